This design comes from an exercise in tuning for small area, a short achievable clock period and few clock cycles on the open sky130 flow, not from production work. Where RTL was checked, it was by simulation tests only, not by an equivalence proof against the original. Order is by start time. A run may have started before the one above it ended, and the first run may already hold edits. The series may have gaps, and a smaller design here may also do less where the tests do not look. For runs 3 to 11, 13, 14 and 17, only the layout was checked, not whether the RTL still works.

File: config.mk
export PLATFORM = sky130hd
export DESIGN_NAME = JAM
export DESIGN_NICKNAME = JAM
export VERILOG_FILES = /design/flow/design.v
export SDC_FILE = /design/flow/constraint.sdc
export NUM_CORES = 4
export LEC_CHECK = 0
export CAP_MARGIN = 20
export CORE_MARGIN = 2
export CORE_UTILIZATION = 40
export SLEW_MARGIN = 20
File: run.sh
#!/bin/bash
# synth_recipe.tcl (not shown) runs the flow's synth.tcl, then flattens the netlist and writes it again
# the make line also repeats each setting of config.mk as NAME=value (left out here)
make -C /OpenROAD-flow-scripts/flow DESIGN_CONFIG=/design/flow/config.mk WORK_HOME=/design/flow/orfs CLKGATE_MAP_FILE= SYNTH_SCRIPT=/design/flow/synth_recipe.tcl finish
File: constraint.sdc
create_clock -name core_clock -period 5.0 [get_ports {CLK}]
set_input_delay 1.0000 -clock core_clock [delete_from_list [all_inputs] [get_ports {CLK}]]
set_output_delay 1.0000 -clock core_clock [all_outputs]
set_load 0.01 [all_outputs]
File: design.v
module JAM (
input CLK,
input RST,
output [2:0] W,
output [2:0] J,
input [6:0] Cost,
output reg [3:0] MatchCount,
output [9:0] MinCost,
output Valid );
reg [2:0]dataN[7:0];
reg [2:0]dataN_reg[7:0];
reg [2:0]countA,countA_next;
reg [3:0]countC,countC_next;
reg [2:0]fsm1,fsm1_next;
reg [2:0]fsm2,fsm2_next;
reg [9:0]sum;
reg mod,mod_next;
reg [10:0]MinCost1,MinCost1_next;
reg [3:0]MatchCount_next;
reg [2:0]dataA,dataA_next;
reg [2:0]dataB,dataB_next;
reg ch;
reg [2:0]dataC;
reg last;
wire [9:0]sum_add_cost;
assign W = countC[2:0];
assign J = dataN_reg[0];
assign Valid  = (fsm2 == 3'd2)? 1'b1:1'b0;
assign MinCost = MinCost1[9:0];
assign sum_add_cost = sum + Cost;
always @(posedge CLK,posedge RST) 
begin
    if(RST)
    begin
        dataN[0] <= 3'd0;
        dataN[1] <= 3'd1;
        dataN[2] <= 3'd2;
        dataN[3] <= 3'd3;
        dataN[4] <= 3'd4;
        dataN[5] <= 3'd5;
        dataN[6] <= 3'd6;
        dataN[7] <= 3'd7;
        dataN_reg[0] <= 3'd0;
        dataN_reg[1] <= 3'd1;
        dataN_reg[2] <= 3'd2;
        dataN_reg[3] <= 3'd3;
        dataN_reg[4] <= 3'd4;
        dataN_reg[5] <= 3'd5;
        dataN_reg[6] <= 3'd6;
        dataN_reg[7] <= 3'd7;
        countA <= 3'd7;
        countC <= 4'd0;
        fsm1 <= 3'd0;
        fsm2 <= 3'd7;
        mod <= 1'b0;
        MinCost1 <= 11'h400;
        MatchCount <= 4'd1;
        dataA <= 3'd7;
        dataB <= 3'd0;
        sum <= 10'd0;
        last <= 1'b0;
    end
    else 
    begin
        if(fsm2 == 3'b0 && countC <= 4'd8 &&  countC != 4'd0)
            sum <= sum_add_cost;
        if(fsm2 == 3'b1)
            sum <= 10'd0;
        if(ch == 1'b1)
        begin
            dataN[dataC] <= dataN[dataB];
            dataN[dataB] <= dataN[dataC];
        end
        if(fsm1 == 3'd1)
        begin
            case(dataA)
                3'd0:
                begin
                    dataN[1] <= dataN[7];
                    dataN[7] <= dataN[1];
                    dataN[2] <= dataN[6];
                    dataN[6] <= dataN[2];
                    dataN[3] <= dataN[5];
                    dataN[5] <= dataN[3];
                end
                3'd1:
                begin
                    dataN[2] <= dataN[7];
                    dataN[7] <= dataN[2];
                    dataN[3] <= dataN[6];
                    dataN[6] <= dataN[3];
                    dataN[4] <= dataN[5];
                    dataN[5] <= dataN[4];
                end
                3'd2:
                begin
                    dataN[3] <= dataN[7];
                    dataN[7] <= dataN[3];
                    dataN[4] <= dataN[6];
                    dataN[6] <= dataN[4];
                end
                3'd3:
                begin
                    dataN[4] <= dataN[7];
                    dataN[7] <= dataN[4];
                    dataN[5] <= dataN[6];
                    dataN[6] <= dataN[5];
                end
                3'd4:
                begin
                    dataN[5] <= dataN[7];
                    dataN[7] <= dataN[5];
                end
                3'd5:
                begin
                    dataN[6] <= dataN[7];
                    dataN[7] <= dataN[6];
                end
            endcase
        end 
        if(mod == 1'b1)
        begin
            dataN_reg[0] <= dataN[0];
            dataN_reg[1] <= dataN[1];
            dataN_reg[2] <= dataN[2];
            dataN_reg[3] <= dataN[3];
            dataN_reg[4] <= dataN[4];
            dataN_reg[5] <= dataN[5];
            dataN_reg[6] <= dataN[6];
            dataN_reg[7] <= dataN[7];
        end
        else if(fsm2 == 3'd0 && countC != 4'd8)
        begin
            dataN_reg[0] <= dataN_reg[1];
            dataN_reg[1] <= dataN_reg[2];
            dataN_reg[2] <= dataN_reg[3];
            dataN_reg[3] <= dataN_reg[4];
            dataN_reg[4] <= dataN_reg[5];
            dataN_reg[5] <= dataN_reg[6];
            dataN_reg[6] <= dataN_reg[7];
            dataN_reg[7] <= dataN_reg[0];
        end
        if(mod == 1'b1)
            last <= (dataN[0] == 3'd7 && dataN[1] == 3'd6 && dataN[2] == 3'd5 && dataN[3] == 3'd4 &&
                     dataN[4] == 3'd3 && dataN[5] == 3'd2 && dataN[6] == 3'd1 && dataN[7] == 3'd0);
        if(mod == 1'b1)
            mod <= 1'b0;
        else
            mod <= mod_next;
        countA <= countA_next;
        countC <= countC_next;
        fsm1 <= fsm1_next;
        fsm2 <= fsm2_next;
        MinCost1 <= MinCost1_next;
        MatchCount <= MatchCount_next;
        dataA <= dataA_next;
        dataB <= dataB_next;
    end
end
always@(*)
begin
    case(fsm2)
        3'd7:
        begin
            fsm2_next = 3'd0;
            countC_next = 4'd0; 
            MinCost1_next = MinCost1;
            MatchCount_next = MatchCount;
        end
        3'd0:
        begin
            if(countC == 4'd8)
            begin
                fsm2_next = 3'd1;
                countC_next = 4'd0;
                if(MinCost1 > sum_add_cost)
                begin
                    MinCost1_next = sum_add_cost;
                    MatchCount_next = 4'd1;
                end
                else if(MinCost1 == sum_add_cost)
                begin
                    MatchCount_next = MatchCount + 4'd1;
                    MinCost1_next = MinCost1;
                end 
                else
                begin
                    MinCost1_next = MinCost1;
                    MatchCount_next = MatchCount;
                end
            end
            else
            begin
                if(countC != 4'd0 && MinCost1 != 11'h400 && MinCost1 < sum_add_cost)
                    fsm2_next = 3'd1;
                else
                    fsm2_next = fsm2;
                countC_next = countC + 4'd1; 
                MinCost1_next = MinCost1;
                MatchCount_next = MatchCount;
            end
        end
        3'd1:
        begin
            if(last)
            begin
                fsm2_next = 3'd2;
                countC_next =  4'd0;
                MinCost1_next = MinCost1;
                MatchCount_next = MatchCount;
            end
            else
            begin
                if(mod)
                begin
                    fsm2_next = 3'd0;
                    countC_next = 4'd0; 
                    MinCost1_next = MinCost1;
                    MatchCount_next = MatchCount;
                end
                else
                begin
                    fsm2_next = fsm2;
                    countC_next = countC; 
                    MinCost1_next = MinCost1;
                    MatchCount_next = MatchCount;
                end
            end
        end
        default:
        begin
            fsm2_next = fsm2;
            countC_next = countC; 
            MinCost1_next = MinCost1;
            MatchCount_next = MatchCount;
        end
    endcase
end
always@(*)
begin
    if(dataN[6] < dataN[7])
    begin
        dataC = 3'd6;
    end
    else if(dataN[5] < dataN[6])
    begin
        dataC = 3'd5;
    end
    else if(dataN[4] < dataN[5])
    begin
        dataC = 3'd4;
    end
    else if(dataN[3] < dataN[4])
    begin
        dataC = 3'd3;
    end
    else if(dataN[2] < dataN[3])
    begin
        dataC = 3'd2;
    end
    else if(dataN[1] < dataN[2])
    begin
        dataC = 3'd1;
    end
    else
    begin
        dataC = 3'd0;
    end
end
always@(*)
begin
    case(fsm1)
        3'd0:
        begin
            mod_next = mod;
            if(countA == dataC)
            begin
                countA_next = countA;
                dataA_next = dataC;
                dataB_next = dataB;
                fsm1_next = 3'd1;
                ch = 1'b1;
            end
            else
            begin
                countA_next = countA - 3'd1;
                fsm1_next = fsm1;
                ch = 1'b0;
                if(dataN[dataC] < dataN[countA] && dataN[countA] <= dataA)
                begin
                    dataA_next = dataN[countA];
                    dataB_next = countA;
                end
                else
                begin
                    dataA_next = dataA;
                    dataB_next = dataB;
                end
            end
        end
        3'd1:
        begin
            countA_next = countA;
            dataA_next = dataA;
            dataB_next = dataB;
            fsm1_next = 3'd2;
            mod_next = mod;
            ch = 1'b0;
        end
        3'd2:
        begin
            ch = 1'b0;
            if(fsm2 != 3'd0)
            begin
                fsm1_next = 3'd0;
                countA_next = 3'd7;
                dataA_next = 3'd7;
                dataB_next = 3'd0;
                mod_next = 1'b1;
            end
            else
            begin
                fsm1_next = fsm1;
                countA_next = countA;
                dataA_next = dataA;
                dataB_next = dataB;
                mod_next = mod;
            end
        end 
        default:
        begin
            countA_next = countA;
            dataA_next = dataA;
            dataB_next = dataB;
            fsm1_next = fsm1;
            mod_next = mod;
            ch = 1'b0;
        end 
    endcase
end
endmodule
==> notes.md, run 1 <==
# TYPE chip_impl_metric gauge
chip_impl_metric{name="cts_setup_buffers",unit=""} 0
chip_impl_metric{name="async_flop_share",unit="%"} 100
chip_impl_metric{name="cp_data_required_time",unit="ps"} 5230
chip_impl_metric{name="die_height",unit="um"} 139
chip_impl_metric{name="effective_utilization_at_floorplan",unit="%"} 40.6
chip_impl_info{name="tritoncts_clock_tree",value="built"} 1
chip_impl_metric{name="place_worst_setup_slack",unit="ps"} -31.9
chip_impl_metric{name="maxSlewHeadroom",unit="%"} 34.8
chip_impl_info{name="synth_top_area_cell",value="dfrtp_1"} 1
chip_impl_metric{name="grt_overflow",unit=""} 0
chip_impl_metric{name="max_freq",unit="MHz"} 211
chip_impl_metric{name="detailedRoute.firstPassIterationCount",unit=""} 5
chip_impl_metric{name="vias",unit=""} 6359
chip_impl_metric{name="hold_viol",unit=""} 0
chip_impl_metric{name="gr-usage-met2",unit="%"} 33.1
chip_impl_info{name="post_synth_main_area_contributors",value="dfrtp_1 (20%), dfstp_2 (13%), ha_1 (7.9%)"} 1
chip_impl_metric{name="fin_crit",unit="ps"} 4730
chip_impl_metric{name="residual_drc",unit=""} 0
chip_impl_info{name="startpoint",value="Cost[0]"} 1
chip_impl_info{name="worstSetupStartpointType",value="primary input"} 1
chip_impl_metric{name="htree_num_levels",unit=""} 3
chip_impl_metric{name="flow.area_growth_from_synthesis",unit="%"} 9.61
chip_impl_metric{name="setup_ws",unit="ps"} 269
chip_impl_info{name="ys_top_cells_by_count",value="nand2_1 (93), o21ai_0 (79), a21oi_1 (63), dfrtp_1 (58), mux2i_1 (51)"} 1
chip_impl_metric{name="cts.path.max_buffers",unit=""} 2
chip_impl_info{name="cts.root.buffer_cell",value="clkbuf_16"} 1
chip_impl_metric{name="crit_buf_inv",unit=""} 1
chip_impl_metric{name="hpwlAfterDp",unit="um"} 14900
chip_impl_metric{name="max_stage_delay",unit="ps"} 590
chip_impl_metric{name="post-route-util",unit="%"} 44.5
chip_impl_metric{name="largest_register_ffs",unit=""} 48
chip_impl_metric{name="drt-wirelength-per-cell",unit="um"} 19.3
chip_impl_metric{name="antenna_found_initial",unit=""} 0
chip_impl_metric{name="globalRouteTotalUtil",unit="%"} 22.0
chip_impl_metric{name="drive_gt1_share",unit="%"} 12.8
chip_impl_info{name="synthFlopType",value="dfrtp_1"} 1
chip_impl_metric{name="clk_latency",unit="ps"} 350
chip_impl_info{name="min-delay-path-class",value="register to register"} 1
chip_impl_info{name="worstSetupEndpointType",value="register"} 1
chip_impl_metric{name="slew_viol_final",unit=""} 0
chip_impl_info{name="timing.setup.critical_path_class",value="primary input to register"} 1
chip_impl_metric{name="tritoncts_num_sinks",unit=""} 93
chip_impl_metric{name="worst_setup_hold_path_clk_slew",unit="ps"} 60
chip_impl_metric{name="number_of_placed_i_o_pins",unit=""} 30
chip_impl_metric{name="mapped_cell_area",unit="sq mm"} 0.00727
chip_impl_metric{name="mapped_cells",unit=""} 852
chip_impl_metric{name="grt_max_degree",unit=""} 51
chip_impl_info{name="timing.critical_path.cells",value="clkdlybuf4s50_1 -> ha_1 -> fa_1 -> a21o_1 -> a21oi_1 -> o21bai_1 -> a21oi_1 -> nor2b_1 -> o21ai_0 -> xor2_1 -> ha_1 -> nand4_1 -> or4_1 -> nand4_1 -> a21oi_2 -> mux2_2"} 1
chip_impl_metric{name="synth-seq-cells",unit=""} 93
chip_impl_metric{name="worst_pin_slew",unit="ps"} 978
chip_impl_metric{name="grt_pass1_wl",unit="um"} 33800
chip_impl_metric{name="gp_congestion",unit=""} 0.970
chip_impl_metric{name="finalSetupViolCount",unit=""} 0
chip_impl_info{name="min_from",value="sum[2]"} 1
chip_impl_metric{name="antenna_left",unit=""} 0
chip_impl_metric{name="insertedDiodeCount",unit=""} 0
chip_impl_info{name="grt_busiest_layer",value="met2"} 1
chip_impl_metric{name="final_min_period_over_clock_period",unit="%"} 94.6
chip_impl_metric{name="wirelength",unit="um"} 20900
chip_impl_metric{name="synth.avg_cell_area",unit="sq um"} 8.53
chip_impl_metric{name="drtIter0Drc",unit=""} 698
chip_impl_metric{name="synth.yosys.warnings",unit=""} 3
chip_impl_metric{name="cp_data_arrival_time",unit="ps"} 4960
chip_impl_info{name="grt_setup_unrepaired",value="false"} 1
chip_impl_metric{name="synth_cell_types",unit=""} 76
chip_impl_metric{name="gr-usage-met3",unit="%"} 4.56
chip_impl_info{name="critical_path.slowest_cell",value="a21oi_2"} 1
chip_impl_metric{name="final_nets",unit=""} 904
chip_impl_metric{name="num_rows",unit=""} 49
chip_impl_info{name="status",value="timing/DRC/antenna clean"} 1
chip_impl_metric{name="count_of_flip_flops_with_a_built_in_enable_after_synthesis",unit=""} 0
chip_impl_metric{name="clock_skew",unit="ps"} 13.4
chip_impl_info{name="synthMostInstantiatedCell",value="nand2_1"} 1
chip_impl_metric{name="synth.yosys.seq_area_share",unit="%"} 32.6
chip_impl_metric{name="worstPathMaxFanout",unit=""} 10
chip_impl_metric{name="numPortBuffers",unit=""} 29
chip_impl_metric{name="grt.met1_usage",unit="%"} 31.4
chip_impl_metric{name="post_cts_hold_buffer_count",unit=""} 0
chip_impl_metric{name="grt_pass1_vias",unit=""} 6050
chip_impl_info{name="cell_type_group_with_the_largest_total_delay_on_the_critical_path",value="compound AO/OA/AOI/OAI gates"} 1
chip_impl_info{name="timing.rr.start",value="countA[1]"} 1
chip_impl_metric{name="numCtsBuffers",unit=""} 9
chip_impl_metric{name="chipWidth",unit="um"} 139
chip_impl_metric{name="via_per_inst",unit=""} 5.88
chip_impl_metric{name="post_cts_resize_count",unit=""} 0
chip_impl_metric{name="maxCapViolations",unit=""} 0
chip_impl_metric{name="netlist.area_leader.share",unit="%"} 20.0
chip_impl_metric{name="placeableCoreArea",unit="sq mm"} 0.0179
chip_impl_metric{name="floorplan.die_area",unit="sq mm"} 0.0193
worst paths after layout:
kind                       depth (start not counted)               to  slack (ps)
max                                               16      MinCost1[1]         270
min                                                2           sum[2]         500
max reg2reg                                       13         dataB[0]         850
min reg2reg                                        2           sum[2]         500
max in group asynchronous                          3  dataN_reg[3][0]        3130
min in group asynchronous                          2          fsm1[0]        1000
metrics by stage:
| stage | instances | hold slack [ps] | TNS [ps] | cell area, sq um |
|---|---|---|---|---|
| 2_1_floorplan | 852 | 454 | 0 | 7270 |
| 3_3_place_gp | 1066 | 474 | 0 | 7660 |
| 3_5_place_dp | 1066 | 489 | -143 | 7660 |
| 4_1_cts | 1082 | 502 | 0 | 7960 |
| 5_1_grt | 1082 | 527 | 0 | 7960 |
| 6_report | 1082 | 498 | 0 | 7960 |
cells in the final DEF (no fill, tap or decap), types with 5 or more instances in the layout:
cell type,netlist,routed
buf_4,15,19
a22oi_1,8,8
o21ai_0,79,79
ha_1,46,46
dfstp_2,35,35
a21o_1,13,13
a31oi_1,13,13
a211oi_1,9,9
nor3_1,18,18
nor2_1,49,49
xnor2_1,6,6
clkdlybuf4s50_1,0,29
a21oi_1,63,63
dfrtp_1,58,58
nand3_1,19,19
a22o_1,8,8
inv_1,47,46
o21a_1,11,11
nor2b_1,15,15
o22ai_1,8,8
o211ai_1,5,5
nand2_1,93,93
mux2_2,18,18
mux2i_1,51,51
nor4_1,5,5
a221oi_1,11,11
o21ai_1,16,16
nand2b_1,6,6
clkbuf_16,0,9
worst register-to-register path, cell delays in order, from the launching register on:
cell and delay (ps):
dfstp_2 590, inv_1 150, ha_1 300, a2111oi_1 740, mux2i_1 510, ha_1 230
inv_1 40, a21o_1 160, a21oi_1 150, a31oi_1 70, a211oi_1 220, o22ai_1 130
or3_4 420, mux2_4 310
cell families after synthesis:
group                    Yosys count  synth area share [%]
multiplexers                      71                  10.2
AO/OA/AOI/OAI                    283                  25.0
XOR/XNOR                           8                 0.964
buffers and inverters            111                  6.97
flip-flops                        93                  32.6
adder cells (fa/ha/maj)           47                  8.20
AND/OR/NAND/NOR                  239                  16.0
cell type report:
cell class / count / area [sq um]
Clock inverter: 5 / 60.1
Inverter: 48 / 183
Tap cell: 229 / 287
Sequential cell: 93 / 2370
Fill cell: 1808 / 9940
Clock buffer: 11 / 243
Multi-Input combinational cell: 648 / 4390
Timing Repair Buffer: 48 / 433
layer usage:
metal | wire, um | vias to the layer above
met3 | 1530 | 55
met4 | 660 | 0
met1 | 9570 | 2969
li1 | - | 3080
met5 | 0 | -
met2 | 9160 | 255
Testbench counts, summed over its fixed seeds: cycles 3,632,609.
Power of run 1 is not shown: the default activity estimate is doubtful for this run.
==> inputs of run 2 (changes only) <==
==> design.v (replaced) <==
module JAM (
input CLK,
input RST,
output [2:0] W,
output [2:0] J,
input [6:0] Cost,
output [3:0] MatchCount,
output [9:0] MinCost,
output Valid );
localparam P_RED = 2'd0, P_DFS = 2'd1, P_DONE = 2'd2;
reg [1:0] phase;
reg [6:0] a;         
reg [6:0] d;         
reg [6:0] rm [0:7];
reg [6:0] cm [0:7];
reg [7:0] zc [0:7];  
reg [9:0] base;      
reg [9:0] S [1:7];   
reg [2:0] js [0:7];  
reg [7:0] ph;        
reg [7:0] used;      
reg [2:0] lv;        
reg       ev;        
reg       st;        
reg [9:0] best;
reg [3:0] cnt;
assign MinCost = best;
assign MatchCount = cnt;
assign Valid = (phase == P_DONE);
wire       pass2 = d[6];
wire [2:0] dw = pass2 ? d[2:0] : d[5:3];
wire [2:0] dj = pass2 ? d[5:3] : d[2:0];
wire [6:0] rmin = (dj == 3'd0 || Cost < rm[dw]) ? Cost : rm[dw];
wire [6:0] x = Cost - rm[dw];
wire       xlt = x < cm[dj];
wire       xeq = x == cm[dj];
wire [6:0] cmin = (dw == 3'd0 || xlt) ? x : cm[dj];
wire [7:0] dwbit = 8'd1 << dw;
wire [7:0] zcol = (dw == 3'd0 || xlt) ? dwbit : (xeq ? (zc[dj] | dwbit) : zc[dj]);
function [7:0] zrow(input [2:0] w);
    integer k;
    for (k = 0; k < 8; k = k + 1) zrow[k] = zc[k][w];
endfunction
function [7:0] above(input [2:0] j);
    above = ~((8'd2 << j) - 8'd1);
endfunction
function [4:0] pick(input [7:0] m0, input [7:0] m1);
    integer k;
    reg f; reg [2:0] jj; reg p;
    begin
        f = 1'b0; jj = 3'd0; p = 1'b0;
        for (k = 7; k >= 0; k = k - 1)
            if (m1[k]) begin f = 1'b1; jj = k; p = 1'b1; end
        for (k = 7; k >= 0; k = k - 1)
            if (m0[k]) begin f = 1'b1; jj = k; p = 1'b0; end
        pick = {f, p, jj};
    end
endfunction
wire [2:0] lvp = lv - 3'd1;
wire [2:0] lvpp = lv - 3'd2;
wire [2:0] lvc = lv + 3'd1;
wire [2:0] jc = js[lv];
wire [2:0] jp = js[lvp];
wire [2:0] jpp = js[lvpp];
wire [9:0] Sc = (lv == 3'd0) ? base : S[lv];
wire [9:0] Sp = (lvp == 3'd0) ? base : S[lvp];
wire [7:0] bc = 8'd1 << jc;
wire [7:0] bp = 8'd1 << jp;
wire [7:0] bpp = 8'd1 << jpp;
wire [10:0] v = ph[lv] ? ({1'b0, Sc} + {4'd0, Cost} - {4'd0, rm[lv]} - {4'd0, cm[jc]}) : {1'b0, Sc};
wire le = v <= {1'b0, best};
wire lt = v <  {1'b0, best};
wire leaf = (lv == 3'd7);
wire lfe = ev & leaf;
wire [7:0] zch = zrow(lvc);
wire [7:0] fch = ~(used | bc);
wire [4:0] cch = pick(zch & fch, ~zch & fch & {8{lt}});
wire desc = ev & ~leaf & le & cch[4];
wire [7:0] zcu = zrow(lv);
wire [7:0] fcu = ~used;
wire [7:0] acu = st ? 8'hff : above(jc);
wire       alc = Sc < best;
wire [4:0] csb = pick(ph[lv] ? 8'd0 : (zcu & fcu & acu), ~zcu & fcu & (ph[lv] ? acu : 8'hff) & {8{alc}});
wire [7:0] zpa = zrow(lvp);
wire [7:0] fpa = ~(used & ~bp);
wire [7:0] apa = above(jp);
wire       alp = (Sp < best) & ~(lfe & (v <= {1'b0, Sp}));
wire [4:0] cpa = pick(ph[lvp] ? 8'd0 : (zpa & fpa & apa), ~zpa & fpa & (ph[lvp] ? apa : 8'hff) & {8{alp}});
reg [2:0] nW, nJ;
always @(*) begin
    if (phase == P_RED) begin
        nW = a[6] ? a[2:0] : a[5:3];
        nJ = a[6] ? a[5:3] : a[2:0];
    end else if (desc) begin
        nW = lvc; nJ = cch[2:0];
    end else if (csb[4]) begin
        nW = lv; nJ = csb[2:0];
    end else begin
        nW = lvp; nJ = cpa[2:0];
    end
end
assign W = nW;
assign J = nJ;
integer i;
always @(posedge CLK or posedge RST) begin
    if (RST) begin
        phase <= P_RED;
        a <= 7'd0;
        d <= 7'd0;
        for (i = 0; i < 8; i = i + 1) begin
            rm[i] <= 7'd0;
            cm[i] <= 7'd0;
            zc[i] <= 8'd0;
            js[i] <= 3'd0;
        end
        for (i = 1; i < 8; i = i + 1) S[i] <= 10'd0;
        base <= 10'd0;
        ph <= 8'd0;
        used <= 8'd0;
        lv <= 3'd0;
        ev <= 1'b0;
        st <= 1'b0;
        best <= 10'h3ff;
        cnt <= 4'd0;
    end else begin
        case (phase)
        P_RED: begin
            a <= a + 7'd1;
            d <= a;
            if (!pass2) begin
                rm[dw] <= rmin;
                if (dj == 3'd7) base <= base + rmin;
            end else begin
                cm[dj] <= cmin;
                zc[dj] <= zcol;
                if (dw == 3'd7) base <= base + cmin;
                if (d == 7'd127) begin
                    phase <= P_DFS;
                    st <= 1'b1;
                end
            end
        end
        P_DFS: begin
            st <= 1'b0;
            if (lfe) begin
                if (lt) begin best <= v[9:0]; cnt <= 4'd1; end
                else if (v[9:0] == best) cnt <= cnt + 4'd1;
            end
            if (desc) begin
                S[lvc] <= v[9:0];
                used <= used | bc;
                lv <= lvc;
                js[lvc] <= cch[2:0];
                ph[lvc] <= cch[3];
                ev <= 1'b1;
            end else if (csb[4]) begin
                js[lv] <= csb[2:0];
                ph[lv] <= csb[3];
                ev <= 1'b1;
            end else if (lv != 3'd0 && cpa[4]) begin
                lv <= lvp;
                used <= used & ~bp;
                js[lvp] <= cpa[2:0];
                ph[lvp] <= cpa[3];
                ev <= 1'b1;
            end else if (lv <= 3'd1) begin
                phase <= P_DONE;
                ev <= 1'b0;
            end else begin
                lv <= lvpp;
                used <= used & ~bp & ~bpp;
                ev <= 1'b0;
            end
        end
        default: ;
        endcase
    end
end
endmodule
==> run 2 against run 1 <==
Clock skew increased by 12 ps. Worst setup slack worse by 4400 ps. Now fails the layout checks on negative setup slack. Synthesized area grew to 3.3 times the previous value. Cell count grew to 4.0 times the previous value. Critical path type is now register to output pin.
==> notes.md, run 2 <==
# TYPE chip_impl_metric gauge
chip_impl_metric{name="hold_viol",unit=""} 0
chip_impl_metric{name="floorplan.die_area",unit="sq mm"} 0.0614
chip_impl_metric{name="timing.reg2reg.setup_slack",unit="ps"} -3290
chip_impl_info{name="worstSetupStartpointType",value="register"} 1
chip_impl_metric{name="max_freq",unit="MHz"} 109
chip_impl_metric{name="drive_gt1_share",unit="%"} 38.8
chip_impl_metric{name="grt_overflow",unit=""} 0
chip_impl_metric{name="post_cts_hold_buffer_count",unit=""} 0
chip_impl_metric{name="cts.path.max_buffers",unit=""} 3
chip_impl_info{name="cts.root.buffer_cell",value="clkbuf_16"} 1
chip_impl_metric{name="gp_congestion",unit=""} 1.01
chip_impl_metric{name="synth.yosys.seq_area_share",unit="%"} 34.9
chip_impl_metric{name="cp_data_required_time",unit="ps"} 4000
chip_impl_metric{name="count_of_flip_flops_with_a_built_in_enable_after_synthesis",unit=""} 0
chip_impl_metric{name="synth.avg_cell_area",unit="sq um"} 8.63
chip_impl_metric{name="flow.area_growth_from_synthesis",unit="%"} 44.1
chip_impl_metric{name="vias",unit=""} 26024
chip_impl_metric{name="drt-wirelength-per-cell",unit="um"} 23.8
chip_impl_metric{name="async_flop_share",unit="%"} 100
chip_impl_metric{name="via_per_inst",unit=""} 6.07
chip_impl_metric{name="number_of_placed_i_o_pins",unit=""} 30
chip_impl_metric{name="cp_data_arrival_time",unit="ps"} 8150
chip_impl_info{name="layout_common_cells",value="buf_4 (745), nand2_1 (394), dfrtp_1 (317), a21oi_1 (180), nor2_1 (179)"} 1
chip_impl_metric{name="n_fill_cell",unit=""} 5059
chip_impl_info{name="tritoncts_clock_tree",value="built"} 1
chip_impl_info{name="min-delay-path-class",value="register to register"} 1
chip_impl_metric{name="setup_ws",unit="ps"} -4150
chip_impl_info{name="synthFlopType",value="dfrtp_1"} 1
chip_impl_metric{name="crit_buf_inv",unit=""} 10
chip_impl_info{name="check.faults",value="negative setup slack"} 1
chip_impl_info{name="regMostFlops",value="S"} 1
chip_impl_info{name="ys_top_cells_by_count",value="nand2_1 (437), dfrtp_1 (321), a21oi_1 (231), nor2_1 (219), o21ai_0 (216)"} 1
chip_impl_info{name="leading_cell_type_in_the_layout_fill_and_taps_excluded",value="buf_4"} 1
chip_impl_metric{name="numCtsBuffers",unit=""} 42
chip_impl_info{name="synth_top_area_cell",value="dfrtp_1"} 1
chip_impl_metric{name="antenna_found_initial",unit=""} 0
chip_impl_info{name="reg.largest.list",value="S (70), zc (64)"} 1
chip_impl_metric{name="worst_pin_slew",unit="ps"} 1170
chip_impl_metric{name="synth.yosys.warnings",unit=""} 6
chip_impl_metric{name="grt_pass1_vias",unit=""} 25066
chip_impl_metric{name="die_height",unit="um"} 248
chip_impl_metric{name="final_nets",unit=""} 3602
chip_impl_metric{name="grt_pass1_wl",unit="um"} 151000
chip_impl_metric{name="detailedRoute.firstPassIterationCount",unit=""} 6
chip_impl_metric{name="clock_skew",unit="ps"} 25.8
chip_impl_info{name="worstSetupEndpointType",value="output pin"} 1
chip_impl_metric{name="grt_max_degree",unit=""} 128
chip_impl_metric{name="fin_crit",unit="ps"} 9150
chip_impl_metric{name="synth-seq-cells",unit=""} 331
chip_impl_metric{name="placeableCoreArea",unit="sq mm"} 0.0589
chip_impl_metric{name="numPortBuffers",unit=""} 29
chip_impl_metric{name="netlist.area_leader.share",unit="%"} 33.8
chip_impl_metric{name="worst_setup_hold_path_clk_slew",unit="ps"} 60
chip_impl_metric{name="tritoncts_num_sinks",unit=""} 331
chip_impl_metric{name="chipWidth",unit="um"} 248
chip_impl_metric{name="worstPathMaxFanout",unit=""} 7
chip_impl_info{name="critical_path.slowest_cell",value="fa_2"} 1
chip_impl_metric{name="slew_viol_final",unit=""} 0
chip_impl_metric{name="synth_cell_types",unit=""} 108
chip_impl_metric{name="finalSetupViolCount",unit=""} 146
chip_impl_metric{name="maxCapViolations",unit=""} 0
chip_impl_metric{name="mapped_cell_area",unit="sq mm"} 0.0238
chip_impl_metric{name="globalRouteTotalUtil",unit="%"} 32.2
chip_impl_metric{name="clk_latency",unit="ps"} 600
chip_impl_metric{name="drtIter0Drc",unit=""} 2690
chip_impl_metric{name="residual_drc",unit=""} 0
chip_impl_metric{name="antenna_left",unit=""} 0
chip_impl_metric{name="maxSlewHeadroom",unit="%"} 22.1
chip_impl_info{name="post_synth_main_area_contributors",value="dfrtp_1 (34%), nand2_1 (6.9%), ha_1 (4.9%)"} 1
chip_impl_info{name="cell_type_group_with_the_largest_total_delay_on_the_critical_path",value="compound AO/OA/AOI/OAI gates"} 1
chip_impl_info{name="synthMostInstantiatedCell",value="nand2_1"} 1
chip_impl_metric{name="max_stage_delay",unit="ps"} 600
chip_impl_metric{name="final_min_period_over_clock_period",unit="%"} 183
chip_impl_metric{name="mapped_cells",unit=""} 2755
chip_impl_metric{name="num_rows",unit=""} 89
chip_impl_metric{name="effective_utilization_at_floorplan",unit="%"} 40.4
chip_impl_info{name="status",value="complete, but fails checks"} 1
chip_impl_metric{name="largest_register_ffs",unit=""} 70
chip_impl_metric{name="htree_num_levels",unit=""} 2
chip_impl_info{name="grt_setup_unrepaired",value="true"} 1
chip_impl_metric{name="wirelength",unit="um"} 102000
chip_impl_info{name="timing.setup.critical_path_class",value="register to output pin"} 1
chip_impl_metric{name="totalNegativeSetupSlack",unit="ps"} -428180
chip_impl_metric{name="hpwlAfterDp",unit="um"} 73600
[run 2: worst reg2reg max path: cells and delay by family (launching register included)]
kind / cells / cell delay (ps)
fa+ha+maj: 6 / 1910
simple gates: 6 / 1020
buf+inv: 12 / 1610
flops: 1 / 430
xor+xnor: 1 / 100
compound gates: 16 / 2610
mux: 2 / 500
[run 2: final timing paths]
check	cells after the start	from	to
max in group asynchronous	3	RST	zc[7][7]
worst min-delay path	2	best[6]	best[6]
worst min register to register	2	best[6]	best[6]
worst max-delay path	41	lv[1]	W[0]
min in group asynchronous	3	RST	phase[0]
worst max register to register	43	lv[1]	S[5][2]
[run 2: kinds of logic (layout without fill, tap and decap cells)]
group | after synthesis | count (layout) | share of synthesized area (%)
muxes | 207 | 207 | 11.1
adders and majority gates | 110 | 110 | 6.30
AOI/OAI and AO/OA | 840 | 840 | 23.3
xor gates and xnor gates | 32 | 32 | 1.26
buffers and inverters | 280 | 1041 | 5.11
DFF | 331 | 331 | 34.9
and+or+nand+nor | 955 | 955 | 18.1
other | 0 | 1 | 0
[run 2: timing repair]
item	4_1_cts	5_1_grt
resized for setup	234	277
endpoints found under the setup margin	261	263
cloned	3	8
buffers inserted	34	52
pin swaps	77	106
[run 2: area by class of cell]
class	count	area, sq um	share of cell area, %
multi-input combinational	2144	16000	46.7
tap	773	967	2.82
sequential	331	8300	24.2
clock inverter	12	136	0.398
inverter	102	398	1.16
timing repair buffer	862	7160	20.9
clock buffer	65	1300	3.79
antenna	1	2.50	0.00731
[run 2: through the flow]
stage	setup WS (ps)	utilization, %	hold slack [ps]	cells	cell area (sq um)
finish	-4150	58.1	513	4290	34200
global route	-4490	58.1	547	4289	34200
CTS	-3960	55.6	513	4236	32700
detailed placement	-4220	51.3	501	4124	30200
global placement	-3930	51.3	488	4124	30200
floorplan	-3700	-	445	2755	24200
[run 2: layer usage]
layer | up-vias | global-route usage, % | routed length (um)
met5 | - | 0 | 0
met4 | 0 | 13.4 | 4620
met1 | 12758 | 44.6 | 42300
met2 | 1404 | 49.5 | 45200
li1 | 11584 | - | -
met3 | 278 | 6.02 | 9950
Testbench counts for the RTL of run 2, summed over its fixed seeds: cycles 8,663.
Power of run 2 is not shown: default switching activity piles up to over one toggle a cycle in this logic, so the estimate is an artifact.
==> inputs of run 3 (changes only) <==
==> design.v (replaced) <==
module JAM (
input CLK,
input RST,
output [2:0] W,
output [2:0] J,
input [6:0] Cost,
output [3:0] MatchCount,
output [9:0] MinCost,
output Valid );
reg        dfs, done;    
reg        first;        
reg  [6:0] p;            
reg  [6:0] mn;           
reg  [7:0] zm;           
reg  [9:0] base;         
reg  [6:0] rm [0:7];     
reg  [6:0] cm [0:7];     
reg  [7:0] zc [0:7];     
reg  [6:0] R  [0:7];     
reg  [2:0] js [0:7];     
reg  [7:0] used;         
reg  [7:0] L;            
reg  [2:0] lv;           
reg  [7:0] jo;           
reg        ev;           
reg        st;           
reg  [9:0] best;
reg  [3:0] cnt;
reg [11:0] G;            
reg [11:0] Gq;           
reg        fix;          
reg        addp;         
reg  [6:0] rq;           
assign MinCost = best;
assign MatchCount = cnt;
assign Valid = done;
integer i;
function [12:0] fadd(input [11:0] a, input [11:0] b, input cin);
    reg [11:0] g, p, gg, pp, c;
    integer k, m;
    begin
        g = a & b;
        p = a ^ b;
        gg = g; pp = p;
        for (k = 1; k < 12; k = k * 2)
            for (m = 11; m >= k; m = m - 1) begin
                gg[m] = gg[m] | (pp[m] & gg[m-k]);
                pp[m] = pp[m] & pp[m-k];
            end
        c[0] = cin;
        for (m = 1; m < 12; m = m + 1) c[m] = gg[m-1] | (pp[m-1] & cin);
        fadd = {gg[11] | (pp[11] & cin), p ^ c};
    end
endfunction
wire [7:0] Lc  = {L[6:0], L[7]};
wire [7:0] Lp  = {L[0], L[7:1]};
wire [7:0] Lpp = {L[1:0], L[7:2]};
function [7:0] zrow(input [7:0] sel);
    integer k;
    for (k = 0; k < 8; k = k + 1) zrow[k] = |(zc[k] & sel);
endfunction
reg [6:0] rmc, cmc, Rpp, Rppp;
reg [2:0] jp, jpp;
always @(*) begin
    rmc = 7'd0; cmc = 7'd0; Rpp = 7'd0; Rppp = 7'd0; jp = 3'd0; jpp = 3'd0;
    for (i = 0; i < 8; i = i + 1) begin
        rmc  = rmc  | (rm[i] & {7{L[i]}});
        cmc  = cmc  | (cm[i] & {7{jo[i]}});
        Rpp  = Rpp  | (R[i]  & {7{Lpp[i]}});
        Rppp = Rppp | (R[i]  & {7{L[(i+3)%8]}});
        jp   = jp   | (js[i] & {3{Lp[i]}});
        jpp  = jpp  | (js[i] & {3{Lpp[i]}});
    end
end
wire [7:0] zr_c  = zrow(L);
wire [7:0] zr_ch = zrow(Lc);
wire [7:0] zr_p  = zrow(Lp);
wire [7:0] bp  = 8'd1 << jp;
wire [7:0] bpp = 8'd1 << jpp;
wire       pass2 = p[6];
wire [6:0] x = pass2 ? (Cost - rmc) : Cost;         
wire       newmin = (p[2:0] == 3'd0) | (x < mn);
wire [6:0] mnn = newmin ? x : mn;
wire [7:0] zmn = newmin ? L : ((x == mn) ? (zm | L) : zm);
wire       lastpos = (p[2:0] == 3'd7);
wire [6:0] pa = p + {6'd0, ~first};                  
function [7:0] lowbit(input [7:0] m);
    lowbit = m & (~m + 8'd1);
endfunction
function [2:0] enc(input [7:0] oh);
    enc = {|(oh & 8'hf0), |(oh & 8'hcc), |(oh & 8'haa)};
endfunction
function [7:0] above(input [7:0] oh);    
    integer k;
    begin
        above[0] = 1'b0;
        for (k = 1; k < 8; k = k + 1) above[k] = above[k-1] | oh[k-1];
    end
endfunction
wire        phc = ~st & ~|(zr_c & jo);               
wire        php = ~|(zr_p & bp);
wire        sle = ~G[11];
wire        slt = (~G[11] & (|G)) | st;
wire        alp = ~Gq[11] & (|Gq);
wire [12:0] Ux  = fadd(G, {5'd0, rq}, 1'b0);
wire [11:0] U   = Ux[11:0];
wire [12:0] Ulx = fadd({5'd0, G[6:0]}, {5'd0, rq}, 1'b0);
wire [7:0]  Ul  = Ulx[7:0];                           
wire        Gbig = ~G[11] & (|G[10:7]);
wire [12:0] cmpe = fadd({4'd0, Ul}, {4'hf, 1'b1, ~Cost}, 1'b1);    
wire [12:0] cmpt = fadd({4'd0, Ul}, {4'hf, 1'b1, ~Cost}, 1'b0);    
wire        cle = Gbig | ~cmpe[11];
wire        clt = Gbig | ~cmpt[11];
wire [9:0]  Y   = best - U[9:0];                      
wire        le  = phc ? cle : sle;
wire        lt  = phc ? clt : slt;
wire [12:0] slx = fadd(U, {5'h1f, ~Cost}, 1'b1);
wire [11:0] sl  = phc ? slx[11:0] : G;               
wire [9:0]  v   = phc ? (Y + {3'd0, Cost}) : (best - G[9:0]);
wire        leaf = L[7];
wire        lfe = ev & leaf;
wire        imp = lfe & lt;                           
wire [7:0] fch = ~used & ~jo;
wire [7:0] m0c = zr_ch & fch;
wire [7:0] m1c = ~zr_ch & fch;
wire       f0c = |m0c;
wire       f1c = |m1c;
wire [7:0] ohc = f0c ? lowbit(m0c) : lowbit(m1c);
wire       desc = ev & ~leaf & le & (f0c | (lt & f1c));
wire [7:0] acu = st ? 8'hff : above(jo);
wire [7:0] m0s = phc ? 8'd0 : (zr_c & ~used & acu);
wire [7:0] m1s = ~zr_c & ~used & (phc ? acu : 8'hff) & {8{slt}};
wire       f0s = |m0s;
wire       fs  = f0s | (|m1s);
wire [7:0] ohs = f0s ? lowbit(m0s) : lowbit(m1s);
wire [7:0] fpa = ~(used & ~bp);
wire [7:0] apa = above(bp);
wire [7:0] m0p = php ? 8'd0 : (zr_p & fpa & apa);
wire [7:0] m1p = ~zr_p & fpa & (php ? apa : 8'hff) & {8{alp}};
wire       f0p = |m0p;
wire       fp  = (f0p | (|m1p)) & ~L[0];
wire [7:0] ohp = f0p ? lowbit(m0p) : lowbit(m1p);
wire [11:0] gpp  = Gq + {5'd0, Rpp};                 
wire [11:0] gppp = gpp + {5'd0, Rppp};               
wire [6:0]  rnew = phc ? (Cost - rq) : 7'd0;    
reg [6:0] rmch, rmp, cmch, cmnc;
always @(*) begin
    rmch = 7'd0; rmp = 7'd0; cmch = 7'd0; cmnc = 7'd0;
    for (i = 0; i < 8; i = i + 1) begin
        rmch = rmch | (rm[i] & {7{Lc[i]}});
        rmp  = rmp  | (rm[i] & {7{Lp[i]}});
        cmch = cmch | (cm[i] & {7{ohc[i]}});
        cmnc = cmnc | (cm[i] & {7{fs ? ohs[i] : ohp[i]}});
    end
end
wire [12:0] rqchx = fadd({5'd0, rmch}, {5'd0, cmch}, 1'b0);
wire [6:0] rqch = rqchx[6:0];
wire [12:0] rqncx = fadd({5'd0, fs ? rmc : rmp}, {5'd0, cmnc}, 1'b0);
wire [6:0] rqnc = rqncx[6:0];
wire [2:0] Wnc = !dfs ? (pass2 ? pa[2:0] : pa[5:3]) : (fs ? lv : lv - 3'd1);
wire [2:0] Jnc = !dfs ? (pass2 ? pa[5:3] : pa[2:0]) : enc(fs ? ohs : ohp);
assign W = desc ? lv + 3'd1 : Wnc;
assign J = desc ? enc(ohc) : Jnc;
always @(posedge CLK) begin
    if (!dfs && !done) begin
        mn <= mnn;
        zm <= zmn;
        if (!pass2 && lastpos) begin
            for (i = 0; i < 7; i = i + 1) rm[i] <= rm[i+1];
            rm[7] <= mnn;
        end
        if (pass2 && lastpos) begin
            for (i = 0; i < 7; i = i + 1) begin cm[i] <= cm[i+1]; zc[i] <= zc[i+1]; end
            cm[7] <= mnn;
            zc[7] <= zmn;
        end
    end else if (dfs && !fix) begin
        if (desc) begin
            for (i = 0; i < 8; i = i + 1) if (L[i]) R[i] <= rnew;
            for (i = 0; i < 8; i = i + 1) if (Lc[i]) js[i] <= enc(ohc);
        end else if (imp) begin
        end else if (fs) begin
            for (i = 0; i < 8; i = i + 1) if (L[i]) js[i] <= enc(ohs);
        end else if (fp) begin
            for (i = 0; i < 8; i = i + 1) if (Lp[i]) js[i] <= enc(ohp);
        end
    end
end
always @(posedge CLK or posedge RST) begin
    if (RST) begin
        dfs <= 1'b0; done <= 1'b0; first <= 1'b1; p <= 7'd0; addp <= 1'b0; fix <= 1'b0; Gq <= 12'd0;
        base <= 10'd0;
        L <= 8'd1; lv <= 3'd0; used <= 8'd0; jo <= 8'd0;
        ev <= 1'b0; st <= 1'b0;
        best <= 10'h3ff; cnt <= 4'd0; G <= 12'd0; rq <= 7'd0;
    end else begin
    if (addp) base <= base + {3'd0, mn};
    if (!dfs && !done) begin
        addp <= lastpos;
        first <= 1'b0;
        p <= pa;
        if (pass2) L <= Lc;
        if (p == 7'd127) begin dfs <= 1'b1; st <= 1'b1; end
    end else if (dfs && fix) begin
        fix <= 1'b0;
        Gq <= Gq - G;
    end else if (dfs) begin
        st <= 1'b0;
        addp <= 1'b0;
        fix <= imp;
        if (lfe) begin
            if (lt) begin best <= v; cnt <= 4'd1; end
            else if (le) cnt <= cnt + 4'd1;
        end
        if (desc) begin
            used <= used | jo;
            L <= Lc; lv <= lv + 3'd1; jo <= ohc; ev <= 1'b1; G <= sl; Gq <= G; rq <= rqch;
        end else if (imp) begin
            ev <= 1'b0; G <= sl;
        end else if (fs) begin
            jo <= ohs; ev <= 1'b1; rq <= rqnc;
        end else if (fp) begin
            used <= used & ~bp;
            L <= Lp; lv <= lv - 3'd1; jo <= ohp; ev <= 1'b1; G <= Gq; Gq <= gpp; rq <= rqnc;
        end else if (L[0] | L[1]) begin
            done <= 1'b1; dfs <= 1'b0;
        end else begin
            used <= used & ~bp & ~bpp;
            L <= Lpp; lv <= lv - 3'd2; jo <= bpp; ev <= 1'b0; G <= gpp; Gq <= gppp;
        end
        if (st) G <= {2'b00, best} - {2'b00, base} - {5'd0, mn};
    end
    end
end
endmodule
==> run 3 against run 2 <==
Global-route usage shrank 3.4 points. Critical path depth down 22. Still fails the layout checks on negative setup slack. Cell count fell by 12%. Die area is 1.5% higher. Via count decreased by 10%. Non-clock buffer count down 226. First-iteration DRC count shrank 12%. Final area shrank 4.5%. Highest routed layer unchanged. Synthesized cell count down 12%.
==> notes.md, run 3 <==
# TYPE chip_impl_metric gauge
chip_impl_metric{name="dpl_cell_area",unit="sq mm"} 0.0289
chip_impl_metric{name="largest_register_ffs",unit=""} 64
chip_impl_metric{name="floorplan.die_area",unit="sq mm"} 0.0623
chip_impl_info{name="cts.root.buffer_cell",value="clkbuf_16"} 1
chip_impl_info{name="grt_setup_unrepaired",value="true"} 1
chip_impl_metric{name="netlist.area_leader.share",unit="%"} 33.7
chip_impl_metric{name="via_per_inst",unit=""} 6.19
chip_impl_metric{name="mapped_cells",unit=""} 2424
chip_impl_metric{name="drive_gt1_share",unit="%"} 31.5
chip_impl_metric{name="numPlacedInstances",unit=""} 3607
chip_impl_metric{name="maxSlewHeadroom",unit="%"} 39.5
chip_impl_metric{name="detailedRoute.firstPassIterationCount",unit=""} 9
chip_impl_metric{name="numCtsBuffers",unit=""} 44
chip_impl_metric{name="vias",unit=""} 23409
chip_impl_metric{name="wirelength",unit="um"} 92700
chip_impl_metric{name="max_freq",unit="MHz"} 183
chip_impl_info{name="crit_top_cell",value="a21o_1"} 1
chip_impl_info{name="synthFlopType",value="edfxtp_1"} 1
chip_impl_metric{name="effective_utilization_at_floorplan",unit="%"} 40.2
chip_impl_metric{name="final_nets",unit=""} 3114
chip_impl_metric{name="worstPathMaxFanout",unit=""} 5
chip_impl_info{name="layout_common_cells",value="buf_4 (540), edfxtp_1 (271), a22oi_1 (238), nor2_1 (159), nand2_1 (125)"} 1
chip_impl_metric{name="worst_setup_hold_path_clk_slew",unit="ps"} 60
chip_impl_info{name="critical_path.slowest_cell",value="a2111o_2"} 1
chip_impl_info{name="ys_top_cells_by_count",value="a22oi_1 (277), edfxtp_1 (271), nor2_1 (171), a21oi_1 (135), nand2_1 (133)"} 1
chip_impl_metric{name="grt_pass1_wl",unit="um"} 139000
chip_impl_metric{name="final_cell_area",unit="sq mm"} 0.0327
chip_impl_info{name="synthMostInstantiatedCell",value="a22oi_1"} 1
chip_impl_metric{name="numPortBuffers",unit=""} 29
chip_impl_info{name="regMostFlops",value="zc"} 1
chip_impl_info{name="worstSetupStartpointType",value="register"} 1
chip_impl_metric{name="mapped_cell_area",unit="sq mm"} 0.0241
chip_impl_metric{name="hold_viol",unit=""} 0
chip_impl_metric{name="num_rows",unit=""} 90
chip_impl_metric{name="clock_skew",unit="ps"} 22.7
chip_impl_metric{name="cp_data_arrival_time",unit="ps"} 4480
chip_impl_metric{name="synth.yosys.seq_area_share",unit="%"} 43.7
chip_impl_metric{name="final_min_period_over_clock_period",unit="%"} 110
chip_impl_metric{name="chipWidth",unit="um"} 250
chip_impl_info{name="post_synth_main_area_contributors",value="edfxtp_1 (34%), dfrtp_1 (8.7%), a22oi_1 (8.6%)"} 1
chip_impl_metric{name="flow.area_growth_from_synthesis",unit="%"} 35.6
chip_impl_info{name="synth_top_area_cell",value="edfxtp_1"} 1
chip_impl_metric{name="antenna_found_initial",unit=""} 0
chip_impl_metric{name="hpwlAfterDp",unit="um"} 69100
chip_impl_metric{name="residual_drc",unit=""} 0
chip_impl_metric{name="insertedDiodeCount",unit=""} 0
chip_impl_metric{name="n_fill_cell",unit=""} 5306
chip_impl_metric{name="finalSetupViolCount",unit=""} 9
chip_impl_metric{name="count_of_flip_flops_with_a_built_in_enable_after_synthesis",unit=""} 271
chip_impl_metric{name="stdcell_count",unit=""} 3783
chip_impl_metric{name="async_flop_share",unit="%"} 26.2
chip_impl_metric{name="synth.avg_cell_area",unit="sq um"} 9.95
chip_impl_metric{name="worst_pin_slew",unit="ps"} 906
chip_impl_metric{name="grt_pass1_vias",unit=""} 23168
chip_impl_info{name="min-delay-path-class",value="register to register"} 1
chip_impl_metric{name="maxCapViolations",unit=""} 0
chip_impl_metric{name="die_height",unit="um"} 250
chip_impl_metric{name="drtIter0Drc",unit=""} 2362
chip_impl_metric{name="synth-seq-cells",unit=""} 367
chip_impl_metric{name="grt_max_degree",unit=""} 35
chip_impl_metric{name="setup_ws",unit="ps"} -477
chip_impl_info{name="leading_cell_type_in_the_layout_fill_and_taps_excluded",value="buf_4"} 1
chip_impl_metric{name="globalRouteTotalUtil",unit="%"} 28.9
chip_impl_info{name="timing.critical_path.cells",value="ha_4 -> fa_2 -> a21o_1 -> a21oi_2 -> o21bai_1 -> a21oi_1 -> xnor2_1 -> ha_1 -> nand4_1 -> inv_1 -> a21o_1 -> nor2_1 -> a32o_2 -> a2111o_2 -> nor2_4 -> buf_4 -> nand2_2 -> a21boi_2 -> buf_2"} 1
chip_impl_metric{name="number_of_placed_i_o_pins",unit=""} 30
chip_impl_metric{name="drt-wirelength-per-cell",unit="um"} 24.5
chip_impl_metric{name="cp_data_required_time",unit="ps"} 4000
chip_impl_metric{name="max_stage_delay",unit="ps"} 450
chip_impl_metric{name="gp_congestion",unit=""} 1.02
chip_impl_metric{name="synth.yosys.warnings",unit=""} 6
chip_impl_info{name="check.faults",value="negative setup slack"} 1
chip_impl_metric{name="cts.path.max_buffers",unit=""} 3
chip_impl_metric{name="htree_num_levels",unit=""} 2
chip_impl_metric{name="tritoncts_num_sinks",unit=""} 367
chip_impl_metric{name="antenna_left",unit=""} 0
chip_impl_info{name="timing.setup.critical_path_class",value="register to output pin"} 1
chip_impl_metric{name="slew_viol_final",unit=""} 0
chip_impl_info{name="status",value="complete, but fails checks"} 1
chip_impl_metric{name="placeableCoreArea",unit="sq mm"} 0.0600
chip_impl_info{name="tritoncts_clock_tree",value="built"} 1
chip_impl_metric{name="clk_latency",unit="ps"} 610
chip_impl_metric{name="post-route-util",unit="%"} 54.5
chip_impl_metric{name="synth_cell_types",unit=""} 89
chip_impl_info{name="worstSetupEndpointType",value="output pin"} 1
chip_impl_metric{name="fin_crit",unit="ps"} 5480
chip_impl_metric{name="grt_overflow",unit=""} 0
## run 3: cell types whose count changed after synthesis, moves of 39 or more
| cell | delta |
|---|---|
| dfrtp_1 | -237 |
| nor2_1 | -48 |
| a211oi_1 | +39 |
| a22oi_1 | +244 |
| a21oi_1 | -96 |
| xnor2_1 | +53 |
| nand3_1 | -58 |
| edfxtp_1 | +271 |
| mux2_2 | -61 |
| nand2_1 | -304 |
| o21ai_0 | -95 |
| mux2i_1 | -74 |
## run 3: final timing paths
path / startpoint / end / slack (ps) / cells past startpoint
setup / recovery: G[0] / J[2] / -480 / 19
hold / removal: first / first / 470 / 2
setup reg to reg: L[3] / rq[6] / -150 / 26
hold reg to reg: first / first / 470 / 2
max in group asynchronous: RST / first / 3300 / 3
min in group asynchronous: RST / cnt[1] / 790 / 2
## run 3: what timing repair did
item | in CTS | in global routing
setup endpoints to repair | 77 | 147
pin swaps | 45 | 108
cloned | 1 | 1
hold buffers | 0 | 0
buffers inserted | 39 | 56
gates resized for setup | 144 | 204
## run 3: kinds of logic after synthesis
kind of cell             count (synthesis)  synth area share, %
multiplexers                            28                 1.21
buffers and inverters                  273                 4.39
adder cells (fa/ha/maj)                140                 7.85
other                                    1               0.0155
XOR/XNOR                               117                 4.25
flip-flops                             367                 43.7
AND/OR/NAND/NOR                        621                 13.0
AO/OA/AOI/OAI                          877                 25.6
## run 3: routing by layer
layer  GRT usage (%)  vias up  part of all wire [%]
met5               0        -                     0
met4            15.9        0                   5.9
met3            4.50      293                   6.7
met2            48.1     1088                    48
met1            35.9    11522                    40
li1                -    10506                     -
## run 3: layout make-up
type	instances	area, sq um	share of cell area [%]
inverters	126	475	1.45
clock inverters	28	475	1.45
clock buffers	54	1180	3.60
repair buffers	636	5290	16.2
flip-flops and latches	367	10600	32.3
well taps	782	978	2.99
multi-input cells	1790	13700	42.0
## run 3: through the flow
step | setup TNS, ps | hold WS, ps | setup slack, ps
6_report | -2980 | 471 | -477
4_1_cts | -3020 | 471 | -544
5_1_grt | -6640 | 480 | -723
3_3_place_gp | -11950 | 451 | -560
3_5_place_dp | -18640 | 462 | -712
2_1_floorplan | -62.7 | 443 | -62.7
## run 3: worst max-delay path: cells and delay by family (launching register included)
family | cells | cell delay, ps
AOI/OAI and AO/OA | 8 | 1690
xor gates and xnor gates | 1 | 120
adders and majority gates | 3 | 840
buffers and inverters | 3 | 380
DFF | 1 | 410
and+or+nand+nor | 4 | 450
Power of run 3 is left out for the same reason.
==> inputs of run 4 (changes only) <==
--- a/design.v
+++ b/design.v
@@ -11,7 +11,7 @@
 reg        first;        
 reg  [6:0] p;            
 reg  [6:0] mn;           
-reg  [7:0] zm;           
+reg  [6:0] bf [0:7];     
 reg  [9:0] base;         
 reg  [6:0] rm [0:7];     
 reg  [6:0] cm [0:7];     
@@ -20,6 +20,10 @@
 reg  [2:0] js [0:7];     
 reg  [7:0] used;         
 reg  [7:0] L;            
+reg  [2:0] perm [0:7];   
+reg  [7:0] picked;       
+reg  [2:0] sk;           
+reg        srt;          
 reg  [2:0] lv;           
 reg  [7:0] jo;           
 reg        ev;           
@@ -30,7 +34,9 @@
 reg [11:0] Gq;           
 reg        fix;          
 reg        addp;         
+reg        addc;         
 reg  [6:0] rq;           
+reg [11:0] U;            
 assign MinCost = best;
 assign MatchCount = cnt;
 assign Valid = done;
@@ -59,12 +65,24 @@
     integer k;
     for (k = 0; k < 8; k = k + 1) zrow[k] = |(zc[k] & sel);
 endfunction
+reg [2:0] pc, pch, pp;
+always @(*) begin
+    pc = 3'd0; pch = 3'd0; pp = 3'd0;
+    for (i = 0; i < 8; i = i + 1) begin
+        pc  = pc  | (perm[i] & {3{L[i]}});
+        pch = pch | (perm[i] & {3{Lc[i]}});
+        pp  = pp  | (perm[i] & {3{Lp[i]}});
+    end
+end
+wire [7:0] Rc  = 8'd1 << pc;
+wire [7:0] Rch = 8'd1 << pch;
+wire [7:0] Rp  = 8'd1 << pp;
 reg [6:0] rmc, cmc, Rpp, Rppp;
 reg [2:0] jp, jpp;
 always @(*) begin
     rmc = 7'd0; cmc = 7'd0; Rpp = 7'd0; Rppp = 7'd0; jp = 3'd0; jpp = 3'd0;
     for (i = 0; i < 8; i = i + 1) begin
-        rmc  = rmc  | (rm[i] & {7{L[i]}});
+        rmc  = rmc  | (rm[i] & {7{Rc[i]}});
         cmc  = cmc  | (cm[i] & {7{jo[i]}});
         Rpp  = Rpp  | (R[i]  & {7{Lpp[i]}});
         Rppp = Rppp | (R[i]  & {7{L[(i+3)%8]}});
@@ -72,17 +90,38 @@
         jpp  = jpp  | (js[i] & {3{Lpp[i]}});
     end
 end
-wire [7:0] zr_c  = zrow(L);
-wire [7:0] zr_ch = zrow(Lc);
-wire [7:0] zr_p  = zrow(Lp);
+wire [7:0] zr_c  = zrow(Rc);
+wire [7:0] zr_ch = zrow(Rch);
+wire [7:0] zr_p  = zrow(Rp);
 wire [7:0] bp  = 8'd1 << jp;
 wire [7:0] bpp = 8'd1 << jpp;
-wire       pass2 = p[6];
-wire [6:0] x = pass2 ? (Cost - rmc) : Cost;         
-wire       newmin = (p[2:0] == 3'd0) | (x < mn);
-wire [6:0] mnn = newmin ? x : mn;
-wire [7:0] zmn = newmin ? L : ((x == mn) ? (zm | L) : zm);
+reg [3:0] zk [0:7];
+always @(*) begin
+    for (i = 0; i < 8; i = i + 1)
+        zk[i] = picked[i] ? 4'd15 :
+                ({3'd0, zc[0][i]} + {3'd0, zc[1][i]} + {3'd0, zc[2][i]} + {3'd0, zc[3][i]} +
+                 {3'd0, zc[4][i]} + {3'd0, zc[5][i]} + {3'd0, zc[6][i]} + {3'd0, zc[7][i]});
+end
+function [6:0] kmin(input [6:0] a, input [6:0] b);    
+    kmin = (b[6:3] < a[6:3]) ? b : a;
+endfunction
+wire [6:0] k01 = kmin({zk[0], 3'd0}, {zk[1], 3'd1});
+wire [6:0] k23 = kmin({zk[2], 3'd2}, {zk[3], 3'd3});
+wire [6:0] k45 = kmin({zk[4], 3'd4}, {zk[5], 3'd5});
+wire [6:0] k67 = kmin({zk[6], 3'd6}, {zk[7], 3'd7});
+wire [6:0] kmn = kmin(kmin(k01, k23), kmin(k45, k67));
+wire [2:0] wsel = kmn[2:0];
+wire       red = ~dfs & ~done & ~srt;
+wire       rdrow = ~p[6];                            
 wire       lastpos = (p[2:0] == 3'd7);
+wire [6:0] rmin = ((p[2:0] == 3'd0) | (Cost < mn)) ? Cost : mn;
+wire [3:0] wq = p[6:3] - 4'd1;                       
+wire [7:0] wqoh = 8'd1 << wq[2:0];
+wire [6:0] x = bf[0] - rm[7];
+wire       colinit = (wq == 4'd0);
+wire       xlt = x < cm[0];
+wire [6:0] cmn = (colinit | xlt) ? x : cm[0];
+wire [7:0] zcn = (colinit | xlt) ? wqoh : ((x == cm[0]) ? (zc[0] | wqoh) : zc[0]);
 wire [6:0] pa = p + {6'd0, ~first};                  
 function [7:0] lowbit(input [7:0] m);
     lowbit = m & (~m + 8'd1);
@@ -102,15 +141,9 @@
 wire        sle = ~G[11];
 wire        slt = (~G[11] & (|G)) | st;
 wire        alp = ~Gq[11] & (|Gq);
-wire [12:0] Ux  = fadd(G, {5'd0, rq}, 1'b0);
-wire [11:0] U   = Ux[11:0];
-wire [12:0] Ulx = fadd({5'd0, G[6:0]}, {5'd0, rq}, 1'b0);
-wire [7:0]  Ul  = Ulx[7:0];                           
-wire        Gbig = ~G[11] & (|G[10:7]);
-wire [12:0] cmpe = fadd({4'd0, Ul}, {4'hf, 1'b1, ~Cost}, 1'b1);    
-wire [12:0] cmpt = fadd({4'd0, Ul}, {4'hf, 1'b1, ~Cost}, 1'b0);    
-wire        cle = Gbig | ~cmpe[11];
-wire        clt = Gbig | ~cmpt[11];
+wire        Ubig = ~U[11] & (|U[10:7]);
+wire        cle = Ubig | ({1'b0, Cost} <= {1'b0, U[6:0]});
+wire        clt = Ubig | ({1'b0, Cost} <  {1'b0, U[6:0]});
 wire [9:0]  Y   = best - U[9:0];                      
 wire        le  = phc ? cle : sle;
 wire        lt  = phc ? clt : slt;
@@ -147,8 +180,8 @@
 always @(*) begin
     rmch = 7'd0; rmp = 7'd0; cmch = 7'd0; cmnc = 7'd0;
     for (i = 0; i < 8; i = i + 1) begin
-        rmch = rmch | (rm[i] & {7{Lc[i]}});
-        rmp  = rmp  | (rm[i] & {7{Lp[i]}});
+        rmch = rmch | (rm[i] & {7{Rch[i]}});
+        rmp  = rmp  | (rm[i] & {7{Rp[i]}});
         cmch = cmch | (cm[i] & {7{ohc[i]}});
         cmnc = cmnc | (cm[i] & {7{fs ? ohs[i] : ohp[i]}});
     end
@@ -157,22 +190,29 @@
 wire [6:0] rqch = rqchx[6:0];
 wire [12:0] rqncx = fadd({5'd0, fs ? rmc : rmp}, {5'd0, cmnc}, 1'b0);
 wire [6:0] rqnc = rqncx[6:0];
-wire [2:0] Wnc = !dfs ? (pass2 ? pa[2:0] : pa[5:3]) : (fs ? lv : lv - 3'd1);
-wire [2:0] Jnc = !dfs ? (pass2 ? pa[5:3] : pa[2:0]) : enc(fs ? ohs : ohp);
-assign W = desc ? lv + 3'd1 : Wnc;
+wire [12:0] Uchx = fadd(sl, {5'd0, rqch}, 1'b0);
+wire [12:0] Uncx = fadd(fs ? G : Gq, {5'd0, rqnc}, 1'b0);
+wire [2:0] Wnc = !dfs ? pa[5:3] : (fs ? pc : pp);
+wire [2:0] Jnc = !dfs ? pa[2:0] : enc(fs ? ohs : ohp);
+assign W = desc ? pch : Wnc;
 assign J = desc ? enc(ohc) : Jnc;
 always @(posedge CLK) begin
-    if (!dfs && !done) begin
-        mn <= mnn;
-        zm <= zmn;
-        if (!pass2 && lastpos) begin
+    if (!srt) picked <= 8'd0;
+    else begin
+        picked <= picked | (8'd1 << wsel);
+        for (i = 0; i < 8; i = i + 1) if (sk == i) perm[i] <= wsel;
+    end
+    if (red) begin
+        if (!first) begin
+            for (i = 0; i < 7; i = i + 1) begin
+                bf[i] <= bf[i+1]; cm[i] <= cm[i+1]; zc[i] <= zc[i+1];
+            end
+            bf[7] <= Cost; cm[7] <= cmn; zc[7] <= zcn;
+        end
+        if (rdrow) mn <= rmin;
+        if (rdrow && lastpos) begin
             for (i = 0; i < 7; i = i + 1) rm[i] <= rm[i+1];
-            rm[7] <= mnn;
-        end
-        if (pass2 && lastpos) begin
-            for (i = 0; i < 7; i = i + 1) begin cm[i] <= cm[i+1]; zc[i] <= zc[i+1]; end
-            cm[7] <= mnn;
-            zc[7] <= zmn;
+            rm[7] <= rmin;
         end
     end else if (dfs && !fix) begin
         if (desc) begin
@@ -188,25 +228,32 @@
 end
 always @(posedge CLK or posedge RST) begin
     if (RST) begin
-        dfs <= 1'b0; done <= 1'b0; first <= 1'b1; p <= 7'd0; addp <= 1'b0; fix <= 1'b0; Gq <= 12'd0;
+        dfs <= 1'b0; done <= 1'b0; first <= 1'b1; p <= 7'd0; srt <= 1'b0; sk <= 3'd0; addp <= 1'b0; addc <= 1'b0; fix <= 1'b0; Gq <= 12'd0;
         base <= 10'd0;
         L <= 8'd1; lv <= 3'd0; used <= 8'd0; jo <= 8'd0;
         ev <= 1'b0; st <= 1'b0;
-        best <= 10'h3ff; cnt <= 4'd0; G <= 12'd0; rq <= 7'd0;
+        best <= 10'h3ff; cnt <= 4'd0; G <= 12'd0; rq <= 7'd0; U <= 12'd0;
     end else begin
-    if (addp) base <= base + {3'd0, mn};
-    if (!dfs && !done) begin
-        addp <= lastpos;
+    if (addp | addc) base <= base + {3'd0, addp ? mn : cm[7]};
+    if (srt) begin
+        sk <= sk + 3'd1;
+        if (sk == 3'd7) srt <= 1'b0;
+    end
+    if (!dfs && !done && !srt) begin
+        addp <= rdrow & lastpos;
+        addc <= (wq == 4'd7) & ~first;
         first <= 1'b0;
         p <= pa;
-        if (pass2) L <= Lc;
-        if (p == 7'd127) begin dfs <= 1'b1; st <= 1'b1; end
+        if (p == 7'd71) srt <= 1'b1;
+    end else if (!dfs && !done) begin
+        addp <= 1'b0; addc <= 1'b0;
+        dfs <= 1'b1; st <= 1'b1;
+        G <= {2'b00, best} - {2'b00, base} - {5'd0, cm[7]};
     end else if (dfs && fix) begin
         fix <= 1'b0;
         Gq <= Gq - G;
     end else if (dfs) begin
         st <= 1'b0;
-        addp <= 1'b0;
         fix <= imp;
         if (lfe) begin
             if (lt) begin best <= v; cnt <= 4'd1; end
@@ -214,21 +261,20 @@
         end
         if (desc) begin
             used <= used | jo;
-            L <= Lc; lv <= lv + 3'd1; jo <= ohc; ev <= 1'b1; G <= sl; Gq <= G; rq <= rqch;
+            L <= Lc; lv <= lv + 3'd1; jo <= ohc; ev <= 1'b1; G <= sl; Gq <= G; rq <= rqch; U <= Uchx[11:0];
         end else if (imp) begin
             ev <= 1'b0; G <= sl;
         end else if (fs) begin
-            jo <= ohs; ev <= 1'b1; rq <= rqnc;
+            jo <= ohs; ev <= 1'b1; rq <= rqnc; U <= Uncx[11:0];
         end else if (fp) begin
             used <= used & ~bp;
-            L <= Lp; lv <= lv - 3'd1; jo <= ohp; ev <= 1'b1; G <= Gq; Gq <= gpp; rq <= rqnc;
+            L <= Lp; lv <= lv - 3'd1; jo <= ohp; ev <= 1'b1; G <= Gq; Gq <= gpp; rq <= rqnc; U <= Uncx[11:0];
         end else if (L[0] | L[1]) begin
             done <= 1'b1; dfs <= 1'b0;
         end else begin
             used <= used & ~bp & ~bpp;
             L <= Lpp; lv <= lv - 3'd2; jo <= bpp; ev <= 1'b0; G <= gpp; Gq <= gppp;
         end
-        if (st) G <= {2'b00, best} - {2'b00, base} - {5'd0, mn};
     end
     end
 end
==> run 4 against run 3 <==
The layout still fails its checks (negative setup slack). Largest cell class unchanged. Routed wire length increased by 26%. Highest routed layer unchanged. Sequential cell count increased by 94. Synthesized cell count increased by 35%. Utilization increased by 0.46 points. Worst hold slack got worse by 53 ps. First-iteration DRC count increased by 30%. Critical path depth increased by 11. Worst setup slack got worse by 1200 ps. Die area increased by 31%. Non-clock buffer count increased by 227. Register-to-register slack got worse by 1600 ps.
==> notes.md, run 4 <==
# TYPE chip_impl_metric gauge
chip_impl_info{name="ys_top_cells_by_count",value="edfxtp_1 (343), nand2_1 (309), inv_1 (266), a21oi_1 (222), nor2_1 (222)"} 1
chip_impl_info{name="cts.root.buffer_cell",value="clkbuf_16"} 1
chip_impl_metric{name="tritoncts_num_sinks",unit=""} 461
chip_impl_metric{name="final_min_period_over_clock_period",unit="%"} 134
chip_impl_info{name="check.faults",value="negative setup slack"} 1
chip_impl_metric{name="clk_latency",unit="ps"} 650
chip_impl_metric{name="netlist.area_leader.share",unit="%"} 32.4
chip_impl_metric{name="drt-wirelength-per-cell",unit="um"} 22.8
chip_impl_metric{name="mapped_cell_area",unit="sq mm"} 0.0317
chip_impl_metric{name="max_freq",unit="MHz"} 149
chip_impl_metric{name="final_nets",unit=""} 4295
chip_impl_info{name="crit-reg2reg-capture",value="U[10]"} 1
chip_impl_info{name="synthMostInstantiatedCell",value="edfxtp_1"} 1
chip_impl_metric{name="detailedRoute.firstPassIterationCount",unit=""} 7
chip_impl_metric{name="worst_pin_slew",unit="ps"} 935
chip_impl_metric{name="num_rows",unit=""} 103
chip_impl_metric{name="number_of_placed_i_o_pins",unit=""} 30
chip_impl_metric{name="die_height",unit="um"} 286
chip_impl_metric{name="effective_utilization_at_floorplan",unit="%"} 40.3
chip_impl_metric{name="grt_pass1_wl",unit="um"} 173000
chip_impl_info{name="synthFlopType",value="edfxtp_1"} 1
chip_impl_info{name="regMostFlops",value="zc"} 1
chip_impl_metric{name="synth_cell_types",unit=""} 91
chip_impl_info{name="grt_setup_unrepaired",value="true"} 1
chip_impl_info{name="tritoncts_clock_tree",value="built"} 1
chip_impl_metric{name="place_worst_setup_slack",unit="ps"} -1900
chip_impl_metric{name="max_stage_delay",unit="ps"} 630
chip_impl_metric{name="placeableCoreArea",unit="sq mm"} 0.0787
chip_impl_metric{name="async_flop_share",unit="%"} 23.9
chip_impl_metric{name="cell_count_of_the_worst_reg_to_reg_path",unit=""} 30
chip_impl_metric{name="maxCapViolations",unit=""} 0
chip_impl_metric{name="flow.area_growth_from_synthesis",unit="%"} 36.3
chip_impl_info{name="status",value="complete, but fails checks"} 1
chip_impl_metric{name="route.met3.wl",unit="um"} 8750
chip_impl_metric{name="worst_setup_hold_path_clk_slew",unit="ps"} 60
chip_impl_metric{name="timing.reg2reg.setup_slack",unit="ps"} -1710
chip_impl_info{name="post_synth_main_area_contributors",value="edfxtp_1 (32%), dfrtp_1 (7.7%), ha_1 (7.7%)"} 1
chip_impl_metric{name="synth.avg_cell_area",unit="sq um"} 9.67
chip_impl_info{name="min_from",value="bf[4][2]"} 1
chip_impl_metric{name="grt_pass1_vias",unit=""} 28235
chip_impl_info{name="timing.setup.critical_path_class",value="register to register"} 1
chip_impl_info{name="crit_top_cell",value="a22o_1"} 1
chip_impl_info{name="worstSetupStartpointType",value="register"} 1
chip_impl_metric{name="grt_overflow",unit=""} 0
chip_impl_metric{name="chipWidth",unit="um"} 286
chip_impl_metric{name="synth.yosys.warnings",unit=""} 9
chip_impl_metric{name="vias",unit=""} 29518
chip_impl_info{name="worstSetupEndpointType",value="register"} 1
chip_impl_metric{name="drtIter0Drc",unit=""} 3064
chip_impl_metric{name="gp_congestion",unit=""} 0.983
chip_impl_metric{name="numPortBuffers",unit=""} 29
chip_impl_metric{name="htree_num_levels",unit=""} 2
chip_impl_metric{name="wirelength",unit="um"} 117000
chip_impl_info{name="leading_cell_type_in_the_layout_fill_and_taps_excluded",value="buf_4"} 1
chip_impl_metric{name="count_of_flip_flops_with_a_built_in_enable_after_synthesis",unit=""} 343
chip_impl_metric{name="via_per_inst",unit=""} 5.75
chip_impl_metric{name="fin_crit",unit="ps"} 6710
chip_impl_metric{name="largest_register_ffs",unit=""} 64
chip_impl_metric{name="antenna_found_initial",unit=""} 1
chip_impl_metric{name="hpwlAfterDp",unit="um"} 87600
chip_impl_metric{name="worstPathMaxFanout",unit=""} 8
chip_impl_info{name="maxUsedRoutingLayer",value="met4"} 1
chip_impl_metric{name="maxSlewHeadroom",unit="%"} 37.7
chip_impl_metric{name="insertedDiodeCount",unit=""} 0
chip_impl_metric{name="globalRouteTotalUtil",unit="%"} 27.6
chip_impl_metric{name="cp_data_required_time",unit="ps"} 5540
chip_impl_metric{name="synth-seq-cells",unit=""} 461
chip_impl_metric{name="grt_max_degree",unit=""} 114
chip_impl_info{name="min-delay-path-class",value="register to register"} 1
chip_impl_info{name="layout_common_cells",value="buf_4 (726), edfxtp_1 (343), nand2_1 (305), inv_1 (262), nor2_1 (201)"} 1
chip_impl_metric{name="crit_buf_inv",unit=""} 4
chip_impl_metric{name="hold_depth",unit=""} 0
chip_impl_metric{name="setup_ws",unit="ps"} -1710
chip_impl_metric{name="met1_length",unit="um"} 50200
chip_impl_info{name="timing.rr.start",value="L[2]"} 1
chip_impl_metric{name="cp_data_arrival_time",unit="ps"} 7250
chip_impl_metric{name="clock_skew",unit="ps"} 34.3
chip_impl_info{name="cell_type_group_with_the_largest_total_delay_on_the_critical_path",value="compound AO/OA/AOI/OAI gates"} 1
chip_impl_info{name="critical_path.slowest_cell",value="fa_2"} 1
chip_impl_metric{name="cts.path.max_buffers",unit=""} 3
chip_impl_metric{name="antenna_left",unit=""} 0
chip_impl_metric{name="numCtsBuffers",unit=""} 55
chip_impl_metric{name="post_cts_hold_buffer_count",unit=""} 0
chip_impl_metric{name="floorplan.die_area",unit="sq mm"} 0.0816
chip_impl_metric{name="mapped_cells",unit=""} 3281
chip_impl_metric{name="synth.yosys.seq_area_share",unit="%"} 41.7
chip_impl_metric{name="n_fill_cell",unit=""} 6960
chip_impl_info{name="whs_endpoint",value="bf[3][2]"} 1
chip_impl_metric{name="drive_gt1_share",unit="%"} 30.6
chip_impl_metric{name="residual_drc",unit=""} 0
chip_impl_metric{name="finalSetupViolCount",unit=""} 142
chip_impl_metric{name="post-route-util",unit="%"} 55.0
chip_impl_metric{name="routed-wl-met2",unit="um"} 53200
chip_impl_info{name="synth_top_area_cell",value="edfxtp_1"} 1
chip_impl_metric{name="hold_viol",unit=""} 0
chip_impl_metric{name="slew_viol_final",unit=""} 0
chip_impl_metric{name="worst_hold_slack",unit="ps"} 417
-- run 4: final cells by class --
type	count	area, sq um	share of cell area, %
clock inverter	43	495	1.14
multi-input combinational	2392	18400	42.5
sequential	461	13200	30.6
inverter	266	1000	2.32
timing repair buffer	863	7420	17.2
tap	1050	1310	3.04
clock buffer	61	1400	3.23
-- run 4: kinds of logic after synthesis --
family / share of synthesized area (%)
buffers and inverters: 5.33
AOI/OAI and AO/OA: 21.4
xor gates and xnor gates: 3.53
muxes: 3.42
other: 0.0118
and+or+nand+nor: 13.7
adders and majority gates: 11.0
DFF: 41.7
-- run 4: layer usage --
| layer | vias to the layer above | track usage (%) |
|---|---|---|
| met5 | - | 0 |
| met4 | 0 | 10.2 |
| met3 | 253 | 4.02 |
| met2 | 1223 | 44.1 |
| met1 | 14317 | 38.0 |
| li1 | 13725 | - |
-- run 4: worst max path at each step --
stage                     startpoint          to  cells past startpoint  slack, ps
after global routing            L[6]       U[11]                     33      -2050
after detailed placement        L[1]        U[8]                     33      -1900
after global placement          L[1]        U[8]                     33      -1910
after floorplan             zc[3][1]  perm[0][1]                     26      -1460
final                           L[2]       U[10]                     30      -1710
after CTS                       L[1]        U[8]                     31      -1630
-- run 4: stage by stage --
step	std cells	setup TNS (ps)	instance area, sq um
floorplan	3287	-49730	32200
global placement	4920	-120670	38700
detailed placement	4920	-114920	38700
CTS	5076	-69550	41700
global route	5136	-118000	43300
finish	5136	-80060	43300
-- run 4: what timing repair did --
item | CTS | global route
gates cloned | 2 | 13
setup endpoints to repair | 202 | 202
setup buffers | 53 | 54
gates resized for setup | 131 | 255
pin swaps | 73 | 110
Power of run 4 is left out for the same reason.
==> inputs of run 5 (changes only) <==
==> design.v (replaced) <==
module JAM (
input CLK,
input RST,
output [2:0] W,
output [2:0] J,
input [6:0] Cost,
output [3:0] MatchCount,
output [9:0] MinCost,
output Valid );
reg        dfs, done;    
reg        srt;          
reg        first;        
reg  [6:0] p;            
reg  [6:0] mn;           
reg  [6:0] bf [0:7];     
reg        addp;         
reg        addc;         
reg  [9:0] base;         
reg  [6:0] rm [0:7];     
reg  [6:0] cm [0:7];     
reg  [7:0] zc [0:7];     
reg  [2:0] row [0:7];    
reg  [7:0] sk;           
reg  [6:0] R  [0:7];     
reg  [2:0] js [0:7];     
reg  [7:0] used;         
reg  [7:0] L;            
reg  [7:0] jo;           
reg        ev;           
reg        st;           
reg        fix;          
reg [11:0] G;            
reg [11:0] Gq;           
reg [11:0] H;            
reg  [9:0] best;
reg  [3:0] cnt;
assign MinCost = best;
assign MatchCount = cnt;
assign Valid = done;
integer i;
function [12:0] fadd(input [11:0] a, input [11:0] b, input cin);
    reg [11:0] g, q, gg, pp, c;
    integer k, m;
    begin
        g = a & b;
        q = a ^ b;
        gg = g; pp = q;
        for (k = 1; k < 12; k = k * 2)
            for (m = 11; m >= k; m = m - 1) begin
                gg[m] = gg[m] | (pp[m] & gg[m-k]);
                pp[m] = pp[m] & pp[m-k];
            end
        c[0] = cin;
        for (m = 1; m < 12; m = m + 1) c[m] = gg[m-1] | (pp[m-1] & cin);
        fadd = {gg[11] | (pp[11] & cin), q ^ c};
    end
endfunction
function [7:0] lowbit(input [7:0] m);
    lowbit = m & (~m + 8'd1);
endfunction
function [2:0] enc(input [7:0] oh);
    enc = {|(oh & 8'hf0), |(oh & 8'hcc), |(oh & 8'haa)};
endfunction
function [7:0] above(input [7:0] oh);    
    integer k;
    begin
        above[0] = 1'b0;
        for (k = 1; k < 8; k = k + 1) above[k] = above[k-1] | oh[k-1];
    end
endfunction
wire [7:0] Lc   = {L[6:0], L[7]};
wire [7:0] Lp   = {L[0], L[7:1]};
wire [7:0] Lpp  = {L[1:0], L[7:2]};
wire [7:0] Lppp = {L[2:0], L[7:3]};
reg [6:0] rmc, rmch, rmp, rmpp, cmc, Rpp, Rppp;
reg [2:0] jp, jpp, wc, wch, wp;
always @(*) begin
    rmc = 7'd0; rmch = 7'd0; rmp = 7'd0; rmpp = 7'd0; cmc = 7'd0; Rpp = 7'd0; Rppp = 7'd0;
    jp = 3'd0; jpp = 3'd0; wc = 3'd0; wch = 3'd0; wp = 3'd0;
    for (i = 0; i < 8; i = i + 1) begin
        rmc  = rmc  | (rm[i] & {7{L[i]}});
        rmch = rmch | (rm[i] & {7{Lc[i]}});
        rmp  = rmp  | (rm[i] & {7{Lp[i]}});
        rmpp = rmpp | (rm[i] & {7{Lpp[i]}});
        cmc  = cmc  | (cm[i] & {7{jo[i]}});
        Rpp  = Rpp  | (R[i]  & {7{Lpp[i]}});
        Rppp = Rppp | (R[i]  & {7{Lppp[i]}});
        jp   = jp   | (js[i] & {3{Lp[i]}});
        jpp  = jpp  | (js[i] & {3{Lpp[i]}});
        wc   = wc   | (row[i] & {3{L[i]}});
        wch  = wch  | (row[i] & {3{Lc[i]}});
        wp   = wp   | (row[i] & {3{Lp[i]}});
    end
end
reg  [7:0] zr_c, zr_ch, zr_p;                        
always @(*) begin
    for (i = 0; i < 8; i = i + 1) begin
        zr_c[i]  = |(zc[i] & L);
        zr_ch[i] = |(zc[i] & Lc);
        zr_p[i]  = |(zc[i] & Lp);
    end
end
wire [7:0] bp  = 8'd1 << jp;
wire [7:0] bpp = 8'd1 << jpp;
wire       red = ~dfs & ~done & ~srt;
wire       rdrow = ~p[6];                            
wire       lastpos = (p[2:0] == 3'd7);
wire [6:0] rmin = ((p[2:0] == 3'd0) | (Cost < mn)) ? Cost : mn;
wire [3:0] wq = p[6:3] - 4'd1;                       
wire [7:0] wqoh = 8'd1 << wq[2:0];
wire [6:0] x = bf[0] - rm[7];
wire       colinit = (wq == 4'd0);
wire       xlt = x < cm[0];
wire [6:0] cmn = (colinit | xlt) ? x : cm[0];
wire [7:0] zcn = (colinit | xlt) ? wqoh : ((x == cm[0]) ? (zc[0] | wqoh) : zc[0]);
wire [6:0] pa = p + {6'd0, ~first};                  
reg [3:0] zk [0:7];
reg [7:0] placed;
always @(*) begin
    placed[7] = 1'b0;
    for (i = 6; i >= 0; i = i - 1) placed[i] = placed[i+1] | sk[i+1];
    for (i = 0; i < 8; i = i + 1)
        zk[i] = placed[i] ? 4'd15 :
                ({3'd0, zc[0][i]} + {3'd0, zc[1][i]} + {3'd0, zc[2][i]} + {3'd0, zc[3][i]} +
                 {3'd0, zc[4][i]} + {3'd0, zc[5][i]} + {3'd0, zc[6][i]} + {3'd0, zc[7][i]});
end
function [6:0] kmin(input [6:0] a, input [6:0] b);    
    kmin = (b[6:3] < a[6:3]) ? b : a;
endfunction
wire [6:0] k01 = kmin({zk[0], 3'd0}, {zk[1], 3'd1});
wire [6:0] k23 = kmin({zk[2], 3'd2}, {zk[3], 3'd3});
wire [6:0] k45 = kmin({zk[4], 3'd4}, {zk[5], 3'd5});
wire [6:0] k67 = kmin({zk[6], 3'd6}, {zk[7], 3'd7});
wire [6:0] kmn = kmin(kmin(k01, k23), kmin(k45, k67));
wire [7:0] ws = 8'd1 << kmn[2:0];                    
reg  [6:0] rm_k, rm_w;
reg  [2:0] row_k, row_w;
reg  [7:0] z_k, z_w;                                 
always @(*) begin
    rm_k = 7'd0; rm_w = 7'd0; row_k = 3'd0; row_w = 3'd0;
    for (i = 0; i < 8; i = i + 1) begin
        rm_k  = rm_k  | (rm[i]  & {7{sk[i]}});
        rm_w  = rm_w  | (rm[i]  & {7{ws[i]}});
        row_k = row_k | (row[i] & {3{sk[i]}});
        row_w = row_w | (row[i] & {3{ws[i]}});
    end
end
always @(*) begin
    for (i = 0; i < 8; i = i + 1) begin
        z_k[i] = |(zc[i] & sk);
        z_w[i] = |(zc[i] & ws);
    end
end
wire        phc = ~st & ~|(zr_c & jo);               
wire        php = ~|(zr_p & bp);
wire        sle = ~G[11];
wire        slt = (~G[11] & (|G)) | st;
wire        alp = ~Gq[11] & (|Gq);
wire [6:0]  d   = Cost - cmc;                         
wire        Hbig = ~H[11] & (|H[10:7]);
wire        cle = Hbig | (d <= H[6:0]);
wire        clt = Hbig | (d <  H[6:0]);
wire        le  = phc ? cle : sle;
wire        lt  = phc ? clt : slt;
wire [12:0] slx = fadd(H, {5'h1f, ~d}, 1'b1);        
wire [11:0] sl  = phc ? slx[11:0] : G;               
wire [9:0]  v   = best - sl[9:0];
wire        leaf = L[7];
wire        lfe = ev & leaf;
wire        imp = lfe & lt;                           
wire [7:0] fch = ~used & ~jo;
wire [7:0] m0c = zr_ch & fch;
wire [7:0] m1c = ~zr_ch & fch;
wire       f0c = |m0c;
wire       f1c = |m1c;
wire [7:0] ohc = f0c ? lowbit(m0c) : lowbit(m1c);
wire       desc = ev & ~leaf & le & (f0c | (lt & f1c));
wire [7:0] acu = st ? 8'hff : above(jo);
wire [7:0] m0s = phc ? 8'd0 : (zr_c & ~used & acu);
wire [7:0] m1s = ~zr_c & ~used & (phc ? acu : 8'hff) & {8{slt}};
wire       f0s = |m0s;
wire       fs  = f0s | (|m1s);
wire [7:0] ohs = f0s ? lowbit(m0s) : lowbit(m1s);
wire [7:0] fpa = ~(used & ~bp);
wire [7:0] apa = above(bp);
wire [7:0] m0p = php ? 8'd0 : (zr_p & fpa & apa);
wire [7:0] m1p = ~zr_p & fpa & (php ? apa : 8'hff) & {8{alp}};
wire       f0p = |m0p;
wire       fp  = (f0p | (|m1p)) & ~L[0];
wire [7:0] ohp = f0p ? lowbit(m0p) : lowbit(m1p);
wire [12:0] Hchx  = fadd(sl, {5'd0, rmch}, 1'b0);
wire [12:0] Hpx   = fadd(Gq, {5'd0, rmp}, 1'b0);
wire [12:0] gppx  = fadd(Gq, {5'd0, Rpp}, 1'b0);     
wire [12:0] gpppx = fadd(gppx[11:0], {5'd0, Rppp}, 1'b0);
wire [12:0] Hppx  = fadd(gppx[11:0], {5'd0, rmpp}, 1'b0);
wire [11:0] rnew  = G - sl;                            
wire [11:0] g0    = {2'b00, best} - {2'b00, base};
wire [2:0] Wnc = !dfs ? pa[5:3] : (fs ? wc : wp);
wire [2:0] Jnc = !dfs ? pa[2:0] : enc(fs ? ohs : ohp);
assign W = desc ? wch : Wnc;
assign J = desc ? enc(ohc) : Jnc;
always @(posedge CLK) begin
    if (red) begin
        if (!first) begin
            for (i = 0; i < 7; i = i + 1) begin
                bf[i] <= bf[i+1]; cm[i] <= cm[i+1]; zc[i] <= zc[i+1];
            end
            bf[7] <= Cost; cm[7] <= cmn; zc[7] <= zcn;
        end
        if (rdrow) mn <= rmin;
        if (rdrow && lastpos) begin
            for (i = 0; i < 7; i = i + 1) rm[i] <= rm[i+1];
            rm[7] <= rmin;
        end
        for (i = 0; i < 8; i = i + 1) row[i] <= i;
    end else if (srt) begin
        for (i = 0; i < 8; i = i + 1) begin
            if (ws[i]) begin
                rm[i] <= rm_k; row[i] <= row_k;
                for (int j = 0; j < 8; j = j + 1) zc[j][i] <= z_k[j];
            end
            if (sk[i]) begin
                rm[i] <= rm_w; row[i] <= row_w;
                for (int j = 0; j < 8; j = j + 1) zc[j][i] <= z_w[j];
            end
        end
    end else if (dfs && !fix) begin
        if (desc) begin
            for (i = 0; i < 8; i = i + 1) if (L[i]) R[i] <= rnew[6:0];
            for (i = 0; i < 8; i = i + 1) if (Lc[i]) js[i] <= enc(ohc);
        end else if (imp) begin
        end else if (fs) begin
            for (i = 0; i < 8; i = i + 1) if (L[i]) js[i] <= enc(ohs);
        end else if (fp) begin
            for (i = 0; i < 8; i = i + 1) if (Lp[i]) js[i] <= enc(ohp);
        end
    end
end
always @(posedge CLK or posedge RST) begin
    if (RST) begin
        dfs <= 1'b0; done <= 1'b0; srt <= 1'b0; first <= 1'b1; p <= 7'd0;
        addp <= 1'b0; addc <= 1'b0; base <= 10'd0; sk <= 8'd1;
        L <= 8'd1; used <= 8'd0; jo <= 8'd0;
        ev <= 1'b0; st <= 1'b0; fix <= 1'b0;
        G <= 12'd0; Gq <= 12'd0; H <= 12'd0;
        best <= 10'h3ff; cnt <= 4'd0;
    end else begin
    if (addp | addc) base <= base + {3'd0, addp ? mn : cm[7]};
    if (red) begin
        addp <= rdrow & lastpos;
        addc <= (wq == 4'd7) & ~first;
        first <= 1'b0;
        p <= pa;
        if (p == 7'd71) srt <= 1'b1;
    end else if (srt) begin
        addp <= 1'b0; addc <= 1'b0;
        sk <= {sk[6:0], sk[7]};
        if (sk[6]) begin
            srt <= 1'b0; dfs <= 1'b1; st <= 1'b1;
            G <= g0;
            H <= g0 + {5'd0, rm[0]};
        end
    end else if (dfs && fix) begin
        fix <= 1'b0;
        Gq <= Gq - G;
    end else if (dfs) begin
        st <= 1'b0;
        fix <= imp;
        if (lfe) begin
            if (lt) begin best <= v; cnt <= 4'd1; end
            else if (le) cnt <= cnt + 4'd1;
        end
        if (desc) begin
            used <= used | jo;
            L <= Lc; jo <= ohc; ev <= 1'b1;
            G <= sl; Gq <= G; H <= Hchx[11:0];
        end else if (imp) begin
            ev <= 1'b0; G <= sl;
        end else if (fs) begin
            jo <= ohs; ev <= 1'b1;
        end else if (fp) begin
            used <= used & ~bp;
            L <= Lp; jo <= ohp; ev <= 1'b1;
            G <= Gq; Gq <= gppx[11:0]; H <= Hpx[11:0];
        end else if (L[0] | L[1]) begin
            done <= 1'b1; dfs <= 1'b0;
        end else begin
            used <= used & ~bp & ~bpp;
            L <= Lpp; jo <= bpp; ev <= 1'b0;
            G <= gppx[11:0]; Gq <= gpppx[11:0]; H <= Hppx[11:0];
        end
    end
    end
end
endmodule
==> run 5 against run 4 <==
Die area is 9.6% higher. Synthesized cell count is 14% higher. Clock skew is 12 ps lower. Worst setup slack worse by 780 ps. Critical path depth is 2 higher. Critical endpoint is now rm[5][0]. Global-route usage is 2.4 points higher. Count of clock-buffer cells in the layout is 3 higher. Worst hold slack worse by 2.1 ps. The layout still fails its checks (negative setup slack). First-iteration DRC count is 37% higher. Fmax is 10% lower. Sequential cell count is 10 lower. Non-clock buffer count is 102 lower.
==> notes.md, run 5 <==
# TYPE chip_impl_metric gauge
chip_impl_metric{name="max_freq",unit="MHz"} 133
chip_impl_metric{name="floorplan.die_area",unit="sq mm"} 0.0894
chip_impl_metric{name="effective_utilization_at_floorplan",unit="%"} 40.3
chip_impl_metric{name="netlist.area_leader.share",unit="%"} 27.5
chip_impl_metric{name="final_nets",unit=""} 4534
chip_impl_metric{name="flow.area_growth_from_synthesis",unit="%"} 28.4
chip_impl_metric{name="finalSetupViolCount",unit=""} 322
chip_impl_info{name="worstSetupEndpointType",value="register"} 1
chip_impl_metric{name="mapped_cell_area",unit="sq mm"} 0.0348
chip_impl_info{name="timing.setup.critical_path_class",value="register to register"} 1
chip_impl_info{name="critical_path.slowest_cell",value="fa_1"} 1
chip_impl_metric{name="count_of_flip_flops_with_a_built_in_enable_after_synthesis",unit=""} 319
chip_impl_metric{name="clock_skew",unit="ps"} 22.7
chip_impl_metric{name="tritoncts_num_sinks",unit=""} 451
chip_impl_metric{name="cp_data_required_time",unit="ps"} 5350
chip_impl_metric{name="max_stage_delay",unit="ps"} 570
chip_impl_info{name="post_synth_main_area_contributors",value="edfxtp_1 (28%), a22oi_1 (8.3%), dfrtp_1 (6.8%)"} 1
chip_impl_metric{name="final_min_period_over_clock_period",unit="%"} 150
chip_impl_metric{name="number_of_placed_i_o_pins",unit=""} 30
chip_impl_metric{name="worst_pin_slew",unit="ps"} 1120
chip_impl_info{name="worstSetupStartpointType",value="register"} 1
chip_impl_metric{name="cp_data_arrival_time",unit="ps"} 7850
chip_impl_info{name="layout_common_cells",value="buf_4 (645), a22oi_1 (382), edfxtp_1 (319), inv_1 (253), o21ai_0 (232)"} 1
chip_impl_metric{name="grt_pass1_wl",unit="um"} 207000
chip_impl_metric{name="synth.yosys.warnings",unit=""} 9
chip_impl_metric{name="synth_cell_types",unit=""} 117
chip_impl_info{name="ys_top_cells_by_count",value="a22oi_1 (387), edfxtp_1 (319), inv_1 (261), o21ai_0 (261), nand2_1 (218)"} 1
chip_impl_info{name="regMostFlops",value="zc"} 1
chip_impl_metric{name="hold_viol",unit=""} 0
chip_impl_metric{name="synth-seq-cells",unit=""} 451
chip_impl_metric{name="synth.avg_cell_area",unit="sq um"} 9.33
chip_impl_metric{name="largest_register_ffs",unit=""} 64
chip_impl_metric{name="synth.yosys.seq_area_share",unit="%"} 36.7
chip_impl_info{name="synthFlopType",value="edfxtp_1"} 1
chip_impl_metric{name="vias",unit=""} 34592
chip_impl_metric{name="worst_setup_hold_path_clk_slew",unit="ps"} 60
chip_impl_info{name="crit-reg2reg-capture",value="rm[5][0]"} 1
chip_impl_metric{name="maxCapViolations",unit=""} 0
chip_impl_metric{name="drive_gt1_share",unit="%"} 26.0
chip_impl_metric{name="async_flop_share",unit="%"} 23.9
chip_impl_info{name="tritoncts_clock_tree",value="built"} 1
chip_impl_metric{name="fin_crit",unit="ps"} 7500
chip_impl_metric{name="residual_drc",unit=""} 0
chip_impl_info{name="grt_setup_unrepaired",value="true"} 1
chip_impl_metric{name="clk_latency",unit="ps"} 650
chip_impl_info{name="whs_endpoint",value="bf[5][4]"} 1
chip_impl_metric{name="grt_max_degree",unit=""} 141
chip_impl_metric{name="worstPathMaxFanout",unit=""} 7
chip_impl_metric{name="numPortBuffers",unit=""} 29
chip_impl_metric{name="numCtsBuffers",unit=""} 52
chip_impl_metric{name="slew_viol_final",unit=""} 0
chip_impl_info{name="timing.rr.start",value="zc[0][5]"} 1
chip_impl_metric{name="detailedRoute.firstPassIterationCount",unit=""} 6
chip_impl_metric{name="die_height",unit="um"} 299
chip_impl_metric{name="insertedDiodeCount",unit=""} 0
chip_impl_metric{name="antenna_left",unit=""} 0
chip_impl_metric{name="drtIter0Drc",unit=""} 4189
chip_impl_metric{name="cts.path.max_buffers",unit=""} 3
chip_impl_metric{name="drt-wirelength-per-cell",unit="um"} 25.2
chip_impl_info{name="synthMostInstantiatedCell",value="a22oi_1"} 1
chip_impl_metric{name="timing.reg2reg.setup_slack",unit="ps"} -2500
chip_impl_metric{name="chipWidth",unit="um"} 299
chip_impl_metric{name="post-route-util",unit="%"} 51.7
chip_impl_metric{name="placeableCoreArea",unit="sq mm"} 0.0865
chip_impl_metric{name="grt_overflow",unit=""} 0
chip_impl_metric{name="grt_pass1_vias",unit=""} 32828
chip_impl_metric{name="maxSlewHeadroom",unit="%"} 25.4
chip_impl_info{name="status",value="complete, but fails checks"} 1
chip_impl_metric{name="globalRouteTotalUtil",unit="%"} 30.0
chip_impl_info{name="synth_top_area_cell",value="edfxtp_1"} 1
chip_impl_metric{name="hpwlAfterDp",unit="um"} 100000
chip_impl_info{name="check.faults",value="negative setup slack"} 1
chip_impl_info{name="leading_cell_type_in_the_layout_fill_and_taps_excluded",value="buf_4"} 1
chip_impl_metric{name="mapped_cells",unit=""} 3733
chip_impl_info{name="min-delay-path-class",value="register to register"} 1
chip_impl_metric{name="hold_depth",unit=""} 0
chip_impl_metric{name="post_cts_hold_buffer_count",unit=""} 0
chip_impl_metric{name="htree_num_levels",unit=""} 2
chip_impl_metric{name="antenna_found_initial",unit=""} 1
chip_impl_metric{name="gp_congestion",unit=""} 0.970
chip_impl_metric{name="via_per_inst",unit=""} 6.29
chip_impl_info{name="min_from",value="bf[6][4]"} 1
chip_impl_metric{name="wirelength",unit="um"} 138000
chip_impl_info{name="cts.root.buffer_cell",value="clkbuf_16"} 1
chip_impl_metric{name="cell_count_of_the_worst_reg_to_reg_path",unit=""} 32
chip_impl_metric{name="num_rows",unit=""} 108
chip_impl_metric{name="setup_ws",unit="ps"} -2500
[run 5: cell count changes after synthesis, sizes merged, moves of 33 or more]
| cell | before | now |
|---|---|---|
| a21oi | 222 | 167 |
| nand4 | 54 | 112 |
| and3 | 27 | 60 |
| a31oi | 21 | 96 |
| a21o | 57 | 147 |
| a22oi | 148 | 393 |
| clkbuf | 90 | 152 |
| nand2 | 309 | 221 |
| o21ai | 191 | 283 |
[run 5: worst max path at each step]
stage | from | to | slack [ps] | depth (start not counted)
global route | zc[3][4] | zc[2][4] | -2710 | 35
detailed placement | zc[3][4] | row[5][2] | -2630 | 31
finish | zc[0][5] | rm[5][0] | -2500 | 32
global placement | zc[3][5] | row[5][2] | -2580 | 30
CTS | zc[1][5] | zc[4][5] | -2540 | 32
floorplan | zc[3][5] | zc[7][0] | -2810 | 35
[run 5: metrics by stage]
step | setup WS [ps] | TNS, ps | area, sq um | std cells | hold WS (ps)
6_report | -2500 | -654770 | 44700 | 5498 | 415
5_1_grt | -2710 | -719880 | 44700 | 5498 | 428
3_3_place_gp | -2580 | -753740 | 41400 | 5339 | 402
2_1_floorplan | -2810 | -705310 | 35300 | 3739 | 400
4_1_cts | -2540 | -649080 | 43900 | 5469 | 418
3_5_place_dp | -2630 | -776700 | 41400 | 5339 | 405
[run 5: area by class of cell]
| type | count | area (sq um) |
|---|---|---|
| sequential | 451 | 12800 |
| timing repair buffer | 761 | 6560 |
| fill | 7941 | 41800 |
| tap | 1155 | 1450 |
| multi-input combinational | 2773 | 21100 |
| clock inverter | 31 | 470 |
| clock buffer | 64 | 1350 |
| inverter | 263 | 992 |
[run 5: metal layers]
layer	share of wire [%]	vias to the layer above	track usage [%]
li1	-	15464	-
met1	42	16925	42.3
met2	44	1896	46.3
met3	9.5	305	5.14
met4	3.7	2	10.8
met5	0.036	-	0
[run 5: critical path, delay by kind of cell (launching register included)]
family          cells  cell delay, ps
compound gates     10            1910
fa+ha+maj           8            2850
buf+inv             7             810
flops               1             420
mux                 1             130
simple gates        6            1060
[run 5: logic make-up (layout without fill, tap and decap cells)]
kind of cell               count (synthesis)  after routing  share of synthesized area (%)
and+or+nand+nor                          862            862                           12.6
buffers and inverters                    515           1119                           6.00
muxes                                    155            155                           4.67
other                                      1              7                         0.0108
xor gates and xnor gates                 117            117                           2.94
AOI/OAI and AO/OA                       1409           1409                           28.1
DFF                                      451            451                           36.7
adders and majority gates                223            223                           8.98
[run 5: repair_timing]
item,CTS,global route
setup buffers,32,32
gates resized for setup,105,118
pin swaps,36,65
endpoints found under the setup margin,314,332
cloned,3,1
Power of run 5 is left out for the same reason.
==> inputs of run 6 (changes only) <==
--- a/design.v
+++ b/design.v
@@ -156,15 +156,19 @@
 wire        sle = ~G[11];
 wire        slt = (~G[11] & (|G)) | st;
 wire        alp = ~Gq[11] & (|Gq);
-wire [6:0]  d   = Cost - cmc;                         
+wire [12:0] dx  = fadd({5'd0, Cost}, {5'h1f, ~cmc}, 1'b1);
+wire [6:0]  d   = dx[6:0];                            
 wire        Hbig = ~H[11] & (|H[10:7]);
-wire        cle = Hbig | (d <= H[6:0]);
-wire        clt = Hbig | (d <  H[6:0]);
+wire [12:0] he  = fadd({5'd0, H[6:0]}, {5'h1f, ~d}, 1'b1);    
+wire [12:0] ht  = fadd({5'd0, H[6:0]}, {5'h1f, ~d}, 1'b0);    
+wire        cle = Hbig | ~he[11];
+wire        clt = Hbig | ~ht[11];
 wire        le  = phc ? cle : sle;
 wire        lt  = phc ? clt : slt;
 wire [12:0] slx = fadd(H, {5'h1f, ~d}, 1'b1);        
 wire [11:0] sl  = phc ? slx[11:0] : G;               
-wire [9:0]  v   = best - sl[9:0];
+wire [12:0] vx  = fadd({2'b00, best}, ~sl, 1'b1);
+wire [9:0]  v   = vx[9:0];                            
 wire        leaf = L[7];
 wire        lfe = ev & leaf;
 wire        imp = lfe & lt;                           
@@ -193,7 +197,8 @@
 wire [12:0] gppx  = fadd(Gq, {5'd0, Rpp}, 1'b0);     
 wire [12:0] gpppx = fadd(gppx[11:0], {5'd0, Rppp}, 1'b0);
 wire [12:0] Hppx  = fadd(gppx[11:0], {5'd0, rmpp}, 1'b0);
-wire [11:0] rnew  = G - sl;                            
+wire [12:0] rnx   = fadd(G, ~sl, 1'b1);
+wire [11:0] rnew  = rnx[11:0];                        
 wire [11:0] g0    = {2'b00, best} - {2'b00, base};
 wire [2:0] Wnc = !dfs ? pa[5:3] : (fs ? wc : wp);
 wire [2:0] Jnc = !dfs ? pa[2:0] : enc(fs ? ohs : ohp);
==> run 6 against run 5 <==
Still fails the layout checks on negative setup slack. Worst setup slack better by 360 ps. Sequential cell count stayed put. Clock skew is 11 ps higher. Via count is 0.96% higher. Die area is 1.4% lower. Synthesized cell count hardly changed. Global-route usage is 0.62 points higher. Final area is 1.9% higher. Critical path depth stayed put. Worst hold slack better by 2.4 ps. Routed wire length is 2.7% higher. Cell count is 0.40% higher. Critical endpoint is now row[1][2].
==> notes.md, run 6 <==
# TYPE chip_impl_metric gauge
chip_impl_metric{name="effective_utilization_at_floorplan",unit="%"} 40.3
chip_impl_info{name="synthFlopType",value="edfxtp_1"} 1
chip_impl_metric{name="chipWidth",unit="um"} 297
chip_impl_info{name="tritoncts_clock_tree",value="built"} 1
chip_impl_info{name="leading_cell_type_in_the_layout_fill_and_taps_excluded",value="buf_4"} 1
chip_impl_metric{name="netlist.area_leader.share",unit="%"} 27.9
chip_impl_metric{name="max_stage_delay",unit="ps"} 560
chip_impl_metric{name="drive_gt1_share",unit="%"} 29.3
chip_impl_metric{name="clk_latency",unit="ps"} 640
chip_impl_metric{name="maxSlewHeadroom",unit="%"} 6.59
chip_impl_metric{name="final_nets",unit=""} 4556
chip_impl_metric{name="mapped_cells",unit=""} 3732
chip_impl_info{name="cts.root.buffer_cell",value="clkbuf_16"} 1
chip_impl_metric{name="wirelength",unit="um"} 142000
chip_impl_metric{name="post-route-util",unit="%"} 53.5
chip_impl_metric{name="residual_drc",unit=""} 0
chip_impl_metric{name="numCtsBuffers",unit=""} 53
chip_impl_metric{name="mapped_cell_area",unit="sq mm"} 0.0343
chip_impl_metric{name="largest_register_ffs",unit=""} 64
chip_impl_metric{name="drt-wirelength-per-cell",unit="um"} 25.7
chip_impl_info{name="critical_path.slowest_cell",value="fa_1"} 1
chip_impl_metric{name="flow.area_growth_from_synthesis",unit="%"} 32.6
chip_impl_metric{name="hpwlAfterDp",unit="um"} 102000
chip_impl_info{name="worstSetupStartpointType",value="register"} 1
chip_impl_metric{name="cp_data_arrival_time",unit="ps"} 7630
chip_impl_metric{name="setup_ws",unit="ps"} -2130
chip_impl_metric{name="clock_skew",unit="ps"} 33.6
chip_impl_metric{name="post_cts_hold_buffer_count",unit=""} 0
chip_impl_metric{name="hold_viol",unit=""} 0
chip_impl_metric{name="grt_max_degree",unit=""} 74
chip_impl_metric{name="synth.yosys.warnings",unit=""} 9
chip_impl_info{name="layout_common_cells",value="buf_4 (656), a22oi_1 (392), edfxtp_1 (319), nor2_1 (281), nand2_1 (277)"} 1
chip_impl_metric{name="grt_pass1_wl",unit="um"} 209000
chip_impl_metric{name="die_height",unit="um"} 297
chip_impl_metric{name="num_rows",unit=""} 107
chip_impl_info{name="min-delay-path-class",value="register to register"} 1
chip_impl_metric{name="grt_overflow",unit=""} 0
chip_impl_metric{name="grt_pass1_vias",unit=""} 32756
chip_impl_info{name="ys_top_cells_by_count",value="a22oi_1 (398), edfxtp_1 (319), nor2_1 (296), nand2_1 (293), a21oi_1 (234)"} 1
chip_impl_metric{name="slew_viol_final",unit=""} 0
chip_impl_metric{name="cell_count_of_the_worst_reg_to_reg_path",unit=""} 32
chip_impl_info{name="synthMostInstantiatedCell",value="a22oi_1"} 1
chip_impl_info{name="worstSetupEndpointType",value="register"} 1
chip_impl_metric{name="finalSetupViolCount",unit=""} 439
chip_impl_metric{name="antenna_found_initial",unit=""} 0
chip_impl_metric{name="placeableCoreArea",unit="sq mm"} 0.0851
chip_impl_info{name="post_synth_main_area_contributors",value="edfxtp_1 (28%), a22oi_1 (8.7%), dfrtp_1 (6.9%)"} 1
chip_impl_metric{name="drtIter0Drc",unit=""} 5220
chip_impl_metric{name="worst_pin_slew",unit="ps"} 1400
chip_impl_metric{name="cts.path.max_buffers",unit=""} 3
chip_impl_metric{name="vias",unit=""} 34924
chip_impl_metric{name="fin_crit",unit="ps"} 7130
chip_impl_metric{name="floorplan.die_area",unit="sq mm"} 0.0882
chip_impl_metric{name="number_of_placed_i_o_pins",unit=""} 30
chip_impl_info{name="status",value="complete, but fails checks"} 1
chip_impl_metric{name="count_of_flip_flops_with_a_built_in_enable_after_synthesis",unit=""} 319
chip_impl_metric{name="gp_congestion",unit=""} 1.01
chip_impl_metric{name="antenna_left",unit=""} 0
chip_impl_metric{name="maxCapViolations",unit=""} 0
chip_impl_metric{name="synth-seq-cells",unit=""} 451
chip_impl_metric{name="htree_num_levels",unit=""} 2
chip_impl_metric{name="globalRouteTotalUtil",unit="%"} 30.6
chip_impl_metric{name="numPortBuffers",unit=""} 29
chip_impl_metric{name="async_flop_share",unit="%"} 23.9
chip_impl_info{name="check.faults",value="negative setup slack"} 1
chip_impl_metric{name="tritoncts_num_sinks",unit=""} 451
chip_impl_metric{name="final_min_period_over_clock_period",unit="%"} 143
chip_impl_metric{name="hold_depth",unit=""} 0
chip_impl_metric{name="cp_data_required_time",unit="ps"} 5490
chip_impl_metric{name="worstPathMaxFanout",unit=""} 8
chip_impl_metric{name="worst_setup_hold_path_clk_slew",unit="ps"} 60
chip_impl_metric{name="detailedRoute.firstPassIterationCount",unit=""} 9
chip_impl_info{name="grt_setup_unrepaired",value="true"} 1
chip_impl_metric{name="synth.yosys.seq_area_share",unit="%"} 37.2
chip_impl_metric{name="synth_cell_types",unit=""} 113
chip_impl_info{name="timing.setup.critical_path_class",value="register to register"} 1
chip_impl_info{name="regMostFlops",value="zc"} 1
chip_impl_metric{name="synth.avg_cell_area",unit="sq um"} 9.20
chip_impl_metric{name="via_per_inst",unit=""} 6.33
chip_impl_metric{name="max_freq",unit="MHz"} 140
chip_impl_info{name="synth_top_area_cell",value="edfxtp_1"} 1
==> run 6: cell count changes in the layout (fill, tap and decap cells not counted), sizes merged, moves of 24 or more <==
cell,delta
nand2,+76
a221oi,+53
nand4,-24
mux2i,-43
inv,-29
nor2,+97
a31oi,-59
o22ai,-26
a21oi,+69
o21ai,-71
buf,+25
and3,-50
a21o,-86
==> run 6: area by class of cell <==
type                       instances  area (sq um)
sequential                       451         12800
antenna                            1          2.50
timing repair buffer             790          6980
tap                             1144          1430
inverter                         235           897
clock buffer                      59          1390
fill                            7747         39600
multi-input combinational       2799         21600
clock inverter                    41           450
==> run 6: cell families after synthesis <==
family                     Yosys count  synth area share [%]
AOI/OAI and AO/OA                 1345                  27.6
xor gates and xnor gates           113                  2.88
adders and majority gates          218                  8.85
buffers and inverters              489                  5.97
DFF                                451                  37.2
muxes                              117                  3.56
other                                1                0.0109
and+or+nand+nor                    998                  14.0
==> run 6: path summary, 6_finish.rpt <==
kind | start | to | slack, ps
min reg2reg | bf[4][2] | bf[3][2] | 420
max reg2reg | zc[0][0] | row[1][2] | -2130
min | bf[4][2] | bf[3][2] | 420
max | zc[0][0] | row[1][2] | -2130
max in group asynchronous | RST | L[0] | 3230
min in group asynchronous | RST | H[8] | 840
==> run 6: per-layer routing <==
metal | up-vias | routed length, um | GRT usage (%)
li1 | 15485 | - | -
met1 | 16815 | 59500 | 43.6
met2 | 2176 | 60200 | 45.7
met3 | 448 | 15900 | 6.38
met4 | 0 | 6390 | 11.4
met5 | - | 0 | 0
==> run 6: what timing repair did <==
item / in CTS / in global routing
endpoints found under the setup margin: 440 / 468
pin swaps: 53 / 98
setup buffers: 28 / 63
resized for setup: 89 / 231
cloned: 1 / 6
==> run 6: metrics by stage <==
stage                     worst slack [ps]  instance area [sq um]  hold slack [ps]  setup TNS (ps)  std cells
after floorplan                      -2650                  35400              400         -649610       3738
after global placement               -2240                  41500              402         -784480       5331
after detailed placement             -2290                  41500              405         -806150       5331
after CTS                            -2100                  43900              418         -637580       5458
after global routing                 -2380                  45500              425         -691400       5519
final                                -2130                  45500              418         -594440       5520
==> run 6: critical path: cells and delay by family (launching register included) <==
family	cells	cell delay, ps
simple gates	5	820
flops	1	420
compound gates	10	1640
buf+inv	7	670
fa+ha+maj	8	2740
mux	2	710
Power of run 6 is not shown: the default activity estimate is doubtful for this run.
==> inputs of run 7 (changes only) <==
--- a/design.v
+++ b/design.v
@@ -21,6 +21,10 @@
 reg  [7:0] zc [0:7];     
 reg  [2:0] row [0:7];    
 reg  [7:0] sk;           
+reg  [7:0] wsr;          
+reg        sw;           
+reg        sk0;          
+reg  [3:0] zkr [0:7];    
 reg  [6:0] R  [0:7];     
 reg  [2:0] js [0:7];     
 reg  [7:0] used;         
@@ -31,7 +35,7 @@
 reg        fix;          
 reg [11:0] G;            
 reg [11:0] Gq;           
-reg [11:0] H;            
+reg [11:0] T;            
 reg  [9:0] best;
 reg  [3:0] cnt;
 assign MinCost = best;
@@ -115,14 +119,16 @@
 wire [7:0] zcn = (colinit | xlt) ? wqoh : ((x == cm[0]) ? (zc[0] | wqoh) : zc[0]);
 wire [6:0] pa = p + {6'd0, ~first};                  
 reg [3:0] zk [0:7];
+reg [3:0] zcount [0:7];
 reg [7:0] placed;
 always @(*) begin
     placed[7] = 1'b0;
     for (i = 6; i >= 0; i = i - 1) placed[i] = placed[i+1] | sk[i+1];
-    for (i = 0; i < 8; i = i + 1)
-        zk[i] = placed[i] ? 4'd15 :
-                ({3'd0, zc[0][i]} + {3'd0, zc[1][i]} + {3'd0, zc[2][i]} + {3'd0, zc[3][i]} +
-                 {3'd0, zc[4][i]} + {3'd0, zc[5][i]} + {3'd0, zc[6][i]} + {3'd0, zc[7][i]});
+    for (i = 0; i < 8; i = i + 1) begin
+        zcount[i] = {3'd0, zc[0][i]} + {3'd0, zc[1][i]} + {3'd0, zc[2][i]} + {3'd0, zc[3][i]} +
+                    {3'd0, zc[4][i]} + {3'd0, zc[5][i]} + {3'd0, zc[6][i]} + {3'd0, zc[7][i]};
+        zk[i] = placed[i] ? 4'd15 : zkr[i];
+    end
 end
 function [6:0] kmin(input [6:0] a, input [6:0] b);    
     kmin = (b[6:3] < a[6:3]) ? b : a;
@@ -132,13 +138,16 @@
 wire [6:0] k45 = kmin({zk[4], 3'd4}, {zk[5], 3'd5});
 wire [6:0] k67 = kmin({zk[6], 3'd6}, {zk[7], 3'd7});
 wire [6:0] kmn = kmin(kmin(k01, k23), kmin(k45, k67));
-wire [7:0] ws = 8'd1 << kmn[2:0];                    
+wire [7:0] ws = wsr;                                 
 reg  [6:0] rm_k, rm_w;
+reg  [3:0] zk_k, zk_w;
 reg  [2:0] row_k, row_w;
 reg  [7:0] z_k, z_w;                                 
 always @(*) begin
-    rm_k = 7'd0; rm_w = 7'd0; row_k = 3'd0; row_w = 3'd0;
+    rm_k = 7'd0; rm_w = 7'd0; row_k = 3'd0; row_w = 3'd0; zk_k = 4'd0; zk_w = 4'd0;
     for (i = 0; i < 8; i = i + 1) begin
+        zk_k  = zk_k  | (zkr[i] & {4{sk[i]}});
+        zk_w  = zk_w  | (zkr[i] & {4{ws[i]}});
         rm_k  = rm_k  | (rm[i]  & {7{sk[i]}});
         rm_w  = rm_w  | (rm[i]  & {7{ws[i]}});
         row_k = row_k | (row[i] & {3{sk[i]}});
@@ -156,16 +165,14 @@
 wire        sle = ~G[11];
 wire        slt = (~G[11] & (|G)) | st;
 wire        alp = ~Gq[11] & (|Gq);
-wire [12:0] dx  = fadd({5'd0, Cost}, {5'h1f, ~cmc}, 1'b1);
-wire [6:0]  d   = dx[6:0];                            
-wire        Hbig = ~H[11] & (|H[10:7]);
-wire [12:0] he  = fadd({5'd0, H[6:0]}, {5'h1f, ~d}, 1'b1);    
-wire [12:0] ht  = fadd({5'd0, H[6:0]}, {5'h1f, ~d}, 1'b0);    
-wire        cle = Hbig | ~he[11];
-wire        clt = Hbig | ~ht[11];
+wire        Tbig = ~T[11] & (|T[10:7]);
+wire [12:0] te  = fadd({5'd0, T[6:0]}, {5'h1f, ~Cost}, 1'b1);    
+wire [12:0] tt  = fadd({5'd0, T[6:0]}, {5'h1f, ~Cost}, 1'b0);    
+wire        cle = Tbig | ~te[11];
+wire        clt = Tbig | ~tt[11];
 wire        le  = phc ? cle : sle;
 wire        lt  = phc ? clt : slt;
-wire [12:0] slx = fadd(H, {5'h1f, ~d}, 1'b1);        
+wire [12:0] slx = fadd(T, {5'h1f, ~Cost}, 1'b1);     
 wire [11:0] sl  = phc ? slx[11:0] : G;               
 wire [12:0] vx  = fadd({2'b00, best}, ~sl, 1'b1);
 wire [9:0]  v   = vx[9:0];                            
@@ -192,11 +199,21 @@
 wire       f0p = |m0p;
 wire       fp  = (f0p | (|m1p)) & ~L[0];
 wire [7:0] ohp = f0p ? lowbit(m0p) : lowbit(m1p);
-wire [12:0] Hchx  = fadd(sl, {5'd0, rmch}, 1'b0);
-wire [12:0] Hpx   = fadd(Gq, {5'd0, rmp}, 1'b0);
+reg  [6:0] cmch, cmnc;
+always @(*) begin
+    cmch = 7'd0; cmnc = 7'd0;
+    for (i = 0; i < 8; i = i + 1) begin
+        cmch = cmch | (cm[i] & {7{ohc[i]}});
+        cmnc = cmnc | (cm[i] & {7{fs ? ohs[i] : ohp[i]}});
+    end
+end
+wire [12:0] ocx   = fadd({5'd0, rmch}, {5'd0, cmch}, 1'b0);
+wire [12:0] Tchx  = fadd(sl, ocx[11:0], 1'b0);        
+wire [12:0] hcx   = fadd(G, {5'd0, rmc}, 1'b0);
+wire [12:0] hpx   = fadd(Gq, {5'd0, rmp}, 1'b0);
+wire [12:0] Tncx  = fadd(fs ? hcx[11:0] : hpx[11:0], {5'd0, cmnc}, 1'b0);
 wire [12:0] gppx  = fadd(Gq, {5'd0, Rpp}, 1'b0);     
 wire [12:0] gpppx = fadd(gppx[11:0], {5'd0, Rppp}, 1'b0);
-wire [12:0] Hppx  = fadd(gppx[11:0], {5'd0, rmpp}, 1'b0);
 wire [12:0] rnx   = fadd(G, ~sl, 1'b1);
 wire [11:0] rnew  = rnx[11:0];                        
 wire [11:0] g0    = {2'b00, best} - {2'b00, base};
@@ -218,14 +235,16 @@
             rm[7] <= rmin;
         end
         for (i = 0; i < 8; i = i + 1) row[i] <= i;
-    end else if (srt) begin
+    end else if (srt && sk0) begin
+        for (i = 0; i < 8; i = i + 1) zkr[i] <= zcount[i];
+    end else if (srt && sw) begin
         for (i = 0; i < 8; i = i + 1) begin
             if (ws[i]) begin
-                rm[i] <= rm_k; row[i] <= row_k;
+                rm[i] <= rm_k; row[i] <= row_k; zkr[i] <= zk_k;
                 for (int j = 0; j < 8; j = j + 1) zc[j][i] <= z_k[j];
             end
             if (sk[i]) begin
-                rm[i] <= rm_w; row[i] <= row_w;
+                rm[i] <= rm_w; row[i] <= row_w; zkr[i] <= zk_w;
                 for (int j = 0; j < 8; j = j + 1) zc[j][i] <= z_w[j];
             end
         end
@@ -244,10 +263,10 @@
 always @(posedge CLK or posedge RST) begin
     if (RST) begin
         dfs <= 1'b0; done <= 1'b0; srt <= 1'b0; first <= 1'b1; p <= 7'd0;
-        addp <= 1'b0; addc <= 1'b0; base <= 10'd0; sk <= 8'd1;
+        addp <= 1'b0; addc <= 1'b0; base <= 10'd0; sk <= 8'd1; sw <= 1'b0; wsr <= 8'd0; sk0 <= 1'b0;
         L <= 8'd1; used <= 8'd0; jo <= 8'd0;
         ev <= 1'b0; st <= 1'b0; fix <= 1'b0;
-        G <= 12'd0; Gq <= 12'd0; H <= 12'd0;
+        G <= 12'd0; Gq <= 12'd0; T <= 12'd0;
         best <= 10'h3ff; cnt <= 4'd0;
     end else begin
     if (addp | addc) base <= base + {3'd0, addp ? mn : cm[7]};
@@ -256,14 +275,16 @@
         addc <= (wq == 4'd7) & ~first;
         first <= 1'b0;
         p <= pa;
-        if (p == 7'd71) srt <= 1'b1;
+        if (p == 7'd71) begin srt <= 1'b1; sk0 <= 1'b1; end
     end else if (srt) begin
         addp <= 1'b0; addc <= 1'b0;
-        sk <= {sk[6:0], sk[7]};
-        if (sk[6]) begin
+        sk0 <= 1'b0;
+        sw <= ~sw & ~sk0;
+        wsr <= 8'd1 << kmn[2:0];
+        if (sw) sk <= {sk[6:0], sk[7]};
+        if (sw && sk[6]) begin
             srt <= 1'b0; dfs <= 1'b1; st <= 1'b1;
             G <= g0;
-            H <= g0 + {5'd0, rm[0]};
         end
     end else if (dfs && fix) begin
         fix <= 1'b0;
@@ -278,21 +299,21 @@
         if (desc) begin
             used <= used | jo;
             L <= Lc; jo <= ohc; ev <= 1'b1;
-            G <= sl; Gq <= G; H <= Hchx[11:0];
+            G <= sl; Gq <= G; T <= Tchx[11:0];
         end else if (imp) begin
             ev <= 1'b0; G <= sl;
         end else if (fs) begin
-            jo <= ohs; ev <= 1'b1;
+            jo <= ohs; ev <= 1'b1; T <= Tncx[11:0];
         end else if (fp) begin
             used <= used & ~bp;
             L <= Lp; jo <= ohp; ev <= 1'b1;
-            G <= Gq; Gq <= gppx[11:0]; H <= Hpx[11:0];
+            G <= Gq; Gq <= gppx[11:0]; T <= Tncx[11:0];
         end else if (L[0] | L[1]) begin
             done <= 1'b1; dfs <= 1'b0;
         end else begin
             used <= used & ~bp & ~bpp;
             L <= Lpp; jo <= bpp; ev <= 1'b0;
-            G <= gppx[11:0]; Gq <= gpppx[11:0]; H <= Hppx[11:0];
+            G <= gppx[11:0]; Gq <= gpppx[11:0];
         end
     end
     end
==> run 7 against run 6 <==
Still fails the layout checks on negative setup slack. Clock skew is 6.1 ps lower. Worst hold slack improved by 0.65 ps. Register-to-register slack better by 1700 ps. First-iteration DRC count up 6.3%. Global-route usage decreased by 0.38 points. Sequential share of layout area is 2.1 points higher. Final area grew 1.7%. Synthesized cell count is 7.6% higher. Highest routed layer unchanged.
==> notes.md, run 7 <==
# TYPE chip_impl_metric gauge
chip_impl_info{name="grt_setup_unrepaired",value="true"} 1
chip_impl_metric{name="synth_cell_types",unit=""} 113
chip_impl_metric{name="synth-seq-cells",unit=""} 493
chip_impl_info{name="startpoint",value="L[2]"} 1
chip_impl_metric{name="clock_skew",unit="ps"} 27.5
chip_impl_metric{name="netlist.area_leader.share",unit="%"} 29.0
chip_impl_metric{name="drtIter0Drc",unit=""} 5550
chip_impl_metric{name="maxCapViolations",unit=""} 0
chip_impl_metric{name="antenna_left",unit=""} 0
chip_impl_metric{name="cp_data_arrival_time",unit="ps"} 4430
chip_impl_metric{name="finalSetupViolCount",unit=""} 22
chip_impl_metric{name="tritoncts_num_sinks",unit=""} 493
chip_impl_metric{name="maxSlewHeadroom",unit="%"} 33.7
chip_impl_metric{name="async_flop_share",unit="%"} 23.9
chip_impl_metric{name="hpwlAfterDp",unit="um"} 104000
chip_impl_metric{name="grt_max_degree",unit=""} 244
chip_impl_metric{name="gp_congestion",unit=""} 0.998
chip_impl_metric{name="chipWidth",unit="um"} 306
chip_impl_metric{name="max_freq",unit="MHz"} 184
chip_impl_metric{name="detailedRoute.firstPassIterationCount",unit=""} 7
chip_impl_metric{name="globalRouteTotalUtil",unit="%"} 30.3
chip_impl_metric{name="number_of_placed_i_o_pins",unit=""} 30
chip_impl_metric{name="effective_utilization_at_floorplan",unit="%"} 40.4
chip_impl_metric{name="synth.avg_cell_area",unit="sq um"} 9.07
chip_impl_info{name="min-delay-path-class",value="register to register"} 1
chip_impl_metric{name="multiInputGateArea",unit="sq mm"} 0.0218
chip_impl_info{name="tritoncts_clock_tree",value="built"} 1
chip_impl_metric{name="drive_gt1_share",unit="%"} 26.1
chip_impl_metric{name="die_height",unit="um"} 306
chip_impl_metric{name="wirelength",unit="um"} 147000
chip_impl_info{name="timing.setup.critical_path_class",value="register to output pin"} 1
chip_impl_metric{name="hold_viol",unit=""} 0
chip_impl_metric{name="flow.area_growth_from_synthesis",unit="%"} 27.2
chip_impl_metric{name="final_nets",unit=""} 4753
chip_impl_metric{name="grt_overflow",unit=""} 0
chip_impl_info{name="worstSetupStartpointType",value="register"} 1
chip_impl_info{name="synthFlopType",value="edfxtp_1"} 1
chip_impl_metric{name="worst_hold_slack",unit="ps"} 418
chip_impl_metric{name="numPortBuffers",unit=""} 29
chip_impl_info{name="post_synth_main_area_contributors",value="edfxtp_1 (29%), a22oi_1 (9.5%), dfrtp_1 (7.2%)"} 1
chip_impl_metric{name="n_fill_cell",unit=""} 8133
chip_impl_metric{name="residual_drc",unit=""} 0
chip_impl_metric{name="timing.reg2reg.setup_slack",unit="ps"} -420
chip_impl_info{name="synthMostInstantiatedCell",value="a22oi_1"} 1
chip_impl_metric{name="num_rows",unit=""} 110
chip_impl_metric{name="mapped_cells",unit=""} 4014
chip_impl_info{name="ys_top_cells_by_count",value="a22oi_1 (459), nand2_1 (380), edfxtp_1 (351), o21ai_0 (326), nor2_1 (285)"} 1
chip_impl_metric{name="worstPathMaxFanout",unit=""} 5
chip_impl_info{name="endpoint",value="J[2]"} 1
chip_impl_metric{name="slew_viol_final",unit=""} 0
chip_impl_metric{name="drt-wirelength-per-cell",unit="um"} 25.5
chip_impl_metric{name="floorplan.die_area",unit="sq mm"} 0.0934
chip_impl_metric{name="count_of_flip_flops_with_a_built_in_enable_after_synthesis",unit=""} 351
chip_impl_metric{name="worst_pin_slew",unit="ps"} 994
chip_impl_info{name="layout_common_cells",value="buf_4 (619), a22oi_1 (419), nand2_1 (370), edfxtp_1 (351), o21ai_0 (287)"} 1
chip_impl_metric{name="synth.yosys.warnings",unit=""} 11
chip_impl_info{name="cts.root.buffer_cell",value="clkbuf_16"} 1
chip_impl_info{name="status",value="complete, but fails checks"} 1
chip_impl_metric{name="fin_crit",unit="ps"} 5430
chip_impl_metric{name="largest_register_ffs",unit=""} 64
chip_impl_info{name="regMostFlops",value="zc"} 1
chip_impl_info{name="check.faults",value="negative setup slack"} 1
chip_impl_metric{name="cell_count_of_the_worst_reg_to_reg_path",unit=""} 24
chip_impl_metric{name="via_per_inst",unit=""} 6.30
chip_impl_metric{name="regArea",unit="sq mm"} 0.0140
chip_impl_info{name="leading_cell_type_in_the_layout_fill_and_taps_excluded",value="buf_4"} 1
chip_impl_metric{name="grt_pass1_vias",unit=""} 33961
chip_impl_metric{name="synth.yosys.seq_area_share",unit="%"} 38.4
chip_impl_info{name="synth_top_area_cell",value="edfxtp_1"} 1
chip_impl_metric{name="final_min_period_over_clock_period",unit="%"} 109
chip_impl_metric{name="cts.path.max_buffers",unit=""} 3
chip_impl_metric{name="htree_num_levels",unit=""} 2
chip_impl_metric{name="numCtsBuffers",unit=""} 58
chip_impl_info{name="timing.rr.start",value="L[2]"} 1
chip_impl_metric{name="worst_setup_hold_path_clk_slew",unit="ps"} 70
chip_impl_metric{name="grt_pass1_wl",unit="um"} 217000
chip_impl_metric{name="antenna_found_initial",unit=""} 0
chip_impl_metric{name="mapped_cell_area",unit="sq mm"} 0.0364
chip_impl_info{name="worstSetupEndpointType",value="output pin"} 1
chip_impl_metric{name="place_worst_setup_slack",unit="ps"} -712
chip_impl_metric{name="clk_latency",unit="ps"} 660
chip_impl_metric{name="cp_data_required_time",unit="ps"} 4000
chip_impl_metric{name="setup_ws",unit="ps"} -429
chip_impl_info{name="crit-reg2reg-capture",value="T[11]"} 1
chip_impl_metric{name="insertedDiodeCount",unit=""} 0
chip_impl_metric{name="vias",unit=""} 36194
chip_impl_metric{name="placeableCoreArea",unit="sq mm"} 0.0901
==> run 7: worst min-delay path by stage <==
stage / from / to / slack [ps] / cells past startpoint
after detailed placement: bf[1][1] / bf[0][1] / 400 / 0
after global placement: bf[1][1] / bf[0][1] / 400 / 0
after CTS: bf[1][3] / bf[0][3] / 420 / 0
after global routing: bf[6][0] / bf[5][0] / 430 / 0
final: bf[2][0] / bf[1][0] / 420 / 0
after floorplan: bf[1][0] / bf[0][0] / 400 / 0
==> run 7: metrics by stage <==
step           utilization, %  TNS (ps)  cells  area (sq um)
6_report                 51.3     -5510   5748         46300
5_1_grt                  51.3     -9070   5748         46300
4_1_cts                  50.0     -3480   5706         45000
3_5_place_dp             46.1    -10570   5517         41500
3_3_place_gp             46.1     -9510   5517         41500
2_1_floorplan               -      -268   4020         36600
==> run 7: timing repair <==
item / 4_1_cts / 5_1_grt
setup endpoints to repair: 22 / 39
gates resized for setup: 231 / 189
buffers inserted: 86 / 55
hold buffers: 0 / 0
gates cloned: 1 / 0
pin swaps: 93 / 138
==> run 7: cell families after synthesis <==
logic type | share of synthesized area, %
AO/OA/AOI/OAI | 27.6
XOR/XNOR | 2.91
adder cells (fa/ha/maj) | 8.42
buffers and inverters | 6.09
flip-flops | 38.4
multiplexers | 1.97
other | 0.0103
AND/OR/NAND/NOR | 14.6
==> run 7: final cells by class <==
class | instances | share of cell area, %
Timing Repair Buffer | 743 | 13.3
Inverter | 232 | 1.90
Tap cell | 1176 | 3.18
Clock inverter | 39 | 0.889
Clock buffer | 68 | 3.42
Sequential cell | 493 | 30.3
Multi-Input combinational cell | 2997 | 47.0
==> run 7: layer usage <==
metal | track usage [%] | vias to the layer above | share of wire, %
met2 | 45.1 | 2062 | 43
li1 | - | 16210 | -
met1 | 43.0 | 17542 | 42
met4 | 11.2 | 0 | 4.1
met3 | 6.41 | 380 | 10
met5 | 0 | - | 0
==> run 7: worst max-delay path: stages (launching register included) <==
cell	delay [ps]
dfrtp_4	550
buf_6	160
buf_6	110
a22oi_2	220
and4_4	310
buf_6	140
o21ai_4	60
or3_1	360
a32o_2	270
nor4b_4	140
a31o_2	280
a21o_1	200
buf_6	130
or3_4	380
nor3_4	210
o21ai_4	100
buf_6	160
Power of run 7 is not shown: the default activity estimate is doubtful for this run.
==> inputs of run 8 (changes only) <==
--- a/design.v
+++ b/design.v
@@ -21,15 +21,16 @@
 reg  [7:0] zc [0:7];     
 reg  [2:0] row [0:7];    
 reg  [7:0] sk;           
+reg        sk0;          
 reg  [7:0] wsr;          
 reg        sw;           
-reg        sk0;          
 reg  [3:0] zkr [0:7];    
 reg  [6:0] R  [0:7];     
 reg  [2:0] js [0:7];     
 reg  [7:0] used;         
 reg  [7:0] L;            
 reg  [7:0] jo;           
+reg  [7:0] zr_c, zr_ch, zr_p;    
 reg        ev;           
 reg        st;           
 reg        fix;          
@@ -96,12 +97,15 @@
         wp   = wp   | (row[i] & {3{Lp[i]}});
     end
 end
-reg  [7:0] zr_c, zr_ch, zr_p;                        
+wire [7:0] Lcc = {L[5:0], L[7:6]};
+reg  [7:0] zr_cc, zr_pp, zr_ppp, zr_0, zr_1;          
 always @(*) begin
     for (i = 0; i < 8; i = i + 1) begin
-        zr_c[i]  = |(zc[i] & L);
-        zr_ch[i] = |(zc[i] & Lc);
-        zr_p[i]  = |(zc[i] & Lp);
+        zr_cc[i]  = |(zc[i] & Lcc);
+        zr_pp[i]  = |(zc[i] & Lpp);
+        zr_ppp[i] = |(zc[i] & Lppp);
+        zr_0[i]   = zc[i][0];
+        zr_1[i]   = zc[i][1];
     end
 end
 wire [7:0] bp  = 8'd1 << jp;
@@ -130,14 +134,16 @@
         zk[i] = placed[i] ? 4'd15 : zkr[i];
     end
 end
-function [6:0] kmin(input [6:0] a, input [6:0] b);    
-    kmin = (b[6:3] < a[6:3]) ? b : a;
-endfunction
-wire [6:0] k01 = kmin({zk[0], 3'd0}, {zk[1], 3'd1});
-wire [6:0] k23 = kmin({zk[2], 3'd2}, {zk[3], 3'd3});
-wire [6:0] k45 = kmin({zk[4], 3'd4}, {zk[5], 3'd5});
-wire [6:0] k67 = kmin({zk[6], 3'd6}, {zk[7], 3'd7});
-wire [6:0] kmn = kmin(kmin(k01, k23), kmin(k45, k67));
+reg [7:0] tc [0:7];
+reg [7:0] cand;
+always @(*) begin
+    for (i = 0; i < 8; i = i + 1)
+        for (int c = 0; c < 8; c = c + 1)
+            tc[c][i] = ~placed[i] & (zkr[i] <= c + 1);
+    cand = tc[7];
+    for (int c = 6; c >= 0; c = c - 1)
+        if (|tc[c]) cand = tc[c];
+end
 wire [7:0] ws = wsr;                                 
 reg  [6:0] rm_k, rm_w;
 reg  [3:0] zk_k, zk_w;
@@ -199,19 +205,21 @@
 wire       f0p = |m0p;
 wire       fp  = (f0p | (|m1p)) & ~L[0];
 wire [7:0] ohp = f0p ? lowbit(m0p) : lowbit(m1p);
-reg  [6:0] cmch, cmnc;
+reg  [6:0] cmch, cmsb, cmpa;
 always @(*) begin
-    cmch = 7'd0; cmnc = 7'd0;
+    cmch = 7'd0; cmsb = 7'd0; cmpa = 7'd0;
     for (i = 0; i < 8; i = i + 1) begin
         cmch = cmch | (cm[i] & {7{ohc[i]}});
-        cmnc = cmnc | (cm[i] & {7{fs ? ohs[i] : ohp[i]}});
+        cmsb = cmsb | (cm[i] & {7{ohs[i]}});
+        cmpa = cmpa | (cm[i] & {7{ohp[i]}});
     end
 end
 wire [12:0] ocx   = fadd({5'd0, rmch}, {5'd0, cmch}, 1'b0);
 wire [12:0] Tchx  = fadd(sl, ocx[11:0], 1'b0);        
 wire [12:0] hcx   = fadd(G, {5'd0, rmc}, 1'b0);
 wire [12:0] hpx   = fadd(Gq, {5'd0, rmp}, 1'b0);
-wire [12:0] Tncx  = fadd(fs ? hcx[11:0] : hpx[11:0], {5'd0, cmnc}, 1'b0);
+wire [12:0] Tsbx  = fadd(hcx[11:0], {5'd0, cmsb}, 1'b0);
+wire [12:0] Tpax  = fadd(hpx[11:0], {5'd0, cmpa}, 1'b0);
 wire [12:0] gppx  = fadd(Gq, {5'd0, Rpp}, 1'b0);     
 wire [12:0] gpppx = fadd(gppx[11:0], {5'd0, Rppp}, 1'b0);
 wire [12:0] rnx   = fadd(G, ~sl, 1'b1);
@@ -222,12 +230,14 @@
 assign W = desc ? wch : Wnc;
 assign J = desc ? enc(ohc) : Jnc;
 always @(posedge CLK) begin
+    for (i = 0; i < 7; i = i + 1) bf[i] <= bf[i+1];
+    bf[7] <= Cost;
     if (red) begin
         if (!first) begin
             for (i = 0; i < 7; i = i + 1) begin
-                bf[i] <= bf[i+1]; cm[i] <= cm[i+1]; zc[i] <= zc[i+1];
+                cm[i] <= cm[i+1]; zc[i] <= zc[i+1];
             end
-            bf[7] <= Cost; cm[7] <= cmn; zc[7] <= zcn;
+            cm[7] <= cmn; zc[7] <= zcn;
         end
         if (rdrow) mn <= rmin;
         if (rdrow && lastpos) begin
@@ -263,10 +273,11 @@
 always @(posedge CLK or posedge RST) begin
     if (RST) begin
         dfs <= 1'b0; done <= 1'b0; srt <= 1'b0; first <= 1'b1; p <= 7'd0;
-        addp <= 1'b0; addc <= 1'b0; base <= 10'd0; sk <= 8'd1; sw <= 1'b0; wsr <= 8'd0; sk0 <= 1'b0;
+        addp <= 1'b0; addc <= 1'b0; base <= 10'd0; sk <= 8'd1; sk0 <= 1'b0; sw <= 1'b0; wsr <= 8'd0;
         L <= 8'd1; used <= 8'd0; jo <= 8'd0;
         ev <= 1'b0; st <= 1'b0; fix <= 1'b0;
         G <= 12'd0; Gq <= 12'd0; T <= 12'd0;
+        zr_c <= 8'd0; zr_ch <= 8'd0; zr_p <= 8'd0;
         best <= 10'h3ff; cnt <= 4'd0;
     end else begin
     if (addp | addc) base <= base + {3'd0, addp ? mn : cm[7]};
@@ -280,11 +291,12 @@
         addp <= 1'b0; addc <= 1'b0;
         sk0 <= 1'b0;
         sw <= ~sw & ~sk0;
-        wsr <= 8'd1 << kmn[2:0];
+        wsr <= lowbit(cand);
         if (sw) sk <= {sk[6:0], sk[7]};
         if (sw && sk[6]) begin
             srt <= 1'b0; dfs <= 1'b1; st <= 1'b1;
             G <= g0;
+            zr_c <= zr_0; zr_ch <= zr_1;
         end
     end else if (dfs && fix) begin
         fix <= 1'b0;
@@ -299,21 +311,24 @@
         if (desc) begin
             used <= used | jo;
             L <= Lc; jo <= ohc; ev <= 1'b1;
+            zr_p <= zr_c; zr_c <= zr_ch; zr_ch <= zr_cc;
             G <= sl; Gq <= G; T <= Tchx[11:0];
         end else if (imp) begin
             ev <= 1'b0; G <= sl;
         end else if (fs) begin
-            jo <= ohs; ev <= 1'b1; T <= Tncx[11:0];
+            jo <= ohs; ev <= 1'b1; T <= Tsbx[11:0];
         end else if (fp) begin
             used <= used & ~bp;
             L <= Lp; jo <= ohp; ev <= 1'b1;
-            G <= Gq; Gq <= gppx[11:0]; T <= Tncx[11:0];
+            G <= Gq; Gq <= gppx[11:0]; T <= Tpax[11:0];
+            zr_c <= zr_p; zr_ch <= zr_c; zr_p <= zr_pp;
         end else if (L[0] | L[1]) begin
             done <= 1'b1; dfs <= 1'b0;
         end else begin
             used <= used & ~bp & ~bpp;
             L <= Lpp; jo <= bpp; ev <= 1'b0;
             G <= gppx[11:0]; Gq <= gpppx[11:0];
+            zr_c <= zr_pp; zr_ch <= zr_p; zr_p <= zr_ppp;
         end
     end
     end
==> run 8 against run 7 <==
Still fails the layout checks on negative setup slack. Synthesized cell count is 7.2% higher. Clock skew increased by 4.4 ps. Global-route usage is 0.54 points higher. Cell count up 1.7%. Final area down 3.5%. Sequential share of layout area rose by 1.2 points. Critical path depth fell by 1. Via count up 4.6%. Utilization shrank 3.3 points. Worst hold slack worse by 96 ps. Non-clock buffer count shrank 216. Synthesized area increased by 2.9%. Critical endpoint is now J[1]. Highest routed layer unchanged.
==> notes.md, run 8 <==
# TYPE chip_impl_metric gauge
chip_impl_metric{name="synth.avg_cell_area",unit="sq um"} 8.70
chip_impl_metric{name="number_of_placed_i_o_pins",unit=""} 30
chip_impl_info{name="regMostFlops",value="zc"} 1
chip_impl_metric{name="slew_viol_final",unit=""} 0
chip_impl_metric{name="count_of_flip_flops_with_a_built_in_enable_after_synthesis",unit=""} 295
chip_impl_metric{name="die_height",unit="um"} 310
chip_impl_metric{name="flow.area_growth_from_synthesis",unit="%"} 19.3
chip_impl_metric{name="numPortBuffers",unit=""} 29
chip_impl_metric{name="htree_num_levels",unit=""} 2
chip_impl_metric{name="maxSlewHeadroom",unit="%"} 23.4
chip_impl_info{name="whs_endpoint",value="bf[6][6]"} 1
chip_impl_metric{name="stdcell_count",unit=""} 5845
chip_impl_metric{name="globalRouteTotalUtil",unit="%"} 30.8
chip_impl_metric{name="gp_congestion",unit=""} 0.984
chip_impl_metric{name="worstPathMaxFanout",unit=""} 3
chip_impl_metric{name="final_nets",unit=""} 4747
chip_impl_metric{name="cts.path.max_buffers",unit=""} 3
chip_impl_metric{name="synth.yosys.seq_area_share",unit="%"} 37.5
chip_impl_metric{name="floorplan.die_area",unit="sq mm"} 0.0961
chip_impl_metric{name="worst_setup_hold_path_clk_slew",unit="ps"} 60
chip_impl_metric{name="worst_pin_slew",unit="ps"} 1150
chip_impl_metric{name="grt_pass1_wl",unit="um"} 225000
chip_impl_metric{name="setup_ws",unit="ps"} -516
chip_impl_metric{name="clock_skew",unit="ps"} 31.9
chip_impl_info{name="worstSetupStartpointType",value="register"} 1
chip_impl_metric{name="mapped_cell_area",unit="sq mm"} 0.0374
chip_impl_metric{name="place_worst_setup_slack",unit="ps"} -515
chip_impl_metric{name="hold_depth",unit=""} 0
chip_impl_metric{name="hpwlAfterDp",unit="um"} 105000
chip_impl_metric{name="numPlacedInstances",unit=""} 5686
chip_impl_info{name="timing.setup.critical_path_class",value="register to output pin"} 1
chip_impl_info{name="tritoncts_clock_tree",value="built"} 1
chip_impl_metric{name="num_rows",unit=""} 112
chip_impl_metric{name="final_min_period_over_clock_period",unit="%"} 110
chip_impl_metric{name="placeableCoreArea",unit="sq mm"} 0.0930
chip_impl_metric{name="max_freq",unit="MHz"} 181
chip_impl_metric{name="hold_viol",unit=""} 0
chip_impl_metric{name="cp_data_required_time",unit="ps"} 4000
chip_impl_metric{name="antenna_left",unit=""} 0
chip_impl_metric{name="drt-wirelength-per-cell",unit="um"} 26.0
chip_impl_metric{name="cp_data_arrival_time",unit="ps"} 4520
chip_impl_metric{name="clk_latency",unit="ps"} 680
chip_impl_metric{name="timing.reg2reg.setup_slack",unit="ps"} -360
chip_impl_metric{name="antenna_found_initial",unit=""} 2
chip_impl_metric{name="cell_count_of_the_worst_reg_to_reg_path",unit=""} 24
chip_impl_metric{name="final_cell_area",unit="sq mm"} 0.0447
chip_impl_metric{name="vias",unit=""} 37852
chip_impl_info{name="synth_top_area_cell",value="edfxtp_1"} 1
chip_impl_info{name="synthMostInstantiatedCell",value="a22oi_1"} 1
chip_impl_metric{name="grt_max_degree",unit=""} 122
chip_impl_metric{name="tritoncts_num_sinks",unit=""} 517
chip_impl_metric{name="wirelength",unit="um"} 152000
chip_impl_metric{name="numCtsBuffers",unit=""} 60
chip_impl_metric{name="synth.yosys.warnings",unit=""} 12
chip_impl_metric{name="async_flop_share",unit="%"} 27.5
chip_impl_metric{name="drtIter0Drc",unit=""} 5556
chip_impl_metric{name="finalSetupViolCount",unit=""} 11
chip_impl_info{name="crit-reg2reg-capture",value="T[11]"} 1
chip_impl_metric{name="effective_utilization_at_floorplan",unit="%"} 40.2
chip_impl_info{name="timing.rr.start",value="L[0]"} 1
chip_impl_metric{name="synth_cell_types",unit=""} 98
chip_impl_info{name="synthFlopType",value="edfxtp_1"} 1
chip_impl_metric{name="n_fill_cell",unit=""} 8893
chip_impl_metric{name="detailedRoute.firstPassIterationCount",unit=""} 10
chip_impl_info{name="min_from",value="bf[7][6]"} 1
chip_impl_metric{name="synth-seq-cells",unit=""} 517
chip_impl_info{name="post_synth_main_area_contributors",value="edfxtp_1 (24%), a22oi_1 (8.9%), dfrtp_1 (8.6%)"} 1
chip_impl_metric{name="fin_crit",unit="ps"} 5520
chip_impl_metric{name="worst_hold_slack",unit="ps"} 322
chip_impl_metric{name="via_per_inst",unit=""} 6.48
chip_impl_metric{name="dpl_cell_area",unit="sq mm"} 0.0417
chip_impl_metric{name="netlist.area_leader.share",unit="%"} 23.7
chip_impl_info{name="status",value="complete, but fails checks"} 1
chip_impl_metric{name="maxCapViolations",unit=""} 0
chip_impl_info{name="grt_setup_unrepaired",value="true"} 1
chip_impl_info{name="min-delay-path-class",value="register to register"} 1
chip_impl_info{name="worstSetupEndpointType",value="output pin"} 1
chip_impl_metric{name="grt_pass1_vias",unit=""} 34985
chip_impl_info{name="leading_cell_type_in_the_layout_fill_and_taps_excluded",value="buf_4"} 1
chip_impl_metric{name="mapped_cells",unit=""} 4305
chip_impl_info{name="check.faults",value="negative setup slack"} 1
chip_impl_metric{name="largest_register_ffs",unit=""} 64
chip_impl_metric{name="chipWidth",unit="um"} 310
chip_impl_metric{name="grt_overflow",unit=""} 0
chip_impl_metric{name="residual_drc",unit=""} 0
chip_impl_info{name="cts.root.buffer_cell",value="clkbuf_16"} 1
chip_impl_info{name="layout_common_cells",value="buf_4 (453), a22oi_1 (442), nand2_1 (398), o21ai_0 (323), nor2_1 (299)"} 1
chip_impl_metric{name="drive_gt1_share",unit="%"} 17.4
chip_impl_info{name="ys_top_cells_by_count",value="a22oi_1 (442), nand2_1 (401), o21ai_0 (341), nor2_1 (302), edfxtp_1 (295)"} 1
==> run 8: cell types whose count changed after synthesis, moves of 28 or more <==
cell,change
a211oi_1,+28
a21oi_1,+49
a221oi_1,+46
clkbuf_1,+85
dfxtp_1,+56
edfxtp_1,-56
==> run 8: logic make-up (layout without fill, tap and decap cells) <==
family | count (synthesis) | count (layout) | synth area share (%)
buf+inv | 597 | 875 | 6.09
xor+xnor | 130 | 130 | 3.04
flops | 517 | 517 | 37.5
fa+ha+maj | 200 | 200 | 7.57
other cells | 1 | 8 | 0.0100
simple gates | 1184 | 1185 | 15.0
mux | 42 | 42 | 1.21
compound gates | 1634 | 1634 | 29.6
==> run 8: worst max-delay path by stage <==
stage | startpoint | endpoint | slack [ps] | depth (start not counted)
global placement | Cost[6] | J[1] | -490 | 17
detailed placement | Cost[6] | J[1] | -520 | 16
CTS | js[0][0] | J[1] | -470 | 17
finish | js[0][0] | J[1] | -520 | 15
floorplan | L[0] | T[10] | -80 | 26
global route | js[0][0] | J[1] | -660 | 15
==> run 8: stage by stage <==
stage,setup TNS (ps),utilization (%)
6_report,-2810,48.0
5_1_grt,-5330,48.0
4_1_cts,-3020,47.7
3_5_place_dp,-5380,44.8
3_3_place_gp,-4570,44.8
2_1_floorplan,-151,-
==> run 8: final cells by class <==
type / instances / area (sq um) / area share (%)
clock buffers: 87 / 1760 / 3.93
multi-input cells: 3198 / 21700 / 48.7
well taps: 1254 / 1570 / 3.51
flip-flops and latches: 517 / 14100 / 31.5
repair buffers: 527 / 4360 / 9.75
inverters: 234 / 883 / 1.98
diodes: 1 / 2.50 / 0.00560
clock inverters: 27 / 307 / 0.686
==> run 8: critical path, cell delays in order, from the launching register on <==
cell	delay, ps
edfxtp_1	410
a22o_4	290
buf_4	150
buf_4	130
o41a_1	360
a2111oi_4	290
buf_4	190
nor4b_4	50
buf_4	140
a41o_1	210
a32o_1	220
a32o_2	280
or4_4	440
a2111oi_4	360
a211oi_2	160
buf_2	170
==> run 8: layer usage <==
| metal | track usage (%) | vias to the layer above | wire length, um |
|---|---|---|---|
| met5 | 0.101 | - | 0 |
| met4 | 13.0 | 0 | 7080 |
| met3 | 7.22 | 429 | 17500 |
| met2 | 45.7 | 2419 | 64700 |
| met1 | 42.9 | 18227 | 62500 |
| li1 | - | 16777 | - |
==> run 8: repair_timing <==
item	4_1_cts	5_1_grt
endpoints found under the setup margin	16	23
gates cloned	1	0
hold buffers	0	0
pin swaps	56	45
gates resized for setup	101	66
buffers inserted	34	14
Power of run 8 is left out: the tool's default activity adds up to more than one toggle a clock period on the data nets, which glitch-free logic cannot reach.
==> inputs of run 9 (changes only) <==
--- a/design.v
+++ b/design.v
@@ -31,6 +31,7 @@
 reg  [7:0] L;            
 reg  [7:0] jo;           
 reg  [7:0] zr_c, zr_ch, zr_p;    
+reg  [7:0] bp;           
 reg        ev;           
 reg        st;           
 reg        fix;          
@@ -78,10 +79,10 @@
 wire [7:0] Lpp  = {L[1:0], L[7:2]};
 wire [7:0] Lppp = {L[2:0], L[7:3]};
 reg [6:0] rmc, rmch, rmp, rmpp, cmc, Rpp, Rppp;
-reg [2:0] jp, jpp, wc, wch, wp;
+reg [2:0] jpp, jppp, wc, wch, wp;
 always @(*) begin
     rmc = 7'd0; rmch = 7'd0; rmp = 7'd0; rmpp = 7'd0; cmc = 7'd0; Rpp = 7'd0; Rppp = 7'd0;
-    jp = 3'd0; jpp = 3'd0; wc = 3'd0; wch = 3'd0; wp = 3'd0;
+    jpp = 3'd0; jppp = 3'd0; wc = 3'd0; wch = 3'd0; wp = 3'd0;
     for (i = 0; i < 8; i = i + 1) begin
         rmc  = rmc  | (rm[i] & {7{L[i]}});
         rmch = rmch | (rm[i] & {7{Lc[i]}});
@@ -90,7 +91,7 @@
         cmc  = cmc  | (cm[i] & {7{jo[i]}});
         Rpp  = Rpp  | (R[i]  & {7{Lpp[i]}});
         Rppp = Rppp | (R[i]  & {7{Lppp[i]}});
-        jp   = jp   | (js[i] & {3{Lp[i]}});
+        jppp = jppp | (js[i] & {3{Lppp[i]}});
         jpp  = jpp  | (js[i] & {3{Lpp[i]}});
         wc   = wc   | (row[i] & {3{L[i]}});
         wch  = wch  | (row[i] & {3{Lc[i]}});
@@ -108,8 +109,8 @@
         zr_1[i]   = zc[i][1];
     end
 end
-wire [7:0] bp  = 8'd1 << jp;
 wire [7:0] bpp = 8'd1 << jpp;
+wire [7:0] bppp = 8'd1 << jppp;
 wire       red = ~dfs & ~done & ~srt;
 wire       rdrow = ~p[6];                            
 wire       lastpos = (p[2:0] == 3'd7);
@@ -277,7 +278,7 @@
         L <= 8'd1; used <= 8'd0; jo <= 8'd0;
         ev <= 1'b0; st <= 1'b0; fix <= 1'b0;
         G <= 12'd0; Gq <= 12'd0; T <= 12'd0;
-        zr_c <= 8'd0; zr_ch <= 8'd0; zr_p <= 8'd0;
+        zr_c <= 8'd0; zr_ch <= 8'd0; zr_p <= 8'd0; bp <= 8'd0;
         best <= 10'h3ff; cnt <= 4'd0;
     end else begin
     if (addp | addc) base <= base + {3'd0, addp ? mn : cm[7]};
@@ -310,7 +311,7 @@
         end
         if (desc) begin
             used <= used | jo;
-            L <= Lc; jo <= ohc; ev <= 1'b1;
+            L <= Lc; jo <= ohc; ev <= 1'b1; bp <= jo;
             zr_p <= zr_c; zr_c <= zr_ch; zr_ch <= zr_cc;
             G <= sl; Gq <= G; T <= Tchx[11:0];
         end else if (imp) begin
@@ -319,14 +320,14 @@
             jo <= ohs; ev <= 1'b1; T <= Tsbx[11:0];
         end else if (fp) begin
             used <= used & ~bp;
-            L <= Lp; jo <= ohp; ev <= 1'b1;
+            L <= Lp; jo <= ohp; ev <= 1'b1; bp <= bpp;
             G <= Gq; Gq <= gppx[11:0]; T <= Tpax[11:0];
             zr_c <= zr_p; zr_ch <= zr_c; zr_p <= zr_pp;
         end else if (L[0] | L[1]) begin
             done <= 1'b1; dfs <= 1'b0;
         end else begin
             used <= used & ~bp & ~bpp;
-            L <= Lpp; jo <= bpp; ev <= 1'b0;
+            L <= Lpp; jo <= bpp; ev <= 1'b0; bp <= bppp;
             G <= gppx[11:0]; Gq <= gpppx[11:0];
             zr_c <= zr_pp; zr_ch <= zr_p; zr_p <= zr_ppp;
         end
==> run 9 against run 8 <==
The layout still fails its checks (negative setup slack). First-iteration DRC count increased by 5.8%. Worst setup slack improved by 410 ps. Count of clock-buffer cells in the layout increased by 5. Register-to-register slack improved by 250 ps. Clock skew increased by 5.8 ps. Sequential cell count increased by 8. Via count increased by 0.81%. Final area about the same. Die area increased by 1.2%. Routed wire length increased by 1.2%. Critical path type is now register to register. Cell count increased by 0.51%. Sequential share of layout area increased by 0.47 points.
==> notes.md, run 9 <==
# TYPE chip_impl_metric gauge
chip_impl_info{name="status",value="complete, but fails checks"} 1
chip_impl_info{name="check.faults",value="negative setup slack"} 1
chip_impl_metric{name="tritoncts_num_sinks",unit=""} 525
chip_impl_info{name="timing.setup.critical_path_class",value="register to register"} 1
chip_impl_metric{name="residual_drc",unit=""} 0
chip_impl_metric{name="hold_viol",unit=""} 0
chip_impl_metric{name="setup_ws",unit="ps"} -108
chip_impl_metric{name="grt.met1_usage",unit="%"} 41.9
chip_impl_metric{name="netlist.area_leader.share",unit="%"} 23.4
chip_impl_info{name="layout_common_cells",value="nand2_1 (518), a22oi_1 (448), buf_4 (378), o21ai_0 (371), edfxtp_1 (295)"} 1
chip_impl_metric{name="drtIter0Drc",unit=""} 5880
chip_impl_metric{name="final_nets",unit=""} 4775
chip_impl_metric{name="numCtsBuffers",unit=""} 66
chip_impl_info{name="crit_top_cell",value="or4_4"} 1
chip_impl_metric{name="gr-usage-met2",unit="%"} 46.3
chip_impl_info{name="worstSetupEndpointType",value="register"} 1
chip_impl_metric{name="gr-usage-met3",unit="%"} 6.58
chip_impl_info{name="min-delay-path-class",value="register to register"} 1
chip_impl_metric{name="stdcell_count",unit=""} 5875
chip_impl_metric{name="slew_viol_final",unit=""} 0
chip_impl_metric{name="drive_gt1_share",unit="%"} 15.6
chip_impl_metric{name="htree_num_levels",unit=""} 3
chip_impl_metric{name="detailedRoute.firstPassIterationCount",unit=""} 10
chip_impl_metric{name="number_of_placed_i_o_pins",unit=""} 30
chip_impl_metric{name="largest_register_ffs",unit=""} 64
chip_impl_metric{name="synth-seq-cells",unit=""} 525
chip_impl_metric{name="synth_cell_types",unit=""} 100
chip_impl_info{name="post_synth_main_area_contributors",value="edfxtp_1 (23%), dfrtp_1 (9.0%), a22oi_1 (8.9%)"} 1
chip_impl_info{name="regMostFlops",value="zc"} 1
chip_impl_metric{name="async_flop_share",unit="%"} 28.6
chip_impl_metric{name="floorplan.die_area",unit="sq mm"} 0.0972
chip_impl_metric{name="max_freq",unit="MHz"} 196
chip_impl_metric{name="die_height",unit="um"} 312
chip_impl_metric{name="grt_pass1_wl",unit="um"} 229000
chip_impl_metric{name="count_of_flip_flops_with_a_built_in_enable_after_synthesis",unit=""} 295
chip_impl_info{name="synth_top_area_cell",value="edfxtp_1"} 1
chip_impl_metric{name="num_rows",unit=""} 112
chip_impl_info{name="leading_cell_type_in_the_layout_fill_and_taps_excluded",value="nand2_1"} 1
chip_impl_info{name="worstSetupStartpointType",value="register"} 1
chip_impl_metric{name="effective_utilization_at_floorplan",unit="%"} 40.5
chip_impl_metric{name="fin_crit",unit="ps"} 5110
chip_impl_metric{name="grt_overflow",unit=""} 0
chip_impl_metric{name="maxCapViolations",unit=""} 0
chip_impl_metric{name="gp_congestion",unit=""} 1.00
chip_impl_metric{name="finalSetupViolCount",unit=""} 5
chip_impl_metric{name="maxSlewHeadroom",unit="%"} 33.0
chip_impl_metric{name="cp_data_required_time",unit="ps"} 5530
chip_impl_metric{name="crit_buf_inv",unit=""} 2
chip_impl_info{name="critical_path.slowest_cell",value="or4_4"} 1
chip_impl_metric{name="synth.yosys.warnings",unit=""} 12
chip_impl_metric{name="globalRouteTotalUtil",unit="%"} 30.5
chip_impl_metric{name="antenna_left",unit=""} 0
chip_impl_metric{name="mapped_cell_area",unit="sq mm"} 0.0379
chip_impl_metric{name="placeableCoreArea",unit="sq mm"} 0.0936
chip_impl_metric{name="max_stage_delay",unit="ps"} 550
chip_impl_metric{name="post_cts_hold_buffer_count",unit=""} 0
chip_impl_metric{name="wirelength",unit="um"} 153000
chip_impl_metric{name="grt_max_degree",unit=""} 243
chip_impl_info{name="cts.root.buffer_cell",value="clkbuf_16"} 1
chip_impl_info{name="grt_busiest_layer",value="met2"} 1
chip_impl_metric{name="via_per_inst",unit=""} 6.49
chip_impl_info{name="synthFlopType",value="edfxtp_1"} 1
chip_impl_metric{name="vias",unit=""} 38157
chip_impl_metric{name="worst_setup_hold_path_clk_slew",unit="ps"} 70
chip_impl_metric{name="cts.path.max_buffers",unit=""} 3
chip_impl_metric{name="final_cell_area",unit="sq mm"} 0.0447
chip_impl_info{name="timing.critical_path.cells",value="or4_4 -> or4_4 -> nand3b_1 -> a41oi_2 -> a211o_4 -> or4_4 -> o22ai_4 -> buf_6 -> nand2_2 -> nand4_1 -> ha_2 -> inv_2 -> fa_2 -> nor2b_1 -> o21ai_1 -> nand2b_1 -> a21o_1 -> a31o_4 -> nand2_1 -> xor2_1 -> nor2_1 -> a211oi_2 -> o31a_1"} 1
chip_impl_metric{name="antenna_found_initial",unit=""} 3
chip_impl_info{name="tritoncts_clock_tree",value="built"} 1
chip_impl_metric{name="final_min_period_over_clock_period",unit="%"} 102
chip_impl_metric{name="clock_skew",unit="ps"} 37.7
chip_impl_metric{name="numPortBuffers",unit=""} 29
chip_impl_metric{name="grt_pass1_vias",unit=""} 35340
chip_impl_info{name="ys_top_cells_by_count",value="nand2_1 (521), a22oi_1 (448), o21ai_0 (384), nor2_1 (301), edfxtp_1 (295)"} 1
chip_impl_metric{name="synth.yosys.seq_area_share",unit="%"} 37.5
chip_impl_metric{name="worst_hold_slack",unit="ps"} 323
chip_impl_metric{name="worst_pin_slew",unit="ps"} 1000
chip_impl_metric{name="dpl_cell_area",unit="sq mm"} 0.0415
chip_impl_metric{name="flow.area_growth_from_synthesis",unit="%"} 17.9
chip_impl_metric{name="hpwlAfterDp",unit="um"} 108000
chip_impl_metric{name="mapped_cells",unit=""} 4411
chip_impl_metric{name="synth.avg_cell_area",unit="sq um"} 8.59
chip_impl_metric{name="numPlacedInstances",unit=""} 5713
chip_impl_metric{name="cp_data_arrival_time",unit="ps"} 5640
chip_impl_info{name="synthMostInstantiatedCell",value="nand2_1"} 1
chip_impl_metric{name="clk_latency",unit="ps"} 650
chip_impl_metric{name="chipWidth",unit="um"} 312
chip_impl_metric{name="n_fill_cell",unit=""} 8950
chip_impl_info{name="grt_setup_unrepaired",value="true"} 1
chip_impl_info{name="cell_type_group_with_the_largest_total_delay_on_the_critical_path",value="simple AND/OR/NAND/NOR gates"} 1
chip_impl_metric{name="worstPathMaxFanout",unit=""} 3
chip_impl_metric{name="drt-wirelength-per-cell",unit="um"} 26.1
==> run 9: logic make-up (layout without fill, tap and decap cells) <==
family | count (synthesis) | in the layout | share of synthesized area (%)
other | 1 | 9 | 0.00989
multiplexers | 43 | 43 | 1.21
AO/OA/AOI/OAI | 1621 | 1621 | 28.7
buffers and inverters | 581 | 783 | 5.91
AND/OR/NAND/NOR | 1313 | 1313 | 16.2
flip-flops | 525 | 525 | 37.5
adder cells (fa/ha/maj) | 201 | 201 | 7.50
XOR/XNOR | 126 | 126 | 2.91
==> run 9: area by class of cell <==
cell class,instances,area (sq um),share of cell area [%]
Sequential cell,525,14300,31.9
Tap cell,1254,1570,3.51
Timing Repair Buffer,442,3690,8.26
Clock inverter,29,383,0.857
Inverter,220,830,1.86
Antenna cell,2,5.00,0.0112
Clock buffer,92,1920,4.29
Multi-Input combinational cell,3311,22000,49.3
==> run 9: repair_timing <==
item	4_1_cts	5_1_grt
setup buffers	18	26
resized for setup	70	83
endpoints found under the setup margin	13	14
pin swaps	40	65
==> run 9: metrics by stage <==
stage,util [%],setup TNS (ps),setup slack [ps]
after detailed placement,44.4,-4630,-669
after global routing,47.7,-1870,-270
after global placement,44.4,-3200,-654
after CTS,47.2,-98.8,-32.9
after floorplan,-,0,2.18
final,47.7,-376,-108
==> run 9: path summary, 6_finish.rpt <==
check / from / end / slack, ps / cells past startpoint
max: st / T[8] / -110 / 23
min: bf[7][2] / bf[6][2] / 320 / 0
max reg2reg: st / T[8] / -110 / 23
min reg2reg: bf[7][2] / bf[6][2] / 320 / 0
max in group asynchronous: RST / sk[2] / 3200 / 3
min in group asynchronous: RST / bp[7] / 980 / 3
==> run 9: layer usage <==
metal	vias up	part of all wire [%]
li1	16917	-
met1	18247	41
met2	2538	43
met3	449	11
met4	6	4.7
met5	-	0.027
Power of run 9 is left out for the same reason.
==> inputs of run 10 (changes only) <==
--- a/config.mk
+++ b/config.mk
@@ -7,5 +7,6 @@
 export LEC_CHECK = 0
 export CAP_MARGIN = 20
 export CORE_MARGIN = 2
-export CORE_UTILIZATION = 40
+export CORE_UTILIZATION = 55
+export PLACE_DENSITY = 0.68
 export SLEW_MARGIN = 20
==> run 10 against run 9 <==
Still fails the layout checks on negative setup slack. Worst hold slack worse by 2.7 ps. Routed wire length shrank 3.8%. Register-to-register slack got worse by 40 ps. Cell count decreased by 6.1%. Count of clock-buffer cells in the layout decreased by 6. Synthesized area stayed put. Synthesized cell count unchanged. Utilization grew 16 points. Final area is 1.7% lower. Non-clock buffer count increased by 24. First-iteration DRC count increased by 4.6%. Die area decreased by 27%. Highest routed layer unchanged.
==> notes.md, run 10 <==
# TYPE chip_impl_metric gauge
chip_impl_metric{name="antenna_found_initial",unit=""} 2
chip_impl_metric{name="synth-seq-cells",unit=""} 525
chip_impl_info{name="timing.critical_path.cells",value="buf_4 -> a22oi_2 -> buf_4 -> and4_1 -> a211oi_2 -> nor4b_4 -> buf_4 -> a21oi_4 -> nor4_4 -> buf_4 -> nor2_4 -> o211ai_1 -> buf_4 -> o221ai_2 -> o21ai_1 -> buf_4 -> buf_6"} 1
chip_impl_metric{name="count_of_flip_flops_with_a_built_in_enable_after_synthesis",unit=""} 295
chip_impl_metric{name="hpwlAfterDp",unit="um"} 105000
chip_impl_metric{name="maxSlewHeadroom",unit="%"} 24.3
chip_impl_metric{name="via_per_inst",unit=""} 6.92
chip_impl_metric{name="largest_register_ffs",unit=""} 64
chip_impl_metric{name="chipWidth",unit="um"} 267
chip_impl_metric{name="globalRouteTotalUtil",unit="%"} 40.6
chip_impl_metric{name="drt-wirelength-per-cell",unit="um"} 26.8
chip_impl_metric{name="worst_pin_slew",unit="ps"} 1140
chip_impl_metric{name="stdcell_count",unit=""} 5517
chip_impl_metric{name="grt_max_degree",unit=""} 130
chip_impl_metric{name="placeableCoreArea",unit="sq mm"} 0.0685
chip_impl_metric{name="async_flop_share",unit="%"} 28.6
chip_impl_metric{name="mapped_cells",unit=""} 4411
chip_impl_metric{name="drive_gt1_share",unit="%"} 15.6
chip_impl_metric{name="number_of_placed_i_o_pins",unit=""} 30
chip_impl_info{name="timing.setup.critical_path_class",value="register to output pin"} 1
chip_impl_metric{name="grt_pass1_vias",unit=""} 35933
chip_impl_metric{name="gp_congestion",unit=""} 1.01
chip_impl_metric{name="effective_utilization_at_floorplan",unit="%"} 55.4
chip_impl_info{name="ys_top_cells_by_count",value="nand2_1 (521), a22oi_1 (448), o21ai_0 (384), nor2_1 (301), edfxtp_1 (295)"} 1
chip_impl_info{name="synthFlopType",value="edfxtp_1"} 1
chip_impl_metric{name="worstPathMaxFanout",unit=""} 10
chip_impl_metric{name="vias",unit=""} 38180
chip_impl_metric{name="gr-usage-met3",unit="%"} 8.68
chip_impl_metric{name="die_height",unit="um"} 267
chip_impl_info{name="grt_setup_unrepaired",value="true"} 1
chip_impl_info{name="tritoncts_clock_tree",value="built"} 1
chip_impl_metric{name="clock_skew",unit="ps"} 69.5
chip_impl_info{name="grt_busiest_layer",value="met2"} 1
chip_impl_info{name="min-delay-path-class",value="register to register"} 1
chip_impl_metric{name="flow.area_growth_from_synthesis",unit="%"} 15.8
chip_impl_info{name="check.faults",value="negative setup slack"} 1
chip_impl_metric{name="numPlacedInstances",unit=""} 5352
chip_impl_metric{name="grt_overflow",unit=""} 0
chip_impl_info{name="worstSetupEndpointType",value="output pin"} 1
chip_impl_metric{name="clk_latency",unit="ps"} 680
chip_impl_metric{name="antenna_left",unit=""} 0
chip_impl_info{name="leading_cell_type_in_the_layout_fill_and_taps_excluded",value="nand2_1"} 1
chip_impl_metric{name="tritoncts_num_sinks",unit=""} 525
chip_impl_metric{name="htree_num_levels",unit=""} 2
chip_impl_metric{name="cp_data_arrival_time",unit="ps"} 4300
chip_impl_metric{name="final_nets",unit=""} 4793
chip_impl_metric{name="floorplan.die_area",unit="sq mm"} 0.0710
chip_impl_metric{name="post_cts_hold_buffer_count",unit=""} 0
chip_impl_info{name="synth_top_area_cell",value="edfxtp_1"} 1
chip_impl_metric{name="max_freq",unit="MHz"} 189
chip_impl_metric{name="cts.path.max_buffers",unit=""} 3
chip_impl_metric{name="numCtsBuffers",unit=""} 60
chip_impl_metric{name="fin_crit",unit="ps"} 5300
chip_impl_metric{name="insertedDiodeCount",unit=""} 0
chip_impl_metric{name="maxCapViolations",unit=""} 0
chip_impl_metric{name="n_fill_cell",unit=""} 5777
chip_impl_metric{name="synth.avg_cell_area",unit="sq um"} 8.59
chip_impl_metric{name="regArea",unit="sq mm"} 0.0143
chip_impl_metric{name="netlist.area_leader.share",unit="%"} 23.4
chip_impl_info{name="regMostFlops",value="zc"} 1
chip_impl_info{name="crit_top_cell",value="buf_4"} 1
chip_impl_metric{name="numPortBuffers",unit=""} 29
chip_impl_metric{name="slew_viol_final",unit=""} 0
chip_impl_metric{name="residual_drc",unit=""} 0
chip_impl_metric{name="synth.yosys.warnings",unit=""} 12
chip_impl_metric{name="setup_ws",unit="ps"} -295
chip_impl_metric{name="hold_viol",unit=""} 0
chip_impl_metric{name="num_rows",unit=""} 96
chip_impl_info{name="post_synth_main_area_contributors",value="edfxtp_1 (23%), dfrtp_1 (9.0%), a22oi_1 (8.9%)"} 1
chip_impl_metric{name="max_stage_delay",unit="ps"} 560
chip_impl_info{name="critical_path.slowest_cell",value="nor4_4"} 1
chip_impl_metric{name="drtIter0Drc",unit=""} 6151
chip_impl_metric{name="detailedRoute.firstPassIterationCount",unit=""} 9
chip_impl_metric{name="dpl_cell_area",unit="sq mm"} 0.0410
chip_impl_info{name="layout_common_cells",value="nand2_1 (519), a22oi_1 (447), buf_4 (415), o21ai_0 (372), nor2_1 (297)"} 1
chip_impl_metric{name="synth_cell_types",unit=""} 100
chip_impl_info{name="synthMostInstantiatedCell",value="nand2_1"} 1
chip_impl_metric{name="multiInputGateArea",unit="sq mm"} 0.0220
chip_impl_metric{name="final_min_period_over_clock_period",unit="%"} 106
chip_impl_metric{name="finalSetupViolCount",unit=""} 10
chip_impl_metric{name="wirelength",unit="um"} 148000
chip_impl_info{name="worstSetupStartpointType",value="register"} 1
chip_impl_metric{name="grt_pass1_wl",unit="um"} 221000
chip_impl_metric{name="cp_data_required_time",unit="ps"} 4000
chip_impl_metric{name="worst_hold_slack",unit="ps"} 320
chip_impl_metric{name="gr-usage-met2",unit="%"} 63.5
chip_impl_info{name="status",value="complete, but fails checks"} 1
chip_impl_metric{name="worst_setup_hold_path_clk_slew",unit="ps"} 60
chip_impl_metric{name="grt.met1_usage",unit="%"} 52.5
chip_impl_metric{name="mapped_cell_area",unit="sq mm"} 0.0379
chip_impl_metric{name="synth.yosys.seq_area_share",unit="%"} 37.5
chip_impl_info{name="cts.root.buffer_cell",value="clkbuf_16"} 1
chip_impl_metric{name="final_cell_area",unit="sq mm"} 0.0439
[run 10: cell count changes in the layout (fill, tap and decap cells not counted), sizes merged]
cell / before / now
buf: 419 / 442
clkdlybuf4s50: 22 / 23
diode: 2 / 0
clkbuf: 92 / 86
clkinv: 18 / 13
bufinv: 7 / 3
clkinvlp: 1 / 3
inv: 223 / 228
[run 10: cell type report]
class                   instances  share of cell area [%]
clock buffers                  86                    3.97
clock inverters                27                   0.621
flip-flops and latches        525                    32.5
well taps                     882                    2.51
inverters                     220                    1.89
multi-input cells            3311                    50.2
repair buffers                466                    8.36
[run 10: cells by family after synthesis]
logic type / after synthesis / share of synthesized area [%]
and+or+nand+nor: 1313 / 16.2
xor gates and xnor gates: 126 / 2.91
buffers and inverters: 581 / 5.91
other: 1 / 0.00989
adders and majority gates: 201 / 7.50
DFF: 525 / 37.5
AOI/OAI and AO/OA: 1621 / 28.7
muxes: 43 / 1.21
[run 10: worst max-delay path: cells and delay by family (launching register included)]
family	cells	cell delay (ps)
buffers and inverters	7	1200
AO/OA/AOI/OAI	6	810
flip-flops	1	410
AND/OR/NAND/NOR	4	1190
[run 10: timing repair]
item / CTS / global route
setup buffers: 40 / 21
setup endpoints to repair: 12 / 24
pin swaps: 48 / 61
resized for setup: 80 / 65
[run 10: path summary, 6_finish.rpt]
check	start	to	slack, ps	depth (start not counted)
max	jo[3]	J[1]	-300	17
min	bf[1][3]	bf[0][3]	320	0
max reg2reg	st	T[9]	-150	22
min reg2reg	bf[1][3]	bf[0][3]	320	0
max in group asynchronous	RST	best[2]	3400	3
min in group asynchronous	RST	L[6]	680	2
[run 10: per-stage QoR]
| stage | setup slack [ps] | util, % | setup TNS, ps |
|---|---|---|---|
| global route | -401 | 64.1 | -3350 |
| CTS | -163 | 63.6 | -1170 |
| detailed placement | -644 | 59.9 | -9260 |
| finish | -295 | 64.1 | -1360 |
| global placement | -528 | 59.9 | -3730 |
| floorplan | 2.18 | - | 0 |
[run 10: routing by layer]
layer | vias to the layer above | share of wire [%]
li1 | 16948 | -
met3 | 645 | 11
met2 | 2634 | 44
met5 | - | 0.022
met4 | 4 | 6.7
met1 | 17949 | 38
Power of run 10 is left out for the same reason.
==> inputs of run 11 (changes only) <==
--- a/design.v
+++ b/design.v
@@ -32,6 +32,9 @@
 reg  [7:0] jo;           
 reg  [7:0] zr_c, zr_ch, zr_p;    
 reg  [7:0] bp;           
+reg        phc;          
+reg  [7:0] ac;           
+reg  [7:0] ap;           
 reg        ev;           
 reg        st;           
 reg        fix;          
@@ -67,6 +70,15 @@
 function [2:0] enc(input [7:0] oh);
     enc = {|(oh & 8'hf0), |(oh & 8'hcc), |(oh & 8'haa)};
 endfunction
+function [7:0] after(input [7:0] oh);    
+    integer k;
+    reg [7:0] le;
+    begin
+        le[7] = oh[7];
+        for (k = 6; k >= 0; k = k - 1) le[k] = le[k+1] | oh[k];
+        after = ~le;
+    end
+endfunction
 function [7:0] above(input [7:0] oh);    
     integer k;
     begin
@@ -167,10 +179,9 @@
         z_w[i] = |(zc[i] & ws);
     end
 end
-wire        phc = ~st & ~|(zr_c & jo);               
 wire        php = ~|(zr_p & bp);
 wire        sle = ~G[11];
-wire        slt = (~G[11] & (|G)) | st;
+wire        slt = ~G[11] & (|G);
 wire        alp = ~Gq[11] & (|Gq);
 wire        Tbig = ~T[11] & (|T[10:7]);
 wire [12:0] te  = fadd({5'd0, T[6:0]}, {5'h1f, ~Cost}, 1'b1);    
@@ -193,14 +204,14 @@
 wire       f1c = |m1c;
 wire [7:0] ohc = f0c ? lowbit(m0c) : lowbit(m1c);
 wire       desc = ev & ~leaf & le & (f0c | (lt & f1c));
-wire [7:0] acu = st ? 8'hff : above(jo);
+wire [7:0] acu = ac;
 wire [7:0] m0s = phc ? 8'd0 : (zr_c & ~used & acu);
 wire [7:0] m1s = ~zr_c & ~used & (phc ? acu : 8'hff) & {8{slt}};
 wire       f0s = |m0s;
 wire       fs  = f0s | (|m1s);
 wire [7:0] ohs = f0s ? lowbit(m0s) : lowbit(m1s);
 wire [7:0] fpa = ~(used & ~bp);
-wire [7:0] apa = above(bp);
+wire [7:0] apa = ap;
 wire [7:0] m0p = php ? 8'd0 : (zr_p & fpa & apa);
 wire [7:0] m1p = ~zr_p & fpa & (php ? apa : 8'hff) & {8{alp}};
 wire       f0p = |m0p;
@@ -278,7 +289,7 @@
         L <= 8'd1; used <= 8'd0; jo <= 8'd0;
         ev <= 1'b0; st <= 1'b0; fix <= 1'b0;
         G <= 12'd0; Gq <= 12'd0; T <= 12'd0;
-        zr_c <= 8'd0; zr_ch <= 8'd0; zr_p <= 8'd0; bp <= 8'd0;
+        zr_c <= 8'd0; zr_ch <= 8'd0; zr_p <= 8'd0; bp <= 8'd0; phc <= 1'b0; ac <= 8'd0; ap <= 8'd0;
         best <= 10'h3ff; cnt <= 4'd0;
     end else begin
     if (addp | addc) base <= base + {3'd0, addp ? mn : cm[7]};
@@ -298,6 +309,7 @@
             srt <= 1'b0; dfs <= 1'b1; st <= 1'b1;
             G <= g0;
             zr_c <= zr_0; zr_ch <= zr_1;
+            jo <= 8'd0; phc <= 1'b0; ac <= 8'hff;
         end
     end else if (dfs && fix) begin
         fix <= 1'b0;
@@ -311,23 +323,27 @@
         end
         if (desc) begin
             used <= used | jo;
-            L <= Lc; jo <= ohc; ev <= 1'b1; bp <= jo;
+            L <= Lc; jo <= ohc; ev <= 1'b1; bp <= jo; phc <= ~f0c;
+            ac <= after(ohc); ap <= ac;
             zr_p <= zr_c; zr_c <= zr_ch; zr_ch <= zr_cc;
             G <= sl; Gq <= G; T <= Tchx[11:0];
         end else if (imp) begin
             ev <= 1'b0; G <= sl;
         end else if (fs) begin
-            jo <= ohs; ev <= 1'b1; T <= Tsbx[11:0];
+            jo <= ohs; ev <= 1'b1; T <= Tsbx[11:0]; phc <= ~f0s;
+            ac <= after(ohs);
         end else if (fp) begin
             used <= used & ~bp;
-            L <= Lp; jo <= ohp; ev <= 1'b1; bp <= bpp;
+            L <= Lp; jo <= ohp; ev <= 1'b1; bp <= bpp; phc <= ~f0p;
+            ac <= after(ohp); ap <= after(bpp);
             G <= Gq; Gq <= gppx[11:0]; T <= Tpax[11:0];
             zr_c <= zr_p; zr_ch <= zr_c; zr_p <= zr_pp;
         end else if (L[0] | L[1]) begin
             done <= 1'b1; dfs <= 1'b0;
         end else begin
             used <= used & ~bp & ~bpp;
-            L <= Lpp; jo <= bpp; ev <= 1'b0; bp <= bppp;
+            L <= Lpp; jo <= bpp; ev <= 1'b0; bp <= bppp; phc <= ~|(zr_pp & bpp);
+            ac <= after(bpp); ap <= after(bppp);
             G <= gppx[11:0]; Gq <= gpppx[11:0];
             zr_c <= zr_pp; zr_ch <= zr_p; zr_p <= zr_ppp;
         end
--- a/config.mk
+++ b/config.mk
@@ -7,6 +7,5 @@
 export LEC_CHECK = 0
 export CAP_MARGIN = 20
 export CORE_MARGIN = 2
-export CORE_UTILIZATION = 55
-export PLACE_DENSITY = 0.68
+export CORE_UTILIZATION = 40
 export SLEW_MARGIN = 20
==> run 11 against run 10 <==
Now clean on timing, DRC and antenna. Final area grew 3.2%. Critical path type is now primary input to output pin. Synthesized area up 2.4%. Global-route usage fell by 8.8 points. Register-to-register slack improved by 290 ps. First-iteration DRC count grew 4.8%. Clock skew fell by 31 ps. Worst setup slack improved by 360 ps.
==> notes.md, run 11 <==
# TYPE chip_impl_metric gauge
chip_impl_info{name="status",value="timing/DRC/antenna clean"} 1
chip_impl_metric{name="globalRouteTotalUtil",unit="%"} 31.8
chip_impl_metric{name="effective_utilization_at_floorplan",unit="%"} 40.2
chip_impl_info{name="synthFlopType",value="edfxtp_1"} 1
chip_impl_metric{name="htree_num_levels",unit=""} 3
chip_impl_metric{name="async_flop_share",unit="%"} 30.7
chip_impl_metric{name="numCtsBuffers",unit=""} 67
chip_impl_metric{name="via_per_inst",unit=""} 6.58
chip_impl_metric{name="drtIter0Drc",unit=""} 6445
chip_impl_info{name="post_synth_main_area_contributors",value="edfxtp_1 (23%), dfrtp_1 (9.9%), a22oi_1 (8.6%)"} 1
chip_impl_metric{name="wirelength",unit="um"} 162000
chip_impl_metric{name="floorplan.die_area",unit="sq mm"} 0.0995
chip_impl_metric{name="mapped_cell_area",unit="sq mm"} 0.0388
chip_impl_metric{name="cp_data_arrival_time",unit="ps"} 3930
chip_impl_metric{name="slew_viol_final",unit=""} 0
chip_impl_metric{name="grt_max_degree",unit=""} 156
chip_impl_metric{name="grt_pass1_wl",unit="um"} 239000
chip_impl_metric{name="antenna_left",unit=""} 0
chip_impl_metric{name="grt_overflow",unit=""} 0
chip_impl_info{name="synthMostInstantiatedCell",value="nand2_1"} 1
chip_impl_metric{name="mapped_cells",unit=""} 4495
chip_impl_metric{name="worst_pin_slew",unit="ps"} 1050
chip_impl_metric{name="grt_pass1_vias",unit=""} 35944
chip_impl_metric{name="numPlacedInstances",unit=""} 5824
chip_impl_metric{name="gp_congestion",unit=""} 0.995
chip_impl_info{name="synth_top_area_cell",value="edfxtp_1"} 1
chip_impl_metric{name="drive_gt1_share",unit="%"} 14.9
chip_impl_metric{name="chipWidth",unit="um"} 315
chip_impl_info{name="cts.root.buffer_cell",value="clkbuf_16"} 1
chip_impl_metric{name="worst_setup_hold_path_clk_slew",unit="ps"} 60
chip_impl_metric{name="maxSlewHeadroom",unit="%"} 29.6
chip_impl_metric{name="max_freq",unit="MHz"} 203
chip_impl_metric{name="tritoncts_num_sinks",unit=""} 541
chip_impl_metric{name="synth.avg_cell_area",unit="sq um"} 8.63
chip_impl_metric{name="hpwlAfterDp",unit="um"} 116000
chip_impl_metric{name="vias",unit=""} 39273
chip_impl_info{name="timing.setup.critical_path_class",value="primary input to output pin"} 1
chip_impl_info{name="tritoncts_clock_tree",value="built"} 1
chip_impl_metric{name="hold_viol",unit=""} 0
chip_impl_info{name="grt_setup_unrepaired",value="true"} 1
chip_impl_info{name="ys_top_cells_by_count",value="nand2_1 (474), a22oi_1 (442), nor2_1 (351), o21ai_0 (337), edfxtp_1 (295)"} 1
chip_impl_info{name="regMostFlops",value="zc"} 1
chip_impl_metric{name="largest_register_ffs",unit=""} 64
chip_impl_metric{name="synth_cell_types",unit=""} 103
chip_impl_info{name="worstSetupEndpointType",value="output pin"} 1
chip_impl_metric{name="post_cts_hold_buffer_count",unit=""} 0
chip_impl_metric{name="final_nets",unit=""} 4848
chip_impl_metric{name="drt-wirelength-per-cell",unit="um"} 27.2
chip_impl_metric{name="flow.area_growth_from_synthesis",unit="%"} 16.8
chip_impl_metric{name="detailedRoute.firstPassIterationCount",unit=""} 9
chip_impl_metric{name="die_height",unit="um"} 315
chip_impl_metric{name="maxCapViolations",unit=""} 0
chip_impl_info{name="worstSetupStartpointType",value="primary input"} 1
chip_impl_metric{name="number_of_placed_i_o_pins",unit=""} 30
chip_impl_metric{name="worst_hold_slack",unit="ps"} 319
chip_impl_metric{name="antenna_found_initial",unit=""} 3
chip_impl_metric{name="post-route-util",unit="%"} 47.0
chip_impl_metric{name="regArea",unit="sq mm"} 0.0147
chip_impl_metric{name="num_rows",unit=""} 114
chip_impl_metric{name="cp_data_required_time",unit="ps"} 4000
chip_impl_metric{name="stdcell_count",unit=""} 5969
chip_impl_info{name="layout_common_cells",value="nand2_1 (470), a22oi_1 (436), buf_4 (394), nor2_1 (347), o21ai_0 (326)"} 1
chip_impl_metric{name="synth.yosys.seq_area_share",unit="%"} 37.7
chip_impl_metric{name="synth-seq-cells",unit=""} 541
chip_impl_metric{name="residual_drc",unit=""} 0
chip_impl_metric{name="placeableCoreArea",unit="sq mm"} 0.0964
chip_impl_metric{name="fin_crit",unit="ps"} 4930
chip_impl_metric{name="multiInputGateArea",unit="sq mm"} 0.0224
chip_impl_metric{name="totalNegativeSetupSlack",unit="ps"} 0
chip_impl_info{name="min-delay-path-class",value="register to register"} 1
chip_impl_metric{name="hold_depth",unit=""} 0
chip_impl_metric{name="clk_latency",unit="ps"} 640
chip_impl_metric{name="cell_count_of_the_worst_reg_to_reg_path",unit=""} 24
chip_impl_metric{name="netlist.area_leader.share",unit="%"} 22.8
chip_impl_metric{name="numPortBuffers",unit=""} 29
chip_impl_info{name="leading_cell_type_in_the_layout_fill_and_taps_excluded",value="nand2_1"} 1
chip_impl_metric{name="cts.path.max_buffers",unit=""} 3
chip_impl_metric{name="clock_skew",unit="ps"} 38.5
chip_impl_metric{name="n_fill_cell",unit=""} 9329
chip_impl_metric{name="count_of_flip_flops_with_a_built_in_enable_after_synthesis",unit=""} 295
chip_impl_metric{name="synth.yosys.warnings",unit=""} 12
chip_impl_metric{name="finalSetupViolCount",unit=""} 0
chip_impl_metric{name="worstPathMaxFanout",unit=""} 5
chip_impl_metric{name="final_min_period_over_clock_period",unit="%"} 98.6
[run 11: cell count changes after synthesis, sizes merged, moves of 21 or more]
cell / delta
nand3: +35
a221oi: +21
a22o: +24
nand2: -47
nor2: +49
nand4: -23
[run 11: kinds of logic (layout without fill, tap and decap cells)]
logic type               after synthesis  count (layout)  share of synthesized area (%)
AO/OA/AOI/OAI                       1657            1657                           28.8
XOR/XNOR                             133             133                           3.00
adder cells (fa/ha/maj)              200             200                           7.30
buffers and inverters                586             777                           5.80
flip-flops                           541             541                           37.7
multiplexers                          53              53                           1.44
other                                  1               8                        0.00966
AND/OR/NAND/NOR                     1324            1324                           15.9
[run 11: path summary, 6_finish.rpt]
kind | startpoint | to | slack, ps
worst min-delay path | bf[4][2] | bf[3][2] | 320
worst max register to register | jo[0] | T[10] | 140
worst max-delay path | Cost[4] | J[0] | 70
worst min register to register | bf[4][2] | bf[3][2] | 320
max in group asynchronous | RST | bp[6] | 3130
min in group asynchronous | RST | wsr[7] | 860
[run 11: metrics by stage]
stage / worst slack (ps) / instance area, sq um
final: 68.3 / 45300
after global routing: -131 / 45300
after CTS: 0.0471 / 44900
after detailed placement: -568 / 42400
after global placement: -549 / 42400
after floorplan: -92.0 / 38900
[run 11: critical path: stages]
cell and delay (ps):
clkdlybuf4s50_1 490, inv_1 90, ha_1 320, a21o_1 190
a21o_1 230, a211oi_4 330, buf_12 160, nor4b_4 50
a21boi_4 210, buf_4 150, buf_4 130, o31a_1 290
o21ai_1 130, buf_2 150
[run 11: final cells by class]
type	instances	area share [%]
Multi-Input combinational cell	3374	49.5
Sequential cell	541	32.4
Timing Repair Buffer	441	7.76
Clock buffer	99	4.45
Tap cell	1276	3.52
Inverter	214	1.78
Clock inverter	23	0.596
Antenna cell	1	0.00552
[run 11: repair_timing]
item | CTS | global route
pin swaps | 13 | 30
resized for setup | 42 | 85
buffers inserted | 9 | 13
setup endpoints to repair | 10 | 12
[run 11: per-layer routing]
metal	share of wire, %	GRT usage, %	up-vias
met4	5.0	13.8	2
met1	41	45.3	18931
li1	-	-	17191
met5	0.0080	0	-
met3	12	6.84	455
met2	42	46.1	2694
Power of run 11 is not shown: the default activity estimate is doubtful for this run.
==> inputs of run 12 (changes only) <==
--- a/design.v
+++ b/design.v
@@ -33,8 +33,6 @@
 reg  [7:0] zr_c, zr_ch, zr_p;    
 reg  [7:0] bp;           
 reg        phc;          
-reg  [7:0] ac;           
-reg  [7:0] ap;           
 reg        ev;           
 reg        st;           
 reg        fix;          
@@ -204,14 +202,14 @@
 wire       f1c = |m1c;
 wire [7:0] ohc = f0c ? lowbit(m0c) : lowbit(m1c);
 wire       desc = ev & ~leaf & le & (f0c | (lt & f1c));
-wire [7:0] acu = ac;
+wire [7:0] acu = after(jo);
 wire [7:0] m0s = phc ? 8'd0 : (zr_c & ~used & acu);
 wire [7:0] m1s = ~zr_c & ~used & (phc ? acu : 8'hff) & {8{slt}};
 wire       f0s = |m0s;
 wire       fs  = f0s | (|m1s);
 wire [7:0] ohs = f0s ? lowbit(m0s) : lowbit(m1s);
 wire [7:0] fpa = ~(used & ~bp);
-wire [7:0] apa = ap;
+wire [7:0] apa = above(bp);
 wire [7:0] m0p = php ? 8'd0 : (zr_p & fpa & apa);
 wire [7:0] m1p = ~zr_p & fpa & (php ? apa : 8'hff) & {8{alp}};
 wire       f0p = |m0p;
@@ -289,7 +287,7 @@
         L <= 8'd1; used <= 8'd0; jo <= 8'd0;
         ev <= 1'b0; st <= 1'b0; fix <= 1'b0;
         G <= 12'd0; Gq <= 12'd0; T <= 12'd0;
-        zr_c <= 8'd0; zr_ch <= 8'd0; zr_p <= 8'd0; bp <= 8'd0; phc <= 1'b0; ac <= 8'd0; ap <= 8'd0;
+        zr_c <= 8'd0; zr_ch <= 8'd0; zr_p <= 8'd0; bp <= 8'd0; phc <= 1'b0;
         best <= 10'h3ff; cnt <= 4'd0;
     end else begin
     if (addp | addc) base <= base + {3'd0, addp ? mn : cm[7]};
@@ -309,7 +307,7 @@
             srt <= 1'b0; dfs <= 1'b1; st <= 1'b1;
             G <= g0;
             zr_c <= zr_0; zr_ch <= zr_1;
-            jo <= 8'd0; phc <= 1'b0; ac <= 8'hff;
+            jo <= 8'd0; phc <= 1'b0;
         end
     end else if (dfs && fix) begin
         fix <= 1'b0;
@@ -324,18 +322,15 @@
         if (desc) begin
             used <= used | jo;
             L <= Lc; jo <= ohc; ev <= 1'b1; bp <= jo; phc <= ~f0c;
-            ac <= after(ohc); ap <= ac;
             zr_p <= zr_c; zr_c <= zr_ch; zr_ch <= zr_cc;
             G <= sl; Gq <= G; T <= Tchx[11:0];
         end else if (imp) begin
             ev <= 1'b0; G <= sl;
         end else if (fs) begin
             jo <= ohs; ev <= 1'b1; T <= Tsbx[11:0]; phc <= ~f0s;
-            ac <= after(ohs);
         end else if (fp) begin
             used <= used & ~bp;
             L <= Lp; jo <= ohp; ev <= 1'b1; bp <= bpp; phc <= ~f0p;
-            ac <= after(ohp); ap <= after(bpp);
             G <= Gq; Gq <= gppx[11:0]; T <= Tpax[11:0];
             zr_c <= zr_p; zr_ch <= zr_c; zr_p <= zr_pp;
         end else if (L[0] | L[1]) begin
@@ -343,7 +338,6 @@
         end else begin
             used <= used & ~bp & ~bpp;
             L <= Lpp; jo <= bpp; ev <= 1'b0; bp <= bppp; phc <= ~|(zr_pp & bpp);
-            ac <= after(bpp); ap <= after(bppp);
             G <= gppx[11:0]; Gq <= gpppx[11:0];
             zr_c <= zr_pp; zr_ch <= zr_p; zr_p <= zr_ppp;
         end
==> run 12 against run 11 <==
Worst hold slack improved by 3.5 ps. Still clean. Utilization rose by 0.21 points. Cell count decreased by 1.2%.
==> notes.md, run 12 <==
# TYPE chip_impl_metric gauge
chip_impl_metric{name="final_nets",unit=""} 4787
chip_impl_metric{name="via_per_inst",unit=""} 6.57
chip_impl_metric{name="multiInputGateArea",unit="sq mm"} 0.0224
chip_impl_metric{name="cell_count_of_the_worst_reg_to_reg_path",unit=""} 24
chip_impl_metric{name="timing.reg2reg.setup_slack",unit="ps"} 150
chip_impl_info{name="status",value="timing/DRC/antenna clean"} 1
chip_impl_metric{name="num_rows",unit=""} 113
chip_impl_metric{name="globalRouteTotalUtil",unit="%"} 31.2
chip_impl_metric{name="clk_latency",unit="ps"} 670
chip_impl_info{name="post_synth_main_area_contributors",value="edfxtp_1 (23%), a22oi_1 (9.3%), dfrtp_1 (8.9%)"} 1
chip_impl_info{name="worstSetupStartpointType",value="register"} 1
chip_impl_metric{name="regArea",unit="sq mm"} 0.0142
chip_impl_metric{name="placeableCoreArea",unit="sq mm"} 0.0950
chip_impl_metric{name="count_of_flip_flops_with_a_built_in_enable_after_synthesis",unit=""} 295
chip_impl_metric{name="synth-seq-cells",unit=""} 525
chip_impl_info{name="worstSetupEndpointType",value="output pin"} 1
chip_impl_metric{name="fin_crit",unit="ps"} 4950
chip_impl_metric{name="grt_overflow",unit=""} 0
chip_impl_metric{name="htree_num_levels",unit=""} 2
chip_impl_metric{name="cts.path.max_buffers",unit=""} 3
chip_impl_metric{name="gr-usage-met3",unit="%"} 7.25
chip_impl_metric{name="flow.area_growth_from_synthesis",unit="%"} 16.8
chip_impl_metric{name="grt.met1_usage",unit="%"} 43.8
chip_impl_info{name="timing.critical_path.cells",value="or4_4 -> or3_4 -> and3b_4 -> o31a_1 -> or3b_4 -> o32ai_4 -> buf_4 -> a21oi_2 -> o2111a_1 -> a22oi_1 -> buf_2"} 1
chip_impl_metric{name="synth.yosys.warnings",unit=""} 12
chip_impl_info{name="tritoncts_clock_tree",value="built"} 1
chip_impl_metric{name="worst_setup_hold_path_clk_slew",unit="ps"} 60
chip_impl_metric{name="async_flop_share",unit="%"} 28.6
chip_impl_info{name="cts.root.buffer_cell",value="clkbuf_16"} 1
chip_impl_metric{name="max_stage_delay",unit="ps"} 580
chip_impl_info{name="leading_cell_type_in_the_layout_fill_and_taps_excluded",value="a22oi_1"} 1
chip_impl_metric{name="hpwlAfterDp",unit="um"} 115000
chip_impl_info{name="layout_common_cells",value="a22oi_1 (475), nand2_1 (428), buf_4 (408), o21ai_0 (383), nor2_1 (302)"} 1
chip_impl_metric{name="synth.avg_cell_area",unit="sq um"} 8.68
chip_impl_metric{name="slew_viol_final",unit=""} 0
chip_impl_metric{name="chipWidth",unit="um"} 314
chip_impl_metric{name="worst_pin_slew",unit="ps"} 1140
chip_impl_info{name="ys_top_cells_by_count",value="a22oi_1 (476), nand2_1 (430), o21ai_0 (396), nor2_1 (305), edfxtp_1 (295)"} 1
chip_impl_metric{name="cp_data_arrival_time",unit="ps"} 3950
chip_impl_metric{name="hold_viol",unit=""} 0
chip_impl_metric{name="mapped_cells",unit=""} 4424
chip_impl_metric{name="n_fill_cell",unit=""} 9167
chip_impl_metric{name="antenna_found_initial",unit=""} 8
chip_impl_info{name="crit-reg2reg-capture",value="T[10]"} 1
chip_impl_metric{name="numCtsBuffers",unit=""} 61
chip_impl_info{name="grt_busiest_layer",value="met2"} 1
chip_impl_info{name="min-delay-path-class",value="register to register"} 1
chip_impl_info{name="regMostFlops",value="zc"} 1
chip_impl_metric{name="die_height",unit="um"} 314
chip_impl_metric{name="gr-usage-met2",unit="%"} 46.6
chip_impl_metric{name="synth.yosys.seq_area_share",unit="%"} 37.0
chip_impl_metric{name="worstPathMaxFanout",unit=""} 6
chip_impl_metric{name="effective_utilization_at_floorplan",unit="%"} 40.4
chip_impl_metric{name="detailedRoute.firstPassIterationCount",unit=""} 13
chip_impl_info{name="endpoint",value="J[2]"} 1
chip_impl_info{name="timing.setup.critical_path_class",value="register to output pin"} 1
chip_impl_metric{name="largest_register_ffs",unit=""} 64
chip_impl_info{name="startpoint",value="bp[2]"} 1
chip_impl_metric{name="mapped_cell_area",unit="sq mm"} 0.0384
chip_impl_metric{name="cp_data_required_time",unit="ps"} 4000
chip_impl_info{name="synthMostInstantiatedCell",value="a22oi_1"} 1
chip_impl_metric{name="final_min_period_over_clock_period",unit="%"} 99.0
chip_impl_metric{name="gp_congestion",unit=""} 1.02
chip_impl_metric{name="number_of_placed_i_o_pins",unit=""} 30
chip_impl_metric{name="maxSlewHeadroom",unit="%"} 23.1
chip_impl_metric{name="numPortBuffers",unit=""} 29
chip_impl_info{name="synthFlopType",value="edfxtp_1"} 1
chip_impl_metric{name="residual_drc",unit=""} 0
chip_impl_metric{name="wirelength",unit="um"} 158000
chip_impl_metric{name="finalSetupViolCount",unit=""} 0
chip_impl_metric{name="totalNegativeSetupSlack",unit="ps"} 0
chip_impl_metric{name="max_freq",unit="MHz"} 202
chip_impl_info{name="timing.rr.start",value="zr_ch[3]"} 1
chip_impl_metric{name="netlist.area_leader.share",unit="%"} 23.1
chip_impl_info{name="synth_top_area_cell",value="edfxtp_1"} 1
chip_impl_info{name="cell_type_group_with_the_largest_total_delay_on_the_critical_path",value="simple AND/OR/NAND/NOR gates"} 1
chip_impl_metric{name="grt_pass1_wl",unit="um"} 235000
chip_impl_metric{name="vias",unit=""} 38722
chip_impl_metric{name="maxCapViolations",unit=""} 0
chip_impl_metric{name="tritoncts_num_sinks",unit=""} 525
chip_impl_metric{name="grt_pass1_vias",unit=""} 35705
chip_impl_info{name="critical_path.slowest_cell",value="or4_4"} 1
chip_impl_metric{name="grt_max_degree",unit=""} 91
chip_impl_metric{name="drive_gt1_share",unit="%"} 15.4
chip_impl_metric{name="post-route-util",unit="%"} 47.2
chip_impl_metric{name="drtIter0Drc",unit=""} 6255
chip_impl_metric{name="drt-wirelength-per-cell",unit="um"} 26.8
chip_impl_metric{name="floorplan.die_area",unit="sq mm"} 0.0985
chip_impl_metric{name="post_cts_hold_buffer_count",unit=""} 0
chip_impl_metric{name="antenna_left",unit=""} 0
chip_impl_metric{name="clock_skew",unit="ps"} 20.5
chip_impl_metric{name="cp.depth",unit=""} 11
chip_impl_metric{name="crit_buf_inv",unit=""} 2
chip_impl_info{name="grt_setup_unrepaired",value="true"} 1
chip_impl_metric{name="synth_cell_types",unit=""} 105
-- run 12: cell families after synthesis --
| kind of cell | synth area share (%) |
|---|---|
| xor+xnor | 2.83 |
| compound gates | 29.8 |
| fa+ha+maj | 7.38 |
| flops | 37.0 |
| other cells | 0.00976 |
| buf+inv | 5.93 |
| simple gates | 15.1 |
| mux | 1.91 |
-- run 12: worst reg2reg max path, cell delays in order (launching register included) --
cell and delay [ps]:
dfrtp_1 430, nor3b_1 170, nor4_2 320, buf_4 190
nand2_1 130, nor4_4 480, buf_6 170, a222oi_1 80
nand4_1 140, ha_1 170, inv_1 60, fa_2 350
inv_1 60, a21o_1 140, a21oi_2 70, o21bai_1 140
a21oi_1 100, xnor2_1 140, ha_2 340, nor3_2 50
nor2_2 170, o41ai_4 120, or3_1 310, a32o_2 270
o31ai_1 180
-- run 12: worst min-delay path by stage --
stage                    end  cells past startpoint  startpoint
floorplan           bf[0][0]                      0    bf[1][0]
global placement    bf[6][5]                      0    bf[7][5]
detailed placement  bf[6][5]                      0    bf[7][5]
CTS                 bf[3][2]                      0    bf[4][2]
global route        bf[3][6]                      0    bf[4][6]
finish              bf[0][0]                      0    bf[1][0]
-- run 12: per-layer routing --
metal / wire [um] / part of all wire, %
met1: 64700 / 41
met2: 67400 / 43
met3: 19200 / 12
met4: 6860 / 4.3
met5: 53 / 0.033
-- run 12: layout make-up --
class	count	area share [%]
antenna	2	0.0112
clock buffer	78	3.73
clock inverter	38	0.968
inverter	219	1.84
multi-input combinational	3317	50.0
sequential	525	31.8
tap	1265	3.53
timing repair buffer	454	8.15
-- run 12: timing repair --
action / 4_1_cts / 5_1_grt
gates cloned: 0 / 0
setup buffers: 11 / 14
setup endpoints to repair: 8 / 11
pin swaps: 11 / 47
resized for setup: 38 / 74
hold endpoints to repair: 0 / 0
-- run 12: through the flow --
| stage | hold WS, ps | setup slack, ps | instances | instance area, sq um |
|---|---|---|---|---|
| 2_1_floorplan | 310 | -4.26 | 4430 | 38500 |
| 3_3_place_gp | 310 | -551 | 5757 | 42200 |
| 3_5_place_dp | 312 | -613 | 5757 | 42200 |
| 4_1_cts | 325 | -6.62 | 5883 | 44500 |
| 5_1_grt | 330 | -37.9 | 5896 | 44800 |
| 6_report | 323 | 52.3 | 5898 | 44800 |
Testbench counts for the RTL of run 12, summed over its fixed seeds: cycles 2,472.
Power of run 12 is not shown: the default activity estimate is doubtful for this run.
==> inputs of run 13 (changes only) <==
--- a/design.v
+++ b/design.v
@@ -20,10 +20,9 @@
 reg  [6:0] cm [0:7];     
 reg  [7:0] zc [0:7];     
 reg  [2:0] row [0:7];    
-reg  [7:0] sk;           
-reg        sk0;          
-reg  [7:0] wsr;          
-reg        sw;           
+reg  [3:0] sph;          
+reg  [9:0] rs;           
+reg  [3:0] k2r [0:7];    
 reg  [3:0] zkr [0:7];    
 reg  [6:0] R  [0:7];     
 reg  [2:0] js [0:7];     
@@ -33,6 +32,8 @@
 reg  [7:0] zr_c, zr_ch, zr_p;    
 reg  [7:0] bp;           
 reg        phc;          
+reg  [7:0] ac;           
+reg  [7:0] ap;           
 reg        ev;           
 reg        st;           
 reg        fix;          
@@ -133,50 +134,22 @@
 wire [6:0] cmn = (colinit | xlt) ? x : cm[0];
 wire [7:0] zcn = (colinit | xlt) ? wqoh : ((x == cm[0]) ? (zc[0] | wqoh) : zc[0]);
 wire [6:0] pa = p + {6'd0, ~first};                  
-reg [3:0] zk [0:7];
+wire [9:0] rsn = (p[2:0] == 3'd0) ? {3'd0, Cost} : (rs + {3'd0, Cost});
+wire [9:0] k2  = rsn - {rmin, 3'b000};               
 reg [3:0] zcount [0:7];
-reg [7:0] placed;
+reg [7:0] key [0:7];
+reg [7:0] sv;                                        
 always @(*) begin
-    placed[7] = 1'b0;
-    for (i = 6; i >= 0; i = i - 1) placed[i] = placed[i+1] | sk[i+1];
     for (i = 0; i < 8; i = i + 1) begin
         zcount[i] = {3'd0, zc[0][i]} + {3'd0, zc[1][i]} + {3'd0, zc[2][i]} + {3'd0, zc[3][i]} +
                     {3'd0, zc[4][i]} + {3'd0, zc[5][i]} + {3'd0, zc[6][i]} + {3'd0, zc[7][i]};
-        zk[i] = placed[i] ? 4'd15 : zkr[i];
-    end
-end
-reg [7:0] tc [0:7];
-reg [7:0] cand;
-always @(*) begin
-    for (i = 0; i < 8; i = i + 1)
-        for (int c = 0; c < 8; c = c + 1)
-            tc[c][i] = ~placed[i] & (zkr[i] <= c + 1);
-    cand = tc[7];
-    for (int c = 6; c >= 0; c = c - 1)
-        if (|tc[c]) cand = tc[c];
-end
-wire [7:0] ws = wsr;                                 
-reg  [6:0] rm_k, rm_w;
-reg  [3:0] zk_k, zk_w;
-reg  [2:0] row_k, row_w;
-reg  [7:0] z_k, z_w;                                 
-always @(*) begin
-    rm_k = 7'd0; rm_w = 7'd0; row_k = 3'd0; row_w = 3'd0; zk_k = 4'd0; zk_w = 4'd0;
-    for (i = 0; i < 8; i = i + 1) begin
-        zk_k  = zk_k  | (zkr[i] & {4{sk[i]}});
-        zk_w  = zk_w  | (zkr[i] & {4{ws[i]}});
-        rm_k  = rm_k  | (rm[i]  & {7{sk[i]}});
-        rm_w  = rm_w  | (rm[i]  & {7{ws[i]}});
-        row_k = row_k | (row[i] & {3{sk[i]}});
-        row_w = row_w | (row[i] & {3{ws[i]}});
-    end
-end
-always @(*) begin
-    for (i = 0; i < 8; i = i + 1) begin
-        z_k[i] = |(zc[i] & sk);
-        z_w[i] = |(zc[i] & ws);
+        key[i] = {zkr[i], ~k2r[i]};
     end
+    sv = 8'd0;
+    for (i = 0; i < 7; i = i + 1)
+        sv[i] = (i[0] == sph[0]) ? 1'b0 : (key[i] > key[i+1]);
 end
+wire sorting = srt & (sph != 4'd0) & (sph != 4'd9);
 wire        php = ~|(zr_p & bp);
 wire        sle = ~G[11];
 wire        slt = ~G[11] & (|G);
@@ -202,14 +175,14 @@
 wire       f1c = |m1c;
 wire [7:0] ohc = f0c ? lowbit(m0c) : lowbit(m1c);
 wire       desc = ev & ~leaf & le & (f0c | (lt & f1c));
-wire [7:0] acu = after(jo);
+wire [7:0] acu = ac;
 wire [7:0] m0s = phc ? 8'd0 : (zr_c & ~used & acu);
 wire [7:0] m1s = ~zr_c & ~used & (phc ? acu : 8'hff) & {8{slt}};
 wire       f0s = |m0s;
 wire       fs  = f0s | (|m1s);
 wire [7:0] ohs = f0s ? lowbit(m0s) : lowbit(m1s);
 wire [7:0] fpa = ~(used & ~bp);
-wire [7:0] apa = above(bp);
+wire [7:0] apa = ap;
 wire [7:0] m0p = php ? 8'd0 : (zr_p & fpa & apa);
 wire [7:0] m1p = ~zr_p & fpa & (php ? apa : 8'hff) & {8{alp}};
 wire       f0p = |m0p;
@@ -249,25 +222,26 @@
             end
             cm[7] <= cmn; zc[7] <= zcn;
         end
-        if (rdrow) mn <= rmin;
+        if (rdrow) begin mn <= rmin; rs <= rsn; end
         if (rdrow && lastpos) begin
-            for (i = 0; i < 7; i = i + 1) rm[i] <= rm[i+1];
+            for (i = 0; i < 7; i = i + 1) begin rm[i] <= rm[i+1]; k2r[i] <= k2r[i+1]; end
             rm[7] <= rmin;
+            k2r[7] <= k2[9:6];
         end
         for (i = 0; i < 8; i = i + 1) row[i] <= i;
-    end else if (srt && sk0) begin
+    end else if (srt && sph == 4'd0) begin
         for (i = 0; i < 8; i = i + 1) zkr[i] <= zcount[i];
-    end else if (srt && sw) begin
-        for (i = 0; i < 8; i = i + 1) begin
-            if (ws[i]) begin
-                rm[i] <= rm_k; row[i] <= row_k; zkr[i] <= zk_k;
-                for (int j = 0; j < 8; j = j + 1) zc[j][i] <= z_k[j];
-            end
-            if (sk[i]) begin
-                rm[i] <= rm_w; row[i] <= row_w; zkr[i] <= zk_w;
-                for (int j = 0; j < 8; j = j + 1) zc[j][i] <= z_w[j];
+    end else if (sorting) begin
+        for (i = 0; i < 7; i = i + 1)
+            if (sv[i]) begin
+                rm[i] <= rm[i+1];   rm[i+1] <= rm[i];
+                row[i] <= row[i+1]; row[i+1] <= row[i];
+                zkr[i] <= zkr[i+1]; zkr[i+1] <= zkr[i];
+                k2r[i] <= k2r[i+1]; k2r[i+1] <= k2r[i];
+                for (int j = 0; j < 8; j = j + 1) begin
+                    zc[j][i] <= zc[j][i+1]; zc[j][i+1] <= zc[j][i];
+                end
             end
-        end
     end else if (dfs && !fix) begin
         if (desc) begin
             for (i = 0; i < 8; i = i + 1) if (L[i]) R[i] <= rnew[6:0];
@@ -283,11 +257,11 @@
 always @(posedge CLK or posedge RST) begin
     if (RST) begin
         dfs <= 1'b0; done <= 1'b0; srt <= 1'b0; first <= 1'b1; p <= 7'd0;
-        addp <= 1'b0; addc <= 1'b0; base <= 10'd0; sk <= 8'd1; sk0 <= 1'b0; sw <= 1'b0; wsr <= 8'd0;
+        addp <= 1'b0; addc <= 1'b0; base <= 10'd0; sph <= 4'd0;
         L <= 8'd1; used <= 8'd0; jo <= 8'd0;
         ev <= 1'b0; st <= 1'b0; fix <= 1'b0;
         G <= 12'd0; Gq <= 12'd0; T <= 12'd0;
-        zr_c <= 8'd0; zr_ch <= 8'd0; zr_p <= 8'd0; bp <= 8'd0; phc <= 1'b0;
+        zr_c <= 8'd0; zr_ch <= 8'd0; zr_p <= 8'd0; bp <= 8'd0; phc <= 1'b0; ac <= 8'd0; ap <= 8'd0;
         best <= 10'h3ff; cnt <= 4'd0;
     end else begin
     if (addp | addc) base <= base + {3'd0, addp ? mn : cm[7]};
@@ -296,18 +270,15 @@
         addc <= (wq == 4'd7) & ~first;
         first <= 1'b0;
         p <= pa;
-        if (p == 7'd71) begin srt <= 1'b1; sk0 <= 1'b1; end
+        if (p == 7'd71) begin srt <= 1'b1; sph <= 4'd0; end
     end else if (srt) begin
         addp <= 1'b0; addc <= 1'b0;
-        sk0 <= 1'b0;
-        sw <= ~sw & ~sk0;
-        wsr <= lowbit(cand);
-        if (sw) sk <= {sk[6:0], sk[7]};
-        if (sw && sk[6]) begin
+        sph <= sph + 4'd1;
+        if (sph == 4'd9) begin
             srt <= 1'b0; dfs <= 1'b1; st <= 1'b1;
             G <= g0;
             zr_c <= zr_0; zr_ch <= zr_1;
-            jo <= 8'd0; phc <= 1'b0;
+            jo <= 8'd0; phc <= 1'b0; ac <= 8'hff;
         end
     end else if (dfs && fix) begin
         fix <= 1'b0;
@@ -322,15 +293,18 @@
         if (desc) begin
             used <= used | jo;
             L <= Lc; jo <= ohc; ev <= 1'b1; bp <= jo; phc <= ~f0c;
+            ac <= after(ohc); ap <= ac;
             zr_p <= zr_c; zr_c <= zr_ch; zr_ch <= zr_cc;
             G <= sl; Gq <= G; T <= Tchx[11:0];
         end else if (imp) begin
             ev <= 1'b0; G <= sl;
         end else if (fs) begin
             jo <= ohs; ev <= 1'b1; T <= Tsbx[11:0]; phc <= ~f0s;
+            ac <= after(ohs);
         end else if (fp) begin
             used <= used & ~bp;
             L <= Lp; jo <= ohp; ev <= 1'b1; bp <= bpp; phc <= ~f0p;
+            ac <= after(ohp); ap <= after(bpp);
             G <= Gq; Gq <= gppx[11:0]; T <= Tpax[11:0];
             zr_c <= zr_p; zr_ch <= zr_c; zr_p <= zr_pp;
         end else if (L[0] | L[1]) begin
@@ -338,6 +312,7 @@
         end else begin
             used <= used & ~bp & ~bpp;
             L <= Lpp; jo <= bpp; ev <= 1'b0; bp <= bppp; phc <= ~|(zr_pp & bpp);
+            ac <= after(bpp); ap <= after(bppp);
             G <= gppx[11:0]; Gq <= gpppx[11:0];
             zr_c <= zr_pp; zr_ch <= zr_p; zr_p <= zr_ppp;
         end
==> run 13 against run 12 <==
Now fails the layout checks on negative setup slack. Critical path type is now register to register. Utilization grew 0.54 points. Global-route usage fell by 2.4 points. Sequential cell count up 44. Critical endpoint is now T[9]. Register-to-register slack got worse by 310 ps.
==> notes.md, run 13 <==
# TYPE chip_impl_metric gauge
chip_impl_metric{name="htree_num_levels",unit=""} 3
chip_impl_metric{name="effective_utilization_at_floorplan",unit="%"} 40.4
chip_impl_metric{name="drtIter0Drc",unit=""} 4821
chip_impl_metric{name="mapped_cells",unit=""} 4155
chip_impl_metric{name="number_of_placed_i_o_pins",unit=""} 30
chip_impl_info{name="check.faults",value="negative setup slack"} 1
chip_impl_metric{name="synth.avg_cell_area",unit="sq um"} 9.26
chip_impl_info{name="synth_top_family_by_area",value="compound AO/OA/AOI/OAI gates"} 1
chip_impl_metric{name="hpwlAfterDp",unit="um"} 107000
chip_impl_info{name="cts.root.buffer_cell",value="clkbuf_16"} 1
chip_impl_info{name="leading_cell_type_in_the_layout_fill_and_taps_excluded",value="nand2_1"} 1
chip_impl_info{name="min-delay-path-class",value="register to register"} 1
chip_impl_metric{name="mapped_cell_area",unit="sq mm"} 0.0385
chip_impl_metric{name="cp_data_arrival_time",unit="ps"} 5720
chip_impl_metric{name="antenna_left",unit=""} 0
chip_impl_metric{name="worstPathMaxFanout",unit=""} 4
chip_impl_metric{name="grt_overflow",unit=""} 0
chip_impl_metric{name="slew_viol_final",unit=""} 0
chip_impl_metric{name="gp_congestion",unit=""} 1.00
chip_impl_metric{name="yosys.area_share.adder",unit="%"} 9.72
chip_impl_metric{name="numPortBuffers",unit=""} 29
chip_impl_metric{name="clock_skew",unit="ps"} 32.4
chip_impl_metric{name="synth-seq-cells",unit=""} 569
chip_impl_metric{name="via_per_inst",unit=""} 6.21
chip_impl_info{name="synthFlopType",value="edfxtp_1"} 1
chip_impl_metric{name="synth.mux.area_fraction",unit="%"} 3.72
chip_impl_metric{name="maxCapViolations",unit=""} 0
chip_impl_metric{name="cp_data_required_time",unit="ps"} 5560
chip_impl_metric{name="grt_pass1_vias",unit=""} 33683
chip_impl_info{name="regMostFlops",value="zc"} 1
chip_impl_metric{name="final_min_period_over_clock_period",unit="%"} 103
chip_impl_metric{name="floorplan.die_area",unit="sq mm"} 0.0987
chip_impl_info{name="status",value="complete, but fails checks"} 1
chip_impl_info{name="synth_top_area_cell",value="edfxtp_1"} 1
chip_impl_metric{name="hold_viol",unit=""} 0
chip_impl_metric{name="maxSlewHeadroom",unit="%"} 27.0
chip_impl_info{name="post_synth_main_area_contributors",value="edfxtp_1 (26%), dfrtp_1 (9.1%), ha_1 (7.4%)"} 1
chip_impl_metric{name="max_freq",unit="MHz"} 194
chip_impl_metric{name="grt_max_degree",unit=""} 117
chip_impl_metric{name="final_nets",unit=""} 4701
chip_impl_metric{name="setup_ws",unit="ps"} -160
chip_impl_metric{name="antenna_found_initial",unit=""} 7
chip_impl_info{name="ys_top_cells_by_count",value="nand2_1 (395), edfxtp_1 (337), nor2_1 (336), o21ai_0 (303), inv_1 (287)"} 1
chip_impl_info{name="tritoncts_clock_tree",value="built"} 1
chip_impl_metric{name="drt-wirelength-per-cell",unit="um"} 25.3
chip_impl_metric{name="share_of_the_synthesized_area_in_compound_gates_ao_oa_aoi_oai",unit="%"} 23.7
chip_impl_metric{name="dpl_cell_area",unit="sq mm"} 0.0426
chip_impl_metric{name="synth.yosys.warnings",unit=""} 12
chip_impl_info{name="worstSetupEndpointType",value="register"} 1
chip_impl_metric{name="numCtsBuffers",unit=""} 70
chip_impl_metric{name="synth.yosys.seq_area_share",unit="%"} 40.4
chip_impl_info{name="grt_setup_unrepaired",value="true"} 1
chip_impl_metric{name="detailedRoute.firstPassIterationCount",unit=""} 10
chip_impl_metric{name="netlist.area_leader.share",unit="%"} 26.3
chip_impl_info{name="timing.setup.critical_path_class",value="register to register"} 1
chip_impl_metric{name="synth_xor_xnor_area_share",unit="%"} 2.75
chip_impl_metric{name="cts.path.max_buffers",unit=""} 3
chip_impl_metric{name="num_rows",unit=""} 113
chip_impl_metric{name="residual_drc",unit=""} 0
chip_impl_metric{name="clk_latency",unit="ps"} 650
chip_impl_info{name="synthMostInstantiatedCell",value="nand2_1"} 1
chip_impl_metric{name="async_flop_share",unit="%"} 26.7
chip_impl_metric{name="n_fill_cell",unit=""} 8910
chip_impl_metric{name="synth_simple_gate_area_share",unit="%"} 14.4
chip_impl_metric{name="multiInputGateArea",unit="sq mm"} 0.0214
chip_impl_metric{name="globalRouteTotalUtil",unit="%"} 28.8
chip_impl_metric{name="worst_pin_slew",unit="ps"} 1090
chip_impl_metric{name="fin_crit",unit="ps"} 5160
chip_impl_metric{name="tritoncts_num_sinks",unit=""} 569
chip_impl_metric{name="vias",unit=""} 35666
chip_impl_metric{name="final_cell_area",unit="sq mm"} 0.0454
chip_impl_metric{name="wirelength",unit="um"} 145000
chip_impl_metric{name="die_height",unit="um"} 314
chip_impl_metric{name="drive_gt1_share",unit="%"} 16.1
chip_impl_metric{name="count_of_flip_flops_with_a_built_in_enable_after_synthesis",unit=""} 337
chip_impl_metric{name="largest_register_ffs",unit=""} 64
chip_impl_metric{name="placeableCoreArea",unit="sq mm"} 0.0952
chip_impl_metric{name="finalSetupViolCount",unit=""} 5
chip_impl_metric{name="worst_setup_hold_path_clk_slew",unit="ps"} 70
chip_impl_metric{name="regArea",unit="sq mm"} 0.0156
chip_impl_metric{name="synth_cell_types",unit=""} 101
chip_impl_info{name="worstSetupStartpointType",value="register"} 1
chip_impl_metric{name="grt_pass1_wl",unit="um"} 216000
chip_impl_metric{name="insertedDiodeCount",unit=""} 0
chip_impl_metric{name="chipWidth",unit="um"} 314
chip_impl_info{name="layout_common_cells",value="nand2_1 (391), buf_4 (389), edfxtp_1 (337), nor2_1 (328), o21ai_0 (287)"} 1
chip_impl_metric{name="flow.area_growth_from_synthesis",unit="%"} 18.0
==> run 13: cell types whose count changed after synthesis, sizes merged, moves of 54 or more <==
cell / delta
a22oi: -212
clkbuf: -118
o21ai: -76
ha: +71
inv: +70
o211ai: -54
==> run 13: metal layers <==
layer	track usage, %	vias up	wire length [um]
li1	-	16095	-
met1	38.9	17182	59700
met2	44.7	1984	64100
met3	5.59	405	14000
met4	13.2	0	7520
met5	0	-	0
==> run 13: area by class of cell <==
| type | count | area share [%] |
|---|---|---|
| Tap cell | 1265 | 3.48 |
| Inverter | 290 | 2.40 |
| Clock buffer | 81 | 4.20 |
| Multi-Input combinational cell | 3055 | 47.0 |
| Clock inverter | 48 | 0.890 |
| Timing Repair Buffer | 434 | 7.76 |
| Sequential cell | 569 | 34.3 |
==> run 13: what timing repair did <==
item / 4_1_cts / 5_1_grt
hold buffers: 0 / 0
setup buffers: 11 / 9
pin swaps: 30 / 42
hold endpoints to repair: 0 / 0
resized for setup: 50 / 43
endpoints found under the setup margin: 11 / 10
==> run 13: final timing paths <==
check	slack, ps	endpoint	startpoint	cells after the start
min in group asynchronous	740	bp[0]	RST	2
max in group asynchronous	3420	best[2]	RST	3
hold reg to reg	320	bf[0][0]	bf[1][0]	0
setup / recovery	-160	T[9]	zr_ch[2]	20
setup reg to reg	-160	T[9]	zr_ch[2]	20
hold / removal	320	bf[0][0]	bf[1][0]	0
==> run 13: kinds of logic (layout without fill, tap and decap cells) <==
logic type,Yosys count,in the layout
compound gates,1345,1345
xor+xnor,121,121
fa+ha+maj,272,272
buf+inv,537,853
flops,569,569
mux,134,134
other cells,1,7
simple gates,1176,1176
==> run 13: critical path, stage by stage (launching register included) <==
cell	delay (ps)
dfrtp_1	380
nor3b_2	170
a2111oi_4	420
nand4_4	170
or4_4	560
a211oi_4	350
a222oi_1	180
nand4_1	250
ha_2	250
fa_1	450
ha_1	300
a21o_1	160
a21o_1	180
a211oi_2	240
nor2_2	90
o31ai_4	240
buf_4	170
a21oi_2	50
xnor2_1	170
a21oi_1	110
a21oi_1	170
==> run 13: per-stage QoR <==
step,utilization (%),cells,setup TNS (ps),hold slack (ps),worst slack (ps)
after floorplan,-,4161,0,310,27.1
after global placement,44.8,5595,-5980,311,-449
after detailed placement,44.8,5595,-13940,312,-488
after CTS,47.5,5733,-147,326,-76.8
after global routing,47.7,5742,-1390,327,-377
final,47.7,5742,-337,322,-160
Power of run 13 is not shown: the default activity estimate is doubtful for this run.
==> inputs of run 14 (changes only) <==
--- a/config.mk
+++ b/config.mk
@@ -8,4 +8,6 @@
 export CAP_MARGIN = 20
 export CORE_MARGIN = 2
 export CORE_UTILIZATION = 40
+export CTS_BUF_LIST = sky130_fd_sc_hd__clkbuf_4 sky130_fd_sc_hd__clkbuf_8
+export GPL_TIMING_DRIVEN = 0
 export SLEW_MARGIN = 20
==> run 14 against run 13 <==
Still fails the layout checks on negative setup slack. Non-clock buffer count down 95. Final area is 1.9% lower. Synthesized cell count unchanged. Worst setup slack got worse by 350 ps. Global-route usage increased by 3.2 points. Synthesized area unchanged. Cell count shrank 0.42%. Routed wire length increased by 12%. Clock skew up 26 ps. Critical path depth is the same. Count of clock-buffer cells in the layout rose by 61. Sequential cell count did not move. Critical path type unchanged.
==> notes.md, run 14 <==
# TYPE chip_impl_metric gauge
chip_impl_metric{name="mapped_cell_area",unit="sq mm"} 0.0385
chip_impl_metric{name="num_rows",unit=""} 113
chip_impl_metric{name="synth-seq-cells",unit=""} 569
chip_impl_info{name="timing.setup.critical_path_class",value="register to register"} 1
chip_impl_metric{name="worstPathMaxFanout",unit=""} 3
chip_impl_metric{name="antenna_found_initial",unit=""} 5
chip_impl_metric{name="n_fill_cell",unit=""} 9185
chip_impl_metric{name="synth.yosys.seq_area_share",unit="%"} 40.4
chip_impl_metric{name="setup_ws",unit="ps"} -509
chip_impl_metric{name="netlist.area_leader.share",unit="%"} 26.3
chip_impl_metric{name="grt_pass1_wl",unit="um"} 234000
chip_impl_metric{name="grt_overflow",unit=""} 0
chip_impl_metric{name="stdcell_count",unit=""} 5718
chip_impl_metric{name="vias",unit=""} 37288
chip_impl_metric{name="drt-wirelength-per-cell",unit="um"} 28.4
chip_impl_info{name="timing.critical_path.cells",value="nor3b_4 -> a2111oi_4 -> nand4_4 -> or4_4 -> a211oi_4 -> buf_4 -> a222oi_1 -> nand4_1 -> ha_2 -> fa_1 -> ha_1 -> a21o_1 -> a21o_1 -> a211oi_2 -> nor2_2 -> o31ai_4 -> a2111oi_4 -> xnor2_1 -> nor2_1 -> o31ai_1"} 1
chip_impl_metric{name="async_flop_share",unit="%"} 26.7
chip_impl_metric{name="effective_utilization_at_floorplan",unit="%"} 40.4
chip_impl_metric{name="die_height",unit="um"} 314
chip_impl_metric{name="htree_num_levels",unit=""} 3
chip_impl_metric{name="floorplan.die_area",unit="sq mm"} 0.0987
chip_impl_metric{name="synth.yosys.warnings",unit=""} 12
chip_impl_metric{name="largest_register_ffs",unit=""} 64
chip_impl_metric{name="worst_pin_slew",unit="ps"} 1210
chip_impl_info{name="cell_type_group_with_the_largest_total_delay_on_the_critical_path",value="compound AO/OA/AOI/OAI gates"} 1
chip_impl_info{name="tritoncts_clock_tree",value="built"} 1
chip_impl_metric{name="numPortBuffers",unit=""} 29
chip_impl_info{name="worstSetupEndpointType",value="register"} 1
chip_impl_metric{name="regArea",unit="sq mm"} 0.0156
chip_impl_metric{name="worst_setup_hold_path_clk_slew",unit="ps"} 60
chip_impl_metric{name="wirelength",unit="um"} 162000
chip_impl_metric{name="drtIter0Drc",unit=""} 6293
chip_impl_metric{name="mapped_cells",unit=""} 4155
chip_impl_metric{name="antenna_left",unit=""} 0
chip_impl_metric{name="grt_max_degree",unit=""} 31
chip_impl_info{name="status",value="complete, but fails checks"} 1
chip_impl_info{name="synth_top_area_cell",value="edfxtp_1"} 1
chip_impl_metric{name="synth.avg_cell_area",unit="sq um"} 9.26
chip_impl_metric{name="cts.path.max_buffers",unit=""} 3
chip_impl_metric{name="cp_data_required_time",unit="ps"} 5690
chip_impl_metric{name="numPlacedInstances",unit=""} 5467
chip_impl_info{name="synthMostInstantiatedCell",value="nand2_1"} 1
chip_impl_metric{name="tritoncts_num_sinks",unit=""} 569
chip_impl_metric{name="detailedRoute.firstPassIterationCount",unit=""} 11
chip_impl_metric{name="place_worst_setup_slack",unit="ps"} -2990
chip_impl_metric{name="hold_viol",unit=""} 0
chip_impl_metric{name="clk_latency",unit="ps"} 810
chip_impl_info{name="critical_path.slowest_cell",value="or4_4"} 1
chip_impl_metric{name="timing.reg2reg.setup_slack",unit="ps"} -510
chip_impl_metric{name="maxSlewHeadroom",unit="%"} 19.1
chip_impl_info{name="worstSetupStartpointType",value="register"} 1
chip_impl_metric{name="synth_cell_types",unit=""} 101
chip_impl_metric{name="finalSetupViolCount",unit=""} 10
chip_impl_info{name="min-delay-path-class",value="register to register"} 1
chip_impl_metric{name="multiInputGateArea",unit="sq mm"} 0.0219
chip_impl_metric{name="gp_congestion",unit=""} 1.05
chip_impl_metric{name="count_of_flip_flops_with_a_built_in_enable_after_synthesis",unit=""} 337
chip_impl_metric{name="hpwlAfterDp",unit="um"} 122000
chip_impl_info{name="layout_common_cells",value="nand2_1 (393), edfxtp_1 (337), nor2_1 (326), o21ai_0 (284), inv_1 (281)"} 1
chip_impl_metric{name="slew_viol_final",unit=""} 0
chip_impl_metric{name="worst_hold_slack",unit="ps"} 318
chip_impl_info{name="check.faults",value="negative setup slack"} 1
chip_impl_metric{name="flow.area_growth_from_synthesis",unit="%"} 15.8
chip_impl_metric{name="drive_gt1_share",unit="%"} 14.4
chip_impl_info{name="post_synth_main_area_contributors",value="edfxtp_1 (26%), dfrtp_1 (9.1%), ha_1 (7.4%)"} 1
chip_impl_info{name="leading_cell_type_in_the_layout_fill_and_taps_excluded",value="nand2_1"} 1
chip_impl_metric{name="number_of_placed_i_o_pins",unit=""} 30
chip_impl_metric{name="max_stage_delay",unit="ps"} 550
chip_impl_metric{name="crit_buf_inv",unit=""} 1
chip_impl_metric{name="chipWidth",unit="um"} 314
chip_impl_metric{name="max_freq",unit="MHz"} 182
chip_impl_metric{name="numCtsBuffers",unit=""} 103
chip_impl_info{name="cts.root.buffer_cell",value="clkbuf_8"} 1
chip_impl_metric{name="via_per_inst",unit=""} 6.52
chip_impl_metric{name="clock_skew",unit="ps"} 58.4
chip_impl_info{name="regMostFlops",value="zc"} 1
chip_impl_metric{name="cp_data_arrival_time",unit="ps"} 6190
chip_impl_metric{name="final_min_period_over_clock_period",unit="%"} 110
chip_impl_metric{name="residual_drc",unit=""} 0
chip_impl_metric{name="globalRouteTotalUtil",unit="%"} 32.0
chip_impl_info{name="ys_top_cells_by_count",value="nand2_1 (395), edfxtp_1 (337), nor2_1 (336), o21ai_0 (303), inv_1 (287)"} 1
chip_impl_metric{name="post_cts_hold_buffer_count",unit=""} 0
chip_impl_metric{name="final_nets",unit=""} 4639
chip_impl_info{name="grt_setup_unrepaired",value="true"} 1
chip_impl_metric{name="grt_pass1_vias",unit=""} 34517
chip_impl_info{name="synthFlopType",value="edfxtp_1"} 1
chip_impl_metric{name="fin_crit",unit="ps"} 5510
chip_impl_metric{name="maxCapViolations",unit=""} 0
chip_impl_metric{name="placeableCoreArea",unit="sq mm"} 0.0952
[run 14: what timing repair did]
item	in CTS	in global routing
endpoints found under the setup margin	141	29
buffers inserted	37	38
pin swaps	42	30
gates resized for setup	320	84
[run 14: cell families (layout without fill, tap and decap cells)]
| family | Yosys count | after routing | share of synthesized area (%) |
|---|---|---|---|
| AO/OA/AOI/OAI | 1345 | 1345 | 23.7 |
| AND/OR/NAND/NOR | 1176 | 1176 | 14.4 |
| flip-flops | 569 | 569 | 40.4 |
| buffers and inverters | 537 | 825 | 5.36 |
| adder cells (fa/ha/maj) | 272 | 272 | 9.72 |
| multiplexers | 134 | 134 | 3.72 |
| XOR/XNOR | 121 | 121 | 2.75 |
| other | 1 | 11 | 0.00974 |
[run 14: routing by layer]
layer / up-vias / track usage (%) / share of wire (%)
li1: 16010 / - / -
met1: 17853 / 43.3 / 39
met2: 2768 / 46.1 / 41
met3: 653 / 9.10 / 13
met4: 4 / 17.5 / 6.6
met5: - / 0 / 0.046
[run 14: worst reg2reg max path: cells and delay by family, from the launching register on]
| kind | cells | cell delay, ps |
|---|---|---|
| AND/OR/NAND/NOR | 6 | 1350 |
| flip-flops | 1 | 450 |
| XOR/XNOR | 1 | 150 |
| buffers and inverters | 1 | 200 |
| adder cells (fa/ha/maj) | 3 | 980 |
| AO/OA/AOI/OAI | 9 | 2310 |
[run 14: path summary, 6_finish.rpt]
| check | startpoint | end | depth (start not counted) |
|---|---|---|---|
| worst min-delay path | bf[3][0] | bf[2][0] | 0 |
| min in group asynchronous | RST | cnt[3] | 2 |
| worst max-delay path | zr_ch[1] | T[11] | 20 |
| worst max register to register | zr_ch[1] | T[11] | 20 |
| max in group asynchronous | RST | first | 5 |
| worst min register to register | bf[3][0] | bf[2][0] | 0 |
[run 14: final cells by class]
cell class              count  area share (%)
clock buffers             142            3.91
clock inverters            54           0.876
repair buffers            114            2.39
well taps                1265            3.55
inverters                 290            2.46
diodes                      4          0.0225
plain buffers             225            2.76
multi-input cells        3055            49.1
flip-flops and latches    569            34.9
[run 14: per-stage QoR]
step | area (sq um) | TNS (ps) | util (%)
2_1_floorplan | 38500 | 0 | -
3_3_place_gp | 40400 | -425950 | 42.4
3_5_place_dp | 40700 | -233850 | 42.8
4_1_cts | 44000 | -1180 | 46.3
5_1_grt | 44600 | -2690 | 46.8
6_report | 44600 | -2100 | 46.8
Power of run 14 is not shown: the default activity estimate is doubtful for this run.
==> inputs of run 15 (changes only) <==
--- a/design.v
+++ b/design.v
@@ -89,21 +89,20 @@
 wire [7:0] Lp   = {L[0], L[7:1]};
 wire [7:0] Lpp  = {L[1:0], L[7:2]};
 wire [7:0] Lppp = {L[2:0], L[7:3]};
-reg [6:0] rmc, rmch, rmp, rmpp, cmc, Rpp, Rppp;
+reg [6:0] rmc, rmch, rmp, cmc, Rpp, Rppp;
 reg [2:0] jpp, jppp, wc, wch, wp;
 always @(*) begin
-    rmc = 7'd0; rmch = 7'd0; rmp = 7'd0; rmpp = 7'd0; cmc = 7'd0; Rpp = 7'd0; Rppp = 7'd0;
+    rmc = 7'd0; rmch = 7'd0; rmp = 7'd0; cmc = 7'd0; Rpp = 7'd0; Rppp = 7'd0;
     jpp = 3'd0; jppp = 3'd0; wc = 3'd0; wch = 3'd0; wp = 3'd0;
     for (i = 0; i < 8; i = i + 1) begin
         rmc  = rmc  | (rm[i] & {7{L[i]}});
         rmch = rmch | (rm[i] & {7{Lc[i]}});
         rmp  = rmp  | (rm[i] & {7{Lp[i]}});
-        rmpp = rmpp | (rm[i] & {7{Lpp[i]}});
         cmc  = cmc  | (cm[i] & {7{jo[i]}});
-        Rpp  = Rpp  | (R[i]  & {7{Lpp[i]}});
-        Rppp = Rppp | (R[i]  & {7{Lppp[i]}});
-        jppp = jppp | (js[i] & {3{Lppp[i]}});
-        jpp  = jpp  | (js[i] & {3{Lpp[i]}});
+        if (i < 6) Rpp  = Rpp  | (R[i]  & {7{Lpp[i]}});   
+        if (i < 5) Rppp = Rppp | (R[i]  & {7{Lppp[i]}});
+        if (i < 5) jppp = jppp | (js[i] & {3{Lppp[i]}});
+        if (i < 6) jpp  = jpp  | (js[i] & {3{Lpp[i]}});
         wc   = wc   | (row[i] & {3{L[i]}});
         wch  = wch  | (row[i] & {3{Lc[i]}});
         wp   = wp   | (row[i] & {3{Lp[i]}});
@@ -188,17 +187,29 @@
 wire       f0p = |m0p;
 wire       fp  = (f0p | (|m1p)) & ~L[0];
 wire [7:0] ohp = f0p ? lowbit(m0p) : lowbit(m1p);
-reg  [6:0] cmch, cmsb, cmpa;
+wire [7:0] ohc0 = lowbit(m0c);
+wire [7:0] ohc1 = lowbit(m1c);
+wire [7:0] ohs0 = lowbit(m0s);
+wire [7:0] ohs1 = lowbit(m1s);
+wire [7:0] ohp0 = lowbit(m0p);
+wire [7:0] ohp1 = lowbit(m1p);
+reg  [6:0] cmc0, cmc1, cms0, cms1, cmp0, cmp1;
 always @(*) begin
-    cmch = 7'd0; cmsb = 7'd0; cmpa = 7'd0;
+    cmc0 = 7'd0; cmc1 = 7'd0; cms0 = 7'd0; cms1 = 7'd0; cmp0 = 7'd0; cmp1 = 7'd0;
     for (i = 0; i < 8; i = i + 1) begin
-        cmch = cmch | (cm[i] & {7{ohc[i]}});
-        cmsb = cmsb | (cm[i] & {7{ohs[i]}});
-        cmpa = cmpa | (cm[i] & {7{ohp[i]}});
+        cmc0 = cmc0 | (cm[i] & {7{ohc0[i]}});
+        cmc1 = cmc1 | (cm[i] & {7{ohc1[i]}});
+        cms0 = cms0 | (cm[i] & {7{ohs0[i]}});
+        cms1 = cms1 | (cm[i] & {7{ohs1[i]}});
+        cmp0 = cmp0 | (cm[i] & {7{ohp0[i]}});
+        cmp1 = cmp1 | (cm[i] & {7{ohp1[i]}});
     end
 end
-wire [12:0] ocx   = fadd({5'd0, rmch}, {5'd0, cmch}, 1'b0);
-wire [12:0] Tchx  = fadd(sl, ocx[11:0], 1'b0);        
+wire [6:0] cmsb = f0s ? cms0 : cms1;
+wire [6:0] cmpa = f0p ? cmp0 : cmp1;
+wire [6:0]  cmch  = f0c ? cmc0 : cmc1;
+wire [12:0] slrx  = fadd(sl, {5'd0, rmch}, 1'b0);
+wire [12:0] Tchx  = fadd(slrx[11:0], {5'd0, cmch}, 1'b0);    
 wire [12:0] hcx   = fadd(G, {5'd0, rmc}, 1'b0);
 wire [12:0] hpx   = fadd(Gq, {5'd0, rmp}, 1'b0);
 wire [12:0] Tsbx  = fadd(hcx[11:0], {5'd0, cmsb}, 1'b0);
--- a/config.mk
+++ b/config.mk
@@ -8,6 +8,4 @@
 export CAP_MARGIN = 20
 export CORE_MARGIN = 2
 export CORE_UTILIZATION = 40
-export CTS_BUF_LIST = sky130_fd_sc_hd__clkbuf_4 sky130_fd_sc_hd__clkbuf_8
-export GPL_TIMING_DRIVEN = 0
 export SLEW_MARGIN = 20
==> run 15 against run 14 <==
The run now finishes clean. Clock skew is 31 ps lower. Final area rose by 1.9%. Highest routed layer unchanged. Sequential cell count is 20 lower. Cell count rose by 1.1%. Worst hold slack gained 3.4 ps. Worst setup slack improved by 620 ps. Non-clock buffer count rose by 51. Via count decreased by 2.7%. Critical path type is now primary input to output pin. First-iteration DRC count is 28% lower.
==> notes.md, run 15 <==
# TYPE chip_impl_metric gauge
chip_impl_metric{name="floorplan.die_area",unit="sq mm"} 0.0998
chip_impl_info{name="post_synth_main_area_contributors",value="edfxtp_1 (24%), dfrtp_1 (9.0%), ha_1 (7.3%)"} 1
chip_impl_metric{name="maxSlewHeadroom",unit="%"} 23.2
chip_impl_metric{name="netlist.area_leader.share",unit="%"} 24.5
chip_impl_metric{name="drtIter0Drc",unit=""} 4519
chip_impl_metric{name="cts.path.max_buffers",unit=""} 3
chip_impl_metric{name="gr-usage-met3",unit="%"} 5.70
chip_impl_metric{name="drt-wirelength-per-cell",unit="um"} 25.4
chip_impl_info{name="grt_busiest_layer",value="met2"} 1
chip_impl_metric{name="timing.reg2reg.setup_slack",unit="ps"} 160
chip_impl_metric{name="final_min_period_over_clock_period",unit="%"} 97.8
chip_impl_metric{name="post-route-util",unit="%"} 47.0
chip_impl_metric{name="fin_crit",unit="ps"} 4890
chip_impl_metric{name="chipWidth",unit="um"} 316
chip_impl_metric{name="numPortBuffers",unit=""} 29
chip_impl_info{name="timing.setup.critical_path_class",value="primary input to output pin"} 1
chip_impl_metric{name="final_nets",unit=""} 4730
chip_impl_info{name="worstSetupStartpointType",value="primary input"} 1
chip_impl_metric{name="synth.yosys.seq_area_share",unit="%"} 38.4
chip_impl_metric{name="grt_max_degree",unit=""} 107
chip_impl_metric{name="count_of_flip_flops_with_a_built_in_enable_after_synthesis",unit=""} 317
chip_impl_metric{name="flow.area_growth_from_synthesis",unit="%"} 16.8
chip_impl_info{name="whs_endpoint",value="bf[4][3]"} 1
chip_impl_metric{name="worst_pin_slew",unit="ps"} 1150
chip_impl_metric{name="synth-seq-cells",unit=""} 549
chip_impl_info{name="leading_cell_type_in_the_layout_fill_and_taps_excluded",value="nand2_1"} 1
chip_impl_info{name="layout_common_cells",value="nand2_1 (410), buf_4 (342), nor2_1 (334), edfxtp_1 (317), o21ai_0 (287)"} 1
chip_impl_metric{name="n_fill_cell",unit=""} 9227
chip_impl_metric{name="synth.yosys.warnings",unit=""} 12
chip_impl_info{name="grt_setup_unrepaired",value="true"} 1
chip_impl_metric{name="synth.avg_cell_area",unit="sq um"} 9.18
chip_impl_info{name="cts.root.buffer_cell",value="clkbuf_16"} 1
chip_impl_metric{name="async_flop_share",unit="%"} 27.7
chip_impl_metric{name="finalSetupViolCount",unit=""} 0
chip_impl_metric{name="residual_drc",unit=""} 0
chip_impl_info{name="synthMostInstantiatedCell",value="nand2_1"} 1
chip_impl_metric{name="placeableCoreArea",unit="sq mm"} 0.0966
chip_impl_info{name="ys_top_cells_by_count",value="nand2_1 (412), nor2_1 (338), edfxtp_1 (317), o21ai_0 (294), inv_1 (285)"} 1
chip_impl_metric{name="numCtsBuffers",unit=""} 68
chip_impl_info{name="worstSetupEndpointType",value="output pin"} 1
chip_impl_metric{name="worst_setup_hold_path_clk_slew",unit="ps"} 60
chip_impl_metric{name="effective_utilization_at_floorplan",unit="%"} 40.3
chip_impl_metric{name="grt.met1_usage",unit="%"} 40.5
chip_impl_metric{name="mapped_cell_area",unit="sq mm"} 0.0389
chip_impl_metric{name="die_height",unit="um"} 316
chip_impl_metric{name="drive_gt1_share",unit="%"} 14.6
chip_impl_metric{name="grt_pass1_vias",unit=""} 34223
chip_impl_info{name="status",value="timing/DRC/antenna clean"} 1
chip_impl_info{name="min_from",value="bf[5][3]"} 1
chip_impl_metric{name="gr-usage-met2",unit="%"} 43.9
chip_impl_metric{name="totalNegativeSetupSlack",unit="ps"} 0
chip_impl_metric{name="vias",unit=""} 36295
chip_impl_info{name="synthFlopType",value="edfxtp_1"} 1
chip_impl_metric{name="tritoncts_num_sinks",unit=""} 549
chip_impl_metric{name="mapped_cells",unit=""} 4238
chip_impl_metric{name="htree_num_levels",unit=""} 3
chip_impl_metric{name="grt_pass1_wl",unit="um"} 219000
chip_impl_metric{name="maxCapViolations",unit=""} 0
chip_impl_metric{name="antenna_left",unit=""} 0
chip_impl_metric{name="slew_viol_final",unit=""} 0
chip_impl_metric{name="globalRouteTotalUtil",unit="%"} 28.9
chip_impl_metric{name="numPlacedInstances",unit=""} 5636
chip_impl_metric{name="gp_congestion",unit=""} 0.982
chip_impl_metric{name="cp_data_arrival_time",unit="ps"} 3890
chip_impl_metric{name="detailedRoute.firstPassIterationCount",unit=""} 10
chip_impl_info{name="timing.rr.start",value="zr_ch[1]"} 1
chip_impl_metric{name="worstPathMaxFanout",unit=""} 5
chip_impl_metric{name="stdcell_count",unit=""} 5782
chip_impl_info{name="crit-reg2reg-capture",value="T[10]"} 1
chip_impl_metric{name="post_cts_hold_buffer_count",unit=""} 0
chip_impl_info{name="tritoncts_clock_tree",value="built"} 1
chip_impl_metric{name="hold_viol",unit=""} 0
chip_impl_metric{name="hold_depth",unit=""} 0
chip_impl_metric{name="clock_skew",unit="ps"} 27.6
chip_impl_metric{name="grt_overflow",unit=""} 0
chip_impl_metric{name="cp_data_required_time",unit="ps"} 4000
chip_impl_metric{name="number_of_placed_i_o_pins",unit=""} 30
chip_impl_info{name="synth_top_area_cell",value="edfxtp_1"} 1
chip_impl_info{name="regMostFlops",value="zc"} 1
chip_impl_metric{name="via_per_inst",unit=""} 6.28
chip_impl_metric{name="wirelength",unit="um"} 147000
chip_impl_metric{name="antenna_found_initial",unit=""} 4
chip_impl_info{name="startpoint",value="Cost[4]"} 1
chip_impl_metric{name="synth_cell_types",unit=""} 106
chip_impl_metric{name="hpwlAfterDp",unit="um"} 109000
chip_impl_metric{name="insertedDiodeCount",unit=""} 0
chip_impl_metric{name="largest_register_ffs",unit=""} 64
chip_impl_metric{name="cell_count_of_the_worst_reg_to_reg_path",unit=""} 18
chip_impl_info{name="min-delay-path-class",value="register to register"} 1
chip_impl_metric{name="clk_latency",unit="ps"} 660
chip_impl_metric{name="num_rows",unit=""} 114
chip_impl_metric{name="max_freq",unit="MHz"} 205
## run 15: cell count changes after synthesis, sizes merged, moves of 22 or more
cell / previous run / this run
a22oi: 264 / 242
a221o: 2 / 24
mux2i: 62 / 107
nand4: 108 / 70
nand3: 53 / 84
a21oi: 232 / 193
## run 15: through the flow
stage | hold slack, ps | instance area, sq um | worst slack [ps]
after floorplan | 310 | 38900 | 76.9
after global placement | 310 | 42700 | -450
after detailed placement | 312 | 42700 | -449
after CTS | 323 | 45100 | 51.6
after global routing | 330 | 45400 | -71.6
final | 322 | 45400 | 111
## run 15: cell type report
cell class                      instances  area, sq um  share of cell area [%]
Multi-Input combinational cell       3154        22200                    48.9
Sequential cell                       549        15000                    32.9
Timing Repair Buffer                  390         3220                    7.09
Clock buffer                           87         1900                    4.18
Tap cell                             1276         1600                    3.51
Inverter                              287         1080                    2.38
Clock inverter                         39          464                    1.02
## run 15: kinds of logic (layout without fill, tap and decap cells)
logic type,count (synthesis),in the layout,synth area share [%]
compound gates,1356,1356,24.3
simple gates,1240,1240,15.1
flops,549,549,38.4
buf+inv,535,803,5.36
fa+ha+maj,271,271,9.59
mux,171,171,4.61
xor+xnor,116,116,2.61
## run 15: worst max path at each step
stage / to / slack, ps / depth (start not counted)
after floorplan: Gq[8] / 80 / 23
final: J[2] / 110 / 13
after global routing: T[10] / -70 / 23
after CTS: T[10] / 50 / 19
after global placement: T[9] / -450 / 22
after detailed placement: T[9] / -450 / 23
## run 15: timing repair
| item | CTS | global route |
|---|---|---|
| pin swaps | 3 | 20 |
| setup buffers | 1 | 19 |
| endpoints found under the setup margin | 8 | 13 |
| gates resized for setup | 18 | 44 |
## run 15: per-layer routing
layer	up-vias	share of wire (%)
met2	1868	44
met5	-	0.0082
met1	17698	43
met3	346	9.3
li1	16381	-
met4	2	4.0
## run 15: worst max-delay path, cell delays in order
cell             delay, ps
clkdlybuf4s50_1        510
inv_1                   80
ha_1                   330
a211oi_2               270
o22ai_2                170
o31ai_2                290
buf_4                  220
a31oi_2                 60
and2_4                 210
buf_4                  140
o31ai_1                220
a31oi_1                 70
dlygate4sd2_1          290
Testbench counts for the RTL of run 15, summed over its fixed seeds: cycles 2,070.
Power of run 15 is not shown: the default activity estimate is doubtful for this run.
==> inputs of run 16 (changes only) <==
--- a/design.v
+++ b/design.v
@@ -265,14 +265,46 @@
         end
     end
 end
+always @(posedge CLK) begin
+    if (srt && sph == 4'd9) begin
+        L <= 8'd1; used <= 8'd0;
+        G <= g0;
+        zr_c <= zr_0; zr_ch <= zr_1;
+        jo <= 8'd0; phc <= 1'b0; ac <= 8'hff;
+    end else if (dfs && fix) begin
+        Gq <= Gq - G;
+    end else if (dfs) begin
+        if (desc) begin
+            used <= used | jo;
+            L <= Lc; jo <= ohc; bp <= jo; phc <= ~f0c;
+            ac <= after(ohc); ap <= ac;
+            zr_p <= zr_c; zr_c <= zr_ch; zr_ch <= zr_cc;
+            G <= sl; Gq <= G; T <= Tchx[11:0];
+        end else if (imp) begin
+            G <= sl;
+        end else if (fs) begin
+            jo <= ohs; T <= Tsbx[11:0]; phc <= ~f0s;
+            ac <= after(ohs);
+        end else if (fp) begin
+            used <= used & ~bp;
+            L <= Lp; jo <= ohp; bp <= bpp; phc <= ~f0p;
+            ac <= after(ohp); ap <= after(bpp);
+            G <= Gq; Gq <= gppx[11:0]; T <= Tpax[11:0];
+            zr_c <= zr_p; zr_ch <= zr_c; zr_p <= zr_pp;
+        end else if (!(L[0] | L[1])) begin
+            used <= used & ~bp & ~bpp;
+            L <= Lpp; jo <= bpp; bp <= bppp; phc <= ~|(zr_pp & bpp);
+            ac <= after(bpp); ap <= after(bppp);
+            G <= gppx[11:0]; Gq <= gpppx[11:0];
+            zr_c <= zr_pp; zr_ch <= zr_p; zr_p <= zr_ppp;
+        end
+    end
+end
 always @(posedge CLK or posedge RST) begin
     if (RST) begin
         dfs <= 1'b0; done <= 1'b0; srt <= 1'b0; first <= 1'b1; p <= 7'd0;
         addp <= 1'b0; addc <= 1'b0; base <= 10'd0; sph <= 4'd0;
-        L <= 8'd1; used <= 8'd0; jo <= 8'd0;
         ev <= 1'b0; st <= 1'b0; fix <= 1'b0;
-        G <= 12'd0; Gq <= 12'd0; T <= 12'd0;
-        zr_c <= 8'd0; zr_ch <= 8'd0; zr_p <= 8'd0; bp <= 8'd0; phc <= 1'b0; ac <= 8'd0; ap <= 8'd0;
         best <= 10'h3ff; cnt <= 4'd0;
     end else begin
     if (addp | addc) base <= base + {3'd0, addp ? mn : cm[7]};
@@ -287,13 +319,9 @@
         sph <= sph + 4'd1;
         if (sph == 4'd9) begin
             srt <= 1'b0; dfs <= 1'b1; st <= 1'b1;
-            G <= g0;
-            zr_c <= zr_0; zr_ch <= zr_1;
-            jo <= 8'd0; phc <= 1'b0; ac <= 8'hff;
         end
     end else if (dfs && fix) begin
         fix <= 1'b0;
-        Gq <= Gq - G;
     end else if (dfs) begin
         st <= 1'b0;
         fix <= imp;
@@ -302,30 +330,17 @@
             else if (le) cnt <= cnt + 4'd1;
         end
         if (desc) begin
-            used <= used | jo;
-            L <= Lc; jo <= ohc; ev <= 1'b1; bp <= jo; phc <= ~f0c;
-            ac <= after(ohc); ap <= ac;
-            zr_p <= zr_c; zr_c <= zr_ch; zr_ch <= zr_cc;
-            G <= sl; Gq <= G; T <= Tchx[11:0];
+            ev <= 1'b1;
         end else if (imp) begin
-            ev <= 1'b0; G <= sl;
+            ev <= 1'b0;
         end else if (fs) begin
-            jo <= ohs; ev <= 1'b1; T <= Tsbx[11:0]; phc <= ~f0s;
-            ac <= after(ohs);
+            ev <= 1'b1;
         end else if (fp) begin
-            used <= used & ~bp;
-            L <= Lp; jo <= ohp; ev <= 1'b1; bp <= bpp; phc <= ~f0p;
-            ac <= after(ohp); ap <= after(bpp);
-            G <= Gq; Gq <= gppx[11:0]; T <= Tpax[11:0];
-            zr_c <= zr_p; zr_ch <= zr_c; zr_p <= zr_pp;
+            ev <= 1'b1;
         end else if (L[0] | L[1]) begin
             done <= 1'b1; dfs <= 1'b0;
         end else begin
-            used <= used & ~bp & ~bpp;
-            L <= Lpp; jo <= bpp; ev <= 1'b0; bp <= bppp; phc <= ~|(zr_pp & bpp);
-            ac <= after(bpp); ap <= after(bppp);
-            G <= gppx[11:0]; Gq <= gpppx[11:0];
-            zr_c <= zr_pp; zr_ch <= zr_p; zr_p <= zr_ppp;
+            ev <= 1'b0;
         end
     end
     end
==> run 16 against run 15 <==
Clock skew increased by 4.4 ps. Register-to-register slack gained 130 ps. Critical path depth shrank 2. Routed wire length decreased by 6.1%. First-iteration DRC count grew 3.1%. Synthesized cell count decreased by 2.8%. Sequential cell count unchanged. Cell count down 3.0%. Sequential share of layout area increased by 1.4 points. Critical endpoint is now J[0].
==> notes.md, run 16 <==
# TYPE chip_impl_metric gauge
chip_impl_info{name="status",value="timing/DRC/antenna clean"} 1
chip_impl_metric{name="final_cell_area",unit="sq mm"} 0.0441
chip_impl_metric{name="grt_pass1_wl",unit="um"} 208000
chip_impl_metric{name="regArea",unit="sq mm"} 0.0152
chip_impl_metric{name="htree_num_levels",unit=""} 3
chip_impl_metric{name="max_freq",unit="MHz"} 204
chip_impl_metric{name="netlist.area_leader.share",unit="%"} 31.0
chip_impl_metric{name="floorplan.die_area",unit="sq mm"} 0.0977
chip_impl_metric{name="finalSetupViolCount",unit=""} 0
chip_impl_metric{name="count_of_flip_flops_with_a_built_in_enable_after_synthesis",unit=""} 393
chip_impl_info{name="crit_top_cell",value="buf_4"} 1
chip_impl_metric{name="n_fill_cell",unit=""} 9133
chip_impl_info{name="cts.root.buffer_cell",value="clkbuf_16"} 1
chip_impl_metric{name="cts.path.max_buffers",unit=""} 3
chip_impl_info{name="leading_cell_type_in_the_layout_fill_and_taps_excluded",value="nand2_1"} 1
chip_impl_metric{name="synth.avg_cell_area",unit="sq um"} 9.25
chip_impl_metric{name="largest_register_ffs",unit=""} 64
chip_impl_metric{name="synth.yosys.warnings",unit=""} 12
chip_impl_info{name="timing.rr.start",value="bp[2]"} 1
chip_impl_metric{name="drive_gt1_share",unit="%"} 13.9
chip_impl_metric{name="drtIter0Drc",unit=""} 4658
chip_impl_metric{name="grt_max_degree",unit=""} 110
chip_impl_metric{name="grt_overflow",unit=""} 0
chip_impl_metric{name="insertedDiodeCount",unit=""} 0
chip_impl_info{name="min_from",value="bf[5][6]"} 1
chip_impl_metric{name="totalNegativeSetupSlack",unit="ps"} 0
chip_impl_metric{name="dpl_cell_area",unit="sq mm"} 0.0416
chip_impl_metric{name="numPortBuffers",unit=""} 29
chip_impl_metric{name="worst_hold_slack",unit="ps"} 313
chip_impl_metric{name="max_stage_delay",unit="ps"} 570
chip_impl_metric{name="slew_viol_final",unit=""} 0
chip_impl_metric{name="vias",unit=""} 34830
chip_impl_metric{name="globalRouteTotalUtil",unit="%"} 27.6
chip_impl_metric{name="multiInputGateArea",unit="sq mm"} 0.0213
chip_impl_metric{name="cell_count_of_the_worst_reg_to_reg_path",unit=""} 22
chip_impl_metric{name="number_of_placed_i_o_pins",unit=""} 30
chip_impl_metric{name="async_flop_share",unit="%"} 7.83
chip_impl_metric{name="flow.area_growth_from_synthesis",unit="%"} 15.9
chip_impl_metric{name="via_per_inst",unit=""} 6.21
chip_impl_metric{name="effective_utilization_at_floorplan",unit="%"} 40.2
chip_impl_metric{name="mapped_cell_area",unit="sq mm"} 0.0381
chip_impl_metric{name="synth_cell_types",unit=""} 92
chip_impl_metric{name="hold_depth",unit=""} 0
chip_impl_metric{name="residual_drc",unit=""} 0
chip_impl_metric{name="hpwlAfterDp",unit="um"} 103000
chip_impl_info{name="synthMostInstantiatedCell",value="nand2_1"} 1
chip_impl_info{name="post_synth_main_area_contributors",value="edfxtp_1 (31%), ha_1 (7.4%), dfxtp_1 (5.9%)"} 1
chip_impl_metric{name="num_rows",unit=""} 113
chip_impl_metric{name="mapped_cells",unit=""} 4119
chip_impl_metric{name="chipWidth",unit="um"} 313
chip_impl_info{name="grt_setup_unrepaired",value="false"} 1
chip_impl_metric{name="antenna_left",unit=""} 0
chip_impl_metric{name="final_min_period_over_clock_period",unit="%"} 98.2
chip_impl_metric{name="final_nets",unit=""} 4570
chip_impl_info{name="ys_top_cells_by_count",value="nand2_1 (438), edfxtp_1 (393), nor2_1 (306), o21ai_0 (301), inv_1 (270)"} 1
chip_impl_metric{name="wirelength",unit="um"} 138000
chip_impl_metric{name="synth.yosys.seq_area_share",unit="%"} 39.8
chip_impl_info{name="timing.setup.critical_path_class",value="register to output pin"} 1
chip_impl_info{name="tritoncts_clock_tree",value="built"} 1
chip_impl_metric{name="synth-seq-cells",unit=""} 549
chip_impl_metric{name="worst_setup_hold_path_clk_slew",unit="ps"} 60
chip_impl_metric{name="maxSlewHeadroom",unit="%"} 29.0
chip_impl_metric{name="cp_data_required_time",unit="ps"} 4000
chip_impl_metric{name="placeableCoreArea",unit="sq mm"} 0.0947
chip_impl_metric{name="grt_pass1_vias",unit=""} 32797
chip_impl_metric{name="post_cts_hold_buffer_count",unit=""} 0
chip_impl_info{name="worstSetupStartpointType",value="register"} 1
chip_impl_metric{name="gp_congestion",unit=""} 0.977
chip_impl_metric{name="clock_skew",unit="ps"} 32.0
chip_impl_metric{name="drt-wirelength-per-cell",unit="um"} 24.6
chip_impl_info{name="whs_endpoint",value="bf[4][6]"} 1
chip_impl_metric{name="detailedRoute.firstPassIterationCount",unit=""} 8
chip_impl_info{name="synth_top_area_cell",value="edfxtp_1"} 1
chip_impl_metric{name="hold_viol",unit=""} 0
chip_impl_metric{name="numCtsBuffers",unit=""} 68
chip_impl_metric{name="clk_latency",unit="ps"} 660
chip_impl_metric{name="timing.reg2reg.setup_slack",unit="ps"} 290
chip_impl_info{name="critical_path.slowest_cell",value="or4b_1"} 1
chip_impl_metric{name="maxCapViolations",unit=""} 0
chip_impl_metric{name="die_height",unit="um"} 313
chip_impl_info{name="crit-reg2reg-capture",value="T[11]"} 1
chip_impl_metric{name="worst_pin_slew",unit="ps"} 1060
chip_impl_info{name="worstSetupEndpointType",value="output pin"} 1
chip_impl_metric{name="fin_crit",unit="ps"} 4910
chip_impl_metric{name="cp_data_arrival_time",unit="ps"} 3910
chip_impl_metric{name="worstPathMaxFanout",unit=""} 7
chip_impl_info{name="regMostFlops",value="zc"} 1
chip_impl_metric{name="tritoncts_num_sinks",unit=""} 549
chip_impl_metric{name="antenna_found_initial",unit=""} 3
chip_impl_info{name="timing.critical_path.cells",value="buf_4 -> or4bb_1 -> and2_1 -> and3_2 -> buf_4 -> a21o_1 -> or4b_1 -> nor3_2 -> a211oi_1 -> buf_4 -> dlygate4sd2_1"} 1
chip_impl_info{name="layout_common_cells",value="nand2_1 (437), edfxtp_1 (393), buf_4 (310), nor2_1 (294), o21ai_0 (292)"} 1
chip_impl_info{name="synthFlopType",value="edfxtp_1"} 1
chip_impl_info{name="min-delay-path-class",value="register to register"} 1
-- run 16: changes by cell type after synthesis, sizes merged, moves of 23 or more --
cell / delta
edfxtp: +76
a31oi: -23
nor2: -34
a21oi: +31
dfxtp: +33
buf: -32
dfrtp: -108
clkbuf: +31
a311oi: -23
nand2: +25
-- run 16: area by class of cell --
cell class | count | share of cell area (%)
clock inverters | 32 | 0.760
clock buffers | 94 | 4.33
flip-flops and latches | 549 | 34.3
repair buffers | 348 | 6.33
inverters | 271 | 2.30
well taps | 1265 | 3.59
multi-input cells | 3052 | 48.3
-- run 16: how the worst max path moves through the flow --
stage                     startpoint       end  slack (ps)  cells past startpoint
after global placement       Cost[0]     T[11]        -500                     21
after detailed placement     Cost[0]     T[11]        -530                     21
after floorplan                  dfs  zc[0][0]          40                      6
final                            phc      J[0]          90                     11
after global routing           bp[2]      J[0]         0.2                     14
after CTS                      Gq[3]      T[8]          40                     21
-- run 16: per-stage QoR --
step	cells	util [%]	worst slack [ps]
after floorplan	4119	-	37.4
after global placement	5483	43.9	-497
after detailed placement	5483	43.9	-529
after CTS	5610	46.4	41.7
after global routing	5611	46.6	0.213
final	5611	46.6	92.2
-- run 16: logic make-up (layout without fill, tap and decap cells) --
| logic type | after synthesis | in the layout | synth area share, % |
|---|---|---|---|
| AOI/OAI and AO/OA | 1285 | 1285 | 22.8 |
| xor gates and xnor gates | 139 | 139 | 3.20 |
| adders and majority gates | 271 | 271 | 9.79 |
| buffers and inverters | 518 | 745 | 5.20 |
| DFF | 549 | 549 | 39.8 |
| muxes | 147 | 147 | 4.06 |
| and+or+nand+nor | 1210 | 1210 | 15.1 |
-- run 16: critical path, delay by kind of cell (launching register included) --
family / cells / cell delay [ps]
compound gates: 2 / 290
buf+inv: 4 / 800
simple gates: 5 / 1770
flops: 1 / 390
-- run 16: layer usage --
metal	part of all wire, %	GRT usage (%)
met5	0.026	0
met4	3.7	10.2
met3	9.6	4.33
met2	44	42.6
met1	42	39.0
-- run 16: repair_timing --
action / in CTS / in global routing
buffers inserted: 1 / 1
gates resized for setup: 27 / 41
pin swaps: 2 / 3
endpoints found under the setup margin: 6 / 11
Testbench counts for the RTL of run 16, summed over its fixed seeds: cycles 2,070.
Power of run 16 is not shown: the default activity estimate is doubtful for this run.
==> inputs of run 17 (changes only) <==
--- a/design.v
+++ b/design.v
@@ -116,7 +116,7 @@
         zr_pp[i]  = |(zc[i] & Lpp);
         zr_ppp[i] = |(zc[i] & Lppp);
         zr_0[i]   = zc[i][0];
-        zr_1[i]   = zc[i][1];
+        zr_1[i]   = sv[1] ? zc[i][2] : zc[i][1];    
     end
 end
 wire [7:0] bpp = 8'd1 << jpp;
@@ -148,7 +148,7 @@
     for (i = 0; i < 7; i = i + 1)
         sv[i] = (i[0] == sph[0]) ? 1'b0 : (key[i] > key[i+1]);
 end
-wire sorting = srt & (sph != 4'd0) & (sph != 4'd9);
+wire sorting = srt & (sph != 4'd0);
 wire        php = ~|(zr_p & bp);
 wire        sle = ~G[11];
 wire        slt = ~G[11] & (|G);
@@ -266,7 +266,7 @@
     end
 end
 always @(posedge CLK) begin
-    if (srt && sph == 4'd9) begin
+    if (srt && sph == 4'd8) begin
         L <= 8'd1; used <= 8'd0;
         G <= g0;
         zr_c <= zr_0; zr_ch <= zr_1;
@@ -317,7 +317,7 @@
     end else if (srt) begin
         addp <= 1'b0; addc <= 1'b0;
         sph <= sph + 4'd1;
-        if (sph == 4'd9) begin
+        if (sph == 4'd8) begin
             srt <= 1'b0; dfs <= 1'b1; st <= 1'b1;
         end
     end else if (dfs && fix) begin
==> run 17 against run 16 <==
Still clean on timing, DRC and antenna. Worst setup slack worse by 21 ps. Worst hold slack worse by 9.2 ps. Critical endpoint is now J[2]. Routed wire length is 0.80% higher. Final area is 1.4% higher. Fmax is 0.43% lower. Count of clock-buffer cells in the layout is 5 lower.
==> notes.md, run 17 <==
# TYPE chip_impl_metric gauge
chip_impl_metric{name="dpl_cell_area",unit="sq mm"} 0.0421
chip_impl_info{name="ys_top_cells_by_count",value="nand2_1 (450), edfxtp_1 (393), o21ai_0 (315), nor2_1 (299), inv_1 (273)"} 1
chip_impl_info{name="regMostFlops",value="zc"} 1
chip_impl_metric{name="hpwlAfterDp",unit="um"} 104000
chip_impl_metric{name="placeableCoreArea",unit="sq mm"} 0.0949
chip_impl_metric{name="insertedDiodeCount",unit=""} 0
chip_impl_metric{name="maxSlewHeadroom",unit="%"} 27.0
chip_impl_metric{name="netlist.area_leader.share",unit="%"} 30.8
chip_impl_metric{name="mapped_cell_area",unit="sq mm"} 0.0383
chip_impl_metric{name="detailedRoute.firstPassIterationCount",unit=""} 14
chip_impl_info{name="post_synth_main_area_contributors",value="edfxtp_1 (31%), ha_1 (7.4%), dfxtp_1 (5.9%)"} 1
chip_impl_metric{name="synth-seq-cells",unit=""} 549
chip_impl_info{name="worstSetupStartpointType",value="primary input"} 1
chip_impl_metric{name="cp_data_arrival_time",unit="ps"} 3930
chip_impl_metric{name="worstPathMaxFanout",unit=""} 19
chip_impl_metric{name="grt_pass1_vias",unit=""} 33236
chip_impl_metric{name="synth.yosys.seq_area_share",unit="%"} 39.6
chip_impl_metric{name="die_height",unit="um"} 313
chip_impl_metric{name="vias",unit=""} 35396
chip_impl_info{name="worstSetupEndpointType",value="output pin"} 1
chip_impl_metric{name="number_of_placed_i_o_pins",unit=""} 30
chip_impl_metric{name="htree_num_levels",unit=""} 3
chip_impl_metric{name="n_fill_cell",unit=""} 9008
chip_impl_info{name="tritoncts_clock_tree",value="built"} 1
chip_impl_metric{name="drt-wirelength-per-cell",unit="um"} 24.5
chip_impl_info{name="timing.setup.critical_path_class",value="primary input to output pin"} 1
chip_impl_info{name="synthMostInstantiatedCell",value="nand2_1"} 1
chip_impl_metric{name="wirelength",unit="um"} 139000
chip_impl_metric{name="numCtsBuffers",unit=""} 66
chip_impl_metric{name="mapped_cells",unit=""} 4129
chip_impl_metric{name="synth.yosys.warnings",unit=""} 12
chip_impl_metric{name="cp_data_required_time",unit="ps"} 4000
chip_impl_metric{name="synth_cell_types",unit=""} 111
chip_impl_metric{name="chipWidth",unit="um"} 313
chip_impl_metric{name="synth.avg_cell_area",unit="sq um"} 9.27
chip_impl_info{name="cts.root.buffer_cell",value="clkbuf_16"} 1
chip_impl_metric{name="globalRouteTotalUtil",unit="%"} 27.6
chip_impl_metric{name="drive_gt1_share",unit="%"} 15.6
chip_impl_metric{name="hold_viol",unit=""} 0
chip_impl_metric{name="tritoncts_num_sinks",unit=""} 549
chip_impl_metric{name="slew_viol_final",unit=""} 0
chip_impl_metric{name="via_per_inst",unit=""} 6.23
chip_impl_metric{name="grt_max_degree",unit=""} 74
chip_impl_metric{name="final_nets",unit=""} 4642
chip_impl_metric{name="num_rows",unit=""} 113
chip_impl_metric{name="gp_congestion",unit=""} 1.06
chip_impl_info{name="synth_top_area_cell",value="edfxtp_1"} 1
chip_impl_metric{name="clk_latency",unit="ps"} 640
chip_impl_metric{name="final_cell_area",unit="sq mm"} 0.0448
chip_impl_metric{name="antenna_found_initial",unit=""} 1
chip_impl_metric{name="antenna_left",unit=""} 0
chip_impl_info{name="status",value="timing/DRC/antenna clean"} 1
chip_impl_metric{name="floorplan.die_area",unit="sq mm"} 0.0982
chip_impl_metric{name="residual_drc",unit=""} 0
chip_impl_metric{name="cts.path.max_buffers",unit=""} 3
chip_impl_metric{name="worst_setup_hold_path_clk_slew",unit="ps"} 60
chip_impl_info{name="layout_common_cells",value="nand2_1 (449), edfxtp_1 (393), buf_4 (358), o21ai_0 (309), nor2_1 (293)"} 1
chip_impl_metric{name="maxCapViolations",unit=""} 0
chip_impl_metric{name="effective_utilization_at_floorplan",unit="%"} 40.3
chip_impl_metric{name="grt_pass1_wl",unit="um"} 209000
chip_impl_metric{name="final_min_period_over_clock_period",unit="%"} 98.6
chip_impl_metric{name="drtIter0Drc",unit=""} 5082
chip_impl_metric{name="grt_overflow",unit=""} 0
chip_impl_metric{name="largest_register_ffs",unit=""} 64
chip_impl_metric{name="worst_pin_slew",unit="ps"} 1090
chip_impl_metric{name="max_freq",unit="MHz"} 203
chip_impl_metric{name="numPortBuffers",unit=""} 29
chip_impl_info{name="min-delay-path-class",value="register to register"} 1
chip_impl_metric{name="flow.area_growth_from_synthesis",unit="%"} 17.0
chip_impl_metric{name="clock_skew",unit="ps"} 34.3
chip_impl_metric{name="count_of_flip_flops_with_a_built_in_enable_after_synthesis",unit=""} 393
chip_impl_info{name="leading_cell_type_in_the_layout_fill_and_taps_excluded",value="nand2_1"} 1
chip_impl_info{name="synthFlopType",value="edfxtp_1"} 1
chip_impl_metric{name="async_flop_share",unit="%"} 7.83
chip_impl_metric{name="fin_crit",unit="ps"} 4930
chip_impl_metric{name="finalSetupViolCount",unit=""} 0
run 17: cell count changes after synthesis, moves of 19 or more:
| cell | previous run | this run |
|---|---|---|
| nor3_1 | 71 | 90 |
| o21a_1 | 28 | 47 |
| nand3_1 | 65 | 100 |
| o211ai_1 | 49 | 17 |
| a22oi_1 | 260 | 224 |
| clkbuf_1 | 189 | 158 |
run 17: cell families after synthesis:
group | count (synthesis) | share of synthesized area [%]
and+or+nand+nor | 1228 | 15.2
DFF | 549 | 39.6
muxes | 140 | 3.86
buffers and inverters | 504 | 5.14
xor gates and xnor gates | 125 | 2.86
AOI/OAI and AO/OA | 1313 | 23.6
adders and majority gates | 270 | 9.71
run 17: worst max-delay path, stage by stage:
cell and delay, ps:
clkdlybuf4s50_1 500, inv_1 80, ha_1 280, buf_4 140
and4_1 160, a21boi_2 170, o31ai_4 370, nor3b_2 100
and2_4 220, buf_12 140, buf_4 130, buf_6 150
nand2_1 80, o21ai_1 100, dlygate4sd2_1 300
run 17: worst paths after layout:
kind | from | cells after the start | slack [ps] | end
min | bf[6][3] | 0 | 300 | bf[5][3]
max | Cost[3] | 15 | 70 | J[2]
min reg2reg | bf[6][3] | 0 | 300 | bf[5][3]
max reg2reg | G[10] | 20 | 170 | T[11]
min in group asynchronous | RST | 3 | 890 | base[9]
max in group asynchronous | RST | 3 | 3600 | p[0]
run 17: area by class of cell:
cell class	instances	area (sq um)	share of cell area, %
multi-input combinational	3076	21700	48.4
sequential	549	15200	33.9
timing repair buffer	397	3170	7.08
clock buffer	89	1850	4.14
tap	1265	1580	3.54
inverter	273	1020	2.29
clock inverter	33	304	0.679
run 17: metrics by stage:
step / TNS, ps / setup slack (ps) / instances / utilization (%) / hold slack (ps)
2_1_floorplan: 0 / 4.35 / 4129 / - / 310
3_3_place_gp: -8290 / -625 / 5550 / 44.4 / 310
3_5_place_dp: -10310 / -618 / 5551 / 44.4 / 312
4_1_cts: -79.1 / -79.1 / 5676 / 46.8 / 308
5_1_grt: -69.1 / -29.2 / 5682 / 47.2 / 328
6_report: 0 / 70.8 / 5682 / 47.2 / 303
run 17: timing repair:
action | in CTS | in global routing
endpoints found under the hold margin | 0 | 0
hold buffers | 0 | 0
setup endpoints to repair | 9 | 9
gates resized for setup | 22 | 65
pin swaps | 4 | 13
setup buffers | 3 | 5
run 17: metal layers:
metal	share of wire, %	global-route usage, %	up-vias
li1	-	-	16038
met4	4.0	10.4	2
met5	0.0094	0	-
met3	10	4.83	363
met2	44	43.2	1980
met1	41	38.2	17013
Power of run 17 is left out: the tool's default activity adds up to more than one toggle a clock period on the data nets, which glitch-free logic cannot reach.
==> inputs of run 18 (changes only) <==
--- a/design.v
+++ b/design.v
@@ -116,7 +116,7 @@
         zr_pp[i]  = |(zc[i] & Lpp);
         zr_ppp[i] = |(zc[i] & Lppp);
         zr_0[i]   = zc[i][0];
-        zr_1[i]   = sv[1] ? zc[i][2] : zc[i][1];    
+        zr_1[i]   = zc[i][1];
     end
 end
 wire [7:0] bpp = 8'd1 << jpp;
@@ -148,7 +148,7 @@
     for (i = 0; i < 7; i = i + 1)
         sv[i] = (i[0] == sph[0]) ? 1'b0 : (key[i] > key[i+1]);
 end
-wire sorting = srt & (sph != 4'd0);
+wire sorting = srt & (sph != 4'd0) & (sph != 4'd9);
 wire        php = ~|(zr_p & bp);
 wire        sle = ~G[11];
 wire        slt = ~G[11] & (|G);
@@ -266,7 +266,7 @@
     end
 end
 always @(posedge CLK) begin
-    if (srt && sph == 4'd8) begin
+    if (srt && sph == 4'd9) begin
         L <= 8'd1; used <= 8'd0;
         G <= g0;
         zr_c <= zr_0; zr_ch <= zr_1;
@@ -317,7 +317,7 @@
     end else if (srt) begin
         addp <= 1'b0; addc <= 1'b0;
         sph <= sph + 4'd1;
-        if (sph == 4'd8) begin
+        if (sph == 4'd9) begin
             srt <= 1'b0; dfs <= 1'b1; st <= 1'b1;
         end
     end else if (dfs && fix) begin
--- a/config.mk
+++ b/config.mk
@@ -8,4 +8,5 @@
 export CAP_MARGIN = 20
 export CORE_MARGIN = 2
 export CORE_UTILIZATION = 40
+export CTS_BUF_LIST = sky130_fd_sc_hd__clkbuf_4 sky130_fd_sc_hd__clkbuf_8
 export SLEW_MARGIN = 20
==> run 18 against run 17 <==
Still clean. Sequential cell count unchanged. Non-clock buffer count down 45. Die area down 0.47%. Via count down 0.94%. Worst hold slack better by 18 ps. Synthesized cell count down 0.24%. Synthesized area down 0.47%. Critical path depth down 3. Register-to-register slack better by 30 ps. Sequential share of layout area up 0.41 points. Global-route usage down 0.059 points. Largest cell class unchanged.
==> notes.md, run 18 <==
# TYPE chip_impl_metric gauge
chip_impl_metric{name="mapped_cells",unit=""} 4119
chip_impl_metric{name="worstPathMaxFanout",unit=""} 20
chip_impl_metric{name="residual_drc",unit=""} 0
chip_impl_metric{name="cp_data_arrival_time",unit="ps"} 3840
chip_impl_metric{name="hpwlAfterDp",unit="um"} 103000
chip_impl_metric{name="maxSlewHeadroom",unit="%"} 30.4
chip_impl_metric{name="regArea",unit="sq mm"} 0.0152
chip_impl_metric{name="grt_overflow",unit=""} 0
chip_impl_metric{name="numPortBuffers",unit=""} 29
chip_impl_metric{name="globalRouteTotalUtil",unit="%"} 27.6
chip_impl_metric{name="count_of_flip_flops_with_a_built_in_enable_after_synthesis",unit=""} 393
chip_impl_metric{name="cp_data_required_time",unit="ps"} 4000
chip_impl_info{name="layout_common_cells",value="nand2_1 (434), edfxtp_1 (393), buf_4 (313), nor2_1 (294), o21ai_0 (292)"} 1
chip_impl_metric{name="cts.path.max_buffers",unit=""} 3
chip_impl_metric{name="drtIter0Drc",unit=""} 4360
chip_impl_metric{name="synth.yosys.seq_area_share",unit="%"} 39.8
chip_impl_metric{name="final_nets",unit=""} 4604
chip_impl_metric{name="flow.area_growth_from_synthesis",unit="%"} 16.2
chip_impl_metric{name="synth.avg_cell_area",unit="sq um"} 9.25
chip_impl_metric{name="drt-wirelength-per-cell",unit="um"} 24.3
chip_impl_metric{name="mapped_cell_area",unit="sq mm"} 0.0381
chip_impl_metric{name="max_stage_delay",unit="ps"} 410
chip_impl_info{name="leading_cell_type_in_the_layout_fill_and_taps_excluded",value="nand2_1"} 1
chip_impl_metric{name="effective_utilization_at_floorplan",unit="%"} 40.2
chip_impl_metric{name="synth_cell_types",unit=""} 92
chip_impl_info{name="ys_top_cells_by_count",value="nand2_1 (438), edfxtp_1 (393), nor2_1 (306), o21ai_0 (301), inv_1 (270)"} 1
chip_impl_info{name="synth_top_area_cell",value="edfxtp_1"} 1
chip_impl_info{name="synthMostInstantiatedCell",value="nand2_1"} 1
chip_impl_metric{name="numCtsBuffers",unit=""} 98
chip_impl_metric{name="antenna_found_initial",unit=""} 4
chip_impl_metric{name="synth.yosys.warnings",unit=""} 12
chip_impl_metric{name="fin_crit",unit="ps"} 4840
chip_impl_metric{name="max_freq",unit="MHz"} 206
chip_impl_info{name="post_synth_main_area_contributors",value="edfxtp_1 (31%), ha_1 (7.4%), dfxtp_1 (5.9%)"} 1
chip_impl_metric{name="via_per_inst",unit=""} 6.18
chip_impl_metric{name="num_rows",unit=""} 113
chip_impl_metric{name="final_min_period_over_clock_period",unit="%"} 96.9
chip_impl_metric{name="tritoncts_num_sinks",unit=""} 549
chip_impl_metric{name="gp_congestion",unit=""} 0.977
chip_impl_info{name="critical_path.slowest_cell",value="dfxtp_2"} 1
chip_impl_info{name="grt_setup_unrepaired",value="false"} 1
chip_impl_metric{name="wirelength",unit="um"} 138000
chip_impl_metric{name="stdcell_count",unit=""} 5676
chip_impl_metric{name="largest_register_ffs",unit=""} 64
chip_impl_metric{name="grt_pass1_wl",unit="um"} 208000
chip_impl_info{name="tritoncts_clock_tree",value="built"} 1
chip_impl_metric{name="chipWidth",unit="um"} 313
chip_impl_info{name="min-delay-path-class",value="register to register"} 1
chip_impl_metric{name="hold_viol",unit=""} 0
chip_impl_metric{name="slew_viol_final",unit=""} 0
chip_impl_metric{name="maxCapViolations",unit=""} 0
chip_impl_info{name="cts.root.buffer_cell",value="clkbuf_8"} 1
chip_impl_info{name="worstSetupEndpointType",value="output pin"} 1
chip_impl_metric{name="async_flop_share",unit="%"} 7.83
chip_impl_metric{name="numPlacedInstances",unit=""} 5483
chip_impl_metric{name="finalSetupViolCount",unit=""} 0
chip_impl_metric{name="antenna_left",unit=""} 0
chip_impl_metric{name="netlist.area_leader.share",unit="%"} 31.0
chip_impl_metric{name="placeableCoreArea",unit="sq mm"} 0.0947
chip_impl_metric{name="htree_num_levels",unit=""} 3
chip_impl_metric{name="clock_skew",unit="ps"} 51.3
chip_impl_info{name="timing.setup.critical_path_class",value="register to output pin"} 1
chip_impl_metric{name="vias",unit=""} 35062
chip_impl_metric{name="drive_gt1_share",unit="%"} 15.6
chip_impl_metric{name="worst_setup_hold_path_clk_slew",unit="ps"} 60
chip_impl_metric{name="n_fill_cell",unit=""} 9153
chip_impl_metric{name="number_of_placed_i_o_pins",unit=""} 30
chip_impl_metric{name="synth-seq-cells",unit=""} 549
chip_impl_metric{name="clk_latency",unit="ps"} 760
chip_impl_metric{name="multiInputGateArea",unit="sq mm"} 0.0214
chip_impl_info{name="timing.critical_path.cells",value="buf_4 -> buf_4 -> clkinv_1 -> o21ai_1 -> and3b_1 -> buf_4 -> a21oi_2 -> nand2b_1 -> a211oi_1 -> o211a_1 -> o21ai_1 -> dlygate4sd2_1"} 1
chip_impl_metric{name="grt_pass1_vias",unit=""} 33039
chip_impl_info{name="status",value="timing/DRC/antenna clean"} 1
chip_impl_metric{name="detailedRoute.firstPassIterationCount",unit=""} 8
chip_impl_metric{name="floorplan.die_area",unit="sq mm"} 0.0977
chip_impl_info{name="synthFlopType",value="edfxtp_1"} 1
chip_impl_info{name="crit_top_cell",value="buf_4"} 1
chip_impl_metric{name="worst_pin_slew",unit="ps"} 1040
chip_impl_info{name="regMostFlops",value="zc"} 1
chip_impl_metric{name="grt_max_degree",unit=""} 110
chip_impl_metric{name="die_height",unit="um"} 313
chip_impl_info{name="worstSetupStartpointType",value="register"} 1
-- run 18: cell types whose count changed after synthesis, moves of 19 or more --
cell      before  now
a22oi_1      224  260
nand3_1      100   65
o211ai_1      17   49
clkbuf_1     158  189
nor3_1        90   71
o21a_1        47   28
-- run 18: worst paths after layout --
kind	start	to	slack, ps	depth (start not counted)
worst max register to register	zr_p[6]	T[8]	200	20
worst min-delay path	bf[5][2]	bf[4][2]	320	0
worst max-delay path	phc	J[2]	160	12
max in group asynchronous	RST	p[0]	3800	3
min in group asynchronous	RST	base[6]	740	3
worst min register to register	bf[5][2]	bf[4][2]	320	0
-- run 18: final cells by class --
| class | instances | area share [%] |
|---|---|---|
| Clock buffer | 141 | 3.93 |
| Inverter | 271 | 2.30 |
| Multi-Input combinational cell | 3052 | 48.5 |
| Tap cell | 1265 | 3.58 |
| Sequential cell | 549 | 34.3 |
| Timing Repair Buffer | 352 | 6.37 |
| Antenna cell | 1 | 0.00566 |
| Clock inverter | 45 | 1.09 |
-- run 18: kinds of logic (layout without fill, tap and decap cells) --
logic type                 count (synthesis)  count (layout)  synth area share, %
AOI/OAI and AO/OA                       1285            1285                 22.8
xor gates and xnor gates                 139             139                 3.20
adders and majority gates                271             271                 9.79
buffers and inverters                    518             809                 5.20
DFF                                      549             549                 39.8
muxes                                    147             147                 4.06
other                                      0               1                    0
and+or+nand+nor                         1210            1210                 15.1
-- run 18: timing repair --
| action | in CTS | in global routing |
|---|---|---|
| resized for setup | 31 | 58 |
| setup buffers | 2 | 3 |
| hold endpoints to repair | 0 | 0 |
| pin swaps | 2 | 14 |
| setup endpoints to repair | 6 | 11 |
| hold buffers | 0 | 0 |
| gates cloned | 0 | 1 |
-- run 18: routing by layer --
| metal | vias up | routed length [um] | GRT usage [%] | share of wire (%) |
|---|---|---|---|---|
| met1 | 17022 | 58800 | 39.3 | 43 |
| met4 | 6 | 5180 | 10.6 | 3.8 |
| li1 | 15869 | - | - | - |
| met3 | 300 | 13300 | 3.99 | 9.6 |
| met5 | - | 36 | 0 | 0.026 |
| met2 | 1865 | 60800 | 42.3 | 44 |
-- run 18: critical path: cells and delay by family (launching register included) --
kind / cells / cell delay [ps]
buf+inv: 5 / 1120
compound gates: 5 / 1120
simple gates: 2 / 440
flops: 1 / 410
-- run 18: per-stage QoR --
stage	TNS, ps	worst slack (ps)	util [%]	hold slack (ps)	instance area, sq um
3_5_place_dp	-2980	-529	43.9	312	41600
5_1_grt	0	5.17	46.7	331	44200
3_3_place_gp	-2450	-497	43.9	311	41600
4_1_cts	-226	-111	46.4	326	44000
6_report	0	155	46.7	321	44200
2_1_floorplan	0	37.4	-	310	38100
Testbench counts for the RTL of run 18, summed over its fixed seeds: cycles 2,070.
Power of run 18 is not shown: the default activity estimate is doubtful for this run.

[re-timing with driven ports]
In the flow no input, the clock included, has a driving cell. The finished layouts below were timed again as built, in two steps.
Step 1, drivers: a clkbuf_16 drives CLK and a buf_2 each remaining input, both assumed.
Step 2 also shifts input and output timing later by t, the mid clock arrival at the registers, as if the neighbouring blocks saw the same clock.
a / b / c = ideal / step 1 / step 2; a / b = the first two.
run | t (ns) | setup WS [ns] | worst hold slack (ns) | clock arrival spread, ns | worst register clock-pin slew, ns
run 1 | 0.393 | 0.269 / 0.294 / -0.099 | 0.498 / 0.498 / 0.498 | 0.015 / 0.014 | 0.08 / 0.08
run 2 | 0.647 | -4.153 / -4.218 / -3.571 | 0.513 / 0.513 / 0.513 | 0.026 / 0.026 | 0.06 / 0.06
run 3 | 0.655 | -0.477 / -0.538 / -0.154 | 0.471 / 0.471 / 0.471 | 0.023 / 0.024 | 0.06 / 0.06
run 4 | 0.705 | -1.714 / -1.714 / -1.714 | 0.417 / 0.417 / 0.417 | 0.035 / 0.035 | 0.07 / 0.07
run 5 | 0.708 | -2.498 / -2.498 / -2.498 | 0.415 / 0.415 / 0.415 | 0.024 / 0.024 | 0.07 / 0.07
run 6 | 0.697 | -2.134 / -2.134 / -2.134 | 0.418 / 0.418 / 0.418 | 0.034 / 0.033 | 0.07 / 0.07
run 7 | 0.724 | -0.429 / -0.505 / -0.425 | 0.418 / 0.418 / 0.418 | 0.028 / 0.028 | 0.07 / 0.07
run 8 | 0.728 | -0.516 / -0.584 / -0.363 | 0.322 / 0.322 / 0.322 | 0.034 / 0.034 | 0.07 / 0.07
run 9 | 0.704 | -0.108 / -0.146 / -0.108 | 0.323 / 0.323 / 0.323 | 0.038 / 0.037 | 0.07 / 0.07
run 10 | 0.717 | -0.295 / -0.364 / -0.313 | 0.320 / 0.320 / 0.320 | 0.076 / 0.076 | 0.07 / 0.07
run 11 | 0.696 | 0.068 / 0.040 / -0.157 | 0.319 / 0.319 / 0.319 | 0.041 / 0.042 | 0.07 / 0.07
run 12 | 0.728 | 0.052 / -0.019 / -0.174 | 0.323 / 0.323 / 0.323 | 0.023 / 0.022 | 0.07 / 0.07
run 13 | 0.702 | -0.160 / -0.160 / -0.160 | 0.322 / 0.322 / 0.322 | 0.032 / 0.033 | 0.07 / 0.07
run 14 | 0.843 | -0.509 / -0.509 / -0.509 | 0.318 / 0.318 / 0.318 | 0.061 / 0.061 | 0.07 / 0.07
run 15 | 0.715 | 0.111 / 0.060 / -0.433 | 0.322 / 0.322 / 0.322 | 0.036 / 0.036 | 0.07 / 0.07
run 16 | 0.711 | 0.092 / 0.023 / -0.264 | 0.313 / 0.313 / 0.313 | 0.032 / 0.032 | 0.07 / 0.07
run 17 | 0.692 | 0.071 / 0.047 / -0.378 | 0.303 / 0.303 / 0.303 | 0.044 / 0.044 | 0.07 / 0.07
run 18 | 0.797 | 0.155 / 0.090 / -0.368 | 0.321 / 0.321 / 0.321 | 0.051 / 0.052 | 0.08 / 0.08
Met with ideal ports but missed after step 2: setup timing in 7 of these runs. The setup slack of run 15, which loses most, moves by -0.051 ns with the drivers and by -0.544 ns with both steps.
